Context: an optimization exercise on an open-source flow, tuned for small area. The choices shown serve that exercise and are no tape-out recipe. Where RTL was checked, it was by simulation tests only, not by an equivalence proof against the original. Order is by start time. A run may have started before the one above it ended, and the first run may already hold edits. The series may have gaps, and a smaller design here may also do less where the tests do not look. For runs 1, 2, 5 and 11 to 13, only the layout was checked, not whether the RTL still works. Power is estimated from default activity; no workload was simulated.

==> flow/design.v <==
module Contador #(parameter CFG = 1) (
    input wire clk,
    input wire rst,
    input wire clr,
    input wire enable,
    input wire add,              
    input wire [5:0] sel,        
    output reg [3:0] su,
    output reg [2:0] sd,
    output reg [3:0] mu,
    output reg [2:0] md,
    output reg [3:0] hu,
    output reg [1:0] hd
);
    reg [14:0] pre;
    wire tick = enable & (&pre);
    wire su9 = su[3] & su[0];
    wire mu9 = mu[3] & mu[0];
    wire sd5 = sd[2] & ~sd[1];
    wire md5 = md[2] & ~md[1];
    wire hwrap = (hu[3] & hu[0]) | (hd[1] & hu[1] & hu[0]);
    wire c1 = tick & su9;
    wire c2 = c1 & sd5;
    wire c3 = c2 & mu9;
    wire c4 = c3 & md5;
    wire a = (CFG != 0) & add;
    wire i_su = tick | (a & sel[0]);
    wire i_sd = c1 | (a & sel[1]);
    wire i_mu = c2 | (a & sel[2]);
    wire i_md = c3 | (a & sel[3]);
    wire i_hu = c4 | (a & sel[4]);
    wire i_hd = (c4 & hwrap) | (a & sel[5]);
    wire z_hu = a & sel[5] & hd[0] & (hu[3] | hu[2]);
    always @(posedge clk or negedge rst) begin
        if (!rst) begin
            pre <= 15'd0;
            su <= 4'd0; sd <= 3'd0; mu <= 4'd0; md <= 3'd0; hu <= 4'd0; hd <= 2'd0;
        end else if (clr) begin
            pre <= 15'd0;
            su <= 4'd0; sd <= 3'd0; mu <= 4'd0; md <= 3'd0; hu <= 4'd0; hd <= 2'd0;
        end else begin
            if (enable) pre <= pre + 15'd1;
            if (i_su) su <= su9 ? 4'd0 : su + 4'd1;
            if (i_sd) sd <= {sd[1:0], ~sd[2]};
            if (i_mu) mu <= mu9 ? 4'd0 : mu + 4'd1;
            if (i_md) md <= {md[1:0], ~md[2]};
            if (z_hu) hu <= 4'd0;
            else if (i_hu) hu <= hwrap ? 4'd0 : hu + 4'd1;
            if (i_hd) hd <= {hd[0], ~hd[0] & ~hd[1]};
        end
    end
endmodule
module bcd_para_7seg #(parameter KIND = 0) (
    input  wire [3:0] d,
    input  wire blank,
    output wire [6:0] seg
);
    reg [6:0] s;
    always @(*) begin
        s = 7'bxxxxxxx;
        if (KIND == 0) begin
            case (d)
                4'd0: s = 7'b1000000;
                4'd1: s = 7'b1111001;
                4'd2: s = 7'b0100100;
                4'd3: s = 7'b0110000;
                4'd4: s = 7'b0011001;
                4'd5: s = 7'b0010010;
                4'd6: s = 7'b0000010;
                4'd7: s = 7'b1111000;
                4'd8: s = 7'b0000000;
                4'd9: s = 7'b0011000;
                4'd15: s = 7'b1111111;
                default: s = 7'bxxxxxxx;
            endcase
        end else if (KIND == 1) begin
            case (d[2:0])
                3'b000: s = 7'b1000000;
                3'b001: s = 7'b1111001;
                3'b011: s = 7'b0100100;
                3'b111: s = 7'b0110000;
                3'b110: s = 7'b0011001;
                3'b100: s = 7'b0010010;
                3'b101: s = 7'b1111111;
                default: s = 7'bxxxxxxx;
            endcase
        end else begin
            case (d[1:0])
                2'b00: s = 7'b1000000;
                2'b01: s = 7'b1111001;
                2'b10: s = 7'b0100100;
                2'b11: s = 7'b1111111;
                default: s = 7'bxxxxxxx;
            endcase
        end
    end
    assign seg = s;
endmodule
module FSM(
    input wire clk,
    input wire reset,
    input wire btn_mode,
    input wire btn_start,
    input wire btn_change,
    output reg [1:0] st,         
    output reg run,              
    output wire click_mode,
    output wire click_change,
    output wire [5:0] sel        
);
    reg prev_start, prev_change;
    reg [1:0] mode_sync;
    reg mode_stable, prev_mode;
    reg [8:0] db;
    reg [2:0] cd;                
    wire click_start = btn_start & ~prev_start;
    assign click_change = btn_change & ~prev_change;
    assign click_mode = mode_stable & ~prev_mode;
    wire diff = mode_sync[1] ^ mode_stable;
    wire hit = db[0] & ~db[1] & db[2] & ~db[5] & ~db[6] & ~db[7] & ~db[8];
    wire dbfb = ~(db[8] ^ db[1]);
    assign sel[0] = ~cd[2] & ~cd[0];
    assign sel[1] = ~cd[1] & cd[0];
    assign sel[2] = ~cd[2] & cd[1];
    assign sel[3] = cd[2] & cd[0];
    assign sel[4] = cd[1] & ~cd[0];
    assign sel[5] = cd[2] & ~cd[1];
    always @(posedge clk or negedge reset) begin
        if (!reset) begin
            prev_start <= 1'b0;
            prev_change <= 1'b0;
            mode_sync <= 2'b00;
            mode_stable <= 1'b0;
            prev_mode <= 1'b0;
            db <= 9'd0;
            st <= 2'b00;
            run <= 1'b0;
            cd <= 3'b000;
        end else begin
            prev_start <= btn_start;
            prev_change <= btn_change;
            mode_sync <= {mode_sync[0], btn_mode};
            prev_mode <= mode_stable;
            db <= (diff & ~hit) ? {db[7:0], dbfb} : 9'd0;
            if (diff & hit) mode_stable <= mode_sync[1];
            if (click_mode) st <= {st[0], ~st[0] & ~st[1]};
            run <= st[0] & (run ^ click_start);
            if (st[1]) begin
                if (click_start) cd <= {cd[1:0], ~cd[2]};
                else if (click_mode) cd <= 3'b000;
            end
        end
    end
endmodule
module relogio_simples_top(
    input wire btn_mode,
    input wire reset,
    input wire btn_start,
    input wire btn_change,
    input wire clk,
    output wire [6:0] HEX0,
    output wire [6:0] HEX1,
    output wire [6:0] HEX2,
    output wire [6:0] HEX3,
    output wire [6:0] HEX4,
    output wire [6:0] HEX5,
    output wire [2:0] LED
);
    wire [1:0] st;
    wire [2:0] cd;           
    wire [5:0] sel;          
    wire click_change;
    wire click_mode;
    wire run;
    FSM fsm (
        .clk(clk), .reset(reset),
        .btn_mode(btn_mode), .btn_start(btn_start), .btn_change(btn_change),
        .st(st), .run(run), .click_mode(click_mode), .click_change(click_change),
        .sel(sel)
    );
    assign LED[2] = ~(st[0] | st[1]);
    assign LED[1] = st[0];
    assign LED[0] = st[1];
    reg [12:0] pisca_lo;
    reg pisca_hi;
    wire pz = ~|pisca_lo[11:0];
    wire pfb = pisca_lo[12] ^ pisca_lo[4] ^ pisca_lo[1] ^ pisca_lo[0] ^ pz;
    always @(posedge clk or negedge reset)
        if (!reset) begin
            pisca_lo <= 13'd0;
            pisca_hi <= 1'b0;
        end else begin
            pisca_lo <= {pisca_lo[11:0], pfb};
            pisca_hi <= pisca_hi ^ (pisca_lo[12] & pz);
        end
    wire [13:0] pisca = {pisca_hi, pisca_lo};
    wire ca = st[1] & click_change;
    wire [3:0] w_su, w_mu, w_hu;
    wire [2:0] w_sd, w_md;
    wire [1:0] w_hd;
    Contador #(.CFG(1)) watch (
        .clk(clk), .rst(reset), .clr(1'b0), .enable(~st[1]),
        .add(ca), .sel(sel),
        .su(w_su), .sd(w_sd), .mu(w_mu), .md(w_md), .hu(w_hu), .hd(w_hd)
    );
    wire [3:0] c_su, c_mu, c_hu;
    wire [2:0] c_sd, c_md;
    wire [1:0] c_hd;
    Contador #(.CFG(0)) crono (
        .clk(clk), .rst(reset), .clr(~st[0] | btn_change | click_mode), .enable(run),
        .add(1'b0), .sel(6'd0),
        .su(c_su), .sd(c_sd), .mu(c_mu), .md(c_md), .hu(c_hu), .hd(c_hd)
    );
    wire wm = ~st[0];
    wire bl = pisca[13] & st[1];
    bcd_para_7seg #(.KIND(0)) d0 (.d(c_su | (w_su & {4{wm}}) | {4{bl & sel[0]}}), .blank(1'b0), .seg(HEX0));
    bcd_para_7seg #(.KIND(1)) d1 (.d({1'b0, (c_sd | (w_sd & {3{wm}}) | {bl & sel[1], 1'b0, bl & sel[1]}) & ~{1'b0, bl & sel[1], 1'b0}}), .blank(1'b0), .seg(HEX1));
    bcd_para_7seg #(.KIND(0)) d2 (.d(c_mu | (w_mu & {4{wm}}) | {4{bl & sel[2]}}), .blank(1'b0), .seg(HEX2));
    bcd_para_7seg #(.KIND(1)) d3 (.d({1'b0, (c_md | (w_md & {3{wm}}) | {bl & sel[3], 1'b0, bl & sel[3]}) & ~{1'b0, bl & sel[3], 1'b0}}), .blank(1'b0), .seg(HEX3));
    bcd_para_7seg #(.KIND(0)) d4 (.d(c_hu | (w_hu & {4{wm}}) | {4{bl & sel[4]}}), .blank(1'b0), .seg(HEX4));
    bcd_para_7seg #(.KIND(2)) d5 (.d({2'b0, c_hd | (w_hd & {2{wm}}) | {2{bl & sel[5]}}}), .blank(1'b0), .seg(HEX5));
endmodule
==> flow/run.sh <==
#!/bin/bash
# synth_recipe.tcl (not shown) runs the flow's synth.tcl, then flattens the netlist and writes it again
# the make line also repeats each setting of config.mk as NAME=value (left out here)
make -C /OpenROAD-flow-scripts/flow DESIGN_CONFIG=/design/flow/config.mk WORK_HOME=/design/flow/orfs CLKGATE_MAP_FILE= SYNTH_SCRIPT=/design/flow/synth_recipe.tcl finish
==> flow/config.mk <==
export PLATFORM = sky130hd
export DESIGN_NAME = relogio_simples_top
export DESIGN_NICKNAME = relogio_simples_top
export VERILOG_FILES = /design/flow/design.v
export SDC_FILE = /design/flow/constraint.sdc
export NUM_CORES = 4
export LEC_CHECK = 0
export CAP_MARGIN = 20
export CORE_MARGIN = 2
export CORE_UTILIZATION = 40
export SLEW_MARGIN = 20
==> flow/constraint.sdc <==
create_clock -name core_clock -period 10.0 [get_ports {clk}]
set_input_delay 2.0000 -clock core_clock [delete_from_list [all_inputs] [get_ports {clk}]]
set_output_delay 2.0000 -clock core_clock [all_outputs]
set_load 0.01 [all_outputs]
==> impl_metrics.env, run 1 <==
export IMPL_outcome="complete, no violations"
export IMPL_pwr_share_comb=0.336
export IMPL_rsz0062_at_grt="false"
export IMPL_leakage_nw=2.84
export IMPL_drv_cap=0
export IMPL_fillCellCount=1253
export IMPL_dp_cells=775
export IMPL_cp_required_ps=8000
export IMPL_synth_seq_area_share=0.475
export IMPL_p_int_mw=0.885
export IMPL_cts_reportedPaths_clkPinSlew_ps=70
export IMPL_fmax_mhz=185
export IMPL_seqPwrFrac=0.410
export IMPL_switchingPower_mw=0.470
export IMPL_period_minus_slack_ps=5390
export IMPL_vdd_drop_max_mv=0.0965
export IMPL_timing_critical_path_from="fsm.st[0]"
export IMPL_port_buffer_count=49
export IMPL_cp_slowest_cell="a211oi_1"
export IMPL_slew_violations=0
export IMPL_avgSynthCellArea_um2=9.73
export IMPL_crit_type="reg -> out"
export IMPL_r2r_start="fsm.st[0]"
export IMPL_cts_tree="built"
export IMPL_grt_max_degree=70
export IMPL_synth_cell_types=55
export IMPL_hold_viol_final=0
export IMPL_clock_skew_final_ps=11.3
export IMPL_vias_per_cell=5.25
export IMPL_core_area_um2=13400
export IMPL_grtUsageMet2=0.272
export IMPL_detail_route_first_pass_iterations=4
export IMPL_cts_resized=0
export IMPL_worstPathArrival_ps=3390
export IMPL_worst_pin_slew_ps=885
export IMPL_hold_path_class="reg -> reg"
export IMPL_die_x_um=122
export IMPL_die_h_um=122
export IMPL_syn_inst=569
export IMPL_dpl_hpwl_mm=8.39
export IMPL_num_rows=42
export IMPL_hold_buffers=0
export IMPL_ys_ff_latch=105
export IMPL_cpMostUsedCell="inv_1"
export IMPL_period_share=0.539
export IMPL_hp_start="fsm.mode_sync[0]"
export IMPL_drive_gt1_frac=0.0603
export IMPL_ys_warn_count=7
export IMPL_post_synth_instance_area_um2=5530
export IMPL_drtAntennaViolNets=0
export IMPL_antenna_cells=0
export IMPL_grt_use_met3=0.0351
export IMPL_synth_flop_cell="dfrtp_1"
export IMPL_grt_usage=0.170
export IMPL_initialDrtViolationCount=264
export IMPL_async_flop_share=1.00
export IMPL_gp_congestion=0.778
export IMPL_wl_per_cell_um=14.8
export IMPL_drcViolationCount=0
export IMPL_clk_latency_ps=360
export IMPL_stdcell_count=790
export IMPL_placed_cell_area_um2=6150
export IMPL_overflow=0
export IMPL_initial_core_util=0.413
export IMPL_dpl_worst_slack_ps=4960
export IMPL_via_count=4147
export IMPL_setup_ws_ps=4610
export IMPL_post_cts_buffers=0
export IMPL_clock_power_share=0.254
export IMPL_finalInstanceArea_um2=6440
export IMPL_power_density_nw_per_um2=210
export IMPL_grt_busiest_layer="met2"
export IMPL_antenna_found_initial=0
export IMPL_finalSetupTns_ps=0
export IMPL_path_cells="inv_1, a211oi_1, inv_1, ha_1, nor4_1, o22ai_1, clkdlybuf4s50_1"
export IMPL_cts_made_buffers=9
export IMPL_slew_headroom=0.410
export IMPL_worstPathMaxFanout=21
export IMPL_drt_wl_total_mm=11.7
export IMPL_slowest_delay_ps=680
export IMPL_power_switching_share=0.347
export IMPL_area_growth_pct=16.4
export IMPL_final_nets=638
export IMPL_met1_usage=0.235
export IMPL_h_tree_depth=3
export IMPL_io_pins=50
export IMPL_synth_nets=597
export IMPL_dieArea_um2=14800
export IMPL_cts_root_buf="clkbuf_16"
export IMPL_grt_pass1_vias=4039
export IMPL_end_kind="primary output"
export IMPL_grt_pass1_wl_mm=20.0
export IMPL_start_kind="register"
export IMPL_setup_viol=0
export IMPL_clock_sinks=105
export IMPL_cts_path_max_buffers=2
export IMPL_synth_edf_count=0
export IMPL_r2r_setup_slack_ps=7510
export IMPL_fin_util=0.481
==> cell usage after synthesis (9+ instances only) <==
| cell | number | share of area |
|---|---|---|
| xnor2_1 | 28 | 0.044 |
| nand2_1 | 61 | 0.041 |
| nand2b_1 | 12 | 0.014 |
| nand3_1 | 13 | 0.012 |
| ha_1 | 23 | 0.052 |
| clkbuf_1 | 10 | 0.0068 |
| dfrtp_1 | 105 | 0.47 |
| mux2i_1 | 10 | 0.018 |
| nor2b_1 | 18 | 0.020 |
| nor3_1 | 10 | 0.0090 |
| xor2_1 | 14 | 0.022 |
| o21ai_0 | 31 | 0.028 |
| a21oi_1 | 38 | 0.034 |
| nor2_1 | 53 | 0.036 |
| nor4_1 | 9 | 0.010 |
| inv_1 | 20 | 0.014 |
| nand4_1 | 16 | 0.018 |
==> worst max-delay path: cells and delay by family (launching register included) <==
kind	cells	cell delay, ps
and+or+nand+nor	1	350
adders and majority gates	1	240
DFF	1	540
AOI/OAI and AO/OA	2	820
buffers and inverters	3	1090
==> stage by stage <==
step	hold WS (ps)	power, mW
floorplan	331	0.824
global placement	334	1.01
detailed placement	345	1.02
CTS	362	1.37
global route	371	1.45
finish	357	1.36
==> flip-flops by register name, summed over array words and instances (netlist names), 3 cells and up <==
register and count:
watch.su 4, crono.mu 4, watch.hu 4, crono.pre 15, watch.sd 3, crono.sd 3, watch.mu 4, fsm.db 9
watch.pre 15, crono.hu 4, fsm.cd 3, pisca_lo 13, watch.md 3, crono.su 4, crono.md 3
==> cell usage in the layout (no fill, tap or decap), types with 8 or more instances in the layout <==
master             n
clkbuf_16          9
nand3_1           13
nor3_1            10
nand4_1           16
nor2_1            53
o21ai_0           31
a21oi_1           38
xor2_1            14
mux2_2             8
mux2i_1           10
nand2_1           61
inv_1             20
dfrtp_1          105
ha_1              23
nor4_1             9
nor2b_1           18
xnor2_1           28
clkdlybuf4s50_1   48
nand2b_1          12
and2_1             8
==> worst paths after layout <==
kind / endpoint / cells past startpoint
hold / removal: fsm.mode_sync[1] / 0
setup reg to reg: crono.hd[0] / 6
min in group asynchronous: fsm.mode_stable / 1
max in group asynchronous: watch.mu[3] / 2
hold reg to reg: fsm.mode_sync[1] / 0
setup / recovery: HEX0[5] / 7
==> cell families (layout without fill, tap and decap cells) <==
logic type                 Yosys count  count (layout)  share of synthesized area
AOI/OAI and AO/OA                  106             106                      0.116
buffers and inverters               41              86                     0.0330
DFF                                105             105                      0.475
adders and majority gates           23              23                     0.0520
xor gates and xnor gates            42              42                     0.0665
and+or+nand+nor                    234             234                      0.223
muxes                               18              18                     0.0344
==> area by class of cell <==
type / count / area (um2) / area share
clock buffer: 9 / 225 / 0.0350
inverter: 20 / 75.1 / 0.0117
sequential: 105 / 2630 / 0.408
tap: 176 / 220 / 0.0342
timing repair buffer: 51 / 503 / 0.0781
clock inverter: 6 / 60.1 / 0.00933
multi-input combinational: 423 / 2730 / 0.424
==> layer usage <==
layer	vias up	wire length [um]
met4	0	144
met5	-	0
li1	2063	-
met2	55	5590
met3	10	329
met1	2019	5610
==> power groups by stage <==
stage	Sequential, mW	Combinational, mW	Clock (mW)
finish	0.556	0.456	0.344
global placement	0.559	0.450	0
global route	0.567	0.509	0.376
floorplan	0.528	0.296	0
detailed placement	0.563	0.460	0
CTS	0.555	0.462	0.355
==> inputs of run 2 (changes only) <==
==> flow/flow/run.sh (new file) <==
#!/bin/bash
# Own layout flow: the standard ORFS flow with smaller port buffers, a
# clock tree built from small clock buffers without dummy loads, and
# oversized logic cells from synthesis replaced by their smallest variant.
set -euo pipefail
here=$(pwd)
export BUFFER_PORTS_ARGS="-buffer_cell sky130_fd_sc_hd__buf_1"
export CTS_ARGS="-sink_clustering_enable -repair_clock_nets -dont_use_dummy_load -buf_list {sky130_fd_sc_hd__clkbuf_8} -sink_clustering_size 25 -sink_clustering_max_diameter 100"
export PRE_GLOBAL_PLACE_TCL="$here/flow/downsize.tcl"
bash standard.sh finish > "$here/standard_flow.log" 2>&1
==> flow/flow/downsize.tcl (new file) <==
# Replace each logic cell of drive strength above 1 by its _1 (or _0) variant
# when the library has one; timing is checked and repaired later in the flow.
set block [ord::get_db_block]
set n 0
foreach inst [$block getInsts] {
  set m [[$inst getMaster] getName]
  if {[regexp {^(sky130_fd_sc_hd__[a-z0-9]+)_([0-9]+)$} $m -> base drv]} {
    if {$drv > 1 && ![string match "*dfrtp*" $m] && ![string match "*clk*" $m]} {
      foreach d {1 0} {
        set cand "${base}_$d"
        if {[get_lib_cells -quiet */$cand] ne ""} {
          if {$cand ne $m} {
            replace_cell [$inst getName] $cand
            incr n
          }
          break
        }
      }
    }
  }
}
puts "downsize: replaced $n cells"
==> flow/standard.sh (new file) <==
#!/bin/bash
# synth_recipe.tcl (not shown) runs the flow's synth.tcl, then flattens the netlist and writes it again
# the make line also repeats each setting of config.mk as NAME=value (left out here)
make -C /OpenROAD-flow-scripts/flow DESIGN_CONFIG=/design/flow/config.mk WORK_HOME=/design/flow/orfs CLKGATE_MAP_FILE= SYNTH_SCRIPT=/design/flow/synth_recipe.tcl "${@:-finish}"
removed: flow/run.sh
==> impl_metrics.env, run 2 <==
export IMPL_overflow=0
export IMPL_final_common_cell="dfrtp_1"
export IMPL_path_cells="inv_1, a211oi_1, inv_1, ha_1, nor4_1, o22ai_1, buf_1"
export IMPL_drcViolationCount=0
export IMPL_leakage_nw=2.61
export IMPL_synth_cell_types=55
export IMPL_period_minus_slack_ps=5120
export IMPL_hold_path_class="reg -> reg"
export IMPL_crit_type="reg -> out"
export IMPL_synthTopCellsByCount="105 x dfrtp_1, 61 x nand2_1, 53 x nor2_1, 38 x a21oi_1, 31 x o21ai_0"
export IMPL_fin_util=0.443
export IMPL_cts_path_max_buffers=2
export IMPL_worstPathMaxFanout=21
export IMPL_cts_made_buffers=9
export IMPL_num_rows=42
export IMPL_cts_root_buf="clkbuf_8"
export IMPL_drv_cap=0
export IMPL_synth_largest_area_cell="dfrtp_1"
export IMPL_hold_viol_final=0
export IMPL_initialDrtViolationCount=282
export IMPL_avgSynthCellArea_um2=9.73
export IMPL_cp_slowest_cell="a211oi_1"
export IMPL_die_h_um=122
export IMPL_slowest_delay_ps=690
export IMPL_dieArea_um2=14800
export IMPL_antenna_found_initial=0
export IMPL_whs_ps=370
export IMPL_clock_sinks=105
export IMPL_hp_start="fsm.mode_sync[0]"
export IMPL_cp_required_ps=8000
export IMPL_initial_core_util=0.413
export IMPL_async_flop_share=1.00
export IMPL_io_pins=50
export IMPL_rsz0062_at_grt="false"
export IMPL_cpMostUsedCell="inv_1"
export IMPL_die_x_um=122
export IMPL_finalSetupTns_ps=0
export IMPL_fillCellCount=1301
export IMPL_mostFrequentLayoutCells="105 x dfrtp_1, 61 x nand2_1, 53 x nor2_1"
export IMPL_top_regs="crono.pre (15), watch.pre (15), pisca_lo (13)"
export IMPL_port_buffer_count=49
export IMPL_synth_nets=597
export IMPL_drt_wl_total_mm=11.2
export IMPL_slew_headroom=0.320
export IMPL_worst_pin_slew_ps=1010
export IMPL_dp_cells=777
export IMPL_clock_skew_final_ps=27.3
export IMPL_synth_area_leaders="dfrtp_1 47%, ha_1 5.2%, xnor2_1 4.4%"
export IMPL_core_area_um2=13400
export IMPL_final_nets=640
export IMPL_start_kind="register"
export IMPL_detail_route_first_pass_iterations=4
export IMPL_vias_per_cell=5.22
export IMPL_wl_per_cell_um=14.3
export IMPL_h_tree_depth=3
export IMPL_post_cts_buffers=0
export IMPL_syn_inst=569
export IMPL_period_share=0.512
export IMPL_ys_warn_count=7
export IMPL_synth_most_common_cell="dfrtp_1"
export IMPL_end_kind="primary output"
export IMPL_synth_seq_area_share=0.475
export IMPL_outcome="complete, no violations"
export IMPL_synth_edf_count=0
export IMPL_grt_pass1_wl_mm=18.6
export IMPL_power_density_nw_per_um2=190
export IMPL_timing_critical_path_from="fsm.st[0]"
export IMPL_grt_pass1_vias=3870
export IMPL_yosys_area_top_type_share=0.475
export IMPL_area_growth_pct=7.21
export IMPL_via_count=4099
export IMPL_finalInstanceArea_um2=5930
export IMPL_setup_viol=0
export IMPL_drive_gt1_frac=0.0230
export IMPL_vdd_drop_max_mv=0.0673
export IMPL_stdcell_count=786
export IMPL_placed_cell_area_um2=5810
export IMPL_post_synth_instance_area_um2=5530
export IMPL_cts_resized=0
export IMPL_synth_flop_cell="dfrtp_1"
export IMPL_worstPathArrival_ps=3120
export IMPL_slew_violations=0
export IMPL_dpl_hpwl_mm=8.16
export IMPL_hold_buffers=0
export IMPL_cts_reportedPaths_clkPinSlew_ps=100
export IMPL_grt_usage=0.160
export IMPL_r2r_start="fsm.st[0]"
export IMPL_clk_latency_ps=380
export IMPL_ys_ff_latch=105
export IMPL_cts_tree="built"
export IMPL_drtAntennaViolNets=0
export IMPL_gp_congestion=0.864
export IMPL_antenna_cells=0
export IMPL_grt_max_degree=69
export IMPL_fmax_mhz=195
## run 2: path summary, 6_finish.rpt
kind / cells past startpoint / end / slack [ps]
setup / recovery: 7 / HEX0[5] / 4880
hold / removal: 0 / fsm.mode_sync[1] / 370
setup reg to reg: 6 / crono.hd[0] / 7540
hold reg to reg: 0 / fsm.mode_sync[1] / 370
max in group asynchronous: 2 / watch.mu[2] / 7150
min in group asynchronous: 1 / fsm.db[5] / 1600
## run 2: final cells by class
| class | count | area (um2) | share of cell area |
|---|---|---|---|
| flip-flops and latches | 105 | 2630 | 0.443 |
| multi-input cells | 423 | 2670 | 0.450 |
| clock buffers | 9 | 124 | 0.0209 |
| well taps | 176 | 220 | 0.0371 |
| repair buffers | 53 | 218 | 0.0367 |
| inverters | 20 | 75.1 | 0.0127 |
## run 2: where the power goes
part | leakage, nW | total (mW) | internal [mW] | switching (mW)
sequential | 1.39 | 0.553 | 0.479 | 0.0739
combinational | 1.16 | 0.363 | 0.143 | 0.220
clock | 0.0647 | 0.209 | 0.0810 | 0.128
total | 2.61 | 1.13 | 0.703 | 0.422
## run 2: logic make-up after synthesis
logic type | share of synthesized area
fa+ha+maj | 0.0520
mux | 0.0344
simple gates | 0.223
buf+inv | 0.0330
flops | 0.475
compound gates | 0.116
xor+xnor | 0.0665
## run 2: critical path: cells and delay by family (launching register included)
kind                       cells  cell delay, ps
AOI/OAI and AO/OA              2             830
DFF                            1             560
adders and majority gates      1             240
buffers and inverters          3             730
and+or+nand+nor                1             370
## run 2: stage by stage
step | total power, mW | worst slack (ps)
after floorplan | 0.824 | 5770
after global placement | 0.914 | 5510
after detailed placement | 0.927 | 5330
after CTS | 1.14 | 4880
after global routing | 1.21 | 4630
final | 1.13 | 4880
## run 2: per-layer routing
| metal | track usage | wire length (um) | up-vias |
|---|---|---|---|
| li1 | - | - | 2064 |
| met2 | 0.249 | 5170 | 56 |
| met1 | 0.221 | 5540 | 1971 |
| met3 | 0.0426 | 382 | 8 |
| met5 | 0 | 0 | - |
| met4 | 0.0445 | 125 | 0 |
==> inputs of run 3 (changes only) <==
==> flow/design.v (replaced) <==
module relogio_simples_top(
    input wire btn_mode,
    input wire reset,
    input wire btn_start,
    input wire btn_change,
    input wire clk,
    output wire [6:0] HEX0,
    output wire [6:0] HEX1,
    output wire [6:0] HEX2,
    output wire [6:0] HEX3,
    output wire [6:0] HEX4,
    output wire [6:0] HEX5,
    output wire [2:0] LED
);
    function [3:0] u_next;
        input [3:0] q;
        begin
            u_next[0] = (~q[0]);
            u_next[1] = (~q[0] & q[1]) | (q[0] & ~q[1] & ~q[3]);
            u_next[2] = (~q[0] & q[2]) | (q[0] & q[1] & ~q[2]) | (~q[1] & q[2]);
            u_next[3] = (~q[0] & q[3]) | (q[0] & q[1] & q[2]);
        end
    endfunction
    function [0:0] u_is9;
        input [3:0] q;
        begin
            u_is9[0] = (q[0] & q[3]);
        end
    endfunction
    function [0:0] u_is3;
        input [3:0] q;
        begin
            u_is3[0] = (q[0] & q[1] & ~q[2]);
        end
    endfunction
    function [0:0] u_gt3;
        input [3:0] q;
        begin
            u_gt3[0] = (q[2]) | (q[3]);
        end
    endfunction
    function [6:0] u_seg;
        input [3:0] q;
        begin
            u_seg[0] = (~q[0] & ~q[1] & q[2]) | (q[0] & ~q[1] & ~q[2] & ~q[3]) | (q[1] & q[3]);
            u_seg[1] = (~q[0] & q[1] & q[2]) | (q[0] & ~q[1] & q[2]) | (q[1] & q[3]);
            u_seg[2] = (~q[0] & q[1] & ~q[2]) | (q[1] & q[3]);
            u_seg[3] = (~q[0] & ~q[1] & q[2]) | (q[0] & ~q[1] & ~q[2]) | (q[0] & q[1] & q[2]);
            u_seg[4] = (q[0]) | (~q[1] & q[2]);
            u_seg[5] = (q[0] & q[1]) | (q[0] & ~q[2] & ~q[3]) | (q[1] & ~q[2]);
            u_seg[6] = (q[0] & q[1] & q[2]) | (~q[1] & ~q[2] & ~q[3]);
        end
    endfunction
    function [2:0] t_next;
        input [2:0] q;
        begin
            t_next[0] = (q[0] & ~q[2]) | (q[1] & ~q[2]);
            t_next[1] = (~q[0]);
            t_next[2] = (~q[1] & ~q[2]);
        end
    endfunction
    function [0:0] t_is5;
        input [2:0] q;
        begin
            t_is5[0] = (q[0] & q[2]);
        end
    endfunction
    function [6:0] t_seg;
        input [2:0] q;
        begin
            t_seg[0] = (q[0] & ~q[1] & ~q[2]) | (q[1] & q[2]);
            t_seg[1] = (q[0] & q[2]);
            t_seg[2] = (~q[0] & q[1] & ~q[2]) | (q[0] & q[1] & q[2]);
            t_seg[3] = (q[0] & ~q[1] & ~q[2]) | (q[1] & q[2]);
            t_seg[4] = (q[0]) | (q[2]);
            t_seg[5] = (q[1]);
            t_seg[6] = (~q[0] & ~q[1]) | (q[1] & q[2]);
        end
    endfunction
    function [1:0] h_next;
        input [1:0] q;
        begin
            h_next[0] = (~q[0] & ~q[1]);
            h_next[1] = (q[0]);
        end
    endfunction
    function [0:0] h_is1;
        input [1:0] q;
        begin
            h_is1[0] = (q[0]);
        end
    endfunction
    function [0:0] h_is2;
        input [1:0] q;
        begin
            h_is2[0] = (q[1]);
        end
    endfunction
    function [6:0] h_seg;
        input [1:0] q;
        begin
            h_seg[0] = (q[0]);
            h_seg[1] = (q[0] & q[1]);
            h_seg[2] = (q[1]);
            h_seg[3] = (q[0]);
            h_seg[4] = (q[0]);
            h_seg[5] = (q[0]) | (q[1]);
            h_seg[6] = (q[0]) | (~q[1]);
        end
    endfunction
    reg [1:0] st;
    reg prev_start, prev_change;
    reg [1:0] mode_sync;
    reg mode_stable, prev_mode;
    reg [8:0] db;            
    reg run;                 
    reg [2:0] cd;            
    wire click_start = btn_start & ~prev_start;
    wire click_change = btn_change & ~prev_change;
    wire click_mode = mode_stable & ~prev_mode;
    wire diff = mode_sync[1] ^ mode_stable;
    wire hit = db[0] & ~db[1] & db[2] & ~db[5] & ~db[6] & ~db[7] & ~db[8];
    wire dbfb = ~(db[8] ^ db[1]);
    wire [5:0] sel;
    assign sel[0] = ~cd[2] & ~cd[0];
    assign sel[1] = ~cd[1] & cd[0];
    assign sel[2] = ~cd[2] & cd[1];
    assign sel[3] = cd[2] & cd[0];
    assign sel[4] = cd[1] & ~cd[0];
    assign sel[5] = cd[2] & ~cd[1];
    always @(posedge clk or negedge reset) begin
        if (!reset) begin
            prev_start <= 1'b0;
            prev_change <= 1'b0;
            mode_sync <= 2'b00;
            mode_stable <= 1'b0;
            prev_mode <= 1'b0;
            db <= 9'd0;
            st <= 2'b00;
            run <= 1'b0;
            cd <= 3'b000;
        end else begin
            prev_start <= btn_start;
            prev_change <= btn_change;
            mode_sync <= {mode_sync[0], btn_mode};
            prev_mode <= mode_stable;
            db <= (diff & ~hit) ? {db[7:0], dbfb} : 9'd0;
            if (diff & hit) mode_stable <= mode_sync[1];
            if (click_mode) st <= {st[0], ~st[0] & ~st[1]};
            run <= st[0] & (run ^ click_start);
            if (st[1]) begin
                if (click_start) cd <= {cd[1:0], ~cd[2]};
                else if (click_mode) cd <= 3'b000;
            end
        end
    end
    assign LED[2] = ~(st[0] | st[1]);
    assign LED[1] = st[0];
    assign LED[0] = st[1];
    reg [12:0] pisca_lo;
    reg pisca_hi;
    wire pz = ~|pisca_lo[11:0];
    wire pfb = pisca_lo[12] ^ pisca_lo[4] ^ pisca_lo[1] ^ pisca_lo[0] ^ pz;
    always @(posedge clk or negedge reset)
        if (!reset) begin
            pisca_lo <= 13'd0;
            pisca_hi <= 1'b0;
        end else begin
            pisca_lo <= {pisca_lo[11:0], pfb};
            pisca_hi <= pisca_hi ^ (pisca_lo[12] & pz);
        end
    reg [14:0] w_pre;
    reg [3:0] w_su, w_mu, w_hu;
    reg [2:0] w_sd, w_md;
    reg [1:0] w_hd;
    wire ca = st[1] & click_change;
    wire w_tick = ~st[1] & (&w_pre);
    wire w_c1 = w_tick & u_is9(w_su);
    wire w_c2 = w_c1 & t_is5(w_sd);
    wire w_c3 = w_c2 & u_is9(w_mu);
    wire w_c4 = w_c3 & t_is5(w_md);
    wire w_hwrap = u_is9(w_hu) | (h_is2(w_hd) & u_is3(w_hu));
    always @(posedge clk or negedge reset) begin
        if (!reset) begin
            w_pre <= 15'd0;
            w_su <= 4'd0; w_sd <= 3'd0; w_mu <= 4'd0; w_md <= 3'd0; w_hu <= 4'd0; w_hd <= 2'd0;
        end else begin
            if (~st[1]) w_pre <= w_pre + 15'd1;
            if (w_tick | (ca & sel[0])) w_su <= u_next(w_su);
            if (w_c1 | (ca & sel[1])) w_sd <= t_next(w_sd);
            if (w_c2 | (ca & sel[2])) w_mu <= u_next(w_mu);
            if (w_c3 | (ca & sel[3])) w_md <= t_next(w_md);
            if (ca & sel[5] & h_is1(w_hd) & u_gt3(w_hu)) w_hu <= 4'd0;
            else if (w_c4 | (ca & sel[4])) w_hu <= w_hwrap ? 4'd0 : u_next(w_hu);
            if ((w_c4 & w_hwrap) | (ca & sel[5])) w_hd <= h_next(w_hd);
        end
    end
    reg [14:0] c_pre;
    reg [3:0] c_su, c_mu, c_hu;
    reg [2:0] c_sd, c_md;
    reg [1:0] c_hd;
    wire c_clr = ~st[0] | btn_change | click_mode;
    wire c_tick = run & (&c_pre);
    wire c_c1 = c_tick & u_is9(c_su);
    wire c_c2 = c_c1 & t_is5(c_sd);
    wire c_c3 = c_c2 & u_is9(c_mu);
    wire c_c4 = c_c3 & t_is5(c_md);
    wire c_hwrap = u_is9(c_hu) | (h_is2(c_hd) & u_is3(c_hu));
    always @(posedge clk or negedge reset) begin
        if (!reset) begin
            c_pre <= 15'd0;
            c_su <= 4'd0; c_sd <= 3'd0; c_mu <= 4'd0; c_md <= 3'd0; c_hu <= 4'd0; c_hd <= 2'd0;
        end else if (c_clr) begin
            c_pre <= 15'd0;
            c_su <= 4'd0; c_sd <= 3'd0; c_mu <= 4'd0; c_md <= 3'd0; c_hu <= 4'd0; c_hd <= 2'd0;
        end else begin
            if (run) c_pre <= c_pre + 15'd1;
            if (c_tick) c_su <= u_next(c_su);
            if (c_c1) c_sd <= t_next(c_sd);
            if (c_c2) c_mu <= u_next(c_mu);
            if (c_c3) c_md <= t_next(c_md);
            if (c_c4) c_hu <= c_hwrap ? 4'd0 : u_next(c_hu);
            if (c_c4 & c_hwrap) c_hd <= h_next(c_hd);
        end
    end
    wire wm = ~st[0];
    wire bl = pisca_hi & st[1];
    assign HEX0 = u_seg(c_su | (w_su & {4{wm}}) | {4{bl & sel[0]}});
    assign HEX1 = t_seg(c_sd | (w_sd & {3{wm}}) | {3{bl & sel[1]}});
    assign HEX2 = u_seg(c_mu | (w_mu & {4{wm}}) | {4{bl & sel[2]}});
    assign HEX3 = t_seg(c_md | (w_md & {3{wm}}) | {3{bl & sel[3]}});
    assign HEX4 = u_seg(c_hu | (w_hu & {4{wm}}) | {4{bl & sel[4]}});
    assign HEX5 = h_seg(c_hd | (w_hd & {2{wm}}) | {2{bl & sel[5]}});
endmodule
==> impl_metrics.env, run 3 <==
export IMPL_cts_reportedPaths_clkPinSlew_ps=100
export IMPL_fmax_mhz=221
export IMPL_hold_viol_final=0
export IMPL_wl_per_cell_um=14.3
export IMPL_avgSynthCellArea_um2=10.0
export IMPL_synth_most_common_cell="dfrtp_1"
export IMPL_r2r_cells=4
export IMPL_overflow=0
export IMPL_cp_required_ps=8000
export IMPL_synth_seq_area_share=0.514
export IMPL_hp_start="mode_sync[0]"
export IMPL_drtAntennaViolNets=0
export IMPL_worstPathMaxFanout=28
export IMPL_synth_nets=518
export IMPL_cts_root_buf="clkbuf_8"
export IMPL_antenna_cells=0
export IMPL_cts_made_buffers=9
export IMPL_gp_congestion=0.770
export IMPL_hold_path_class="reg -> reg"
export IMPL_drv_cap=0
export IMPL_worst_pin_slew_ps=852
export IMPL_r2r_end="w_sd[2]"
export IMPL_area_growth_pct=8.23
export IMPL_outcome="complete, no violations"
export IMPL_leakage_nw=2.36
export IMPL_synth_flop_cell="dfrtp_1"
export IMPL_synth_edf_count=0
export IMPL_setup_ws_ps=5480
export IMPL_whs_ps=365
export IMPL_top_regs="c_pre (15), w_pre (15), pisca_lo (13)"
export IMPL_crit_end="HEX4[3]"
export IMPL_power_density_nw_per_um2=218
export IMPL_ys_warn_count=1
export IMPL_syn_inst=511
export IMPL_crit_type="reg -> out"
export IMPL_finalInstanceArea_um2=5530
export IMPL_worstPathArrival_ps=2520
export IMPL_r2r_setup_slack_ps=7130
export IMPL_hold_buffers=0
export IMPL_core_area_um2=12600
export IMPL_fin_total_pwr_mw=1.21
export IMPL_clock_sinks=105
export IMPL_fin_util=0.440
export IMPL_grt_usage=0.162
export IMPL_vdd_drop_max_mv=0.141
export IMPL_synth_area_leaders="dfrtp_1 51%, xnor2_1 4.3%, a21oi_1 3.9%"
export IMPL_yosys_area_top_type_share=0.514
export IMPL_antenna_found_initial=0
export IMPL_drive_gt1_frac=0.0254
export IMPL_fillCellCount=1187
export IMPL_port_buffer_count=49
export IMPL_period_share=0.452
export IMPL_period_minus_slack_ps=4520
export IMPL_synth_cell_types=55
export IMPL_via_count=3888
export IMPL_setup_viol=0
export IMPL_dieArea_um2=13700
export IMPL_post_synth_instance_area_um2=5110
export IMPL_vias_per_cell=5.37
export IMPL_synth_largest_area_cell="dfrtp_1"
export IMPL_async_flop_share=1.00
export IMPL_slew_headroom=0.431
export IMPL_clock_skew_final_ps=24.9
export IMPL_detail_route_first_pass_iterations=4
export IMPL_end_kind="primary output"
export IMPL_initial_core_util=0.407
export IMPL_ys_ff_latch=105
export IMPL_clk_latency_ps=370
export IMPL_dp_cells=715
export IMPL_post_cts_buffers=0
export IMPL_initialDrtViolationCount=216
export IMPL_stdcell_count=724
export IMPL_final_nets=561
export IMPL_rsz0062_at_grt="false"
export IMPL_r2r_start="st[1]"
export IMPL_placed_cell_area_um2=5410
export IMPL_drcViolationCount=0
export IMPL_final_common_cell="dfrtp_1"
export IMPL_dpl_worst_slack_ps=5900
export IMPL_start_kind="register"
export IMPL_finalSetupTns_ps=0
export IMPL_grt_max_degree=57
export IMPL_die_x_um=117
export IMPL_grt_pass1_wl_mm=17.2
export IMPL_io_pins=50
export IMPL_synthTopCellsByCount="105 x dfrtp_1, 46 x nor2_1, 43 x nand2_1, 40 x a21oi_1, 31 x o21ai_0"
export IMPL_dpl_hpwl_mm=7.40
export IMPL_die_h_um=117
export IMPL_grt_pass1_vias=3565
export IMPL_cts_tree="built"
export IMPL_cts_path_max_buffers=2
export IMPL_timing_critical_path_from="st[0]"
export IMPL_mostFrequentLayoutCells="105 x dfrtp_1, 48 x buf_1, 46 x nor2_1"
export IMPL_slew_violations=0
export IMPL_drt_wl_total_mm=10.3
export IMPL_cts_resized=0
export IMPL_h_tree_depth=3
export IMPL_num_rows=41
-- run 3: cell count changes in the layout (fill, tap and decap cells not counted), sizes merged, moves of 8 or more --
cell and delta:
nand2 -18, xor2 +8, inv -11, ha -21
nand3 +13, nand2b -9, nor2b -10
-- run 3: report_power, final --
part	total [mW]	leakage, nW	internal, mW	switching, mW
sequential	0.563	1.36	0.484	0.0790
combinational	0.437	0.938	0.169	0.268
clock	0.206	0.0647	0.0810	0.125
total	1.21	2.36	0.734	0.472
-- run 3: how the worst min path moves through the flow --
stage	depth (start not counted)	to
2_1_floorplan	0	mode_sync[1]
3_3_place_gp	0	pisca_lo[4]
3_5_place_dp	0	pisca_lo[7]
4_1_cts	0	mode_sync[1]
5_1_grt	0	mode_sync[1]
6_report	0	mode_sync[1]
-- run 3: cell type report --
cell class                 count  area, um2  area share
clock buffer                   9        124      0.0224
sequential                   105       2630       0.475
tap                          172        215      0.0389
timing repair buffer          52        210      0.0380
multi-input combinational    377       2320       0.420
inverter                       9       33.8     0.00611
-- run 3: metal layers --
metal	vias to the layer above	global-route usage	part of all wire
met1	1903	0.220	0.48
met3	12	0.0391	0.046
met5	-	0	0
li1	1899	-	-
met2	74	0.262	0.46
met4	0	0.0471	0.013
-- run 3: cell families (layout without fill, tap and decap cells) --
logic type,count (synthesis),in the layout,share of synthesized area
fa+ha+maj,2,2,0.00490
compound gates,112,112,0.134
buf+inv,29,70,0.0259
simple gates,201,201,0.209
xor+xnor,47,47,0.0805
mux,15,15,0.0316
flops,105,105,0.514
-- run 3: worst max-delay path, cell delays in order, from the launching register on --
cell,delay (ps)
dfrtp_1,420
inv_1,640
a21oi_1,380
xnor2_1,270
nor2_1,80
o21ai_0,200
buf_1,170
==> inputs of run 4 (changes only) <==
--- a/flow/design.v
+++ b/flow/design.v
@@ -130,22 +130,19 @@
     assign sel[5] = cd[2] & ~cd[1];
+    always @(posedge clk) begin
+        prev_start <= btn_start;
+        prev_change <= btn_change;
+        prev_mode <= mode_stable;
+        db <= (diff & ~hit) ? {db[7:0], dbfb} : 9'd0;
+        run <= st[0] & (run ^ click_start);
+    end
     always @(posedge clk or negedge reset) begin
         if (!reset) begin
-            prev_start <= 1'b0;
-            prev_change <= 1'b0;
             mode_sync <= 2'b00;
             mode_stable <= 1'b0;
-            prev_mode <= 1'b0;
-            db <= 9'd0;
             st <= 2'b00;
-            run <= 1'b0;
             cd <= 3'b000;
         end else begin
-            prev_start <= btn_start;
-            prev_change <= btn_change;
             mode_sync <= {mode_sync[0], btn_mode};
-            prev_mode <= mode_stable;
-            db <= (diff & ~hit) ? {db[7:0], dbfb} : 9'd0;
             if (diff & hit) mode_stable <= mode_sync[1];
             if (click_mode) st <= {st[0], ~st[0] & ~st[1]};
-            run <= st[0] & (run ^ click_start);
             if (st[1]) begin
@@ -201,3 +198,3 @@
     reg [1:0] c_hd;
-    wire c_clr = ~st[0] | btn_change | click_mode;
+    wire c_clr = ~st[0] | btn_change;
     wire c_tick = run & (&c_pre);
@@ -208,7 +205,4 @@
     wire c_hwrap = u_is9(c_hu) | (h_is2(c_hd) & u_is3(c_hu));
-    always @(posedge clk or negedge reset) begin
-        if (!reset) begin
-            c_pre <= 15'd0;
-            c_su <= 4'd0; c_sd <= 3'd0; c_mu <= 4'd0; c_md <= 3'd0; c_hu <= 4'd0; c_hd <= 2'd0;
-        end else if (c_clr) begin
+    always @(posedge clk) begin
+        if (c_clr) begin
             c_pre <= 15'd0;
@@ -225,10 +219,9 @@
     end
-    wire wm = ~st[0];
     wire bl = pisca_hi & st[1];
-    assign HEX0 = u_seg(c_su | (w_su & {4{wm}}) | {4{bl & sel[0]}});
-    assign HEX1 = t_seg(c_sd | (w_sd & {3{wm}}) | {3{bl & sel[1]}});
-    assign HEX2 = u_seg(c_mu | (w_mu & {4{wm}}) | {4{bl & sel[2]}});
-    assign HEX3 = t_seg(c_md | (w_md & {3{wm}}) | {3{bl & sel[3]}});
-    assign HEX4 = u_seg(c_hu | (w_hu & {4{wm}}) | {4{bl & sel[4]}});
-    assign HEX5 = h_seg(c_hd | (w_hd & {2{wm}}) | {2{bl & sel[5]}});
+    assign HEX0 = u_seg((st[0] ? c_su : w_su) | {4{bl & sel[0]}});
+    assign HEX1 = t_seg((st[0] ? c_sd : w_sd) | {3{bl & sel[1]}});
+    assign HEX2 = u_seg((st[0] ? c_mu : w_mu) | {4{bl & sel[2]}});
+    assign HEX3 = t_seg((st[0] ? c_md : w_md) | {3{bl & sel[3]}});
+    assign HEX4 = u_seg((st[0] ? c_hu : w_hu) | {4{bl & sel[4]}});
+    assign HEX5 = h_seg((st[0] ? c_hd : w_hd) | {2{bl & sel[5]}});
 endmodule
==> impl_metrics.env, run 4 <==
export IMPL_synth_cell_types=51
export IMPL_hold_path_class="reg -> reg"
export IMPL_vdd_drop_max_mv=0.114
export IMPL_synth_fa_ha_area_frac=0.00499
export IMPL_outcome="complete, no violations"
export IMPL_port_buffer_count=49
export IMPL_antenna_found_initial=0
export IMPL_io_pins=50
export IMPL_crit_end="HEX0[0]"
export IMPL_yosys_area_top_type_share=0.284
export IMPL_die_h_um=116
export IMPL_ys_ff_latch=105
export IMPL_cts_path_max_buffers=2
export IMPL_ys_warn_count=1
export IMPL_initial_core_util=0.414
export IMPL_grt_max_degree=58
export IMPL_r2r_setup_slack_ps=7450
export IMPL_antenna_cells=0
export IMPL_finalSetupTns_ps=0
export IMPL_synth_edf_count=0
export IMPL_hold_viol_final=0
export IMPL_leakage_nw=2.26
export IMPL_grt_pass1_vias=3481
export IMPL_fmax_mhz=234
export IMPL_cts_reportedPaths_clkPinSlew_ps=90
export IMPL_end_kind="primary output"
export IMPL_dieArea_um2=13500
export IMPL_clock_sinks=105
export IMPL_syn_inst=526
export IMPL_async_flop_share=0.543
export IMPL_post_cts_buffers=0
export IMPL_initialDrtViolationCount=225
export IMPL_synth_largest_area_cell="dfrtp_1"
export IMPL_rsz0062_at_grt="false"
export IMPL_setup_viol=0
export IMPL_detail_route_first_pass_iterations=4
export IMPL_yosys_area_share_simple=0.220
export IMPL_synth_top_family_by_area="simple AND/OR/NAND/NOR gates"
export IMPL_placed_cell_area_um2=5320
export IMPL_overflow=0
export IMPL_synthTopCellsByCount="57 x dfrtp_1, 56 x nor2_1, 49 x nand2_1, 48 x dfxtp_1, 37 x o21ai_0"
export IMPL_synth_most_common_cell="dfrtp_1"
export IMPL_finalInstanceArea_um2=5440
export IMPL_synth_flop_cell="dfrtp_1"
export IMPL_whs_path_depth=0
export IMPL_timing_critical_path_from="st[0]"
export IMPL_drv_cap=0
export IMPL_core_area_um2=12100
export IMPL_dpl_hpwl_mm=7.20
export IMPL_avgSynthCellArea_um2=9.54
export IMPL_r2r_end="c_hd[0]"
export IMPL_fin_util=0.449
export IMPL_via_count=3744
export IMPL_grt_usage=0.156
export IMPL_cp_required_ps=8000
export IMPL_synth_xor_area_share=0.0855
export IMPL_worstPathMaxFanout=24
export IMPL_area_growth_pct=8.45
export IMPL_seq_area_um2=2390
export IMPL_gp_congestion=0.809
export IMPL_slew_violations=0
export IMPL_clk_latency_ps=380
export IMPL_r2r_start="c_pre[0]"
export IMPL_multi_input_area_um2=2450
export IMPL_start_kind="register"
export IMPL_wl_per_cell_um=13.4
export IMPL_period_minus_slack_ps=4270
export IMPL_worstPathArrival_ps=2270
export IMPL_num_rows=40
export IMPL_die_x_um=116
export IMPL_vias_per_cell=5.08
export IMPL_fillCellCount=1194
export IMPL_synth_seq_area_share=0.476
export IMPL_hold_buffers=0
export IMPL_drt_wl_total_mm=9.85
export IMPL_cts_tree="built"
export IMPL_synthMuxAreaShare=0.0847
export IMPL_post_synth_instance_area_um2=5020
export IMPL_period_share=0.427
export IMPL_final_common_cell="dfrtp_1"
export IMPL_mostFrequentLayoutCells="57 x dfrtp_1, 56 x nor2_1, 49 x nand2_1"
export IMPL_cts_root_buf="clkbuf_8"
export IMPL_synth_area_leaders="dfrtp_1 28%, dfxtp_1 19%, xor2_1 4.7%"
export IMPL_r2r_cells=7
export IMPL_synth_compound_area_frac=0.101
export IMPL_synth_nets=533
export IMPL_drive_gt1_frac=0.0264
export IMPL_top_regs="c_pre (15), w_pre (15), pisca_lo (13)"
export IMPL_h_tree_depth=3
export IMPL_grt_pass1_wl_mm=16.6
export IMPL_crit_type="reg -> out"
export IMPL_power_density_nw_per_um2=215
export IMPL_final_nets=578
export IMPL_cts_resized=0
export IMPL_cts_made_buffers=9
export IMPL_drcViolationCount=0
export IMPL_drtAntennaViolNets=0
export IMPL_clock_skew_final_ps=44.9
export IMPL_slew_headroom=0.525
export IMPL_worst_pin_slew_ps=713
-- run 4: cell types whose count changed in the layout (fill, tap and decap cells not counted), sizes merged, moves of 11 or more --
cell / delta
a21oi: -21
mux2i: +14
dfrtp: -48
mux2: +11
dfxtp: +48
-- run 4: logic make-up (layout without fill, tap and decap cells) --
group           Yosys count  in the layout
compound gates           86             86
xor+xnor                 49             49
fa+ha+maj                 2              2
buf+inv                  33             76
flops                   105            105
mux                      40             40
simple gates            211            211
-- run 4: worst min path at each step --
stage                 start           end  slack (ps)
3_5_place_dp   mode_sync[0]  mode_sync[1]         340
2_1_floorplan  mode_sync[0]  mode_sync[1]         330
6_report       mode_sync[0]  mode_sync[1]         360
5_1_grt        mode_sync[0]  mode_sync[1]         370
3_3_place_gp   mode_sync[0]  mode_sync[1]         330
4_1_cts        mode_sync[0]  mode_sync[1]         360
-- run 4: final cells by class --
| class | instances | area share |
|---|---|---|
| Tap cell | 168 | 0.0386 |
| Multi-Input combinational cell | 388 | 0.451 |
| Inverter | 14 | 0.00965 |
| Timing Repair Buffer | 53 | 0.0395 |
| Clock buffer | 9 | 0.0228 |
| Sequential cell | 105 | 0.439 |
-- run 4: where the power goes --
part | internal (mW) | switching [mW] | total, mW | leakage, nW
registers | 0.485 | 0.0789 | 0.564 | 1.11
clock network | 0.0810 | 0.125 | 0.206 | 0.0647
logic | 0.161 | 0.239 | 0.401 | 1.08
-- run 4: metrics by stage --
stage	instances	hold WS, ps	setup slack [ps]	total power, mW
finish	737	356	5730	1.17
global route	737	368	5440	1.26
CTS	737	359	5700	1.19
detailed placement	728	336	6090	0.976
global placement	728	334	6160	0.965
floorplan	526	331	5990	0.864
-- run 4: worst max-delay path, cell delays in order, from the launching register on --
cell	delay, ps
dfrtp_1	450
buf_4	360
mux2i_1	580
mux2i_1	150
o21ai_0	170
buf_1	170
-- run 4: per-layer routing --
| metal | track usage | vias to the layer above | routed length, um | share of wire |
|---|---|---|---|---|
| met5 | 0 | - | 0 | 0 |
| met4 | 0.0595 | 0 | 150 | 0.015 |
| met3 | 0.0356 | 12 | 410 | 0.042 |
| met2 | 0.235 | 55 | 4250 | 0.43 |
| met1 | 0.218 | 1768 | 5040 | 0.51 |
| li1 | - | 1909 | - | - |
==> inputs of run 5 (changes only) <==
--- a/flow/design.v
+++ b/flow/design.v
@@ -198,3 +198,3 @@
     reg [1:0] c_hd;
-    wire c_clr = ~st[0] | btn_change;
+    wire c_clr = ~st[0] | btn_change | click_mode;
     wire c_tick = run & (&c_pre);
@@ -205,8 +205,11 @@
     wire c_hwrap = u_is9(c_hu) | (h_is2(c_hd) & u_is3(c_hu));
-    always @(posedge clk) begin
-        if (c_clr) begin
-            c_pre <= 15'd0;
+    always @(posedge clk)
+        if (c_clr) c_pre <= 15'd0;
+        else if (run) c_pre <= c_pre + 15'd1;
+    always @(posedge clk or negedge reset) begin
+        if (!reset) begin
             c_su <= 4'd0; c_sd <= 3'd0; c_mu <= 4'd0; c_md <= 3'd0; c_hu <= 4'd0; c_hd <= 2'd0;
-        end else begin
-            if (run) c_pre <= c_pre + 15'd1;
+        end else if (c_clr) begin
+            c_su <= 4'd0; c_sd <= 3'd0; c_mu <= 4'd0; c_md <= 3'd0; c_hu <= 4'd0; c_hd <= 2'd0;
+        end else begin
             if (c_tick) c_su <= u_next(c_su);
@@ -219,9 +222,10 @@
     end
+    wire wm = ~st[0];
     wire bl = pisca_hi & st[1];
-    assign HEX0 = u_seg((st[0] ? c_su : w_su) | {4{bl & sel[0]}});
-    assign HEX1 = t_seg((st[0] ? c_sd : w_sd) | {3{bl & sel[1]}});
-    assign HEX2 = u_seg((st[0] ? c_mu : w_mu) | {4{bl & sel[2]}});
-    assign HEX3 = t_seg((st[0] ? c_md : w_md) | {3{bl & sel[3]}});
-    assign HEX4 = u_seg((st[0] ? c_hu : w_hu) | {4{bl & sel[4]}});
-    assign HEX5 = h_seg((st[0] ? c_hd : w_hd) | {2{bl & sel[5]}});
+    assign HEX0 = u_seg(c_su | (w_su & {4{wm}}) | {4{bl & sel[0]}});
+    assign HEX1 = t_seg(c_sd | (w_sd & {3{wm}}) | {3{bl & sel[1]}});
+    assign HEX2 = u_seg(c_mu | (w_mu & {4{wm}}) | {4{bl & sel[2]}});
+    assign HEX3 = t_seg(c_md | (w_md & {3{wm}}) | {3{bl & sel[3]}});
+    assign HEX4 = u_seg(c_hu | (w_hu & {4{wm}}) | {4{bl & sel[4]}});
+    assign HEX5 = h_seg(c_hd | (w_hd & {2{wm}}) | {2{bl & sel[5]}});
 endmodule
==> impl_metrics.env, run 5 <==
export IMPL_outcome="complete, no violations"
export IMPL_num_rows=40
export IMPL_synth_edf_count=0
export IMPL_detail_route_first_pass_iterations=6
export IMPL_die_x_um=116
export IMPL_dpl_worst_slack_ps=5950
export IMPL_clk_latency_ps=380
export IMPL_period_minus_slack_ps=4460
export IMPL_grt_pass1_wl_mm=16.9
export IMPL_final_common_cell="dfrtp_1"
export IMPL_clock_sinks=105
export IMPL_core_area_um2=12200
export IMPL_synth_cell_types=58
export IMPL_cts_resized=0
export IMPL_cp_required_ps=8000
export IMPL_end_kind="primary output"
export IMPL_initialDrtViolationCount=265
export IMPL_drive_gt1_frac=0.0233
export IMPL_h_tree_depth=3
export IMPL_cts_path_max_buffers=2
export IMPL_power_density_nw_per_um2=208
export IMPL_drv_cap=0
export IMPL_synthTopCellsByCount="77 x dfrtp_1, 62 x nor2_1, 34 x a21oi_1, 34 x nand2_1, 34 x xnor2_1"
export IMPL_timing_critical_path_from="st[0]"
export IMPL_cts_made_buffers=9
export IMPL_rsz0062_at_grt="false"
export IMPL_io_pins=50
export IMPL_antenna_found_initial=0
export IMPL_slew_violations=0
export IMPL_initial_core_util=0.414
export IMPL_dieArea_um2=13500
export IMPL_clock_skew_final_ps=21.5
export IMPL_start_kind="register"
export IMPL_synth_seq_area_share=0.494
export IMPL_synth_nets=525
export IMPL_fillCellCount=1182
export IMPL_setup_ws_ps=5540
export IMPL_avgSynthCellArea_um2=9.72
export IMPL_slew_headroom=0.351
export IMPL_overflow=0
export IMPL_cp_slowest_cell="inv_1"
export IMPL_fmax_mhz=224
export IMPL_hold_path_class="reg -> reg"
export IMPL_period_share=0.446
export IMPL_synth_largest_area_cell="dfrtp_1"
export IMPL_hold_buffers=0
export IMPL_placed_cell_area_um2=5320
export IMPL_die_h_um=116
export IMPL_cts_root_buf="clkbuf_8"
export IMPL_gp_congestion=0.799
export IMPL_slowest_delay_ps=600
export IMPL_grt_pass1_vias=3590
export IMPL_path_cells="inv_1, a21oi_1, xnor2_1, nor2_1, o21ai_0, buf_1"
export IMPL_drt_wl_total_mm=9.91
export IMPL_crit_type="reg -> out"
export IMPL_drcViolationCount=0
export IMPL_top_regs="c_pre (15), w_pre (15), pisca_lo (13)"
export IMPL_finalInstanceArea_um2=5440
export IMPL_dp_cells=716
export IMPL_r2r_setup_slack_ps=7650
export IMPL_yosys_area_top_type_share=0.383
export IMPL_fin_util=0.447
export IMPL_cts_reportedPaths_clkPinSlew_ps=100
export IMPL_post_synth_instance_area_um2=5040
export IMPL_grt_max_degree=78
export IMPL_synth_most_common_cell="dfrtp_1"
export IMPL_via_count=3814
export IMPL_r2r_start="st[0]"
export IMPL_leakage_nw=2.20
export IMPL_setup_viol=0
export IMPL_vias_per_cell=5.26
export IMPL_wl_per_cell_um=13.7
export IMPL_r2r_cells=6
export IMPL_grt_usage=0.160
export IMPL_synth_area_leaders="dfrtp_1 38%, dfxtp_1 11%, xnor2_1 5.9%"
export IMPL_syn_inst=518
export IMPL_whs_path_depth=0
export IMPL_area_growth_pct=8.02
export IMPL_stdcell_count=725
export IMPL_r2r_end="c_hd[0]"
export IMPL_worst_pin_slew_ps=973
export IMPL_crit_end="HEX2[3]"
export IMPL_hold_viol_final=0
export IMPL_port_buffer_count=49
export IMPL_mostFrequentLayoutCells="77 x dfrtp_1, 62 x nor2_1, 48 x buf_1"
export IMPL_ys_ff_latch=105
export IMPL_antenna_cells=0
export IMPL_async_flop_share=0.733
export IMPL_finalSetupTns_ps=0
export IMPL_drtAntennaViolNets=0
export IMPL_worstPathArrival_ps=2460
export IMPL_vdd_drop_max_mv=0.104
export IMPL_worstPathMaxFanout=26
export IMPL_final_nets=566
export IMPL_post_cts_buffers=0
export IMPL_synth_flop_cell="dfrtp_1"
export IMPL_ys_warn_count=1
export IMPL_dpl_hpwl_mm=7.06
export IMPL_cts_tree="built"
run 5: cell count changes in the layout (fill, tap and decap cells not counted), moves of 6 or more:
cell	before	now
dfrtp_1	57	77
dfxtp_1	48	28
a21oi_1	19	34
nand2_1	49	34
xor2_1	27	14
xnor2_1	22	34
o21ai_0	37	26
mux2_1	20	10
mux2i_1	20	11
and2_1	12	5
nor2_1	56	62
run 5: cell type report:
type | instances | area (um2) | area share
Clock buffer | 9 | 124 | 0.0228
Multi-Input combinational cell | 380 | 2370 | 0.436
Inverter | 12 | 45.0 | 0.00828
Sequential cell | 105 | 2490 | 0.457
Timing Repair Buffer | 51 | 203 | 0.0373
Tap cell | 168 | 210 | 0.0386
run 5: power breakdown:
group / total [mW] / switching, mW / internal (mW)
sequential: 0.554 / 0.0747 / 0.480
clock: 0.211 / 0.130 / 0.0811
combinational: 0.365 / 0.219 / 0.145
run 5: critical path, delay by kind of cell (launching register included):
| kind | cells | cell delay, ps |
|---|---|---|
| AO/OA/AOI/OAI | 2 | 530 |
| XOR/XNOR | 1 | 290 |
| buffers and inverters | 2 | 770 |
| flip-flops | 1 | 420 |
| AND/OR/NAND/NOR | 1 | 60 |
run 5: metal layers:
| layer | vias up | share of wire | track usage |
|---|---|---|---|
| li1 | 1913 | - | - |
| met5 | - | 0 | 0 |
| met1 | 1800 | 0.49 | 0.222 |
| met3 | 17 | 0.045 | 0.0348 |
| met2 | 84 | 0.44 | 0.244 |
| met4 | 0 | 0.021 | 0.0635 |
run 5: stage by stage:
stage	power, mW	hold slack (ps)
after global placement	0.917	336
after floorplan	0.831	331
final	1.13	359
after CTS	1.14	363
after global routing	1.22	370
after detailed placement	0.929	338
run 5: worst min path at each step:
stage	start	end	slack (ps)
CTS	mode_sync[0]	mode_sync[1]	360
global route	mode_sync[0]	mode_sync[1]	370
detailed placement	mode_sync[0]	mode_sync[1]	340
global placement	mode_sync[0]	mode_sync[1]	340
floorplan	mode_sync[0]	mode_sync[1]	330
finish	mode_sync[0]	mode_sync[1]	360
run 5: cells by family (layout without fill, tap and decap cells):
kind of cell | after synthesis | after routing | synth area share
AO/OA/AOI/OAI | 106 | 106 | 0.133
flip-flops | 105 | 105 | 0.494
buffers and inverters | 33 | 72 | 0.0288
multiplexers | 21 | 21 | 0.0442
AND/OR/NAND/NOR | 203 | 203 | 0.211
adder cells (fa/ha/maj) | 2 | 2 | 0.00497
XOR/XNOR | 48 | 48 | 0.0835
==> inputs of run 6 (changes only) <==
--- a/flow/design.v
+++ b/flow/design.v
@@ -198,3 +198,3 @@
     reg [1:0] c_hd;
-    wire c_clr = ~st[0] | btn_change | click_mode;
+    wire c_clr = ~st[0] | btn_change;
     wire c_tick = run & (&c_pre);
@@ -205,11 +205,8 @@
     wire c_hwrap = u_is9(c_hu) | (h_is2(c_hd) & u_is3(c_hu));
-    always @(posedge clk)
-        if (c_clr) c_pre <= 15'd0;
-        else if (run) c_pre <= c_pre + 15'd1;
-    always @(posedge clk or negedge reset) begin
-        if (!reset) begin
+    always @(posedge clk) begin
+        if (c_clr) begin
+            c_pre <= 15'd0;
             c_su <= 4'd0; c_sd <= 3'd0; c_mu <= 4'd0; c_md <= 3'd0; c_hu <= 4'd0; c_hd <= 2'd0;
-        end else if (c_clr) begin
-            c_su <= 4'd0; c_sd <= 3'd0; c_mu <= 4'd0; c_md <= 3'd0; c_hu <= 4'd0; c_hd <= 2'd0;
-        end else begin
+        end else begin
+            if (run) c_pre <= c_pre + 15'd1;
             if (c_tick) c_su <= u_next(c_su);
@@ -222,10 +219,9 @@
     end
-    wire wm = ~st[0];
     wire bl = pisca_hi & st[1];
-    assign HEX0 = u_seg(c_su | (w_su & {4{wm}}) | {4{bl & sel[0]}});
-    assign HEX1 = t_seg(c_sd | (w_sd & {3{wm}}) | {3{bl & sel[1]}});
-    assign HEX2 = u_seg(c_mu | (w_mu & {4{wm}}) | {4{bl & sel[2]}});
-    assign HEX3 = t_seg(c_md | (w_md & {3{wm}}) | {3{bl & sel[3]}});
-    assign HEX4 = u_seg(c_hu | (w_hu & {4{wm}}) | {4{bl & sel[4]}});
-    assign HEX5 = h_seg(c_hd | (w_hd & {2{wm}}) | {2{bl & sel[5]}});
+    assign HEX0 = u_seg((st[0] ? c_su : w_su) | {4{bl & sel[0]}});
+    assign HEX1 = t_seg((st[0] ? c_sd : w_sd) | {3{bl & sel[1]}});
+    assign HEX2 = u_seg((st[0] ? c_mu : w_mu) | {4{bl & sel[2]}});
+    assign HEX3 = t_seg((st[0] ? c_md : w_md) | {3{bl & sel[3]}});
+    assign HEX4 = u_seg((st[0] ? c_hu : w_hu) | {4{bl & sel[4]}});
+    assign HEX5 = h_seg((st[0] ? c_hd : w_hd) | {2{bl & sel[5]}});
 endmodule
--- a/flow/flow/run.sh
+++ b/flow/flow/run.sh
@@ -7,3 +7,3 @@
 export BUFFER_PORTS_ARGS="-buffer_cell sky130_fd_sc_hd__buf_1"
-export CTS_ARGS="-sink_clustering_enable -repair_clock_nets -dont_use_dummy_load -buf_list {sky130_fd_sc_hd__clkbuf_8} -sink_clustering_size 25 -sink_clustering_max_diameter 100"
+export CTS_ARGS="-sink_clustering_enable -repair_clock_nets -dont_use_dummy_load -buf_list {sky130_fd_sc_hd__clkbuf_8} -sink_clustering_size 35 -sink_clustering_max_diameter 200"
 export PRE_GLOBAL_PLACE_TCL="$here/flow/downsize.tcl"
==> impl_metrics.env, run 6 <==
export IMPL_hold_buffers=0
export IMPL_vias_per_cell=5.08
export IMPL_path_cells="buf_4, mux2i_1, mux2i_1, o21ai_0, buf_1"
export IMPL_grt_pass1_vias=3481
export IMPL_slew_headroom=0.525
export IMPL_grt_pass1_wl_mm=16.6
export IMPL_finalSetupTns_ps=0
export IMPL_mostFrequentLayoutCells="57 x dfrtp_1, 56 x nor2_1, 49 x nand2_1"
export IMPL_synth_seq_area_share=0.476
export IMPL_synth_fa_ha_area_frac=0.00499
export IMPL_seq_area_um2=2390
export IMPL_grt_max_degree=58
export IMPL_slowest_delay_ps=580
export IMPL_worstPathMaxFanout=24
export IMPL_crit_type="reg -> out"
export IMPL_avgSynthCellArea_um2=9.54
export IMPL_worstPathArrival_ps=2270
export IMPL_final_nets=578
export IMPL_hold_path_class="reg -> reg"
export IMPL_die_x_um=116
export IMPL_clk_latency_ps=380
export IMPL_synth_flop_cell="dfrtp_1"
export IMPL_h_tree_depth=3
export IMPL_multi_input_area_um2=2450
export IMPL_cp_slowest_cell="mux2i_1"
export IMPL_whs_ps=356
export IMPL_hold_viol_final=0
export IMPL_power_density_nw_per_um2=215
export IMPL_antenna_cells=0
export IMPL_die_h_um=116
export IMPL_clock_sinks=105
export IMPL_slew_violations=0
export IMPL_drive_gt1_frac=0.0264
export IMPL_top_regs="c_pre (15), w_pre (15), pisca_lo (13)"
export IMPL_drtAntennaViolNets=0
export IMPL_wl_per_cell_um=13.4
export IMPL_ys_ff_latch=105
export IMPL_core_area_um2=12100
export IMPL_worst_pin_slew_ps=713
export IMPL_clock_skew_final_ps=44.9
export IMPL_ys_warn_count=1
export IMPL_synth_cell_types=51
export IMPL_drcViolationCount=0
export IMPL_syn_inst=526
export IMPL_cts_tree="built"
export IMPL_port_buffer_count=49
export IMPL_fmax_mhz=234
export IMPL_io_pins=50
export IMPL_start_kind="register"
export IMPL_dpl_hpwl_mm=7.20
export IMPL_drt_wl_total_mm=9.85
export IMPL_synth_top_family_by_area="simple AND/OR/NAND/NOR gates"
export IMPL_gp_congestion=0.809
export IMPL_overflow=0
export IMPL_end_kind="primary output"
export IMPL_async_flop_share=0.543
export IMPL_cts_path_max_buffers=2
export IMPL_fillCellCount=1194
export IMPL_cts_root_buf="clkbuf_8"
export IMPL_synthMuxAreaShare=0.0847
export IMPL_synth_nets=533
export IMPL_cts_resized=0
export IMPL_final_common_cell="dfrtp_1"
export IMPL_setup_viol=0
export IMPL_post_synth_instance_area_um2=5020
export IMPL_antenna_found_initial=0
export IMPL_period_share=0.427
export IMPL_synth_edf_count=0
export IMPL_drv_cap=0
export IMPL_cpMostUsedCell="mux2i_1"
export IMPL_via_count=3744
export IMPL_yosys_area_share_simple=0.220
export IMPL_detail_route_first_pass_iterations=4
export IMPL_outcome="complete, no violations"
export IMPL_yosys_area_top_type_share=0.284
export IMPL_synthTopCellsByCount="57 x dfrtp_1, 56 x nor2_1, 49 x nand2_1, 48 x dfxtp_1, 37 x o21ai_0"
export IMPL_synth_compound_area_frac=0.101
export IMPL_cp_required_ps=8000
export IMPL_num_rows=40
export IMPL_vdd_drop_max_mv=0.114
export IMPL_period_minus_slack_ps=4270
export IMPL_synth_largest_area_cell="dfrtp_1"
export IMPL_synth_most_common_cell="dfrtp_1"
export IMPL_initial_core_util=0.414
export IMPL_synth_xor_area_share=0.0855
export IMPL_cts_made_buffers=9
export IMPL_area_growth_pct=8.45
export IMPL_synth_area_leaders="dfrtp_1 28%, dfxtp_1 19%, xor2_1 4.7%"
export IMPL_grt_usage=0.156
export IMPL_dieArea_um2=13500
export IMPL_post_cts_buffers=0
export IMPL_cts_reportedPaths_clkPinSlew_ps=90
export IMPL_rsz0062_at_grt="false"
export IMPL_initialDrtViolationCount=225
export IMPL_leakage_nw=2.26
==> run 6: through the flow <==
step | cell area, um2 | std cells | total power, mW | setup WS (ps) | utilization
after floorplan | 5020 | 526 | 0.864 | 5990 | -
after global placement | 5320 | 728 | 0.965 | 6160 | 0.439
after detailed placement | 5320 | 728 | 0.976 | 6090 | 0.439
after CTS | 5440 | 737 | 1.19 | 5700 | 0.449
after global routing | 5440 | 737 | 1.26 | 5440 | 0.449
final | 5440 | 737 | 1.17 | 5730 | 0.449
==> run 6: worst paths after layout <==
| check | from | end | slack [ps] | depth (start not counted) |
|---|---|---|---|---|
| hold reg to reg | mode_sync[0] | mode_sync[1] | 360 | 0 |
| min in group asynchronous | reset | pisca_lo[9] | 1750 | 2 |
| hold / removal | mode_sync[0] | mode_sync[1] | 360 | 0 |
| setup / recovery | st[0] | HEX0[0] | 5730 | 5 |
| setup reg to reg | c_pre[0] | c_hd[0] | 7450 | 7 |
| max in group asynchronous | reset | w_mu[3] | 7760 | 2 |
==> run 6: per-layer routing <==
layer	share of wire	track usage	vias to the layer above	wire, um
met3	0.042	0.0356	12	410
met4	0.015	0.0595	0	150
met2	0.43	0.235	55	4250
met5	0	0	-	0
li1	-	-	1909	-
met1	0.51	0.218	1768	5040
==> run 6: area by class of cell <==
cell class / count / area share
inverter: 14 / 0.00965
tap: 168 / 0.0386
timing repair buffer: 53 / 0.0395
sequential: 105 / 0.439
multi-input combinational: 388 / 0.451
clock buffer: 9 / 0.0228
==> run 6: logic make-up (layout without fill, tap and decap cells) <==
family	count (synthesis)	in the layout
buffers and inverters	33	76
and+or+nand+nor	211	211
DFF	105	105
muxes	40	40
xor gates and xnor gates	49	49
adders and majority gates	2	2
AOI/OAI and AO/OA	86	86
==> run 6: critical path, delay by kind of cell (launching register included) <==
kind	cells	cell delay, ps
flip-flops	1	450
multiplexers	2	730
AO/OA/AOI/OAI	1	170
buffers and inverters	2	530
==> run 6: power by group <==
part / switching [mW] / total (mW) / internal [mW] / leakage [nW]
sequential: 0.0789 / 0.564 / 0.485 / 1.11
clock: 0.125 / 0.206 / 0.0810 / 0.0647
combinational: 0.239 / 0.401 / 0.161 / 1.08
==> inputs of run 7 (changes only) <==
--- a/flow/flow/run.sh
+++ b/flow/flow/run.sh
@@ -7,3 +7,3 @@
 export BUFFER_PORTS_ARGS="-buffer_cell sky130_fd_sc_hd__buf_1"
-export CTS_ARGS="-sink_clustering_enable -repair_clock_nets -dont_use_dummy_load -buf_list {sky130_fd_sc_hd__clkbuf_8} -sink_clustering_size 35 -sink_clustering_max_diameter 200"
+export CTS_ARGS="-sink_clustering_enable -repair_clock_nets -dont_use_dummy_load -buf_list {sky130_fd_sc_hd__clkbuf_16} -sink_clustering_size 55 -sink_clustering_max_diameter 300"
 export PRE_GLOBAL_PLACE_TCL="$here/flow/downsize.tcl"
==> impl_metrics.env, run 7 <==
export IMPL_core_area_um2=12100
export IMPL_antenna_cells=0
export IMPL_vdd_drop_max_mv=0.122
export IMPL_worstPathMaxFanout=24
export IMPL_grt_usage=0.157
export IMPL_seq_area_um2=2390
export IMPL_overflow=0
export IMPL_grt_max_degree=58
export IMPL_mostFrequentLayoutCells="57 x dfrtp_1, 56 x nor2_1, 49 x nand2_1"
export IMPL_fin_total_pwr_mw=1.26
export IMPL_cts_path_max_buffers=2
export IMPL_die_x_um=116
export IMPL_drive_gt1_frac=0.0264
export IMPL_clock_skew_final_ps=29.5
export IMPL_ys_ff_latch=105
export IMPL_drt_wl_total_mm=9.92
export IMPL_synth_cell_types=51
export IMPL_slew_headroom=0.524
export IMPL_hold_viol_final=0
export IMPL_cts_root_buf="clkbuf_16"
export IMPL_cts_reportedPaths_clkPinSlew_ps=70
export IMPL_setup_viol=0
export IMPL_synthTopCellsByCount="57 x dfrtp_1, 56 x nor2_1, 49 x nand2_1, 48 x dfxtp_1, 37 x o21ai_0"
export IMPL_dpl_hpwl_mm=7.20
export IMPL_top_regs="c_pre (15), w_pre (15), pisca_lo (13)"
export IMPL_synth_flop_cell="dfrtp_1"
export IMPL_num_rows=40
export IMPL_synth_seq_area_share=0.476
export IMPL_clock_sinks=105
export IMPL_rsz0062_at_grt="false"
export IMPL_hp_start="mode_sync[0]"
export IMPL_dieArea_um2=13500
export IMPL_end_kind="primary output"
export IMPL_finalSetupTns_ps=0
export IMPL_drtAntennaViolNets=0
export IMPL_yosys_area_top_type_share=0.284
export IMPL_antenna_found_initial=0
export IMPL_die_h_um=116
export IMPL_synth_largest_area_cell="dfrtp_1"
export IMPL_timing_critical_path_from="st[0]"
export IMPL_path_cells="buf_4, mux2i_1, mux2i_1, o21ai_0, buf_1"
export IMPL_hold_path_class="reg -> reg"
export IMPL_cp_required_ps=8000
export IMPL_cpMostUsedCell="mux2i_1"
export IMPL_gp_congestion=0.809
export IMPL_final_common_cell="dfrtp_1"
export IMPL_worstPathArrival_ps=2250
export IMPL_dp_cells=728
export IMPL_crit_type="reg -> out"
export IMPL_r2r_start="c_pre[0]"
export IMPL_via_count=3745
export IMPL_synth_edf_count=0
export IMPL_power_density_nw_per_um2=228
export IMPL_period_share=0.425
export IMPL_synth_most_common_cell="dfrtp_1"
export IMPL_synth_area_leaders="dfrtp_1 28%, dfxtp_1 19%, xor2_1 4.7%"
export IMPL_stdcell_count=737
export IMPL_area_growth_pct=10.5
export IMPL_clk_latency_ps=360
export IMPL_final_nets=578
export IMPL_port_buffer_count=49
export IMPL_async_flop_share=0.543
export IMPL_io_pins=50
export IMPL_ys_warn_count=1
export IMPL_hold_buffers=0
export IMPL_wl_per_cell_um=13.5
export IMPL_synth_nets=533
export IMPL_avgSynthCellArea_um2=9.54
export IMPL_fmax_mhz=235
export IMPL_slowest_delay_ps=590
export IMPL_fillCellCount=1181
export IMPL_syn_inst=526
export IMPL_h_tree_depth=3
export IMPL_drcViolationCount=0
export IMPL_cts_tree="built"
export IMPL_initialDrtViolationCount=244
export IMPL_post_synth_instance_area_um2=5020
export IMPL_worst_pin_slew_ps=713
export IMPL_initial_core_util=0.414
export IMPL_slew_violations=0
export IMPL_start_kind="register"
export IMPL_leakage_nw=2.30
export IMPL_drv_cap=0
export IMPL_outcome="complete, no violations"
export IMPL_grt_pass1_wl_mm=16.6
export IMPL_fin_util=0.458
export IMPL_detail_route_first_pass_iterations=4
export IMPL_multi_input_area_um2=2450
export IMPL_cp_slowest_cell="mux2i_1"
export IMPL_period_minus_slack_ps=4250
export IMPL_cts_resized=0
export IMPL_post_cts_buffers=0
export IMPL_grt_pass1_vias=3457
export IMPL_vias_per_cell=5.08
export IMPL_cts_made_buffers=9
-- run 7: worst paths after layout --
check	end	depth (start not counted)	slack (ps)
worst max-delay path	HEX0[0]	5	5750
worst max register to register	c_hd[0]	7	7420
min in group asynchronous	pisca_lo[9]	2	1780
worst min register to register	mode_sync[1]	0	350
max in group asynchronous	w_hu[2]	2	7740
worst min-delay path	mode_sync[1]	0	350
-- run 7: power by group --
part | internal [mW] | total, mW | switching (mW)
clock network | 0.159 | 0.296 | 0.138
logic | 0.161 | 0.401 | 0.240
registers | 0.486 | 0.565 | 0.0786
total | 0.806 | 1.26 | 0.456
-- run 7: worst max-delay path: cells and delay by family, from the launching register on --
| family | cells | cell delay (ps) |
|---|---|---|
| buffers and inverters | 2 | 530 |
| muxes | 2 | 740 |
| AOI/OAI and AO/OA | 1 | 170 |
| DFF | 1 | 450 |
-- run 7: logic make-up after synthesis --
kind of cell | Yosys count | share of synthesized area
fa+ha+maj | 2 | 0.00498
compound gates | 86 | 0.101
buf+inv | 33 | 0.0282
flops | 105 | 0.476
xor+xnor | 49 | 0.0855
mux | 40 | 0.0847
simple gates | 211 | 0.220
-- run 7: stage by stage --
step	area, um2	hold slack, ps	setup WS [ps]
after floorplan	5020	331	5990
final	5550	349	5750
after global placement	5320	334	6160
after CTS	5550	352	5730
after detailed placement	5320	336	6090
after global routing	5550	360	5470
-- run 7: cell type report --
| type | count | share of cell area |
|---|---|---|
| clock buffers | 9 | 0.0406 |
| well taps | 168 | 0.0379 |
| repair buffers | 53 | 0.0388 |
| multi-input cells | 388 | 0.443 |
| flip-flops and latches | 105 | 0.431 |
| inverters | 14 | 0.00948 |
-- run 7: layer usage --
| layer | wire [um] | vias to the layer above | part of all wire | track usage |
|---|---|---|---|---|
| li1 | - | 1920 | - | - |
| met1 | 5140 | 1760 | 0.52 | 0.219 |
| met2 | 4240 | 56 | 0.43 | 0.235 |
| met3 | 435 | 9 | 0.044 | 0.0450 |
| met4 | 115 | 0 | 0.012 | 0.0571 |
| met5 | 0 | - | 0 | 0 |
==> inputs of run 8 (changes only) <==
==> flow/flow/run.sh (replaced) <==
#!/bin/bash
# Own layout flow: the standard ORFS flow (standard.sh) with
#  - synthesis: the standard script (synth_recipe.tcl), with ABC's mapping
#    script replaced by an area-oriented one (flow/area.abc); registers are
#    untouched, so their names, count and cells are the standard ones;
#  - port buffers of the smallest buffer (buf_1);
#  - a clock tree of clkbuf_8 without dummy loads;
#  - logic cells oversized by synthesis replaced by their smallest variant
#    before placement (flow/downsize.tcl); later repair steps resize as needed.
set -euo pipefail
here=$(pwd)
export FLOW_ABC_SCRIPT="$here/flow/area.abc"
export BUFFER_PORTS_ARGS="-buffer_cell sky130_fd_sc_hd__buf_1"
export CTS_ARGS="-sink_clustering_enable -repair_clock_nets -dont_use_dummy_load -buf_list {sky130_fd_sc_hd__clkbuf_8} -sink_clustering_size 25 -sink_clustering_max_diameter 100"
export PRE_GLOBAL_PLACE_TCL="$here/flow/downsize.tcl"
printf 'source %s\nsource %s\n' "$here/flow/abc_override.tcl" "$here/synth_recipe.tcl" > "$here/flow_synth.tcl"
bash standard.sh SYNTH_SCRIPT="$here/flow_synth.tcl" finish > "$here/standard_flow.log" 2>&1
==> flow/flow/abc_override.tcl (new file) <==
# Run Yosys's abc with the flow's own ABC script in place of ORFS's.
proc abc {args} {
  set i [lsearch -exact $args -script]
  if {$i >= 0} { lset args [expr {$i + 1}] $::env(FLOW_ABC_SCRIPT) }
  yosys abc {*}$args
}
==> impl_metrics.env, run 8 <==
export IMPL_failing_step="1_2_yosys"
export IMPL_error_line="ERROR: ABC script did not complete successfully"
export IMPL_outcome="did not finish"
export IMPL_ys_warn_count=1
==> inputs of run 9 (changes only) <==
==> flow/flow/area.abc (new file) <==
&get -n
&st
&deepsyn -T 10
&dch
&nf -R 1000
&put
topo
==> impl_metrics.env, run 9 <==
export IMPL_wl_per_cell_um=12.8
export IMPL_end_kind="primary output"
export IMPL_multi_input_area_um2=2090
export IMPL_slowest_delay_ps=480
export IMPL_synthMuxAreaShare=0.0584
export IMPL_leakage_nw=2.16
export IMPL_worstPathArrival_ps=2600
export IMPL_path_cells="buf_4, mux2i_1, clkinv_1, o21ai_0, nand2_1, o21ai_0, nand3_1, nand3b_1, buf_1"
export IMPL_synth_flop_cell="dfrtp_1"
export IMPL_cp_slowest_cell="dfrtp_1"
export IMPL_synth_largest_area_cell="dfrtp_1"
export IMPL_area_growth_pct=10.4
export IMPL_slew_violations=0
export IMPL_placed_cell_area_um2=4910
export IMPL_cts_path_max_buffers=2
export IMPL_num_rows=39
export IMPL_synth_area_leaders="dfrtp_1 31%, dfxtp_1 21%, a21oi_1 5.7%"
export IMPL_worst_pin_slew_ps=1010
export IMPL_drive_gt1_frac=0.0226
export IMPL_synth_edf_count=0
export IMPL_yosys_area_top_type_share=0.313
export IMPL_synthTopCellsByCount="57 x dfrtp_1, 52 x a21oi_1, 48 x dfxtp_1, 48 x nor2_1, 35 x and3_1"
export IMPL_synth_nets=482
export IMPL_io_pins=50
export IMPL_yosys_area_share_simple=0.221
export IMPL_ys_ff_latch=105
export IMPL_fin_total_pwr_mw=1.15
export IMPL_hold_path_class="reg -> reg"
export IMPL_r2r_setup_slack_ps=5810
export IMPL_outcome="complete, no violations"
export IMPL_h_tree_depth=3
export IMPL_final_common_cell="dfrtp_1"
export IMPL_final_nets=540
export IMPL_mostFrequentLayoutCells="57 x dfrtp_1, 52 x a21oi_1, 48 x nor2_1, 48 x dfxtp_1, 48 x buf_1"
export IMPL_syn_inst=475
export IMPL_synth_most_common_cell="dfrtp_1"
export IMPL_grt_max_degree=58
export IMPL_setup_viol=0
export IMPL_via_count=3580
export IMPL_synth_fa_ha_area_frac=0.00548
export IMPL_drv_cap=0
export IMPL_vias_per_cell=5.31
export IMPL_grt_usage=0.146
export IMPL_dp_cells=665
export IMPL_core_area_um2=11300
export IMPL_antenna_found_initial=0
export IMPL_avgSynthCellArea_um2=9.61
export IMPL_port_buffer_count=49
export IMPL_power_density_nw_per_um2=228
export IMPL_grt_pass1_vias=3233
export IMPL_drcViolationCount=0
export IMPL_fillCellCount=1105
export IMPL_async_flop_share=0.543
export IMPL_clock_skew_final_ps=20.7
export IMPL_finalInstanceArea_um2=5040
export IMPL_dpl_hpwl_mm=6.28
export IMPL_initialDrtViolationCount=167
export IMPL_grt_pass1_wl_mm=14.8
export IMPL_cp_required_ps=8000
export IMPL_synth_cell_types=37
export IMPL_drtAntennaViolNets=0
export IMPL_cts_tree="built"
export IMPL_cpMostUsedCell="o21ai_0"
export IMPL_slew_headroom=0.324
export IMPL_hold_viol_final=0
export IMPL_whs_ps=357
export IMPL_initial_core_util=0.405
export IMPL_synth_compound_area_frac=0.146
export IMPL_drt_wl_total_mm=8.65
export IMPL_die_h_um=111
export IMPL_cts_root_buf="clkbuf_8"
export IMPL_top_regs="c_pre (15), w_pre (15), pisca_lo (13)"
export IMPL_period_minus_slack_ps=4600
export IMPL_hold_buffers=0
export IMPL_vdd_drop_max_mv=0.106
export IMPL_synth_top_family_by_area="simple AND/OR/NAND/NOR gates"
export IMPL_detail_route_first_pass_iterations=5
export IMPL_post_cts_buffers=0
export IMPL_synth_seq_area_share=0.523
export IMPL_cts_resized=0
export IMPL_antenna_cells=0
export IMPL_start_kind="register"
export IMPL_seq_area_um2=2390
export IMPL_dieArea_um2=12300
export IMPL_synth_xor_area_share=0.0269
export IMPL_die_x_um=111
export IMPL_gp_congestion=0.834
export IMPL_cts_reportedPaths_clkPinSlew_ps=90
export IMPL_post_synth_instance_area_um2=4560
export IMPL_cts_made_buffers=9
export IMPL_stdcell_count=674
export IMPL_fmax_mhz=217
export IMPL_period_share=0.460
export IMPL_clock_sinks=105
export IMPL_ys_warn_count=1
export IMPL_crit_type="reg -> out"
export IMPL_finalSetupTns_ps=0
export IMPL_overflow=0
export IMPL_worstPathMaxFanout=31
export IMPL_rsz0062_at_grt="false"
export IMPL_clk_latency_ps=360
==> run 9: worst paths after layout <==
check / from / to / cells after the start
max in group asynchronous: reset / w_md[0] / 2
min in group asynchronous: reset / w_hd[0] / 2
hold / removal: mode_sync[0] / mode_sync[1] / 0
setup / recovery: st[0] / HEX4[0] / 9
setup reg to reg: c_pre[1] / c_hd[1] / 15
hold reg to reg: mode_sync[0] / mode_sync[1] / 0
==> run 9: stage by stage <==
stage	setup WS, ps	utilization
global route	5090	0.447
detailed placement	5810	0.436
floorplan	5420	-
global placement	5910	0.436
CTS	5390	0.447
finish	5400	0.447
==> run 9: metal layers <==
layer	vias to the layer above	track usage	wire (um)
met5	-	0	0
met4	0	0.0375	86
met3	11	0.0465	431
met2	63	0.222	3830
met1	1689	0.204	4300
li1	1817	-	-
==> run 9: worst max-delay path, delay by kind of cell, from the launching register on <==
family | cells | cell delay [ps]
flops | 1 | 480
mux | 1 | 330
buf+inv | 3 | 700
simple gates | 3 | 330
compound gates | 2 | 400
==> run 9: cell type report <==
type,instances,share of cell area
clock buffer,9,0.0246
multi-input combinational,351,0.415
timing repair buffer,51,0.0398
inverter,15,0.0112
tap,143,0.0355
sequential,105,0.474
==> run 9: cell families after synthesis <==
kind of cell,after synthesis
mux,25
simple gates,194
compound gates,116
flops,105
buf+inv,19
xor+xnor,14
fa+ha+maj,2
==> run 9: where the power goes <==
part	internal, mW	leakage [nW]	switching [mW]
logic	0.151	0.984	0.229
clock network	0.0810	0.0647	0.121
registers	0.487	1.11	0.0767
total	0.719	2.16	0.427
==> inputs of run 10 (changes only) <==
==> flow/flow/area.abc (replaced) <==
&get -n
&st
&deepsyn -T 10
&put
dch -f
amap
topo
==> impl_metrics.env, run 10 <==
export IMPL_cts_resized=0
export IMPL_r2r_cells=29
export IMPL_finalSetupTns_ps=0
export IMPL_yosys_area_share_simple=0.207
export IMPL_mostFrequentLayoutCells="87 x clkinv_1, 86 x nor2_1, 57 x dfrtp_1"
export IMPL_drv_cap=0
export IMPL_clock_power_share=0.151
export IMPL_synth_compound_area_frac=0.176
export IMPL_switchingPower_mw=0.583
export IMPL_hp_start="mode_sync[0]"
export IMPL_cts_tree="built"
export IMPL_yosys_area_top_type_share=0.317
export IMPL_synth_nets=547
export IMPL_synth_cell_types=35
export IMPL_ys_warn_count=1
export IMPL_final_nets=606
export IMPL_start_kind="register"
export IMPL_cts_root_buf="clkbuf_8"
export IMPL_multi_input_area_um2=1760
export IMPL_synthMuxAreaShare=0
export IMPL_area_growth_pct=10.6
export IMPL_synth_edf_count=0
export IMPL_via_count=3728
export IMPL_num_rows=38
export IMPL_slew_violations=0
export IMPL_power_switching_share=0.430
export IMPL_initialDrtViolationCount=222
export IMPL_rsz0062_at_grt="false"
export IMPL_seq_area_um2=2390
export IMPL_syn_inst=540
export IMPL_detail_route_first_pass_iterations=5
export IMPL_path_cells="clkinv_1, o22ai_1, clkinv_1, a31o_1, nor2_1, o21ai_0, o21ai_0, buf_1"
export IMPL_hold_viol_final=0
export IMPL_drtAntennaViolNets=0
export IMPL_clock_sinks=105
export IMPL_final_common_cell="clkinv_1"
export IMPL_cts_reportedPaths_clkPinSlew_ps=100
export IMPL_hold_path_class="reg -> reg"
export IMPL_hold_buffers=0
export IMPL_synth_most_common_cell="clkinv_1"
export IMPL_overflow=0
export IMPL_synth_top_family_by_area="simple AND/OR/NAND/NOR gates"
export IMPL_vdd_drop_max_mv=0.195
export IMPL_cts_made_buffers=9
export IMPL_clk_latency_ps=360
export IMPL_port_buffer_count=49
export IMPL_leakage_nw=1.89
export IMPL_die_h_um=110
export IMPL_synth_xor_area_share=0.00194
export IMPL_grt_max_degree=58
export IMPL_avgSynthCellArea_um2=8.34
export IMPL_wl_per_cell_um=12.4
export IMPL_antenna_cells=0
export IMPL_r2r_end="c_hd[0]"
export IMPL_cp_slowest_cell="o22ai_1"
export IMPL_post_cts_buffers=0
export IMPL_async_flop_share=0.543
export IMPL_seqPwrFrac=0.411
export IMPL_antenna_found_initial=0
export IMPL_initial_core_util=0.412
export IMPL_worst_pin_slew_ps=740
export IMPL_outcome="complete, no violations"
export IMPL_grt_pass1_wl_mm=15.4
export IMPL_period_minus_slack_ps=4930
export IMPL_synth_flop_cell="dfrtp_1"
export IMPL_synth_seq_area_share=0.530
export IMPL_fmax_mhz=203
export IMPL_crit_type="reg -> out"
export IMPL_h_tree_depth=3
export IMPL_cts_path_max_buffers=2
export IMPL_r2r_setup_slack_ps=5440
export IMPL_power_density_nw_per_um2=272
export IMPL_period_share=0.493
export IMPL_top_regs="c_pre (15), w_pre (15), pisca_lo (13)"
export IMPL_core_area_um2=10900
export IMPL_cp_required_ps=8000
export IMPL_fin_total_pwr_mw=1.36
export IMPL_r2r_start="c_pre[1]"
export IMPL_clock_skew_final_ps=25.6
export IMPL_dieArea_um2=12100
export IMPL_synth_largest_area_cell="dfrtp_1"
export IMPL_die_x_um=110
export IMPL_worstPathArrival_ps=2930
export IMPL_end_kind="primary output"
export IMPL_dpl_hpwl_mm=6.82
export IMPL_p_int_mw=0.773
export IMPL_drive_gt1_frac=0.0218
export IMPL_synth_fa_ha_area_frac=0.00556
export IMPL_worstPathMaxFanout=24
export IMPL_drcViolationCount=0
export IMPL_fillCellCount=1088
export IMPL_pwr_share_comb=0.438
export IMPL_slowest_delay_ps=560
export IMPL_gp_congestion=0.806
export IMPL_vias_per_cell=5.06
export IMPL_io_pins=50
export IMPL_grt_pass1_vias=3385
export IMPL_drt_wl_total_mm=9.16
export IMPL_slew_headroom=0.507
export IMPL_setup_viol=0
export IMPL_post_synth_instance_area_um2=4500
export IMPL_ys_ff_latch=105
export IMPL_whs_path_depth=0
export IMPL_whs_endpoint="mode_sync[1]"
export IMPL_path_buf_inv=3
export IMPL_synthTopCellsByCount="87 x clkinv_1, 86 x nor2_1, 57 x dfrtp_1, 54 x nand2_1, 48 x dfxtp_1"
export IMPL_cp_top_family="compound AO/OA/AOI/OAI gates"
export IMPL_synth_area_leaders="dfrtp_1 32%, dfxtp_1 21%, clkinv_1 7.3%"
export IMPL_grt_usage=0.162
-- run 10: changes by cell type after synthesis, moves of 13 or more --
cell | previous run | this run
nand2_1 | 31 | 54
nor2_1 | 48 | 86
clkinv_1 | 15 | 87
mux2_1 | 13 | 0
a21oi_1 | 52 | 33
and3_1 | 35 | 11
o22ai_1 | 0 | 27
-- run 10: metal layers --
metal	GRT usage	vias up	part of all wire
met2	0.273	46	0.48
met3	0.0376	11	0.028
met4	0.0518	0	0.011
li1	-	1951	-
met5	0	-	0
met1	0.208	1720	0.48
-- run 10: cell families (layout without fill, tap and decap cells) --
kind of cell | after synthesis | count (layout)
simple gates | 210 | 210
compound gates | 131 | 131
flops | 105 | 105
buf+inv | 91 | 148
fa+ha+maj | 2 | 2
xor+xnor | 1 | 1
-- run 10: final cells by class --
class / count / share of cell area
multi-input combinational: 344 / 0.353
clock buffer: 9 / 0.0249
inverter: 87 / 0.0656
sequential: 105 / 0.479
tap: 140 / 0.0352
timing repair buffer: 52 / 0.0417
-- run 10: worst max-delay path by stage --
stage,from,cells past startpoint,to,slack (ps)
2_1_floorplan,st[0],8,HEX0[5],5260
3_3_place_gp,st[0],9,HEX4[0],5620
3_5_place_dp,c_pre[1],29,c_hd[0],5500
4_1_cts,st[0],9,HEX4[0],5090
5_1_grt,st[0],9,HEX4[0],4690
6_report,st[0],8,HEX2[1],5070
-- run 10: power by group through the flow --
| stage | sequential, mW | combinational, mW | clock (mW) |
|---|---|---|---|
| global placement | 0.564 | 0.579 | 0 |
| global route | 0.570 | 0.676 | 0.233 |
| detailed placement | 0.565 | 0.597 | 0 |
| floorplan | 0.559 | 0.416 | 0 |
| CTS | 0.557 | 0.597 | 0.216 |
| finish | 0.558 | 0.594 | 0.205 |
-- run 10: metrics by stage --
step           area (um2)  hold slack (ps)  worst slack [ps]  utilization  instances
4_1_cts              4980              365              5090        0.455        737
5_1_grt              4980              369              4690        0.455        737
2_1_floorplan        4500              331              5260            -        540
3_3_place_gp         4860              338              5620        0.444        728
6_report             4980              361              5070        0.455        737
3_5_place_dp         4860              342              5500        0.444        728
==> inputs of run 11 (changes only) <==
--- a/flow/design.v
+++ b/flow/design.v
@@ -198,3 +198,3 @@
     reg [1:0] c_hd;
-    wire c_clr = ~st[0] | btn_change;
+    wire c_clr = ~st[0] | btn_change | click_mode;
     wire c_tick = run & (&c_pre);
@@ -205,8 +205,11 @@
     wire c_hwrap = u_is9(c_hu) | (h_is2(c_hd) & u_is3(c_hu));
-    always @(posedge clk) begin
-        if (c_clr) begin
-            c_pre <= 15'd0;
+    always @(posedge clk)
+        if (c_clr) c_pre <= 15'd0;
+        else if (run) c_pre <= c_pre + 15'd1;
+    always @(posedge clk or negedge reset) begin
+        if (!reset) begin
             c_su <= 4'd0; c_sd <= 3'd0; c_mu <= 4'd0; c_md <= 3'd0; c_hu <= 4'd0; c_hd <= 2'd0;
-        end else begin
-            if (run) c_pre <= c_pre + 15'd1;
+        end else if (c_clr) begin
+            c_su <= 4'd0; c_sd <= 3'd0; c_mu <= 4'd0; c_md <= 3'd0; c_hu <= 4'd0; c_hd <= 2'd0;
+        end else begin
             if (c_tick) c_su <= u_next(c_su);
@@ -219,9 +222,10 @@
     end
+    wire wm = ~st[0];
     wire bl = pisca_hi & st[1];
-    assign HEX0 = u_seg((st[0] ? c_su : w_su) | {4{bl & sel[0]}});
-    assign HEX1 = t_seg((st[0] ? c_sd : w_sd) | {3{bl & sel[1]}});
-    assign HEX2 = u_seg((st[0] ? c_mu : w_mu) | {4{bl & sel[2]}});
-    assign HEX3 = t_seg((st[0] ? c_md : w_md) | {3{bl & sel[3]}});
-    assign HEX4 = u_seg((st[0] ? c_hu : w_hu) | {4{bl & sel[4]}});
-    assign HEX5 = h_seg((st[0] ? c_hd : w_hd) | {2{bl & sel[5]}});
+    assign HEX0 = u_seg(c_su | (w_su & {4{wm}}) | {4{bl & sel[0]}});
+    assign HEX1 = t_seg(c_sd | (w_sd & {3{wm}}) | {3{bl & sel[1]}});
+    assign HEX2 = u_seg(c_mu | (w_mu & {4{wm}}) | {4{bl & sel[2]}});
+    assign HEX3 = t_seg(c_md | (w_md & {3{wm}}) | {3{bl & sel[3]}});
+    assign HEX4 = u_seg(c_hu | (w_hu & {4{wm}}) | {4{bl & sel[4]}});
+    assign HEX5 = h_seg(c_hd | (w_hd & {2{wm}}) | {2{bl & sel[5]}});
 endmodule
==> impl_metrics.env, run 11 <==
export IMPL_outcome="complete, no violations"
export IMPL_drv_cap=0
export IMPL_overflow=0
export IMPL_dieArea_um2=12300
export IMPL_slew_headroom=0.362
export IMPL_dpl_hpwl_mm=6.69
export IMPL_async_flop_share=0.733
export IMPL_cts_path_max_buffers=2
export IMPL_hold_path_class="reg -> reg"
export IMPL_detail_route_first_pass_iterations=4
export IMPL_post_synth_instance_area_um2=4570
export IMPL_num_rows=39
export IMPL_initialDrtViolationCount=172
export IMPL_synth_largest_area_cell="dfrtp_1"
export IMPL_fillCellCount=1086
export IMPL_clock_sinks=105
export IMPL_clock_skew_final_ps=30.1
export IMPL_vdd_drop_max_mv=0.143
export IMPL_area_growth_pct=10.1
export IMPL_period_minus_slack_ps=5450
export IMPL_final_nets=590
export IMPL_port_buffer_count=49
export IMPL_worstPathArrival_ps=3450
export IMPL_synth_cell_types=41
export IMPL_finalSetupTns_ps=0
export IMPL_die_x_um=111
export IMPL_syn_inst=527
export IMPL_slew_violations=0
export IMPL_mostFrequentLayoutCells="93 x clkinv_1, 77 x dfrtp_1, 73 x nor2_1"
export IMPL_cts_root_buf="clkbuf_8"
export IMPL_finalInstanceArea_um2=5030
export IMPL_drcViolationCount=0
export IMPL_cp_slowest_cell="dfrtp_1"
export IMPL_end_kind="primary output"
export IMPL_drtAntennaViolNets=0
export IMPL_leakage_nw=1.96
export IMPL_grt_usage=0.156
export IMPL_cts_made_buffers=9
export IMPL_gp_congestion=0.874
export IMPL_hold_viol_final=0
export IMPL_cts_resized=0
export IMPL_cpMostUsedCell="o21ai_0"
export IMPL_cp_required_ps=8000
export IMPL_cts_tree="built"
export IMPL_post_cts_buffers=0
export IMPL_synth_most_common_cell="clkinv_1"
export IMPL_setup_viol=0
export IMPL_worst_pin_slew_ps=957
export IMPL_ys_ff_latch=105
export IMPL_placed_cell_area_um2=4910
export IMPL_via_count=3669
export IMPL_drive_gt1_frac=0.0172
export IMPL_fmax_mhz=183
export IMPL_antenna_found_initial=0
export IMPL_grt_pass1_wl_mm=15.8
export IMPL_yosys_area_top_type_share=0.422
export IMPL_hold_buffers=0
export IMPL_top_regs="c_pre (15), w_pre (15), pisca_lo (13)"
export IMPL_synthTopCellsByCount="93 x clkinv_1, 77 x dfrtp_1, 73 x nor2_1, 43 x nand2_1, 40 x o21ai_0"
export IMPL_core_area_um2=11300
export IMPL_start_kind="register"
export IMPL_io_pins=50
export IMPL_final_common_cell="clkinv_1"
export IMPL_drt_wl_total_mm=9.05
export IMPL_die_h_um=111
export IMPL_h_tree_depth=3
export IMPL_crit_type="reg -> out"
export IMPL_worstPathMaxFanout=16
export IMPL_seq_area_um2=2490
export IMPL_period_share=0.545
export IMPL_synth_flop_cell="dfrtp_1"
export IMPL_multi_input_area_um2=1700
export IMPL_synth_edf_count=0
export IMPL_synth_nets=534
export IMPL_synth_area_leaders="dfrtp_1 42%, dfxtp_1 12%, clkinv_1 7.6%"
export IMPL_wl_per_cell_um=12.5
export IMPL_initial_core_util=0.405
export IMPL_avgSynthCellArea_um2=8.67
export IMPL_power_density_nw_per_um2=226
export IMPL_vias_per_cell=5.07
export IMPL_rsz0062_at_grt="false"
export IMPL_grt_pass1_vias=3467
export IMPL_clk_latency_ps=360
export IMPL_synth_seq_area_share=0.544
export IMPL_grt_max_degree=78
export IMPL_ys_warn_count=1
export IMPL_path_cells="clkinv_1, a21oi_1, clkinv_1, a31oi_1, nor2b_1, o21ai_0, or2_0, o21ai_0, o21ai_0, buf_1"
export IMPL_cts_reportedPaths_clkPinSlew_ps=100
export IMPL_slowest_delay_ps=690
export IMPL_antenna_cells=0
run 11: cell types whose count changed after synthesis, sizes merged, moves of 11 or more:
cell   delta
dfxtp    -20
nand2    -11
nor2     -13
o22ai    -15
dfrtp    +20
run 11: worst max-delay path: cells and delay by family (launching register included):
kind	cells	cell delay, ps
buffers and inverters	3	840
DFF	1	690
and+or+nand+nor	2	450
AOI/OAI and AO/OA	5	1110
run 11: layout make-up:
cell class / count / share of cell area
Sequential cell: 105 / 0.495
Inverter: 93 / 0.0694
Tap cell: 143 / 0.0356
Multi-Input combinational cell: 325 / 0.339
Timing Repair Buffer: 49 / 0.0373
Clock buffer: 9 / 0.0246
run 11: worst paths after layout:
check                                  start            to  slack (ps)  depth (start not counted)
worst max-delay path                   st[0]       HEX4[2]        4550                         10
worst min-delay path            mode_sync[0]  mode_sync[1]         360                          0
worst max register to register      c_pre[1]       c_hd[0]        5470                         25
worst min register to register  mode_sync[0]  mode_sync[1]         360                          0
max in group asynchronous              reset       w_su[3]        7580                          1
min in group asynchronous              reset       w_mu[2]        1810                          1
run 11: logic make-up (layout without fill, tap and decap cells):
| logic type | count (synthesis) | count (layout) | synth area share |
|---|---|---|---|
| AND/OR/NAND/NOR | 184 | 184 | 0.180 |
| flip-flops | 105 | 105 | 0.544 |
| XOR/XNOR | 1 | 1 | 0.00192 |
| AO/OA/AOI/OAI | 138 | 138 | 0.185 |
| adder cells (fa/ha/maj) | 2 | 2 | 0.00548 |
| buffers and inverters | 97 | 151 | 0.0830 |
run 11: power breakdown:
group | total (mW) | internal (mW) | switching, mW
registers | 0.540 | 0.485 | 0.0551
clock network | 0.204 | 0.0812 | 0.123
logic | 0.394 | 0.129 | 0.265
total | 1.14 | 0.696 | 0.443
run 11: layer usage:
layer,vias up,track usage,share of wire,wire [um]
met4,0,0.0575,0.015,137
li1,1898,-,-,-
met2,61,0.255,0.47,4270
met5,-,0,0,0
met3,13,0.0279,0.033,299
met1,1697,0.209,0.48,4340
run 11: through the flow:
stage               instances  hold slack [ps]  total power [mW]  setup slack, ps  utilization
floorplan                 527              331             0.816             5690            -
global placement          715              333             0.931             5320        0.435
detailed placement        715              336             0.948             5030        0.435
CTS                       724              360              1.15             4620        0.446
global route              724              365              1.23             4240        0.446
finish                    724              357              1.14             4550        0.446
==> inputs of run 12 (changes only) <==
--- a/flow/design.v
+++ b/flow/design.v
@@ -56,5 +56,5 @@
         begin
-            t_next[0] = (q[0] & ~q[2]) | (q[1] & ~q[2]);
-            t_next[1] = (~q[0]);
-            t_next[2] = (~q[1] & ~q[2]);
+            t_next[0] = (q[1]);
+            t_next[1] = (~q[1] & q[2]);
+            t_next[2] = (~q[0] & ~q[1]) | (~q[0] & q[2]);
         end
@@ -64,3 +64,3 @@
         begin
-            t_is5[0] = (q[0] & q[2]);
+            t_is5[0] = (q[0] & ~q[2]);
         end
@@ -70,9 +70,9 @@
         begin
-            t_seg[0] = (q[0] & ~q[1] & ~q[2]) | (q[1] & q[2]);
-            t_seg[1] = (q[0] & q[2]);
-            t_seg[2] = (~q[0] & q[1] & ~q[2]) | (q[0] & q[1] & q[2]);
-            t_seg[3] = (q[0] & ~q[1] & ~q[2]) | (q[1] & q[2]);
-            t_seg[4] = (q[0]) | (q[2]);
-            t_seg[5] = (q[1]);
-            t_seg[6] = (~q[0] & ~q[1]) | (q[1] & q[2]);
+            t_seg[0] = (~q[0] & ~q[1] & q[2]) | (q[0] & q[1]) | (q[1] & ~q[2]);
+            t_seg[1] = (q[0] & q[1]) | (q[0] & ~q[2]);
+            t_seg[2] = (q[1] & q[2]);
+            t_seg[3] = (~q[0] & ~q[1] & q[2]) | (q[0] & q[1]) | (q[1] & ~q[2]);
+            t_seg[4] = (q[0]) | (~q[1] & q[2]) | (q[1] & ~q[2]);
+            t_seg[5] = (q[2]);
+            t_seg[6] = (~q[0] & ~q[1]) | (q[0] & q[1]);
         end
@@ -111,2 +111,4 @@
     reg [1:0] st;
+    wire crono = st[0];
+    wire cfg = st[1] & ~st[0];
     reg prev_start, prev_change;
@@ -115,3 +117,2 @@
     reg [8:0] db;            
-    reg run;                 
     reg [2:0] cd;            
@@ -135,3 +136,2 @@
         db <= (diff & ~hit) ? {db[7:0], dbfb} : 9'd0;
-        run <= st[0] & (run ^ click_start);
     end
@@ -146,4 +146,5 @@
             if (diff & hit) mode_stable <= mode_sync[1];
-            if (click_mode) st <= {st[0], ~st[0] & ~st[1]};
-            if (st[1]) begin
+            st[0] <= click_mode ? ~st[0] & ~st[1] : st[0];
+            st[1] <= st[0] ? (click_mode | (st[1] ^ click_start)) : (st[1] & ~click_mode);
+            if (cfg) begin
                 if (click_start) cd <= {cd[1:0], ~cd[2]};
@@ -154,4 +155,4 @@
     assign LED[2] = ~(st[0] | st[1]);
-    assign LED[1] = st[0];
-    assign LED[0] = st[1];
+    assign LED[1] = crono;
+    assign LED[0] = cfg;
     reg [12:0] pisca_lo;
@@ -172,4 +173,4 @@
     reg [1:0] w_hd;
-    wire ca = st[1] & click_change;
-    wire w_tick = ~st[1] & (&w_pre);
+    wire ca = cfg & click_change;
+    wire w_tick = ~cfg & (&w_pre);
     wire w_c1 = w_tick & u_is9(w_su);
@@ -184,3 +185,3 @@
         end else begin
-            if (~st[1]) w_pre <= w_pre + 15'd1;
+            if (~cfg) w_pre <= w_pre + 15'd1;
             if (w_tick | (ca & sel[0])) w_su <= u_next(w_su);
@@ -198,3 +199,4 @@
     reg [1:0] c_hd;
-    wire c_clr = ~st[0] | btn_change | click_mode;
+    wire run = st[0] & st[1];
+    wire c_clr = ~st[0] | btn_change;
     wire c_tick = run & (&c_pre);
@@ -205,11 +207,8 @@
     wire c_hwrap = u_is9(c_hu) | (h_is2(c_hd) & u_is3(c_hu));
-    always @(posedge clk)
-        if (c_clr) c_pre <= 15'd0;
-        else if (run) c_pre <= c_pre + 15'd1;
-    always @(posedge clk or negedge reset) begin
-        if (!reset) begin
+    always @(posedge clk) begin
+        if (c_clr) begin
+            c_pre <= 15'd0;
             c_su <= 4'd0; c_sd <= 3'd0; c_mu <= 4'd0; c_md <= 3'd0; c_hu <= 4'd0; c_hd <= 2'd0;
-        end else if (c_clr) begin
-            c_su <= 4'd0; c_sd <= 3'd0; c_mu <= 4'd0; c_md <= 3'd0; c_hu <= 4'd0; c_hd <= 2'd0;
-        end else begin
+        end else begin
+            if (run) c_pre <= c_pre + 15'd1;
             if (c_tick) c_su <= u_next(c_su);
@@ -222,10 +221,9 @@
     end
-    wire wm = ~st[0];
-    wire bl = pisca_hi & st[1];
-    assign HEX0 = u_seg(c_su | (w_su & {4{wm}}) | {4{bl & sel[0]}});
-    assign HEX1 = t_seg(c_sd | (w_sd & {3{wm}}) | {3{bl & sel[1]}});
-    assign HEX2 = u_seg(c_mu | (w_mu & {4{wm}}) | {4{bl & sel[2]}});
-    assign HEX3 = t_seg(c_md | (w_md & {3{wm}}) | {3{bl & sel[3]}});
-    assign HEX4 = u_seg(c_hu | (w_hu & {4{wm}}) | {4{bl & sel[4]}});
-    assign HEX5 = h_seg(c_hd | (w_hd & {2{wm}}) | {2{bl & sel[5]}});
+    wire bl = pisca_hi & cfg;
+    assign HEX0 = u_seg((st[0] ? c_su : w_su) | {4{bl & sel[0]}});
+    assign HEX1 = t_seg((st[0] ? c_sd : w_sd) | {3{bl & sel[1]}});
+    assign HEX2 = u_seg((st[0] ? c_mu : w_mu) | {4{bl & sel[2]}});
+    assign HEX3 = t_seg((st[0] ? c_md : w_md) | {3{bl & sel[3]}});
+    assign HEX4 = u_seg((st[0] ? c_hu : w_hu) | {4{bl & sel[4]}});
+    assign HEX5 = h_seg((st[0] ? c_hd : w_hd) | {2{bl & sel[5]}});
 endmodule
==> impl_metrics.env, run 12 <==
export IMPL_outcome="complete, no violations"
export IMPL_worstPathMaxFanout=27
export IMPL_path_cells="clkinv_1, o22ai_1, clkinv_1, a221oi_1, or2_0, nor2_1, o22ai_1, o22a_1, buf_1"
export IMPL_top_regs="c_pre (15), w_pre (15), pisca_lo (13)"
export IMPL_yosys_area_top_type_share=0.314
export IMPL_synthTopCellsByCount="91 x clkinv_1, 86 x nor2_1, 57 x dfrtp_1, 47 x dfxtp_1, 37 x nand2_1"
export IMPL_antenna_found_initial=0
export IMPL_slowest_delay_ps=820
export IMPL_period_share=0.600
export IMPL_hold_buffers=0
export IMPL_leakage_nw=1.84
export IMPL_r2r_end="c_hd[0]"
export IMPL_dpl_hpwl_mm=6.49
export IMPL_ys_warn_count=1
export IMPL_whs_ps=358
export IMPL_post_cts_buffers=0
export IMPL_initialDrtViolationCount=232
export IMPL_drt_wl_total_mm=8.83
export IMPL_end_kind="primary output"
export IMPL_async_flop_share=0.548
export IMPL_dpl_worst_slack_ps=4450
export IMPL_h_tree_depth=3
export IMPL_core_area_um2=10900
export IMPL_grt_usage=0.154
export IMPL_syn_inst=532
export IMPL_clock_skew_final_ps=12.9
export IMPL_finalInstanceArea_um2=4990
export IMPL_hp_start="mode_sync[0]"
export IMPL_synth_largest_area_cell="dfrtp_1"
export IMPL_initial_core_util=0.415
export IMPL_io_pins=50
export IMPL_dieArea_um2=12200
export IMPL_setup_ws_ps=4000
export IMPL_finalSetupTns_ps=0
export IMPL_post_synth_instance_area_um2=4540
export IMPL_rsz0062_at_grt="false"
export IMPL_setup_viol=0
export IMPL_slew_violations=0
export IMPL_grt_pass1_vias=3427
export IMPL_wl_per_cell_um=12.2
export IMPL_cts_reportedPaths_clkPinSlew_ps=80
export IMPL_area_growth_pct=10.0
export IMPL_mostFrequentLayoutCells="91 x clkinv_1, 86 x nor2_1, 57 x dfrtp_1"
export IMPL_drv_cap=0
export IMPL_slew_headroom=0.488
export IMPL_avgSynthCellArea_um2=8.53
export IMPL_worstPathArrival_ps=4000
export IMPL_antenna_cells=0
export IMPL_cp_slowest_cell="clkinv_1"
export IMPL_detail_route_first_pass_iterations=4
export IMPL_placed_cell_area_um2=4870
export IMPL_grt_max_degree=58
export IMPL_vdd_drop_max_mv=0.136
export IMPL_synth_area_leaders="dfrtp_1 31%, dfxtp_1 21%, clkinv_1 7.5%"
export IMPL_worst_pin_slew_ps=763
export IMPL_whs_endpoint="mode_sync[1]"
export IMPL_final_nets=599
export IMPL_crit_type="reg -> out"
export IMPL_period_minus_slack_ps=6000
export IMPL_synth_edf_count=0
export IMPL_die_h_um=111
export IMPL_ys_ff_latch=104
export IMPL_num_rows=38
export IMPL_synth_most_common_cell="clkinv_1"
export IMPL_clk_latency_ps=370
export IMPL_whs_path_depth=0
export IMPL_synth_seq_area_share=0.521
export IMPL_die_x_um=111
export IMPL_drcViolationCount=0
export IMPL_cp_required_ps=8000
export IMPL_drtAntennaViolNets=0
export IMPL_gp_congestion=0.792
export IMPL_r2r_setup_slack_ps=5250
export IMPL_synth_nets=543
export IMPL_overflow=0
export IMPL_port_buffer_count=49
export IMPL_start_kind="register"
export IMPL_vias_per_cell=5.08
export IMPL_synth_flop_cell="dfrtp_1"
export IMPL_cts_made_buffers=9
export IMPL_cts_path_max_buffers=2
export IMPL_drive_gt1_frac=0.0205
export IMPL_synth_cell_types=38
export IMPL_via_count=3685
export IMPL_hold_path_class="reg -> reg"
export IMPL_grt_pass1_wl_mm=15.4
export IMPL_fillCellCount=1084
export IMPL_hold_viol_final=0
export IMPL_r2r_start="c_pre[0]"
export IMPL_final_common_cell="clkinv_1"
export IMPL_clock_sinks=104
export IMPL_power_density_nw_per_um2=264
export IMPL_cts_root_buf="clkbuf_8"
export IMPL_fmax_mhz=167
export IMPL_r2r_cells=32
export IMPL_cts_tree="built"
export IMPL_cts_resized=0
-- run 12: changes by cell type after synthesis, sizes merged, moves of 11 or more --
cell and delta:
dfxtp +19, dfrtp -20, o22ai +16, o21ai -14, nor3 -11, nor2 +13
-- run 12: report_power, final --
part           switching (mW)  internal, mW
combinational           0.370         0.189
sequential             0.0656         0.489
clock                   0.123        0.0809
-- run 12: cells by family after synthesis --
logic type / count (synthesis) / synth area share
buf+inv: 97 / 0.0851
xor+xnor: 2 / 0.00386
fa+ha+maj: 6 / 0.0165
flops: 104 / 0.521
simple gates: 186 / 0.182
compound gates: 137 / 0.191
-- run 12: how the worst max path moves through the flow --
stage,start,to,cells past startpoint
after global placement,st[0],HEX4[0],9
after CTS,st[0],HEX4[0],9
final,st[0],HEX4[0],9
after floorplan,st[0],HEX4[0],8
after global routing,st[0],HEX4[0],9
after detailed placement,st[0],HEX4[0],9
-- run 12: final cells by class --
cell class | count | area (um2) | share of cell area
sequential | 104 | 2370 | 0.474
timing repair buffer | 51 | 200 | 0.0401
clock buffer | 9 | 124 | 0.0248
tap | 140 | 175 | 0.0351
inverter | 91 | 342 | 0.0684
multi-input combinational | 331 | 1790 | 0.358
-- run 12: stage by stage --
stage	power, mW	utilization	cells
floorplan	0.963	-	532
global placement	1.11	0.445	717
detailed placement	1.13	0.445	717
CTS	1.33	0.457	726
global route	1.43	0.457	726
finish	1.32	0.457	726
-- run 12: critical path: cells and delay by family, from the launching register on --
family | cells | cell delay [ps]
buffers and inverters | 3 | 1170
flip-flops | 1 | 760
AO/OA/AOI/OAI | 4 | 1370
AND/OR/NAND/NOR | 2 | 310
-- run 12: layer usage --
| layer | GRT usage | vias to the layer above | routed length [um] |
|---|---|---|---|
| li1 | - | 1922 | - |
| met1 | 0.190 | 1705 | 4250 |
| met2 | 0.252 | 49 | 4160 |
| met3 | 0.0472 | 9 | 323 |
| met4 | 0.0583 | 0 | 99 |
| met5 | 0 | - | 0 |
==> inputs of run 13 (changes only) <==
--- a/flow/design.v
+++ b/flow/design.v
@@ -56,5 +56,5 @@
         begin
-            t_next[0] = (q[1]);
-            t_next[1] = (~q[1] & q[2]);
-            t_next[2] = (~q[0] & ~q[1]) | (~q[0] & q[2]);
+            t_next[0] = (~q[0]);
+            t_next[1] = (~q[0] & q[1]) | (q[0] & ~q[1] & ~q[2]);
+            t_next[2] = (~q[0] & q[2]) | (q[0] & q[1]);
         end
@@ -64,3 +64,3 @@
         begin
-            t_is5[0] = (q[0] & ~q[2]);
+            t_is5[0] = (q[0] & q[2]);
         end
@@ -70,9 +70,9 @@
         begin
-            t_seg[0] = (~q[0] & ~q[1] & q[2]) | (q[0] & q[1]) | (q[1] & ~q[2]);
-            t_seg[1] = (q[0] & q[1]) | (q[0] & ~q[2]);
-            t_seg[2] = (q[1] & q[2]);
-            t_seg[3] = (~q[0] & ~q[1] & q[2]) | (q[0] & q[1]) | (q[1] & ~q[2]);
-            t_seg[4] = (q[0]) | (~q[1] & q[2]) | (q[1] & ~q[2]);
-            t_seg[5] = (q[2]);
-            t_seg[6] = (~q[0] & ~q[1]) | (q[0] & q[1]);
+            t_seg[0] = (~q[0] & q[2]) | (q[0] & ~q[1] & ~q[2]) | (q[1] & q[2]);
+            t_seg[1] = (q[0] & q[2]);
+            t_seg[2] = (~q[0] & q[1]) | (q[1] & q[2]);
+            t_seg[3] = (~q[0] & q[2]) | (q[0] & ~q[1] & ~q[2]) | (q[1] & q[2]);
+            t_seg[4] = (q[0]) | (q[2]);
+            t_seg[5] = (q[0] & ~q[2]) | (q[1]);
+            t_seg[6] = (~q[1] & ~q[2]) | (q[1] & q[2]);
         end
==> impl_metrics.env, run 13 <==
export IMPL_outcome="complete, no violations"
export IMPL_avgSynthCellArea_um2=8.53
export IMPL_hold_path_class="reg -> reg"
export IMPL_syn_inst=528
export IMPL_clock_power_share=0.144
export IMPL_grt_max_degree=58
export IMPL_async_flop_share=0.548
export IMPL_port_buffer_count=49
export IMPL_cp_required_ps=8000
export IMPL_clock_skew_final_ps=30.5
export IMPL_cts_root_buf="clkbuf_8"
export IMPL_detail_route_first_pass_iterations=4
export IMPL_synth_seq_area_share=0.526
export IMPL_post_synth_instance_area_um2=4500
export IMPL_drv_cap=0
export IMPL_final_common_cell="nor2_1"
export IMPL_ys_ff_latch=104
export IMPL_fin_total_pwr_mw=1.41
export IMPL_start_kind="register"
export IMPL_slew_violations=0
export IMPL_r2r_cells=24
export IMPL_h_tree_depth=3
export IMPL_p_int_mw=0.796
export IMPL_pwr_share_comb=0.451
export IMPL_leakage_nw=1.86
export IMPL_yosys_area_top_type_share=0.317
export IMPL_cts_reportedPaths_clkPinSlew_ps=100
export IMPL_synthTopCellsByCount="82 x nor2_1, 78 x clkinv_1, 57 x dfrtp_1, 48 x nand2_1, 47 x dfxtp_1"
export IMPL_drcViolationCount=0
export IMPL_overflow=0
export IMPL_hp_start="mode_sync[0]"
export IMPL_drt_wl_total_mm=8.90
export IMPL_dpl_hpwl_mm=6.60
export IMPL_power_density_nw_per_um2=284
export IMPL_setup_viol=0
export IMPL_timing_critical_path_from="st[0]"
export IMPL_synth_flop_cell="dfrtp_1"
export IMPL_synth_area_leaders="dfrtp_1 32%, dfxtp_1 21%, nor2_1 6.8%"
export IMPL_antenna_cells=0
export IMPL_ys_warn_count=1
export IMPL_initial_core_util=0.412
export IMPL_area_growth_pct=10.1
export IMPL_grt_pass1_vias=3412
export IMPL_top_regs="c_pre (15), w_pre (15), pisca_lo (13)"
export IMPL_synth_largest_area_cell="dfrtp_1"
export IMPL_grt_usage=0.160
export IMPL_end_kind="primary output"
export IMPL_synth_nets=537
export IMPL_final_nets=593
export IMPL_switchingPower_mw=0.614
export IMPL_synth_cell_types=37
export IMPL_fmax_mhz=173
export IMPL_crit_type="reg -> out"
export IMPL_seqPwrFrac=0.405
export IMPL_synth_fa_ha_area_frac=0.0111
export IMPL_clk_latency_ps=370
export IMPL_wl_per_cell_um=12.3
export IMPL_core_area_um2=10900
export IMPL_mostFrequentLayoutCells="82 x nor2_1, 78 x clkinv_1, 57 x dfrtp_1"
export IMPL_whs_path_depth=0
export IMPL_period_minus_slack_ps=5770
export IMPL_drive_gt1_frac=0.0206
export IMPL_yosys_area_share_simple=0.204
export IMPL_post_cts_buffers=0
export IMPL_power_switching_share=0.436
export IMPL_synth_most_common_cell="nor2_1"
export IMPL_synthMuxAreaShare=0
export IMPL_cts_path_max_buffers=2
export IMPL_setup_ws_ps=4230
export IMPL_worstPathArrival_ps=3770
export IMPL_finalSetupTns_ps=0
export IMPL_drtAntennaViolNets=0
export IMPL_synth_compound_area_frac=0.183
export IMPL_cts_resized=0
export IMPL_gp_congestion=0.777
export IMPL_clock_sinks=104
export IMPL_period_share=0.577
export IMPL_synth_top_family_by_area="simple AND/OR/NAND/NOR gates"
export IMPL_vias_per_cell=5.13
export IMPL_rsz0062_at_grt="false"
export IMPL_cts_made_buffers=9
export IMPL_synth_edf_count=0
export IMPL_slew_headroom=0.415
export IMPL_worstPathMaxFanout=26
export IMPL_worst_pin_slew_ps=877
export IMPL_dieArea_um2=12100
export IMPL_antenna_found_initial=0
export IMPL_r2r_start="st[0]"
export IMPL_die_x_um=110
export IMPL_grt_pass1_wl_mm=15.0
export IMPL_hold_viol_final=0
export IMPL_die_h_um=110
export IMPL_num_rows=38
export IMPL_synth_xor_area_share=0.00194
export IMPL_initialDrtViolationCount=221
export IMPL_vdd_drop_max_mv=0.220
export IMPL_dpl_worst_slack_ps=4710
export IMPL_io_pins=50
export IMPL_hold_buffers=0
export IMPL_via_count=3702
export IMPL_cts_tree="built"
-- run 13: kinds of logic after synthesis --
group,after synthesis
AO/OA/AOI/OAI,132
XOR/XNOR,1
adder cells (fa/ha/maj),4
buffers and inverters,84
flip-flops,104
AND/OR/NAND/NOR,203
-- run 13: metal layers --
layer  part of all wire  global-route usage  wire (um)  up-vias
li1                   -                   -          -     1921
met1               0.46               0.194       4130     1717
met2               0.48               0.271       4290       61
met3              0.050              0.0564        442        3
met4             0.0045              0.0384         40        0
met5                  0                   0          0        -
-- run 13: worst max-delay path: stages (launching register included) --
cell,delay [ps]
dfrtp_1,930
clkinv_1,820
o22ai_1,530
clkinv_1,180
nor3_1,280
nor2_1,110
o21ai_0,140
clkinv_1,90
o21ai_0,150
buf_1,170
-- run 13: layout make-up --
class | count | area, um2
Tap cell | 140 | 175
Multi-Input combinational cell | 340 | 1800
Sequential cell | 104 | 2370
Timing Repair Buffer | 51 | 200
Fill cell | 1076 | 5980
Inverter | 78 | 293
Clock buffer | 9 | 124
-- run 13: power by group through the flow --
stage	clock network, mW	registers, mW	logic, mW
floorplan	0	0.557	0.474
global placement	0	0.577	0.619
detailed placement	0	0.579	0.639
CTS	0.213	0.570	0.641
global route	0.230	0.583	0.730
finish	0.202	0.571	0.636
-- run 13: final timing paths --
path / endpoint / slack, ps
max: HEX4[5] / 4230
min: mode_sync[1] / 360
max reg2reg: w_hu[2] / 4930
min reg2reg: mode_sync[1] / 360
max in group asynchronous: w_md[0] / 7730
min in group asynchronous: w_pre[2] / 1770
-- run 13: metrics by stage --
step	std cells	instance area [um2]	hold slack, ps	util
floorplan	528	4500	331	-
global placement	713	4830	336	0.442
detailed placement	713	4830	336	0.442
CTS	722	4960	360	0.453
global route	722	4960	378	0.453
finish	722	4960	356	0.453
==> inputs of run 14 (changes only) <==
--- a/flow/design.v
+++ b/flow/design.v
@@ -56,5 +56,5 @@
         begin
-            t_next[0] = (~q[0]);
-            t_next[1] = (~q[0] & q[1]) | (q[0] & ~q[1] & ~q[2]);
-            t_next[2] = (~q[0] & q[2]) | (q[0] & q[1]);
+            t_next[0] = (q[0] & ~q[2]) | (q[1] & ~q[2]);
+            t_next[1] = (~q[0]);
+            t_next[2] = (~q[1] & ~q[2]);
         end
@@ -70,9 +70,9 @@
         begin
-            t_seg[0] = (~q[0] & q[2]) | (q[0] & ~q[1] & ~q[2]) | (q[1] & q[2]);
+            t_seg[0] = (q[0] & ~q[1] & ~q[2]) | (q[1] & q[2]);
             t_seg[1] = (q[0] & q[2]);
-            t_seg[2] = (~q[0] & q[1]) | (q[1] & q[2]);
-            t_seg[3] = (~q[0] & q[2]) | (q[0] & ~q[1] & ~q[2]) | (q[1] & q[2]);
+            t_seg[2] = (~q[0] & q[1] & ~q[2]) | (q[0] & q[1] & q[2]);
+            t_seg[3] = (q[0] & ~q[1] & ~q[2]) | (q[1] & q[2]);
             t_seg[4] = (q[0]) | (q[2]);
-            t_seg[5] = (q[0] & ~q[2]) | (q[1]);
-            t_seg[6] = (~q[1] & ~q[2]) | (q[1] & q[2]);
+            t_seg[5] = (q[1]);
+            t_seg[6] = (~q[0] & ~q[1]) | (q[1] & q[2]);
         end
==> impl_metrics.env, run 14 <==
export IMPL_avgSynthCellArea_um2=8.35
export IMPL_hold_buffers=0
export IMPL_drv_cap=0
export IMPL_post_synth_instance_area_um2=4480
export IMPL_period_share=0.572
export IMPL_gp_congestion=0.775
export IMPL_cts_path_max_buffers=2
export IMPL_seqPwrFrac=0.412
export IMPL_cts_root_buf="clkbuf_8"
export IMPL_start_kind="register"
export IMPL_grt_pass1_wl_mm=15.1
export IMPL_synth_cell_types=34
export IMPL_rsz0062_at_grt="false"
export IMPL_die_h_um=110
export IMPL_setup_viol=0
export IMPL_synth_area_leaders="dfrtp_1 32%, dfxtp_1 21%, clkinv_1 7.4%"
export IMPL_grt_usage=0.161
export IMPL_num_rows=38
export IMPL_slew_violations=0
export IMPL_period_minus_slack_ps=5720
export IMPL_switchingPower_mw=0.598
export IMPL_async_flop_share=0.548
export IMPL_ys_warn_count=1
export IMPL_synthTopCellsByCount="88 x clkinv_1, 78 x nor2_1, 60 x nand2_1, 57 x dfrtp_1, 47 x dfxtp_1"
export IMPL_worstPathArrival_ps=3720
export IMPL_crit_type="reg -> out"
export IMPL_core_area_um2=10900
export IMPL_slew_headroom=0.489
export IMPL_mostFrequentLayoutCells="88 x clkinv_1, 78 x nor2_1, 60 x nand2_1"
export IMPL_pwr_share_comb=0.439
export IMPL_antenna_found_initial=0
export IMPL_leakage_nw=1.84
export IMPL_whs_path_depth=0
export IMPL_h_tree_depth=3
export IMPL_hold_path_class="reg -> reg"
export IMPL_power_switching_share=0.435
export IMPL_ys_ff_latch=104
export IMPL_clock_power_share=0.149
export IMPL_cts_reportedPaths_clkPinSlew_ps=100
export IMPL_initial_core_util=0.412
export IMPL_area_growth_pct=10.1
export IMPL_grt_pass1_vias=3320
export IMPL_antenna_cells=0
export IMPL_synth_flop_cell="dfrtp_1"
export IMPL_top_regs="c_pre (15), w_pre (15), pisca_lo (13)"
export IMPL_clk_latency_ps=370
export IMPL_cts_tree="built"
export IMPL_drive_gt1_frac=0.0203
export IMPL_drt_wl_total_mm=8.89
export IMPL_whs_ps=364
export IMPL_dieArea_um2=12100
export IMPL_initialDrtViolationCount=222
export IMPL_die_x_um=110
export IMPL_post_cts_buffers=0
export IMPL_worstPathMaxFanout=24
export IMPL_cts_made_buffers=9
export IMPL_syn_inst=537
export IMPL_synth_largest_area_cell="dfrtp_1"
export IMPL_clock_sinks=104
export IMPL_r2r_cells=25
export IMPL_detail_route_first_pass_iterations=4
export IMPL_io_pins=50
export IMPL_synth_nets=544
export IMPL_cts_resized=0
export IMPL_dpl_hpwl_mm=6.62
export IMPL_power_density_nw_per_um2=278
export IMPL_cp_required_ps=8000
export IMPL_p_int_mw=0.775
export IMPL_final_nets=600
export IMPL_clock_skew_final_ps=38.7
export IMPL_wl_per_cell_um=12.2
export IMPL_outcome="complete, no violations"
export IMPL_overflow=0
export IMPL_finalSetupTns_ps=0
export IMPL_via_count=3670
export IMPL_port_buffer_count=49
export IMPL_drtAntennaViolNets=0
export IMPL_fillCellCount=1092
export IMPL_yosys_area_top_type_share=0.318
export IMPL_synth_edf_count=0
export IMPL_fmax_mhz=175
export IMPL_synth_most_common_cell="clkinv_1"
export IMPL_synth_seq_area_share=0.528
export IMPL_drcViolationCount=0
export IMPL_vias_per_cell=5.02
export IMPL_final_common_cell="clkinv_1"
export IMPL_worst_pin_slew_ps=766
export IMPL_grt_max_degree=58
export IMPL_end_kind="primary output"
export IMPL_hold_viol_final=0
export IMPL_vdd_drop_max_mv=0.204
-- run 14: path summary, 6_finish.rpt --
check | start | endpoint | slack, ps
hold reg to reg | mode_sync[0] | mode_sync[1] | 360
max in group asynchronous | reset | w_hu[3] | 7740
setup reg to reg | st[0] | w_hu[2] | 5140
hold / removal | mode_sync[0] | mode_sync[1] | 360
setup / recovery | st[0] | HEX0[0] | 4280
min in group asynchronous | reset | w_pre[5] | 1750
-- run 14: critical path, cell delays in order, from the launching register on --
cell and delay [ps]:
dfrtp_1 840, clkinv_1 770, o22ai_1 550, clkinv_1 160, a31o_1 210, a31oi_1 200
clkinv_1 110, a2111o_1 380, buf_1 130
-- run 14: metrics by stage --
step	setup slack, ps	std cells	instance area [um2]	utilization	power [mW]
CTS	4290	731	4940	0.453	1.39
global placement	4840	722	4810	0.442	1.16
detailed placement	4690	722	4810	0.442	1.18
finish	4280	731	4940	0.453	1.37
global route	3860	731	4940	0.453	1.50
floorplan	5370	537	4480	-	1.00
-- run 14: kinds of logic after synthesis --
kind of cell | count (synthesis) | synth area share
xor gates and xnor gates | 1 | 0.00195
and+or+nand+nor | 202 | 0.197
adders and majority gates | 2 | 0.00558
DFF | 104 | 0.528
buffers and inverters | 94 | 0.0838
AOI/OAI and AO/OA | 134 | 0.183
-- run 14: metal layers --
metal / vias to the layer above / global-route usage / part of all wire
li1: 1938 / - / -
met1: 1667 / 0.220 / 0.50
met2: 56 / 0.254 / 0.44
met3: 9 / 0.0344 / 0.037
met4: 0 / 0.0570 / 0.015
met5: - / 0 / 0
-- run 14: power by group through the flow --
| stage | Sequential (mW) | Combinational [mW] | Clock [mW] |
|---|---|---|---|
| 2_1_floorplan | 0.554 | 0.446 | 0 |
| 3_3_place_gp | 0.573 | 0.587 | 0 |
| 3_5_place_dp | 0.575 | 0.605 | 0 |
| 4_1_cts | 0.566 | 0.606 | 0.214 |
| 5_1_grt | 0.579 | 0.693 | 0.230 |
| 6_report | 0.566 | 0.603 | 0.204 |
-- run 14: area by class of cell --
cell class,instances,area (um2),share of cell area
Tap cell,140,175,0.0355
Clock buffer,9,124,0.0251
Sequential cell,104,2370,0.480
Multi-Input combinational cell,339,1740,0.352
Timing Repair Buffer,51,200,0.0406
Inverter,88,330,0.0669
==> inputs of run 15 (changes only) <==
--- a/flow/flow/run.sh
+++ b/flow/flow/run.sh
@@ -13,3 +13,3 @@
 export BUFFER_PORTS_ARGS="-buffer_cell sky130_fd_sc_hd__buf_1"
-export CTS_ARGS="-sink_clustering_enable -repair_clock_nets -dont_use_dummy_load -buf_list {sky130_fd_sc_hd__clkbuf_8} -sink_clustering_size 25 -sink_clustering_max_diameter 100"
+export CTS_ARGS="-sink_clustering_enable -repair_clock_nets -dont_use_dummy_load -buf_list {sky130_fd_sc_hd__clkbuf_8} -sink_clustering_size 30 -sink_clustering_max_diameter 150 -sink_buffer_max_cap_derate 1.0"
 export PRE_GLOBAL_PLACE_TCL="$here/flow/downsize.tcl"
==> impl_metrics.env, run 15 <==
export IMPL_syn_inst=537
export IMPL_via_count=3670
export IMPL_yosys_area_top_type_share=0.318
export IMPL_stdcell_count=731
export IMPL_synth_cell_types=34
export IMPL_start_kind="register"
export IMPL_cp_required_ps=8000
export IMPL_overflow=0
export IMPL_mostFrequentLayoutCells="88 x clkinv_1, 78 x nor2_1, 60 x nand2_1"
export IMPL_worstPathMaxFanout=24
export IMPL_vias_per_cell=5.02
export IMPL_rsz0062_at_grt="false"
export IMPL_slew_headroom=0.489
export IMPL_synth_edf_count=0
export IMPL_drive_gt1_frac=0.0203
export IMPL_clock_skew_final_ps=38.7
export IMPL_outcome="complete, no violations"
export IMPL_drt_wl_total_mm=8.89
export IMPL_cts_resized=0
export IMPL_period_minus_slack_ps=5720
export IMPL_placed_cell_area_um2=4810
export IMPL_post_cts_buffers=0
export IMPL_synth_seq_area_share=0.528
export IMPL_wl_per_cell_um=12.2
export IMPL_dieArea_um2=12100
export IMPL_finalInstanceArea_um2=4940
export IMPL_port_buffer_count=49
export IMPL_cts_tree="built"
export IMPL_gp_congestion=0.775
export IMPL_cts_reportedPaths_clkPinSlew_ps=100
export IMPL_period_share=0.572
export IMPL_synth_largest_area_cell="dfrtp_1"
export IMPL_initial_core_util=0.412
export IMPL_finalSetupTns_ps=0
export IMPL_top_regs="c_pre (15), w_pre (15), pisca_lo (13)"
export IMPL_final_nets=600
export IMPL_crit_type="reg -> out"
export IMPL_dpl_hpwl_mm=6.62
export IMPL_slew_violations=0
export IMPL_end_kind="primary output"
export IMPL_grt_usage=0.161
export IMPL_dp_cells=722
export IMPL_ys_warn_count=1
export IMPL_cpMostUsedCell="clkinv_1"
export IMPL_avgSynthCellArea_um2=8.35
export IMPL_ys_ff_latch=104
export IMPL_slowest_delay_ps=840
export IMPL_clock_sinks=104
export IMPL_path_cells="clkinv_1, o22ai_1, clkinv_1, a31o_1, a31oi_1, clkinv_1, a2111o_1, buf_1"
export IMPL_die_h_um=110
export IMPL_final_common_cell="clkinv_1"
export IMPL_worstPathArrival_ps=3720
export IMPL_area_growth_pct=10.1
export IMPL_leakage_nw=1.84
export IMPL_cts_path_max_buffers=2
export IMPL_die_x_um=110
export IMPL_hold_viol_final=0
export IMPL_antenna_cells=0
export IMPL_setup_viol=0
export IMPL_synth_flop_cell="dfrtp_1"
export IMPL_power_density_nw_per_um2=278
export IMPL_vdd_drop_max_mv=0.204
export IMPL_grt_max_degree=58
export IMPL_h_tree_depth=3
export IMPL_num_rows=38
export IMPL_drv_cap=0
export IMPL_initialDrtViolationCount=222
export IMPL_hold_path_class="reg -> reg"
export IMPL_synthTopCellsByCount="88 x clkinv_1, 78 x nor2_1, 60 x nand2_1, 57 x dfrtp_1, 47 x dfxtp_1"
export IMPL_io_pins=50
export IMPL_grt_pass1_vias=3320
export IMPL_detail_route_first_pass_iterations=4
export IMPL_cts_root_buf="clkbuf_8"
export IMPL_cp_slowest_cell="dfrtp_1"
export IMPL_drtAntennaViolNets=0
export IMPL_worst_pin_slew_ps=766
export IMPL_synth_nets=544
export IMPL_clk_latency_ps=370
export IMPL_async_flop_share=0.548
export IMPL_post_synth_instance_area_um2=4480
export IMPL_synth_most_common_cell="clkinv_1"
export IMPL_hold_buffers=0
export IMPL_grt_pass1_wl_mm=15.1
export IMPL_drcViolationCount=0
export IMPL_fin_total_pwr_mw=1.37
export IMPL_cts_made_buffers=9
export IMPL_synth_area_leaders="dfrtp_1 32%, dfxtp_1 21%, clkinv_1 7.4%"
export IMPL_antenna_found_initial=0
export IMPL_core_area_um2=10900
export IMPL_fmax_mhz=175
==> run 15: logic make-up (layout without fill, tap and decap cells) <==
kind of cell,Yosys count,count (layout),share of synthesized area
AND/OR/NAND/NOR,202,202,0.197
flip-flops,104,104,0.528
adder cells (fa/ha/maj),2,2,0.00558
buffers and inverters,94,148,0.0838
XOR/XNOR,1,1,0.00195
AO/OA/AOI/OAI,134,134,0.183
==> run 15: final timing paths <==
kind	startpoint	endpoint	slack [ps]	depth (start not counted)
max	st[0]	HEX0[0]	4280	8
min	mode_sync[0]	mode_sync[1]	360	0
max reg2reg	st[0]	w_hu[2]	5140	25
min reg2reg	mode_sync[0]	mode_sync[1]	360	0
max in group asynchronous	reset	w_hu[3]	7740	2
min in group asynchronous	reset	w_pre[5]	1750	2
==> run 15: worst max-delay path: cells and delay by family, from the launching register on <==
kind / cells / cell delay (ps)
AOI/OAI and AO/OA: 4 / 1340
DFF: 1 / 840
buffers and inverters: 4 / 1170
==> run 15: per-stage QoR <==
step           setup WS (ps)  hold slack (ps)   util
2_1_floorplan           5370              331      -
3_3_place_gp            4840              337  0.442
3_5_place_dp            4690              347  0.442
4_1_cts                 4290              369  0.453
5_1_grt                 3860              385  0.453
6_report                4280              364  0.453
==> run 15: power by group <==
group | switching (mW) | internal [mW] | total (mW)
sequential | 0.0736 | 0.493 | 0.566
combinational | 0.401 | 0.202 | 0.603
clock | 0.123 | 0.0810 | 0.204
total | 0.598 | 0.775 | 1.37
==> run 15: routing by layer <==
| metal | vias up | share of wire | global-route usage | wire, um |
|---|---|---|---|---|
| met4 | 0 | 0.015 | 0.0570 | 133 |
| met3 | 9 | 0.037 | 0.0344 | 332 |
| met5 | - | 0 | 0 | 0 |
| li1 | 1938 | - | - | - |
| met2 | 56 | 0.44 | 0.254 | 3940 |
| met1 | 1667 | 0.50 | 0.220 | 4490 |
==> run 15: layout make-up <==
| cell class | count | area, um2 |
|---|---|---|
| Clock buffer | 9 | 124 |
| Fill cell | 1092 | 5950 |
| Inverter | 88 | 330 |
| Multi-Input combinational cell | 339 | 1740 |
| Sequential cell | 104 | 2370 |
| Tap cell | 140 | 175 |
| Timing Repair Buffer | 51 | 200 |
==> inputs of run 16 (changes only) <==
--- a/flow/flow/run.sh
+++ b/flow/flow/run.sh
@@ -13,3 +13,3 @@
 export BUFFER_PORTS_ARGS="-buffer_cell sky130_fd_sc_hd__buf_1"
-export CTS_ARGS="-sink_clustering_enable -repair_clock_nets -dont_use_dummy_load -buf_list {sky130_fd_sc_hd__clkbuf_8} -sink_clustering_size 30 -sink_clustering_max_diameter 150 -sink_buffer_max_cap_derate 1.0"
+export CTS_ARGS="-sink_clustering_enable -repair_clock_nets -dont_use_dummy_load -buf_list {sky130_fd_sc_hd__clkbuf_8} -sink_clustering_size 30 -sink_clustering_max_diameter 150 -distance_between_buffers 500 -branching_point_buffers_distance 500"
 export PRE_GLOBAL_PLACE_TCL="$here/flow/downsize.tcl"
==> impl_metrics.env, run 16 <==
export IMPL_overflow=0
export IMPL_synth_xor_area_share=0.00196
export IMPL_synth_most_common_cell="clkinv_1"
export IMPL_grt_max_degree=58
export IMPL_cts_root_buf="clkbuf_8"
export IMPL_mostFrequentLayoutCells="84 x clkinv_1, 79 x nor2_1, 57 x dfrtp_1"
export IMPL_wl_per_cell_um=12.5
export IMPL_crit_type="reg -> out"
export IMPL_end_kind="primary output"
export IMPL_ys_ff_latch=104
export IMPL_cts_tree="built"
export IMPL_hold_viol_final=0
export IMPL_synth_fa_ha_area_frac=0.00560
export IMPL_top_regs="c_pre (15), w_pre (15), pisca_lo (13)"
export IMPL_finalInstanceArea_um2=4920
export IMPL_h_tree_depth=3
export IMPL_vdd_drop_max_mv=0.129
export IMPL_dieArea_um2=12000
export IMPL_cts_made_buffers=9
export IMPL_cp_required_ps=8000
export IMPL_dp_cells=714
export IMPL_post_synth_instance_area_um2=4470
export IMPL_grt_pass1_wl_mm=15.2
export IMPL_synth_nets=536
export IMPL_clock_skew_final_ps=36.7
export IMPL_stdcell_count=723
export IMPL_drtAntennaViolNets=0
export IMPL_worstPathMaxFanout=24
export IMPL_synthMuxAreaShare=0
export IMPL_via_count=3681
export IMPL_yosys_area_top_type_share=0.319
export IMPL_grt_pass1_vias=3432
export IMPL_hold_path_class="reg -> reg"
export IMPL_r2r_end="w_hu[0]"
export IMPL_r2r_setup_slack_ps=4830
export IMPL_dpl_hpwl_mm=6.64
export IMPL_hp_start="mode_sync[0]"
export IMPL_grt_usage=0.162
export IMPL_avgSynthCellArea_um2=8.45
export IMPL_whs_ps=353
export IMPL_synth_cell_types=36
export IMPL_power_density_nw_per_um2=270
export IMPL_detail_route_first_pass_iterations=4
export IMPL_ys_warn_count=1
export IMPL_whs_endpoint="mode_sync[1]"
export IMPL_finalSetupTns_ps=0
export IMPL_cts_reportedPaths_clkPinSlew_ps=80
export IMPL_async_flop_share=0.548
export IMPL_setup_viol=0
export IMPL_placed_cell_area_um2=4800
export IMPL_vias_per_cell=5.09
export IMPL_port_buffer_count=49
export IMPL_antenna_found_initial=0
export IMPL_antenna_cells=0
export IMPL_core_area_um2=10900
export IMPL_outcome="complete, no violations"
export IMPL_clock_sinks=104
export IMPL_synth_compound_area_frac=0.194
export IMPL_yosys_area_share_simple=0.188
export IMPL_start_kind="register"
export IMPL_io_pins=50
export IMPL_synth_seq_area_share=0.530
export IMPL_leakage_nw=1.82
export IMPL_gp_congestion=0.831
export IMPL_initial_core_util=0.410
export IMPL_worstPathArrival_ps=3770
export IMPL_die_x_um=110
export IMPL_post_cts_buffers=0
export IMPL_fmax_mhz=173
export IMPL_clk_latency_ps=370
export IMPL_whs_path_depth=0
export IMPL_drt_wl_total_mm=9.01
export IMPL_synth_largest_area_cell="dfrtp_1"
export IMPL_drv_cap=0
export IMPL_drive_gt1_frac=0.0206
export IMPL_synth_flop_cell="dfrtp_1"
export IMPL_cts_resized=0
export IMPL_syn_inst=529
export IMPL_slew_headroom=0.442
export IMPL_synth_top_family_by_area="compound AO/OA/AOI/OAI gates"
export IMPL_hold_buffers=0
export IMPL_slew_violations=0
export IMPL_r2r_start="st[0]"
export IMPL_period_minus_slack_ps=5770
export IMPL_rsz0062_at_grt="false"
export IMPL_final_nets=592
export IMPL_r2r_cells=24
export IMPL_num_rows=38
export IMPL_area_growth_pct=10.2
export IMPL_drcViolationCount=0
export IMPL_synth_edf_count=0
export IMPL_initialDrtViolationCount=137
export IMPL_die_h_um=110
export IMPL_final_common_cell="clkinv_1"
export IMPL_worst_pin_slew_ps=837
export IMPL_synthTopCellsByCount="84 x clkinv_1, 79 x nor2_1, 57 x dfrtp_1, 48 x nand2_1, 47 x dfxtp_1"
export IMPL_period_share=0.577
export IMPL_cts_path_max_buffers=2
export IMPL_synth_area_leaders="dfrtp_1 32%, dfxtp_1 21%, clkinv_1 7.1%"
[run 16: cell types whose count changed in the layout (fill, tap and decap cells not counted), sizes merged, moves of 4 or more]
cell and delta:
nand2 -12, nor3 -9, a21oi +7, o21ai +7, o22ai -6, clkinv -4
o32ai -4
[run 16: area by class of cell]
| type | instances | area [um2] |
|---|---|---|
| Inverter | 84 | 315 |
| Timing Repair Buffer | 51 | 200 |
| Multi-Input combinational cell | 335 | 1740 |
| Sequential cell | 104 | 2370 |
| Clock buffer | 9 | 124 |
| Fill cell | 1081 | 5970 |
| Tap cell | 140 | 175 |
[run 16: through the flow]
step | utilization | power [mW] | worst slack (ps)
floorplan | - | 0.960 | 5490
detailed placement | 0.441 | 1.13 | 4680
CTS | 0.452 | 1.34 | 4270
finish | 0.452 | 1.33 | 4230
global placement | 0.441 | 1.11 | 4900
global route | 0.452 | 1.45 | 3900
[run 16: cells by family after synthesis]
logic type | Yosys count
AND/OR/NAND/NOR | 188
XOR/XNOR | 1
buffers and inverters | 90
flip-flops | 104
adder cells (fa/ha/maj) | 2
AO/OA/AOI/OAI | 144
[run 16: worst max-delay path, stage by stage, from the launching register on]
cell	delay, ps
dfrtp_1	900
clkinv_1	830
o22ai_1	550
clkinv_1	180
o211ai_1	240
nor2b_1	240
clkinv_1	130
or2_0	210
buf_1	130
[run 16: metal layers]
metal / global-route usage / routed length (um) / vias up
li1: - / - / 1910
met1: 0.198 / 4150 / 1699
met2: 0.268 / 4210 / 55
met3: 0.0462 / 433 / 17
met4: 0.0705 / 219 / 0
met5: 0 / 0 / -
[run 16: report_power, final]
group          switching, mW  internal, mW
combinational          0.376         0.187
sequential            0.0694         0.491
clock                  0.123        0.0811
total                  0.568         0.759
[run 16: worst max-delay path by stage]
stage	start	end	slack [ps]	cells past startpoint
after floorplan	st[0]	HEX4[1]	5490	7
after global placement	st[0]	HEX4[1]	4900	8
after detailed placement	st[0]	HEX0[4]	4680	8
after CTS	st[0]	HEX4[1]	4270	8
after global routing	st[0]	HEX0[1]	3900	9
final	st[0]	HEX0[4]	4230	8
==> inputs of run 17 (changes only) <==
--- a/flow/flow/run.sh
+++ b/flow/flow/run.sh
@@ -13,3 +13,3 @@
 export BUFFER_PORTS_ARGS="-buffer_cell sky130_fd_sc_hd__buf_1"
-export CTS_ARGS="-sink_clustering_enable -repair_clock_nets -dont_use_dummy_load -buf_list {sky130_fd_sc_hd__clkbuf_8} -sink_clustering_size 30 -sink_clustering_max_diameter 150 -distance_between_buffers 500 -branching_point_buffers_distance 500"
+export CTS_ARGS="-repair_clock_nets -dont_use_dummy_load -buf_list {sky130_fd_sc_hd__clkbuf_8}"
 export PRE_GLOBAL_PLACE_TCL="$here/flow/downsize.tcl"
==> impl_metrics.env, run 17 <==
export IMPL_detail_route_first_pass_iterations=4
export IMPL_rsz0062_at_grt="false"
export IMPL_antenna_cells=0
export IMPL_hp_start="mode_sync[0]"
export IMPL_drtAntennaViolNets=0
export IMPL_drcViolationCount=0
export IMPL_vdd_drop_max_mv=0.129
export IMPL_mostFrequentLayoutCells="84 x clkinv_1, 79 x nor2_1, 57 x dfrtp_1"
export IMPL_clk_latency_ps=370
export IMPL_hold_viol_final=0
export IMPL_yosys_area_top_type_share=0.319
export IMPL_start_kind="register"
export IMPL_fin_total_pwr_mw=1.33
export IMPL_synth_area_leaders="dfrtp_1 32%, dfxtp_1 21%, clkinv_1 7.1%"
export IMPL_ys_ff_latch=104
export IMPL_placed_cell_area_um2=4800
export IMPL_hold_buffers=0
export IMPL_dieArea_um2=12000
export IMPL_ys_warn_count=1
export IMPL_synthTopCellsByCount="84 x clkinv_1, 79 x nor2_1, 57 x dfrtp_1, 48 x nand2_1, 47 x dfxtp_1"
export IMPL_post_synth_instance_area_um2=4470
export IMPL_io_pins=50
export IMPL_h_tree_depth=3
export IMPL_synth_largest_area_cell="dfrtp_1"
export IMPL_setup_viol=0
export IMPL_port_buffer_count=49
export IMPL_cp_required_ps=8000
export IMPL_dpl_hpwl_mm=6.64
export IMPL_die_h_um=110
export IMPL_period_minus_slack_ps=5770
export IMPL_period_share=0.577
export IMPL_fin_util=0.452
export IMPL_grt_pass1_wl_mm=15.2
export IMPL_whs_ps=353
export IMPL_post_cts_buffers=0
export IMPL_dp_cells=714
export IMPL_vias_per_cell=5.09
export IMPL_initialDrtViolationCount=137
export IMPL_final_nets=592
export IMPL_synth_flop_cell="dfrtp_1"
export IMPL_gp_congestion=0.831
export IMPL_grt_pass1_vias=3432
export IMPL_antenna_found_initial=0
export IMPL_stdcell_count=723
export IMPL_cts_root_buf="clkbuf_8"
export IMPL_top_regs="c_pre (15), w_pre (15), pisca_lo (13)"
export IMPL_cts_resized=0
export IMPL_core_area_um2=10900
export IMPL_area_growth_pct=10.2
export IMPL_drv_cap=0
export IMPL_avgSynthCellArea_um2=8.45
export IMPL_synth_nets=536
export IMPL_dpl_worst_slack_ps=4680
export IMPL_wl_per_cell_um=12.5
export IMPL_timing_critical_path_from="st[0]"
export IMPL_hold_path_class="reg -> reg"
export IMPL_outcome="complete, no violations"
export IMPL_grt_usage=0.162
export IMPL_finalSetupTns_ps=0
export IMPL_synth_edf_count=0
export IMPL_drive_gt1_frac=0.0206
export IMPL_worstPathMaxFanout=24
export IMPL_worst_pin_slew_ps=837
export IMPL_r2r_start="st[0]"
export IMPL_cts_path_max_buffers=2
export IMPL_grt_max_degree=58
export IMPL_end_kind="primary output"
export IMPL_slew_violations=0
export IMPL_slew_headroom=0.442
export IMPL_finalInstanceArea_um2=4920
export IMPL_syn_inst=529
export IMPL_cts_tree="built"
export IMPL_clock_sinks=104
export IMPL_synth_most_common_cell="clkinv_1"
export IMPL_initial_core_util=0.410
export IMPL_leakage_nw=1.82
export IMPL_power_density_nw_per_um2=270
export IMPL_fmax_mhz=173
export IMPL_overflow=0
export IMPL_num_rows=38
export IMPL_die_x_um=110
export IMPL_worstPathArrival_ps=3770
export IMPL_via_count=3681
export IMPL_final_common_cell="clkinv_1"
export IMPL_drt_wl_total_mm=9.01
export IMPL_synth_seq_area_share=0.530
export IMPL_cts_made_buffers=9
export IMPL_crit_type="reg -> out"
export IMPL_synth_cell_types=36
export IMPL_cts_reportedPaths_clkPinSlew_ps=80
export IMPL_setup_ws_ps=4230
export IMPL_async_flop_share=0.548
export IMPL_clock_skew_final_ps=36.7
-- run 17: cell counts after synthesis --
No cell type changed its count.
-- run 17: layout make-up --
| class | count | area (um2) |
|---|---|---|
| sequential | 104 | 2370 |
| timing repair buffer | 51 | 200 |
| multi-input combinational | 335 | 1740 |
| clock buffer | 9 | 124 |
| tap | 140 | 175 |
| fill | 1081 | 5970 |
| inverter | 84 | 315 |
-- run 17: kinds of logic (layout without fill, tap and decap cells) --
group | after synthesis | count (layout) | synth area share
DFF | 104 | 104 | 0.530
buffers and inverters | 90 | 144 | 0.0806
xor gates and xnor gates | 1 | 1 | 0.00196
adders and majority gates | 2 | 2 | 0.00560
and+or+nand+nor | 188 | 188 | 0.188
AOI/OAI and AO/OA | 144 | 144 | 0.194
-- run 17: worst paths after layout --
path	depth (start not counted)	slack, ps	end
worst max-delay path	8	4230	HEX0[4]
worst min-delay path	0	350	mode_sync[1]
worst max register to register	24	4830	w_hu[0]
worst min register to register	0	350	mode_sync[1]
max in group asynchronous	2	7750	w_sd[0]
min in group asynchronous	2	1750	pisca_lo[9]
-- run 17: critical path, stage by stage, from the launching register on --
cell	delay [ps]
dfrtp_1	900
clkinv_1	830
o22ai_1	550
clkinv_1	180
o211ai_1	240
nor2b_1	240
clkinv_1	130
or2_0	210
buf_1	130
-- run 17: per-layer routing --
metal,part of all wire,track usage,vias to the layer above
li1,-,-,1910
met1,0.46,0.198,1699
met2,0.47,0.268,55
met3,0.048,0.0462,17
met4,0.024,0.0705,0
met5,0,0,-
-- run 17: report_power, final --
part | internal [mW] | switching, mW
Clock | 0.0811 | 0.123
Combinational | 0.187 | 0.376
Sequential | 0.491 | 0.0694
Total | 0.759 | 0.568
==> inputs of run 18 (changes only) <==
--- a/flow/flow/run.sh
+++ b/flow/flow/run.sh
@@ -13,3 +13,3 @@
 export BUFFER_PORTS_ARGS="-buffer_cell sky130_fd_sc_hd__buf_1"
-export CTS_ARGS="-repair_clock_nets -dont_use_dummy_load -buf_list {sky130_fd_sc_hd__clkbuf_8}"
+export CTS_ARGS="-sink_clustering_enable -repair_clock_nets -dont_use_dummy_load -buf_list {sky130_fd_sc_hd__clkbuf_8} -sink_clustering_size 25 -sink_clustering_max_diameter 100"
 export PRE_GLOBAL_PLACE_TCL="$here/flow/downsize.tcl"
==> flow/flow/area.abc (replaced) <==
&get -n
&st
&deepsyn -T 10
&put
strash
dch -f
amap -m
topo
==> impl_metrics.env, run 18 <==
export IMPL_ys_warn_count=1
export IMPL_drcViolationCount=0
export IMPL_whs_path_depth=0
export IMPL_post_cts_buffers=0
export IMPL_cts_made_buffers=9
export IMPL_drv_cap=0
export IMPL_hold_path_class="reg -> reg"
export IMPL_port_buffer_count=49
export IMPL_fin_util=0.454
export IMPL_synth_largest_area_cell="dfrtp_1"
export IMPL_io_pins=50
export IMPL_initialDrtViolationCount=164
export IMPL_clock_skew_final_ps=32.0
export IMPL_rsz0062_at_grt="false"
export IMPL_mostFrequentLayoutCells="88 x clkinv_1, 80 x nor2_1, 62 x nand2_1"
export IMPL_slew_violations=0
export IMPL_final_common_cell="clkinv_1"
export IMPL_syn_inst=539
export IMPL_grt_pass1_wl_mm=15.6
export IMPL_top_layer="met4"
export IMPL_die_x_um=110
export IMPL_setup_viol=0
export IMPL_leakage_nw=1.85
export IMPL_avgSynthCellArea_um2=8.32
export IMPL_fillCellCount=1073
export IMPL_antenna_cells=0
export IMPL_initial_core_util=0.412
export IMPL_worstPathArrival_ps=2950
export IMPL_wl_met1_mm=4.27
export IMPL_synth_cell_types=34
export IMPL_period_minus_slack_ps=4950
export IMPL_slew_headroom=0.520
export IMPL_antenna_found_initial=0
export IMPL_cts_reportedPaths_clkPinSlew_ps=100
export IMPL_area_growth_pct=10.3
export IMPL_worstPathMaxFanout=23
export IMPL_vias_per_cell=5.05
export IMPL_core_area_um2=10900
export IMPL_final_nets=603
export IMPL_via_count=3708
export IMPL_post_synth_instance_area_um2=4480
export IMPL_clock_sinks=104
export IMPL_hold_buffers=0
export IMPL_clk_latency_ps=370
export IMPL_setup_ws_ps=5050
export IMPL_multi_input_area_um2=1740
export IMPL_gp_congestion=0.780
export IMPL_grt_max_degree=58
export IMPL_synth_flop_cell="dfrtp_1"
export IMPL_cts_tree="built"
export IMPL_ys_ff_latch=104
export IMPL_overflow=0
export IMPL_period_share=0.495
export IMPL_cp_required_ps=8000
export IMPL_drtAntennaViolNets=0
export IMPL_cts_path_max_buffers=2
export IMPL_dr_wl_met3_um=468
export IMPL_detail_route_first_pass_iterations=4
export IMPL_power_density_nw_per_um2=279
export IMPL_crit_type="reg -> out"
export IMPL_fmax_mhz=202
export IMPL_grt_usage=0.168
export IMPL_top_regs="c_pre (15), w_pre (15), pisca_lo (13)"
export IMPL_end_kind="primary output"
export IMPL_drive_gt1_frac=0.0219
export IMPL_dpl_hpwl_mm=6.94
export IMPL_cts_resized=0
export IMPL_finalSetupTns_ps=0
export IMPL_r2r_cells=27
export IMPL_synth_nets=546
export IMPL_synthTopCellsByCount="88 x clkinv_1, 80 x nor2_1, 62 x nand2_1, 57 x dfrtp_1, 47 x dfxtp_1"
export IMPL_start_kind="register"
export IMPL_cts_root_buf="clkbuf_8"
export IMPL_synth_most_common_cell="clkinv_1"
export IMPL_hold_viol_final=0
export IMPL_yosys_area_top_type_share=0.318
export IMPL_seq_area_um2=2370
export IMPL_die_h_um=110
export IMPL_synth_seq_area_share=0.528
export IMPL_outcome="complete, no violations"
export IMPL_grt_pass1_vias=3504
export IMPL_synth_area_leaders="dfrtp_1 32%, dfxtp_1 21%, clkinv_1 7.4%"
export IMPL_worst_pin_slew_ps=721
export IMPL_synth_edf_count=0
export IMPL_async_flop_share=0.548
export IMPL_dr_wl_met2_mm=4.37
export IMPL_h_tree_depth=3
export IMPL_wl_per_cell_um=12.5
export IMPL_drt_wl_total_mm=9.17
export IMPL_dieArea_um2=12100
export IMPL_dpl_worst_slack_ps=5450
export IMPL_vdd_drop_max_mv=0.177
export IMPL_num_rows=38
-- run 18: cell types whose count changed after synthesis, sizes merged, moves of 3 or more --
cell and delta:
or2 -3, o32ai +4, and2 -4, a31oi +3
o22ai +6, o21ai -7, o211ai -3, a21oi -7
nor3 +9, a221oi -3, nand2 +14, nand4 -3
clkinv +4
-- run 18: cell families (layout without fill, tap and decap cells) --
kind of cell / Yosys count / in the layout / synth area share
and+or+nand+nor: 204 / 204 / 0.198
AOI/OAI and AO/OA: 134 / 134 / 0.183
DFF: 104 / 104 / 0.528
adders and majority gates: 2 / 2 / 0.00558
xor gates and xnor gates: 1 / 1 / 0.00195
buffers and inverters: 94 / 149 / 0.0837
-- run 18: routing by layer --
layer	up-vias	GRT usage
met4	0	0.0434
met2	60	0.284
met5	-	0
met3	4	0.0551
li1	1949	-
met1	1695	0.205
-- run 18: worst paths after layout --
| kind | from | end | slack (ps) |
|---|---|---|---|
| min | mode_sync[0] | mode_sync[1] | 360 |
| max in group asynchronous | reset | w_pre[7] | 7740 |
| max reg2reg | c_pre[1] | c_hd[0] | 5480 |
| min reg2reg | mode_sync[0] | mode_sync[1] | 360 |
| min in group asynchronous | reset | cd[2] | 1770 |
| max | st[0] | HEX0[0] | 5050 |
-- run 18: final cells by class --
| type | count | area share |
|---|---|---|
| Timing Repair Buffer | 52 | 0.0420 |
| Clock buffer | 9 | 0.0250 |
| Tap cell | 140 | 0.0354 |
| Sequential cell | 104 | 0.479 |
| Inverter | 88 | 0.0668 |
| Multi-Input combinational cell | 341 | 0.352 |
-- run 18: metrics by stage --
step           area [um2]  hold slack (ps)  total power [mW]  instances
4_1_cts              4950              356              1.40        734
2_1_floorplan        4480              331              1.00        539
6_report             4950              356              1.38        734
3_5_place_dp         4820              335              1.19        725
3_3_place_gp         4820              333              1.18        725
5_1_grt              4950              360              1.51        734
-- run 18: worst max-delay path: stages, from the launching register on --
cell	delay, ps
dfrtp_1	360
clkinv_1	520
o22ai_1	460
clkinv_1	200
a31o_1	250
a31oi_1	190
clkinv_1	110
a2111o_1	360
buf_1	130
-- run 18: power breakdown --
part           switching (mW)  internal (mW)  leakage [nW]
combinational           0.414          0.205         0.721
clock                   0.124         0.0811        0.0647
sequential             0.0650          0.493          1.07

afterwards: timing with drivers on the ports:
In the flow no input, the clock included, has a driving cell. The finished layouts below were timed again as built, in two steps.
Step 1: set_driving_cell puts a clkbuf_16 on clk and a buf_2 on each other input, an assumption about the parent block.
Step 2, shift: input delay + t, output delay - t, t = (earliest + latest rising clock arrival at the registers) / 2. This alone moves slack from input paths to output paths.
Slacks: ideal / step 1 / step 2; pairs: ideal / step 1.
| run | t (ns) | setup slack, ns | worst setup path after step 2 |
|---|---|---|---|
| run 1 | 0.387 | 4.606 / 4.570 / 4.957 | register to output |
| run 2 | 0.403 | 4.881 / 4.845 / 5.248 | register to output |
| run 3 | 0.394 | 5.484 / 5.451 / 5.845 | register to output |
| run 4 | 0.394 | 5.734 / 5.703 / 6.097 | register to output |
| run 5 | 0.406 | 5.535 / 5.500 / 5.906 | register to output |
| run 6 | 0.394 | 5.734 / 5.703 / 6.097 | register to output |
| run 7 | 0.382 | 5.751 / 5.712 / 6.093 | register to output |
| run 9 | 0.385 | 5.400 / 5.369 / 5.754 | register to output |
| run 10 | 0.384 | 5.067 / 5.033 / 5.417 | register to output |
| run 11 | 0.375 | 4.545 / 4.513 / 4.888 | register to output |
| run 12 | 0.402 | 4.002 / 3.966 / 4.369 | register to output |
| run 13 | 0.385 | 4.225 / 4.195 / 4.580 | register to output |
| run 14 | 0.385 | 4.280 / 4.246 / 4.631 | register to output |
| run 15 | 0.385 | 4.280 / 4.246 / 4.631 | register to output |
| run 16 | 0.387 | 4.230 / 4.197 / 4.583 | register to output |
| run 17 | 0.387 | 4.230 / 4.197 / 4.583 | register to output |
| run 18 | 0.392 | 5.050 / 5.015 / 5.407 | register to output |
After both steps every run listed still meets setup and hold.
